Background: an optimization exercise with open tools, aiming at small area. Do not read the settings as production practice. The RTL was checked by simulation tests, not by an equivalence proof against the original design. Runs are listed by start time; runs that overlapped did not see each other's results, and the first one shown may already differ from the original design. Some runs may be left out. An edit can pass the tests and still lose a function that they never use.

<file path="run.sh">
#!/bin/bash
# synth_recipe.tcl (not shown) runs the flow's synth.tcl, then flattens the netlist and writes it again
# the make line also repeats each setting of config.mk as NAME=value (left out here)
make -C /OpenROAD-flow-scripts/flow DESIGN_CONFIG=/design/flow/config.mk WORK_HOME=/design/flow/orfs CLKGATE_MAP_FILE= SYNTH_SCRIPT=/design/flow/synth_recipe.tcl finish
</file>
<file path="config.mk">
export PLATFORM = sky130hd
export DESIGN_NAME = fb_read_control
export DESIGN_NICKNAME = fb_read_control
export VERILOG_FILES = /design/flow/design.v
export SDC_FILE = /design/flow/constraint.sdc
export NUM_CORES = 4
export LEC_CHECK = 0
export CAP_MARGIN = 20
export CORE_MARGIN = 2
export CORE_UTILIZATION = 40
export SLEW_MARGIN = 20
</file>
<file path="constraint.sdc">
create_clock -name core_clock -period 8.0 [get_ports {vout_clk_i}]
set_input_delay 1.6000 -clock core_clock [delete_from_list [all_inputs] [get_ports {vout_clk_i}]]
set_output_delay 1.6000 -clock core_clock [all_outputs]
set_load 0.01 [all_outputs]
</file>
<file path="design.v">
/*verilator lint_off WIDTHEXPAND*/
/*verilator lint_off WIDTHTRUNC*/
module fb_read_control #
(
    parameter int BURST_SIZE = 48,  
    parameter int PIXEL_SIZE = 24,   
    parameter int MEMORY_WIDTH = 128,  
    parameter int VOUT_WIDTH = 1280,
    parameter int VOUT_HEIGHT = 720,
    parameter int VOUT_H_FRONT_PORCH = 110,
    parameter int VOUT_H_SYNC_WIDTH = 40,
    parameter int VOUT_H_BACK_PORCH = 220,
    parameter int VOUT_V_FRONT_PORCH = 5,
    parameter int VOUT_V_SYNC_WIDTH = 5,
    parameter int VOUT_V_BACK_PORCH = 20,
    parameter BACKGROUND_TYPE = "GRADIENT"  
)
(
    input  logic                    rstn_i,
    input  logic                    vout_clk_i,
    output logic                    vout_hsync_o,
    output logic                    vout_vsync_o,
    output logic                    vout_de_o,
    output logic [7:0]              vout_r_o,
    output logic [7:0]              vout_g_o,
    output logic [7:0]              vout_b_o,
    output logic [10:0]             vout_h_count_o,  
    output logic [9:0]              vout_v_count_o, 
    input  logic [9:0]              vin_width_i,    
    input  logic [8:0]              vin_height_i,   
    input  logic [10:0]             vout_width_i,   
    input  logic [9:0]              vout_height_i,  
    input  logic [PIXEL_SIZE-1:0]   vout_bg_color_i,  
    output logic                    vout_buf_data_req_o,
    output logic [8:0]              vout_buf_rd_line_o,
    output logic [9:0]              vout_buf_rd_pixel_o,
    output logic [9:0]              vout_buf_rd_word_o,
    input  logic                    vout_buf_rd_complete_i,  
    output logic                    vout_frame_update_o,  
    output logic                    vout_buf_rd_en_o,
    input  logic [23:0]             vout_buf_rd_data_i
);
localparam int WORDS_PER_BURST = BURST_SIZE * PIXEL_SIZE / MEMORY_WIDTH;
localparam int VOUT_HSYNC_START = VOUT_H_FRONT_PORCH;
localparam int VOUT_HSYNC_END = VOUT_H_FRONT_PORCH + VOUT_H_SYNC_WIDTH;
localparam int VOUT_VSYNC_START = VOUT_V_FRONT_PORCH;
localparam int VOUT_VSYNC_END = VOUT_V_FRONT_PORCH + VOUT_V_SYNC_WIDTH;
localparam int VOUT_H_BLANK = VOUT_H_FRONT_PORCH + VOUT_H_SYNC_WIDTH + VOUT_H_BACK_PORCH;
localparam int VOUT_V_BLANK = VOUT_V_FRONT_PORCH + VOUT_V_SYNC_WIDTH + VOUT_V_BACK_PORCH;
localparam int VOUT_H_TOTAL = VOUT_H_BLANK + VOUT_WIDTH;
localparam int VOUT_V_TOTAL = VOUT_V_BLANK + VOUT_HEIGHT;
logic [10:0] o_h_container_start;  
logic [9:0]  o_v_container_start;
logic [10:0] o_h_container_end;
logic [9:0]  o_v_container_end;
logic [10:0] o_cx;  
logic [9:0]  o_cy;   
logic [10:0] o_xcnt;  
logic [10:0] o_ycnt; 
logic        o_container_active;
logic        o_v_count_prev;  
always_ff @(posedge vout_clk_i or negedge rstn_i) begin
    if (!rstn_i) begin
        vout_h_count_o <= 0;
        vout_v_count_o <= 0;
        vout_frame_update_o <= 0;
    end else begin
        vout_frame_update_o <= 0;  
        if (vout_h_count_o == VOUT_H_TOTAL - 1) begin
            vout_h_count_o <= 0;
            if (vout_v_count_o == VOUT_V_TOTAL - 1) begin
                vout_v_count_o <= 0;
                vout_frame_update_o <= 1;
            end else begin
                vout_v_count_o <= vout_v_count_o + 1;
            end
        end else begin
            vout_h_count_o <= vout_h_count_o + 1;
        end
    end
end
logic o_hs;
logic o_vs;
logic o_de;
always_ff @(posedge vout_clk_i or negedge rstn_i) begin
    if (!rstn_i) begin
        vout_hsync_o <= 0;
        vout_vsync_o <= 0;
        vout_de_o <= 0;
    end else begin
        vout_hsync_o <= o_hs;
        vout_vsync_o <= o_vs;
        vout_de_o <= o_de;
    end
end
always_comb begin
    o_hs = (vout_h_count_o >= VOUT_HSYNC_START) && (vout_h_count_o < VOUT_HSYNC_END);
    if (vout_v_count_o == VOUT_VSYNC_START) begin
        o_vs = (vout_h_count_o >= VOUT_HSYNC_START);
    end else if (vout_v_count_o == VOUT_VSYNC_END) begin
        o_vs = (vout_h_count_o < VOUT_HSYNC_START);
    end else begin
        o_vs = (vout_v_count_o >= VOUT_VSYNC_START) && (vout_v_count_o < VOUT_VSYNC_END);
    end
    o_de = (vout_h_count_o >= VOUT_H_BLANK) && (vout_v_count_o >= VOUT_V_BLANK);
end
always_comb begin
    o_h_container_start = VOUT_H_BLANK;
    o_h_container_start = o_h_container_start + ((VOUT_WIDTH - vout_width_i) / 2);
    o_v_container_start = VOUT_V_BLANK;
    o_v_container_start = o_v_container_start + ((VOUT_HEIGHT - vout_height_i) / 2);
    o_h_container_end = o_h_container_start + vout_width_i;
    o_v_container_end = o_v_container_start + vout_height_i;
end
always_ff @(posedge vout_clk_i or negedge rstn_i) begin
    if (!rstn_i) begin
        o_cx <= 0;
        o_cy <= 0;
        o_xcnt <= 0;
        o_ycnt <= 0;
        o_container_active <= 0;
    end else begin
        if(vout_v_count_o >= o_v_container_start && vout_v_count_o < o_v_container_end) begin
            if (vout_h_count_o == o_h_container_start - 1) begin
                o_container_active <= 1;
            end
            if (vout_h_count_o == o_h_container_end - 1) begin
                o_container_active <= 0;
            end
            if (o_container_active) begin
                o_xcnt <= o_xcnt + vin_width_i;
                if (o_xcnt + vin_width_i >= vout_width_i) begin
                    o_xcnt <= o_xcnt + vin_width_i - vout_width_i;
                    o_cx <= o_cx + 1;
                end
            end else begin
                o_cx <= 0;
                o_xcnt <= 0;
            end
            o_v_count_prev <= vout_v_count_o[0];
            if( o_v_count_prev != vout_v_count_o[0]) begin
                o_ycnt <= o_ycnt + vin_height_i;
                if (o_ycnt + vin_height_i >= vout_height_i) begin
                    o_ycnt <= o_ycnt + vin_height_i - vout_height_i;
                    o_cy <= o_cy + 1;
                end
            end
        end else begin
            o_v_count_prev <= o_v_container_start[0];  
            o_cy <= 0;
            o_ycnt <= 0;
        end
    end
end
typedef enum logic {
    IDLE,
    READ
} buffer_read_state;
buffer_read_state buf_state;
always_ff @(posedge vout_clk_i or negedge rstn_i) begin
    if (!rstn_i) begin
        buf_state <= IDLE;
        vout_buf_rd_line_o <= 0;
        vout_buf_rd_pixel_o <= 0;
        vout_buf_rd_word_o <= 0;
        vout_buf_data_req_o <= 0;
    end else begin
        vout_buf_data_req_o <= 0;
        case (buf_state)
            IDLE: begin
                if(vout_v_count_o >= o_v_container_start && vout_v_count_o < o_v_container_end) begin
                    if (vout_h_count_o == VOUT_HSYNC_START) begin
                        vout_buf_rd_line_o <= o_cy;
                        vout_buf_rd_pixel_o <= 0;
                        vout_buf_rd_word_o <= 0;
                        vout_buf_data_req_o <= 1;
                        buf_state <= READ;
                    end else if ((vout_h_count_o >= VOUT_HSYNC_START) && (vout_buf_rd_pixel_o == 0)) begin
                        vout_buf_rd_line_o <= o_cy;
                        vout_buf_rd_pixel_o <= vout_buf_rd_pixel_o + BURST_SIZE;
                        vout_buf_rd_word_o <= vout_buf_rd_word_o + WORDS_PER_BURST;
                        vout_buf_data_req_o <= 1;
                        buf_state <= READ;
                    end else if (o_cx == (vout_buf_rd_pixel_o - 1)) begin  
                        if((vout_buf_rd_pixel_o + BURST_SIZE) < vin_width_i) begin
                            vout_buf_rd_line_o <= o_cy;
                            vout_buf_rd_pixel_o <= vout_buf_rd_pixel_o + BURST_SIZE;
                            vout_buf_rd_word_o <= vout_buf_rd_word_o + WORDS_PER_BURST;
                            vout_buf_data_req_o <= 1;
                            buf_state <= READ;
                        end
                    end
                end
            end
            READ: begin
                if (vout_buf_rd_complete_i) begin
                    buf_state <= IDLE;
                end
            end
            default: buf_state <= IDLE;
        endcase
    end
end
logic [23:0] bg_color;
logic [10:0] o_prev_cx;
logic o_prev_container_active;
assign vout_buf_rd_en_o = o_container_active && (o_cx != o_prev_cx);
assign {vout_r_o, vout_g_o, vout_b_o} = (o_prev_container_active) ? (vout_buf_rd_data_i) : bg_color;
always_ff @(posedge vout_clk_i or negedge rstn_i) begin
    if(!rstn_i) begin
        o_prev_cx <= 0;
        o_prev_container_active <= 0;
    end else begin
        o_prev_container_active <= o_container_active;
        if (o_container_active) begin
            o_prev_cx <= o_cx;
        end else begin
            o_prev_cx <= vin_width_i;
        end
    end
end
generate
    if (BACKGROUND_TYPE == "SOLID") begin : BG_SOLID
        assign bg_color = vout_bg_color_i;
    end 
    else if (BACKGROUND_TYPE == "GRADIENT") begin : BG_GRADIENT
        always_ff @(posedge vout_clk_i or negedge rstn_i) begin
            if(!rstn_i) begin
                bg_color <= 24'h000000;
            end else begin
                bg_color[7:0] <= 8'(11'(vout_bg_color_i[7:0]) + 11'(vout_h_count_o) + 11'(vout_v_count_o));
                bg_color[15:8] <= 8'(11'(vout_bg_color_i[15:8]) + 11'(vout_h_count_o) + 11'(vout_v_count_o));;
                bg_color[23:16] <= 8'(11'(vout_bg_color_i[23:16]) + 11'(vout_h_count_o) + 11'(vout_v_count_o));;
            end
        end
    end
    else begin : BG_DEFAULT
        assign bg_color = 24'h808080;
    end
endgenerate
endmodule
/*verilator lint_on WIDTHEXPAND*/
/*verilator lint_on WIDTHTRUNC*/
</file>
==> results of run 1 <==
-- layout make-up --
cell class              instances  area (um2)  share of cell area
clock buffers                  19         433              0.0290
multi-input cells            1095        8340               0.559
clock inverters                13         173              0.0116
flip-flops and latches        132        3310               0.222
well taps                     396         495              0.0332
inverters                     113         424              0.0284
repair buffers                177        1750               0.117
-- routing by layer --
layer,up-vias,share of wire,track usage,wire [um]
met3,25,0.034,0.0281,1130
met1,5066,0.48,0.289,15800
li1,5181,-,-,-
met5,-,0,0,0
met4,0,0.011,0.0460,357
met2,230,0.48,0.345,15800
-- state kept, by name, indices dropped and copies added, names as in the netlist, 6 cells and up --
register and count:
vout_buf_rd_pixel_o 6, o_xcnt 11, o_prev_cx 11, bg_color 24
o_cx 11, o_cy 9, o_ycnt 11, vout_h_count_o 11
vout_buf_rd_word_o 10, vout_buf_rd_line_o 9, vout_v_count_o 10
-- layout by cell type (no fill, tap or decap), types with 14 or more instances in the layout --
master / Yosys / routed
o21bai_1: 18 / 18
nor3_1: 24 / 24
nor2_1: 90 / 90
a21oi_1: 86 / 86
xor2_1: 46 / 46
mux2_2: 41 / 41
nand4_1: 19 / 19
nand3_1: 50 / 50
mux2i_1: 16 / 16
fa_1: 28 / 28
and2_1: 14 / 14
nand2_1: 100 / 100
o21ai_0: 84 / 84
clkdlybuf4s50_1: 0 / 165
ha_1: 124 / 124
xnor2_1: 120 / 119
and3_1: 22 / 22
a21o_1: 26 / 26
dfrtp_1: 131 / 131
clkbuf_16: 0 / 17
inv_1: 112 / 112
-- metrics by stage --
step	worst slack [ns]	util	cells	hold slack, ns	instance area [um2]
after floorplan	1.98	-	1400	0.428	12300
after global placement	1.08	0.470	1913	0.479	14300
after detailed placement	0.875	0.470	1913	0.478	14300
after CTS	1.28	0.490	1945	0.486	14900
after global routing	0.745	0.490	1945	0.515	14900
final	1.23	0.490	1945	0.481	14900
-- worst min-delay path by stage --
stage                                     start                       to  slack, ns
after floorplan              o_container_active  o_prev_container_active       0.43
after global placement    vout_buf_rd_word_o[9]    vout_buf_rd_word_o[9]       0.48
after detailed placement  vout_buf_rd_word_o[9]    vout_buf_rd_word_o[9]       0.48
after CTS                 vout_buf_rd_word_o[9]    vout_buf_rd_word_o[9]       0.49
after global routing      vout_buf_rd_word_o[9]    vout_buf_rd_word_o[9]       0.52
final                     vout_buf_rd_word_o[9]    vout_buf_rd_word_o[9]       0.48
-- kinds of logic after synthesis --
kind of cell / synth area share
and+or+nand+nor: 0.163
DFF: 0.269
buffers and inverters: 0.0553
xor gates and xnor gates: 0.124
muxes: 0.0506
other: 0.000305
AOI/OAI and AO/OA: 0.166
adders and majority gates: 0.172
-- worst max-delay path, stage by stage --
cell             delay, ns
clkdlybuf4s50_1       0.61
inv_1                 0.14
ha_1                  0.23
xnor2_1               0.28
inv_1                 0.11
ha_1                  0.23
xnor2_1               0.23
ha_1                  0.27
inv_1                 0.10
nor2_1                0.06
nor2_1                0.15
nor2b_1               0.07
o21a_1                0.17
o21ai_0               0.21
nand2b_1              0.08
a21oi_1               0.19
xor2_1                0.19
ha_1                  0.25
o21a_1                0.10
o21ai_0               0.14
a21oi_1               0.05
or3_1                 0.43
inv_1                 0.35
nand2_1               0.30
or3_1                 0.42
o211ai_1              0.15
==> flow_metrics.tcl, run 1 <==
set metrics [dict create \
    status "complete, no violations" \
    portBuffers 166 \
    startpoint "vout_height_i[1]" \
    cts_resized 0 \
    synthFlopType "dfrtp_1" \
    cts_setup_buffers 0 \
    startpoint_type "input pin" \
    fin_crit_sh 0.846 \
    fp.dieH_um 179 \
    syn_area_per_cell_um2 8.80 \
    clkTransAtPathRegs_ns 0.06 \
    synth_area_leaders "dfrtp_1 27%, ha_1 13%, xnor2_1 8.5%" \
    via_per_inst 5.40 \
    ioPinCount 171 \
    cts_hold_buf 0 \
    clock-root-buffer "clkbuf_16" \
    gp_congestion 0.865 \
    cp.arrival_ns 7.10 \
    path_class "input pin to register" \
    post_synth_instance_area_mm2 0.0123 \
    reg2reg_from "o_ycnt[0]" \
    finalSetupViolations 0 \
    grt_max_degree 70 \
    r2r_cells 17 \
    gr-usage-all-layers 0.208 \
    max_freq_mhz 148 \
    finalMaxSlewViolations 0 \
    drtIter0Drc 645 \
    synth_cell_types 84 \
    synth_seq_cells 132 \
    core-area_mm2 0.0304 \
    place.detailed.hpwl_um 25000 \
    area_delta_synth_final_pct 21.3 \
    grt_pass1_wl_um 53100 \
    cts_tree "done" \
    totalWireLength_um 33100 \
    worst_clock_skew_ns 0.0218 \
    nets 1779 \
    rows 64 \
    maxCapViolCount 0 \
    yosysSeqAreaShare 0.269 \
    reg2reg_to "o_ycnt[1]" \
    setup_tns_ns 0 \
    endpoint "o_xcnt[9]" \
    cts_num_sinks 132 \
    cp-end-kind "register" \
    rsz0062_at_grt "no" \
    num_vias 10500 \
    drc 0 \
    async_flop_share 0.992 \
    tightest_slew_ns 1.04 \
    synthCells 1397 \
    ys_warn_count 1 \
    hold_violations 0 \
    grt_pass1_vias 10200 \
    yosysMostFrequentCell "dfrtp_1" \
    start_util 0.404 \
    whs_path_depth 1 \
    drive_gt1_frac 0.0633 \
    slew_headroom 0.306 \
    worst_skew_pair.late_latency_ns 0.43 \
    synth_top_area_cell "dfrtp_1" \
    synthTopCellsByCount "131 x dfrtp_1, 124 x ha_1, 120 x xnor2_1, 112 x inv_1, 100 x nand2_1" \
    clockBufferDepth 2 \
    cp_max_fo 13 \
    die_area_mm2 0.0322 \
    synthDominantCellAreaShare 0.267 \
    min_period_ns 6.77 \
    synth-edff-count 1 \
    die-width_um 179 \
    hp-class "register to register" \
    required_ns 8.34 \
    fillers 2866 \
    dr.pass1.iters 7 \
    ant_nets 0 \
    gr-total-overflow 0 \
    ctsHtreeMaxLevel 4 \
    antenna_found_initial 0 \
    reg2reg_slack_ns 3.34 \
    antenna_cells 0 \
    avgRoutedWirePerCell_um 17.0 \
    cts_made_buffers 17 \
]
Power of run 1 is not shown: the default activity estimate is doubtful for this run.
==> run 2, diff against run 1 <==
==> design.v (replaced) <==
module fbr_add #(parameter int W = 8)
(
    input  logic [W-1:0] a,
    input  logic [W-1:0] b,
    input  logic         ci,
    output logic [W-1:0] s,
    output logic         co
);
    logic [W:0] c;
    assign c[0] = ci;
    genvar i;
    generate
        for (i = 0; i < W; i = i + 1) begin : g_bit
            assign {c[i+1], s[i]} = a[i] + b[i] + c[i];
        end
    endgenerate
    assign co = c[W];
endmodule
module fbr_sum_eq #(parameter int W = 8, parameter logic [W-1:0] K = '0)
(
    input  logic [W-1:0] a,
    input  logic [W-1:0] b,
    input  logic         ci,
    output logic         eq
);
    logic [W-1:0] x;    
    logic [W-1:0] ok;
    assign x = a ^ b ^ K;
    assign ok[0] = (x[0] == ci);
    genvar i;
    generate
        for (i = 1; i < W; i = i + 1) begin : g_bit
            assign ok[i] = (((a[i-1] & b[i-1]) | (x[i-1] & (a[i-1] ^ b[i-1]))) == x[i]);
        end
    endgenerate
    assign eq = &ok;
endmodule
module fb_read_control #
(
    parameter int BURST_SIZE = 48,
    parameter int PIXEL_SIZE = 24,
    parameter int MEMORY_WIDTH = 128,
    parameter int VOUT_WIDTH = 1280,
    parameter int VOUT_HEIGHT = 720,
    parameter int VOUT_H_FRONT_PORCH = 110,
    parameter int VOUT_H_SYNC_WIDTH = 40,
    parameter int VOUT_H_BACK_PORCH = 220,
    parameter int VOUT_V_FRONT_PORCH = 5,
    parameter int VOUT_V_SYNC_WIDTH = 5,
    parameter int VOUT_V_BACK_PORCH = 20,
    parameter BACKGROUND_TYPE = "GRADIENT"
)
(
    input  logic                    rstn_i,
    input  logic                    vout_clk_i,
    output logic                    vout_hsync_o,
    output logic                    vout_vsync_o,
    output logic                    vout_de_o,
    output logic [7:0]              vout_r_o,
    output logic [7:0]              vout_g_o,
    output logic [7:0]              vout_b_o,
    output logic [10:0]             vout_h_count_o,
    output logic [9:0]              vout_v_count_o,
    input  logic [9:0]              vin_width_i,
    input  logic [8:0]              vin_height_i,
    input  logic [10:0]             vout_width_i,
    input  logic [9:0]              vout_height_i,
    input  logic [PIXEL_SIZE-1:0]   vout_bg_color_i,
    output logic                    vout_buf_data_req_o,
    output logic [8:0]              vout_buf_rd_line_o,
    output logic [9:0]              vout_buf_rd_pixel_o,
    output logic [9:0]              vout_buf_rd_word_o,
    input  logic                    vout_buf_rd_complete_i,
    output logic                    vout_frame_update_o,
    output logic                    vout_buf_rd_en_o,
    input  logic [23:0]             vout_buf_rd_data_i
);
logic [10:0] h;
logic [9:0]  v;
assign vout_h_count_o = h;
assign vout_v_count_o = v;
wire h_last = (h == 11'd1649);
wire v_last = (v == 10'd749);
wire h_zero = (h == 11'd0);
logic [10:0] h_inc;
logic [9:0]  v_inc;
logic        h_co, v_co;
fbr_add #(11) u_h_inc (.a(h), .b(11'd0), .ci(1'b1), .s(h_inc), .co(h_co));
fbr_add #(10) u_v_inc (.a(v), .b(10'd0), .ci(1'b1), .s(v_inc), .co(v_co));
always_ff @(posedge vout_clk_i or negedge rstn_i) begin
    if (!rstn_i) begin
        h <= 0;
        v <= 0;
        vout_frame_update_o <= 0;
    end else begin
        vout_frame_update_o <= h_last & v_last;
        if (h_last) begin
            h <= 0;
            v <= v_last ? 10'd0 : v_inc;
        end else begin
            h <= h_inc;
        end
    end
end
assign vout_hsync_o = (h >= 11'd111) && (h <= 11'd150);
assign vout_vsync_o = ((v == 10'd5) && (h >= 11'd111)) || ((v >= 10'd6) && (v <= 10'd9)) ||
                      ((v == 10'd10) && (h <= 11'd110));
assign vout_de_o = ((h >= 11'd371) && (v >= 10'd30)) || (h_zero && ((v >= 10'd31) || vout_frame_update_o));
logic in_v;
logic active;
logic v_hit, h_hit;
wire [9:0]  qv = {1'b0, vout_height_i[9:1]};
wire [10:0] qh = {1'b0, vout_width_i[10:1]};
fbr_sum_eq #(10, 10'd389)  u_v_hit (.a(v), .b(in_v ? ~qv : qv), .ci(in_v | vout_height_i[0]), .eq(v_hit));
fbr_sum_eq #(11, 11'd1009) u_h_hit (.a(h), .b(active ? ~qh : qh), .ci(active | vout_width_i[0]), .eq(h_hit));
logic [10:0] xcnt;
logic [9:0]  cx;
logic [9:0]  ycnt;
logic [8:0]  cy;
logic        first_line;
logic        prev_active;
logic        rd_pending;
logic [10:0] xsum, xdif;
logic        xinc, xs_co;
fbr_add #(11) u_xsum (.a(xcnt), .b({1'b0, vin_width_i}), .ci(1'b0), .s(xsum), .co(xs_co));
fbr_add #(11) u_xdif (.a(xsum), .b(~vout_width_i), .ci(1'b1), .s(xdif), .co(xinc));
logic [10:0] ysum, ydif;
logic        yinc, ys_co;
fbr_add #(11) u_ysum (.a({1'b0, ycnt}), .b({2'b00, vin_height_i}), .ci(1'b0), .s(ysum), .co(ys_co));
fbr_add #(11) u_ydif (.a(ysum), .b(~{1'b0, vout_height_i}), .ci(1'b1), .s(ydif), .co(yinc));
logic [9:0] cx_inc;
logic [8:0] cy_inc;
logic       cx_co, cy_co;
fbr_add #(10) u_cx_inc (.a(cx), .b(10'd0), .ci(1'b1), .s(cx_inc), .co(cx_co));
fbr_add #(9)  u_cy_inc (.a(cy), .b(9'd0), .ci(1'b1), .s(cy_inc), .co(cy_co));
always_ff @(posedge vout_clk_i or negedge rstn_i) begin
    if (!rstn_i) begin
        in_v <= 0;
        active <= 0;
        prev_active <= 0;
    end else begin
        prev_active <= active;
        if (h_last) in_v <= in_v ^ v_hit;
        if (active) active <= !h_hit;
        else        active <= in_v & h_hit;
    end
end
always_ff @(posedge vout_clk_i) begin
    rd_pending <= !active || xinc;
    first_line <= !in_v;
    if (active) begin
        xcnt <= xinc ? xdif : xsum;
        if (xinc) cx <= cx_inc;
    end else begin
        xcnt <= 0;
        if (in_v) cx <= 0;
    end
    if (in_v) begin
        if (h_zero && !first_line) begin
            ycnt <= yinc ? ydif[9:0] : ysum[9:0];
            if (yinc) cy <= cy_inc;
        end
    end else begin
        ycnt <= 0;
        cy <= 0;
    end
end
assign vout_buf_rd_en_o = active && rd_pending;
logic       rd_busy;
logic [5:0] m;
logic [5:0] m3, m_next, m_dec;
logic       m3_co, mn_co, md_co;
assign vout_buf_rd_pixel_o = {m, 4'b0000};
fbr_add #(6) u_m3   (.a({1'b0, m[5:1]}), .b(m), .ci(1'b0), .s(m3), .co(m3_co));
assign vout_buf_rd_word_o  = {2'b00, m3_co, m3, m[0]};
fbr_add #(6) u_mnext (.a(m), .b(6'd3), .ci(1'b0), .s(m_next), .co(mn_co));
fbr_add #(6) u_mdec  (.a(m), .b(6'h3F), .ci(1'b0), .s(m_dec), .co(md_co));
logic more, more_co;
logic [10:0] more_s;
fbr_add #(11) u_more (.a({1'b0, vin_width_i}), .b(~{mn_co, m_next, 4'b0000}), .ci(1'b0), .s(more_s), .co(more));
wire at_burst_end = (m != 0) && (cx[3:0] == 4'hF) && (cx[9:4] == m_dec);
always_ff @(posedge vout_clk_i or negedge rstn_i) begin
    if (!rstn_i) begin
        rd_busy <= 0;
        m <= 0;
        vout_buf_rd_line_o <= 0;
        vout_buf_data_req_o <= 0;
    end else begin
        vout_buf_data_req_o <= 0;
        if (!rd_busy) begin
            if (in_v) begin
                if (h == 11'd110) begin
                    vout_buf_rd_line_o <= cy;
                    m <= 0;
                    vout_buf_data_req_o <= 1;
                    rd_busy <= 1;
                end else if ((h >= 11'd110) && (m == 0)) begin
                    vout_buf_rd_line_o <= cy;
                    m <= 6'd3;
                    vout_buf_data_req_o <= 1;
                    rd_busy <= 1;
                end else if (at_burst_end && more) begin
                    vout_buf_rd_line_o <= cy;
                    m <= m_next;
                    vout_buf_data_req_o <= 1;
                    rd_busy <= 1;
                end
            end
        end else if (vout_buf_rd_complete_i) begin
            rd_busy <= 0;
        end
    end
end
logic [23:0] bg;
logic [23:0] bg_next;
logic [7:0]  hv;
logic        hv_co;
logic [2:0]  bg_co;
fbr_add #(8) u_hv (.a(h[7:0]), .b(v[7:0]), .ci(1'b0), .s(hv), .co(hv_co));
fbr_add #(8) u_bg0 (.a(vout_bg_color_i[7:0]),   .b(hv), .ci(1'b0), .s(bg_next[7:0]),   .co(bg_co[0]));
fbr_add #(8) u_bg1 (.a(vout_bg_color_i[15:8]),  .b(hv), .ci(1'b0), .s(bg_next[15:8]),  .co(bg_co[1]));
fbr_add #(8) u_bg2 (.a(vout_bg_color_i[23:16]), .b(hv), .ci(1'b0), .s(bg_next[23:16]), .co(bg_co[2]));
assign {vout_r_o, vout_g_o, vout_b_o} = prev_active ? vout_buf_rd_data_i : bg;
always_ff @(posedge vout_clk_i or negedge rstn_i) begin
    if (!rstn_i) begin
        bg <= 0;
    end else begin
        bg <= bg_next;
    end
end
endmodule
==> flow_metrics.tcl, run 2 <==
set metrics [dict create \
    antenna_cells 0 \
    max_freq_mhz 142 \
    path_buf_inv 4 \
    status "complete, no violations" \
    portBuffers 164 \
    crit_chain "clkdlybuf4s50_1 -> ha_1 -> fa_1 -> fa_1 -> fa_1 -> inv_1 -> fa_1 -> inv_1 -> fa_1 -> fa_1 -> fa_1 -> fa_1 -> fa_1 -> fa_1 -> fa_1 -> nand2_1 -> o21ai_0 -> buf_4" \
    dr.pass1.iters 4 \
    grt_pass1_vias 5455 \
    ant_nets 0 \
    num_vias 5432 \
    cp-end-kind "register" \
    yosysMostFrequentCell "inv_1" \
    cts_setup_buffers 0 \
    gr-usage-all-layers 0.171 \
    startpoint_type "input pin" \
    fillers 1812 \
    place.detailed.hpwl_um 13400 \
    final_common_cell "clkdlybuf4s50_1" \
    rsz0062_at_grt "no" \
    start_util 0.405 \
    largest_reg_flops 24 \
    gr-total-overflow 0 \
    post_synth_instance_area_mm2 0.00783 \
    synth_seq_cells 108 \
    hp-class "register to register" \
    fp.dieH_um 144 \
    cp_max_fo 10 \
    ctsHtreeMaxLevel 3 \
    cts_num_sinks 108 \
    die-width_um 144 \
    synth_top_area_cell "dfrtp_1" \
    min_period_ns 7.04 \
    finalSetupViolations 0 \
    die_area_mm2 0.0207 \
    slew_headroom 0.360 \
    worst_clock_skew_ns 0.00768 \
    synthFlopType "dfrtp_1" \
    tightest_slew_ns 0.960 \
    cts_made_buffers 9 \
    synth_area_leaders "dfrtp_1 21%, fa_1 16%, ha_1 13%" \
    rows 51 \
    area_delta_synth_final_pct 27.6 \
    finalMaxSlewViolations 0 \
    maxCapViolCount 0 \
    synth_cell_types 52 \
    r2r_cells 17 \
    via_per_inst 4.65 \
    nets 1137 \
    setup_tns_ns 0 \
    fin_area_mm2 0.00999 \
    syn_area_per_cell_um2 10.5 \
    cp.arrival_ns 7.15 \
    top_regs "bg x24, h x11, xcnt x11" \
    hold_violations 0 \
    fin_crit_sh 0.879 \
    synthCells 744 \
    async_flop_share 0.611 \
    cts_hold_buf 0 \
    ioPinCount 171 \
    cts_tree "done" \
    path_common_cell "fa_1" \
    grt_max_degree 67 \
    drive_gt1_frac 0.0642 \
    antenna_found_initial 0 \
    path_delay_family "adder cells" \
    required_ns 8.12 \
    regMostFlops "bg" \
    grt_pass1_wl_um 27500 \
    cts_resized 0 \
    ys_warn_count 1 \
    whs_path_depth 2 \
    clock-root-buffer "clkbuf_16" \
    drtIter0Drc 139 \
    synth-edff-count 10 \
    layout_common_cells "163 x clkdlybuf4s50_1, 132 x inv_1, 83 x ha_1, 66 x dfrtp_1, 64 x fa_1" \
    yosysSeqAreaShare 0.331 \
    slowest_delay_ns 0.48 \
    drc 0 \
    worst_skew_pair.late_latency_ns 0.36 \
    clockBufferDepth 2 \
    worst-path-stages 18 \
    clkTransAtPathRegs_ns 0.08 \
    path_class "input pin to register" \
    core-area_mm2 0.0193 \
    slowest_stage "fa_1" \
    avgRoutedWirePerCell_um 14.4 \
    gp_congestion 0.791 \
    synthDominantCellAreaShare 0.211 \
    dpl-instance-area_mm2 0.00970 \
    totalWireLength_um 16900 \
    synthTopCellsByCount "132 x inv_1, 83 x ha_1, 66 x dfrtp_1, 64 x fa_1, 46 x nand2_1" \
]
==> run 2: cell count changes in the layout (fill, tap and decap cells not counted), moves of 18 or more <==
cell	previous run	this run
xnor2_1	119	25
a21oi_1	86	18
dfrtp_1	131	66
nor2_1	90	25
o21ai_0	84	23
nand2_1	100	46
ha_1	124	83
nand3_1	50	9
fa_1	28	64
dfxtp_1	0	32
inv_1	112	132
and3_1	22	3
a21o_1	26	8
o21bai_1	18	0
==> run 2: through the flow <==
step | utilization | hold slack (ns) | setup WS [ns] | instances
5_1_grt | 0.517 | 0.505 | 0.731 | 1169
3_3_place_gp | 0.502 | 0.467 | 0.700 | 1153
6_report | 0.517 | 0.487 | 0.964 | 1169
3_5_place_dp | 0.502 | 0.475 | 0.565 | 1153
2_1_floorplan | - | 0.366 | 0.805 | 749
4_1_cts | 0.517 | 0.487 | 0.949 | 1169
==> run 2: layer usage <==
metal,vias up,global-route usage,part of all wire
li1,2693,-,-
met1,2602,0.226,0.46
met2,124,0.287,0.47
met3,13,0.0410,0.053
met4,0,0.0351,0.012
met5,-,0,0
==> run 2: cell families after synthesis <==
family          after synthesis  share of synthesized area
flops                       108                      0.331
mux                          44                     0.0636
xor+xnor                     59                     0.0670
simple gates                152                      0.100
fa+ha+maj                   147                      0.296
other cells                   1                   0.000479
buf+inv                     161                     0.0823
compound gates               72                     0.0591
==> run 2: path summary, 6_finish.rpt <==
path / start / endpoint / slack (ns)
worst max-delay path: vin_width_i[0] / cx[0] / 0.96
worst min-delay path: cy[1] / cy[1] / 0.49
worst max register to register: xcnt[0] / cx[0] / 2.37
worst min register to register: cy[1] / cy[1] / 0.49
max in group asynchronous: rstn_i / m[4] / 6.06
min in group asynchronous: rstn_i / v[8] / 1.36
==> run 2: layout make-up <==
cell class / instances / area (um2) / share of cell area
multi-input combinational: 480 / 4610 / 0.461
sequential: 108 / 2590 / 0.259
timing repair buffer: 168 / 1670 / 0.167
inverter: 132 / 495 / 0.0496
tap: 265 / 332 / 0.0332
clock buffer: 9 / 225 / 0.0225
clock inverter: 7 / 66.3 / 0.00664
==> run 2: tightest hold or removal path: stages, from the launching register on <==
cell and delay, ns:
dfxtp_1 0.33, nand2_1 0.06, a21oi_1 0.05
Power of run 2 is not shown: the default activity estimate is doubtful for this run.
==> run 3, diff against run 2 <==
--- a/design.v
+++ b/design.v
@@ -120,14 +120,17 @@
 logic        first_line;
 logic        prev_active;
 logic        rd_pending;
-logic [10:0] xsum, xdif;
-logic        xinc, xs_co;
-fbr_add #(11) u_xsum (.a(xcnt), .b({1'b0, vin_width_i}), .ci(1'b0), .s(xsum), .co(xs_co));
-fbr_add #(11) u_xdif (.a(xsum), .b(~vout_width_i), .ci(1'b1), .s(xdif), .co(xinc));
-logic [10:0] ysum, ydif;
-logic        yinc, ys_co;
-fbr_add #(11) u_ysum (.a({1'b0, ycnt}), .b({2'b00, vin_height_i}), .ci(1'b0), .s(ysum), .co(ys_co));
-fbr_add #(11) u_ydif (.a(ysum), .b(~{1'b0, vout_height_i}), .ci(1'b1), .s(ydif), .co(yinc));
+logic [10:0] acc, addend, modulus;
+assign acc     = xcnt | ({1'b0, ycnt} & {11{~active}});
+assign addend  = active ? {1'b0, vin_width_i} : {2'b00, vin_height_i};
+assign modulus = active ? vout_width_i : {1'b0, vout_height_i};
+logic [10:0] bsum, bdif, bnext;
+logic        binc, bs_co;
+fbr_add #(11) u_bsum (.a(acc), .b(addend), .ci(1'b0), .s(bsum), .co(bs_co));
+fbr_add #(11) u_bdif (.a(bsum), .b(~modulus), .ci(1'b1), .s(bdif), .co(binc));
+assign bnext = binc ? bdif : bsum;
+wire xinc = binc;
+wire yinc = binc;
 logic [9:0] cx_inc;
 logic [8:0] cy_inc;
 logic       cx_co, cy_co;
@@ -149,7 +152,7 @@
     rd_pending <= !active || xinc;
     first_line <= !in_v;
     if (active) begin
-        xcnt <= xinc ? xdif : xsum;
+        xcnt <= bnext;
         if (xinc) cx <= cx_inc;
     end else begin
         xcnt <= 0;
@@ -157,7 +160,7 @@
     end
     if (in_v) begin
         if (h_zero && !first_line) begin
-            ycnt <= yinc ? ydif[9:0] : ysum[9:0];
+            ycnt <= bnext[9:0];
             if (yinc) cy <= cy_inc;
         end
     end else begin
@@ -168,17 +171,16 @@
 assign vout_buf_rd_en_o = active && rd_pending;
 logic       rd_busy;
 logic [5:0] m;
-logic [5:0] m3, m_next, m_dec;
-logic       m3_co, mn_co, md_co;
+logic [5:0] m3, m_next;
+logic       m3_co, mn_co;
 assign vout_buf_rd_pixel_o = {m, 4'b0000};
 fbr_add #(6) u_m3   (.a({1'b0, m[5:1]}), .b(m), .ci(1'b0), .s(m3), .co(m3_co));
 assign vout_buf_rd_word_o  = {2'b00, m3_co, m3, m[0]};
 fbr_add #(6) u_mnext (.a(m), .b(6'd3), .ci(1'b0), .s(m_next), .co(mn_co));
-fbr_add #(6) u_mdec  (.a(m), .b(6'h3F), .ci(1'b0), .s(m_dec), .co(md_co));
-logic more, more_co;
-logic [10:0] more_s;
-fbr_add #(11) u_more (.a({1'b0, vin_width_i}), .b(~{mn_co, m_next, 4'b0000}), .ci(1'b0), .s(more_s), .co(more));
-wire at_burst_end = (m != 0) && (cx[3:0] == 4'hF) && (cx[9:4] == m_dec);
+logic more;
+logic [6:0] more_s;
+fbr_add #(7) u_more (.a({1'b0, vin_width_i[9:4]}), .b(~{mn_co, m_next}), .ci(|vin_width_i[3:0]), .s(more_s), .co(more));
+wire at_burst_end = (cx[3:0] == 4'hF) && !cx_co && (cx_inc[9:4] == m);
 always_ff @(posedge vout_clk_i or negedge rstn_i) begin
     if (!rstn_i) begin
         rd_busy <= 0;
@@ -220,12 +222,17 @@
 fbr_add #(8) u_bg0 (.a(vout_bg_color_i[7:0]),   .b(hv), .ci(1'b0), .s(bg_next[7:0]),   .co(bg_co[0]));
 fbr_add #(8) u_bg1 (.a(vout_bg_color_i[15:8]),  .b(hv), .ci(1'b0), .s(bg_next[15:8]),  .co(bg_co[1]));
 fbr_add #(8) u_bg2 (.a(vout_bg_color_i[23:16]), .b(hv), .ci(1'b0), .s(bg_next[23:16]), .co(bg_co[2]));
-assign {vout_r_o, vout_g_o, vout_b_o} = prev_active ? vout_buf_rd_data_i : bg;
-always_ff @(posedge vout_clk_i or negedge rstn_i) begin
-    if (!rstn_i) begin
-        bg <= 0;
-    end else begin
-        bg <= bg_next;
-    end
+logic bg_valid;
+wire  show_bg = bg_valid & ~prev_active;
+assign {vout_r_o, vout_g_o, vout_b_o} = ({24{prev_active}} & vout_buf_rd_data_i) | ({24{show_bg}} & bg);
+always_ff @(posedge vout_clk_i or negedge rstn_i) begin
+    if (!rstn_i) begin
+        bg_valid <= 0;
+    end else begin
+        bg_valid <= 1;
+    end
+end
+always_ff @(posedge vout_clk_i) begin
+    bg <= bg_next;
 end
 endmodule
==> flow_metrics.tcl, run 3 <==
set metrics [dict create \
    status "complete, no violations" \
    avgRoutedWirePerCell_um 16.7 \
    gr-usage-all-layers 0.194 \
    yosysMostFrequentCell "ha_1" \
    start_util 0.412 \
    startpoint_type "input pin" \
    portBuffers 164 \
    cts_setup_buffers 0 \
    ys_warn_count 1 \
    cts_num_sinks 109 \
    top_regs "bg x24, h x11, xcnt x11" \
    largest_reg_flops 24 \
    post_synth_instance_area_mm2 0.00718 \
    rows 48 \
    fillers 1557 \
    synthFlopType "dfxtp_1" \
    gp_congestion 0.842 \
    clock-root-buffer "clkbuf_16" \
    synth_area_leaders "dfxtp_1 16%, dfrtp_1 15%, ha_1 14%" \
    path_common_cell "fa_1" \
    ant_nets 0 \
    cp.arrival_ns 7.91 \
    slowest_delay_ns 0.57 \
    finalSetupViolations 0 \
    clockBufferDepth 2 \
    place_ws_ns -0.380 \
    crit_chain "clkdlybuf4s50_1 -> mux2_2 -> ha_1 -> inv_1 -> fa_1 -> fa_2 -> fa_2 -> fa_1 -> fa_2 -> fa_1 -> fa_1 -> fa_1 -> fa_1 -> inv_1 -> fa_1 -> inv_1 -> fa_2 -> mux2_2 -> mux2i_1 -> nor2_1" \
    cp-end-kind "register" \
    synth_cell_types 48 \
    synth_top_area_cell "dfxtp_1" \
    slowest_stage "fa_1" \
    maxCapViolCount 0 \
    grt_pass1_vias 5251 \
    num_vias 5165 \
    rsz0062_at_grt "no" \
    core-area_mm2 0.0174 \
    cts_made_buffers 9 \
    cts_tree "done" \
    synth-edff-count 10 \
    fin_crit_sh 0.962 \
    cts_hold_buf 0 \
    worst_skew_pair.late_latency_ns 0.35 \
    grt_max_degree 46 \
    yosysSeqAreaShare 0.348 \
    totalWireLength_um 17600 \
    min_period_ns 7.69 \
    drive_gt1_frac 0.0713 \
    hold_violations 0 \
    synthDominantCellAreaShare 0.156 \
    nets 1040 \
    worst_clock_skew_ns 0.0113 \
    path_buf_inv 4 \
    slew_headroom 0.383 \
    die-width_um 138 \
    ioPinCount 171 \
    path_class "input pin to register" \
    ctsHtreeMaxLevel 3 \
    antenna_found_initial 0 \
    place.detailed.hpwl_um 13800 \
    fp.dieH_um 138 \
    regMostFlops "bg" \
    required_ns 8.21 \
    hp-class "register to register" \
    final_common_cell "clkdlybuf4s50_1" \
    cp_max_fo 6 \
    tightest_slew_ns 0.918 \
    max_freq_mhz 130 \
    synth_seq_cells 109 \
    via_per_inst 4.90 \
    drc 0 \
    gr-total-overflow 0 \
    layout_common_cells "163 x clkdlybuf4s50_1, 79 x ha_1, 74 x inv_1, 56 x dfxtp_1" \
    grt_pass1_wl_um 27900 \
    synthTopCellsByCount "79 x ha_1, 74 x inv_1, 56 x dfxtp_1, 47 x fa_1, 43 x dfrtp_1" \
    die_area_mm2 0.0190 \
    drtIter0Drc 190 \
    path_delay_family "adder cells" \
    async_flop_share 0.394 \
    area_delta_synth_final_pct 30.6 \
    clkTransAtPathRegs_ns 0.07 \
    finalMaxSlewViolations 0 \
    synthCells 663 \
    dr.pass1.iters 4 \
    syn_area_per_cell_um2 10.8 \
    fin_hold_ws_ns 0.499 \
    setup_ws_ns 0.307 \
]
==> run 3: cell types whose count changed after synthesis, moves of 15 or more <==
| cell | delta |
|---|---|
| a22o_1 | +22 |
| nor2_1 | +15 |
| mux2i_1 | +28 |
| nand2_1 | -23 |
| dfrtp_1 | -23 |
| inv_1 | -58 |
| mux2_2 | -18 |
| dfxtp_1 | +24 |
| fa_1 | -17 |
==> run 3: stage by stage <==
step	cells	TNS [ns]	cell area, um2	utilization
floorplan	668	0	7210	-
finish	1054	0	9380	0.539
detailed placement	1037	-12.38	9050	0.520
global placement	1037	-9.63	9050	0.519
global route	1053	0	9380	0.539
CTS	1053	0	9360	0.537
==> run 3: routing by layer <==
layer	vias up	global-route usage	routed length [um]
met3	17	0.0256	996
met2	154	0.304	7810
met5	-	0	0
met4	0	0.0561	252
met1	2447	0.281	8500
li1	2547	-	-
==> run 3: path summary, 6_finish.rpt <==
path / startpoint / to / slack, ns / cells after the start
setup / recovery: vin_width_i[0] / ycnt[6] / 0.31 / 20
hold / removal: ycnt[7] / ycnt[7] / 0.50 / 2
setup reg to reg: active / ycnt[6] / 1.44 / 19
hold reg to reg: ycnt[7] / ycnt[7] / 0.50 / 2
max in group asynchronous: rstn_i / m[3] / 6.24 / 2
min in group asynchronous: rstn_i / vout_buf_rd_line_o[1] / 1.32 / 2
==> run 3: logic make-up (layout without fill, tap and decap cells) <==
logic type / count (synthesis) / after routing / share of synthesized area
AO/OA/AOI/OAI: 86 / 86 / 0.0873
XOR/XNOR: 56 / 56 / 0.0683
adder cells (fa/ha/maj): 126 / 126 / 0.269
buffers and inverters: 106 / 266 / 0.0615
flip-flops: 109 / 109 / 0.348
multiplexers: 51 / 51 / 0.0744
other: 2 / 8 / 0.00105
AND/OR/NAND/NOR: 127 / 127 / 0.0911
==> run 3: area by class of cell <==
class,count,area (um2),area share
flip-flops and latches,109,2500,0.266
multi-input cells,453,4280,0.457
diodes,1,2.50,0.000267
well taps,225,282,0.0300
inverters,75,282,0.0300
clock inverters,5,43.8,0.00467
repair buffers,175,1730,0.184
clock buffers,11,264,0.0281
==> run 3: worst min-delay path: stages, from the launching register on <==
cell and delay [ns]:
dfxtp_1 0.31, nor2_1 0.09, a211oi_1 0.05
==> run 3: repair_timing <==
item | 4_1_cts | 5_1_grt
gates resized for setup | 1 | 7
setup endpoints to repair | 11 | 35
pin swaps | 0 | 1
Power of run 3 is not shown: the default activity estimate is doubtful for this run.
==> run 4, diff against run 3 <==
==> flow/run.sh (new file) <==
#!/bin/bash
# Standard ORFS layout with two changes: port buffers use the smallest buffer cell, and clock tree
# synthesis inserts no dummy loads. Each tool's output goes to its own log here and under orfs/logs.
set -euo pipefail
export BUFFER_PORTS_ARGS="-buffer_cell sky130_fd_sc_hd__buf_1"
export CTS_ARGS="-sink_clustering_enable -repair_clock_nets -dont_use_dummy_load"
bash standard.sh > standard_flow.log 2>&1
==> standard.sh (new file) <==
#!/bin/bash
# synth_recipe.tcl (not shown) runs the flow's synth.tcl, then flattens the netlist and writes it again
# the make line also repeats each setting of config.mk as NAME=value (left out here)
make -C /OpenROAD-flow-scripts/flow DESIGN_CONFIG=/design/flow/config.mk WORK_HOME=/design/flow/orfs CLKGATE_MAP_FILE= SYNTH_SCRIPT=/design/flow/synth_recipe.tcl "${@:-finish}"
removed: run.sh
==> flow_metrics.tcl, run 4 <==
set metrics [dict create \
    slowest_delay_ns 0.51 \
    slowest_stage "fa_1" \
    antenna_cells 0 \
    fin_crit_sh 0.946 \
    antenna_found_initial 1 \
    muxShareOfSynthArea 0.0744 \
    cts_made_buffers 9 \
    hp-start "ycnt[7]" \
    r2r_cells 19 \
    fin_hold_ws_ns 0.503 \
    post_synth_instance_area_mm2 0.00718 \
    grt_busiest_layer "met2" \
    dr.pass1.iters 4 \
    synth-edff-count 10 \
    totalWireLength_um 16900 \
    path_delay_family "adder cells" \
    reg2reg_from "active" \
    slew_headroom 0.430 \
    yosysMostFrequentCell "ha_1" \
    cp_max_fo 8 \
    synth_top_family_by_area "adder cells" \
    hp-class "register to register" \
    grt_pass1_wl_um 26600 \
    ant_nets 0 \
    required_ns 8.05 \
    worst_clock_skew_ns 0.0163 \
    fp.dieH_um 138 \
    grt_util_met3 0.0380 \
    whs_path_depth 2 \
    use_met1 0.265 \
    setup_tns_ns 0 \
    clockBufferDepth 2 \
    finalMaxSlewViolations 0 \
    grt_pass1_vias 4981 \
    die-width_um 138 \
    rows 48 \
    cts_tree "done" \
    largest_reg_flops 24 \
    synthCells 663 \
    clock-root-buffer "clkbuf_16" \
    ys_warn_count 1 \
    path_common_cell "fa_1" \
    crit_chain "buf_1 -> mux2_2 -> ha_1 -> inv_1 -> fa_1 -> fa_1 -> fa_1 -> fa_1 -> fa_1 -> fa_1 -> fa_1 -> fa_1 -> fa_1 -> inv_1 -> fa_1 -> inv_1 -> fa_1 -> buf_4 -> mux2i_2 -> buf_4" \
    synthFlopType "dfxtp_1" \
    ioPinCount 171 \
    yosysSeqAreaShare 0.348 \
    startpoint_type "input pin" \
    synth_compound_area_frac 0.0873 \
    drive_gt1_frac 0.0560 \
    grt_max_degree 44 \
    status "complete, no violations" \
    die_area_mm2 0.0190 \
    area_delta_synth_final_pct 15.0 \
    path_class "input pin to register" \
    core-area_mm2 0.0174 \
    min_period_ns 7.56 \
    cp-end-kind "register" \
    cts_setup_buffers 0 \
    finalSetupViolations 0 \
    synth_area_leaders "dfxtp_1 16%, dfrtp_1 15%, ha_1 14%" \
    dpl-instance-area_mm2 0.00803 \
    synthAdderAreaFrac 0.269 \
    place.detailed.hpwl_um 13400 \
    gr-usage-all-layers 0.185 \
    hold-path-endpoint "ycnt[7]" \
    drc 0 \
    maxCapViolCount 0 \
    portBuffers 164 \
    reg2reg_slack_ns 1.26 \
    synthTopCellsByCount "79 x ha_1, 74 x inv_1, 56 x dfxtp_1, 47 x fa_1, 43 x dfrtp_1" \
    async_flop_share 0.394 \
    hold_violations 0 \
    tightest_slew_ns 0.849 \
    gr-total-overflow 0 \
    ctsHtreeMaxLevel 3 \
    nets 1041 \
    syn_area_per_cell_um2 10.8 \
    drtIter0Drc 198 \
    final_common_cell "buf_1" \
    synth_top_area_cell "dfxtp_1" \
    layout_common_cells "163 x buf_1, 79 x ha_1, 74 x inv_1, 56 x dfxtp_1, 47 x fa_1" \
    num_vias 5103 \
    via_per_inst 4.87 \
    synth_cell_types 48 \
    synthDominantCellAreaShare 0.156 \
    gr-usage-met2 0.291 \
    cts_hold_buf 0 \
    top_regs "bg x24, h x11, xcnt x11" \
    synth-xor-area-share 0.0683 \
    yosys.area_share.simple 0.0911 \
    worst_skew_pair.late_latency_ns 0.35 \
    synth_seq_cells 109 \
    max_freq_mhz 132 \
    rsz0062_at_grt "no" \
    cts_resized 0 \
    fin_area_mm2 0.00826 \
    avgRoutedWirePerCell_um 16.1 \
    clkTransAtPathRegs_ns 0.06 \
    reg2reg_to "cx[4]" \
    cp.arrival_ns 7.62 \
    path_buf_inv 6 \
    gp_congestion 0.827 \
    cts_num_sinks 109 \
    start_util 0.412 \
    regMostFlops "bg" \
]
## run 4: cell counts after synthesis
Identical to the previous run, type by type.
## run 4: worst min-delay path: stages, from the launching register on
cell and delay (ns):
dfxtp_1 0.31, nor2_1 0.09, a211oi_1 0.05
## run 4: through the flow
stage / setup slack [ns] / util / std cells
after floorplan: 0.0646 / - / 668
after global placement: 0.118 / 0.461 / 1038
after detailed placement: 0.0277 / 0.461 / 1038
after CTS: 0.390 / 0.474 / 1047
after global routing: 0.169 / 0.474 / 1047
final: 0.435 / 0.474 / 1047
## run 4: cells by family (layout without fill, tap and decap cells)
logic type,count (synthesis),after routing
and+or+nand+nor,127,127
adders and majority gates,126,126
DFF,109,109
buffers and inverters,106,260
AOI/OAI and AO/OA,86,86
xor gates and xnor gates,56,56
muxes,51,51
other,2,7
## run 4: layout make-up
type | count | area, um2
Fill cell | 1704 | 9160
Multi-Input combinational cell | 453 | 4270
Sequential cell | 109 | 2500
Timing Repair Buffer | 176 | 707
Inverter | 75 | 282
Tap cell | 225 | 282
Clock buffer | 9 | 225
## run 4: metal layers
layer / share of wire / wire length, um / vias up
met3: 0.054 / 909 / 14
li1: - / - / 2534
met1: 0.49 / 8320 / 2412
met5: 0.0011 / 18 / -
met2: 0.44 / 7440 / 141
met4: 0.011 / 180 / 2
## run 4: how the worst max path moves through the flow
stage                               from       to  slack (ns)  depth (start not counted)
after floorplan           vin_width_i[0]    cx[0]        0.06                         19
after global placement    vin_width_i[0]    cx[5]        0.12                         20
after detailed placement  vin_width_i[0]    cx[4]        0.03                         20
after CTS                 vin_width_i[0]    cx[5]        0.39                         20
after global routing      vin_width_i[0]  ycnt[9]        0.17                         22
final                     vin_width_i[0]    cx[4]        0.44                         20
Power of run 4 is not shown: the default activity estimate is doubtful for this run.
==> run 5, diff against run 4 <==
==> flow/run.sh (replaced) <==
#!/bin/bash
# Standard ORFS layout with two changes: port buffers use the smallest buffer cell, and clock tree
# synthesis uses small clock buffers and inserts no dummy loads. Each tool's output goes to its
# own log here and under orfs/logs.
set -euo pipefail
export BUFFER_PORTS_ARGS="-buffer_cell sky130_fd_sc_hd__buf_1"
export CTS_ARGS="-sink_clustering_enable -repair_clock_nets -dont_use_dummy_load -buf_list {sky130_fd_sc_hd__clkbuf_4 sky130_fd_sc_hd__clkbuf_8}"
bash standard.sh > standard_flow.log 2>&1
==> flow_metrics.tcl, run 5 <==
set metrics [dict create \
    status "complete, no violations" \
    fp.dieH_um 138 \
    tightest_slew_ns 0.885 \
    min_period_ns 7.53 \
    rows 48 \
    totalWireLength_um 16800 \
    layout_common_cells "163 x buf_1, 79 x ha_1, 74 x inv_1, 56 x dfxtp_1, 47 x fa_1" \
    finalSetupViolations 0 \
    cp_max_fo 8 \
    drtIter0Drc 195 \
    gr-usage-all-layers 0.184 \
    cp.arrival_ns 7.61 \
    die_area_mm2 0.0190 \
    nets 1041 \
    worst_skew_pair.late_latency_ns 0.38 \
    clock-root-buffer "clkbuf_8" \
    synthFlopType "dfxtp_1" \
    syn_area_per_cell_um2 10.8 \
    ant_nets 0 \
    cts_tree "done" \
    via_per_inst 4.87 \
    num_vias 5099 \
    clockBufferDepth 2 \
    async_flop_share 0.394 \
    place.detailed.hpwl_um 13400 \
    setup_tns_ns 0 \
    slew_headroom 0.406 \
    largest_reg_flops 24 \
    startpoint_type "input pin" \
    hold_violations 0 \
    core-area_mm2 0.0174 \
    antenna_cells 0 \
    ioPinCount 171 \
    grt_max_degree 44 \
    regMostFlops "bg" \
    cp-end-kind "register" \
    gp_congestion 0.827 \
    synth-edff-count 10 \
    cts_made_buffers 9 \
    ctsHtreeMaxLevel 3 \
    path_class "input pin to register" \
    gr-total-overflow 0 \
    required_ns 8.09 \
    area_delta_synth_final_pct 13.6 \
    ys_warn_count 1 \
    synth_top_area_cell "dfxtp_1" \
    finalMaxSlewViolations 0 \
    synth_seq_cells 109 \
    portBuffers 164 \
    hp-class "register to register" \
    synth_area_leaders "dfxtp_1 16%, dfrtp_1 15%, ha_1 14%" \
    cts_hold_buf 0 \
    fillers 1720 \
    synthTopCellsByCount "79 x ha_1, 74 x inv_1, 56 x dfxtp_1, 47 x fa_1, 43 x dfrtp_1" \
    max_freq_mhz 133 \
    grt_pass1_vias 4988 \
    clkTransAtPathRegs_ns 0.09 \
    final_common_cell "buf_1" \
    synth_cell_types 48 \
    top_regs "bg x24, h x11, xcnt x11" \
    drive_gt1_frac 0.0560 \
    worst_clock_skew_ns 0.0296 \
    drc 0 \
    yosysSeqAreaShare 0.348 \
    synthDominantCellAreaShare 0.156 \
    rsz0062_at_grt "no" \
    cts_resized 0 \
    start_util 0.412 \
    post_synth_instance_area_mm2 0.00718 \
    final_util 0.468 \
    die-width_um 138 \
    avgRoutedWirePerCell_um 16.0 \
    cts_num_sinks 109 \
    grt_pass1_wl_um 26500 \
    maxCapViolCount 0 \
    synthCells 663 \
    cts_setup_buffers 0 \
    yosysMostFrequentCell "ha_1" \
    antenna_found_initial 1 \
    dr.pass1.iters 4 \
    fin_crit_sh 0.941 \
]
## run 5: cell counts after synthesis
No cell type changed its count.
## run 5: cells by family (layout without fill, tap and decap cells)
group / Yosys count / in the layout / synth area share
xor gates and xnor gates: 56 / 56 / 0.0683
AOI/OAI and AO/OA: 86 / 86 / 0.0873
buffers and inverters: 106 / 260 / 0.0615
adders and majority gates: 126 / 126 / 0.269
other: 2 / 7 / 0.00105
DFF: 109 / 109 / 0.348
and+or+nand+nor: 127 / 127 / 0.0911
muxes: 51 / 51 / 0.0744
## run 5: worst max-delay path, cell delays in order
cell and delay, ns:
buf_1 0.08, mux2_2 0.15, ha_1 0.14, inv_1 0.05
fa_1 0.44, fa_1 0.46, fa_1 0.48, fa_1 0.46
fa_1 0.46, fa_1 0.46, fa_1 0.46, fa_1 0.46
fa_1 0.51, inv_1 0.10, fa_1 0.17, inv_1 0.05
fa_1 0.50, buf_4 0.22, mux2i_2 0.17, buf_4 0.19
## run 5: final timing paths
kind	cells after the start	end	slack, ns	from
min in group asynchronous	2	vout_buf_rd_line_o[1]	1.29	rstn_i
min	2	ycnt[7]	0.51	ycnt[7]
max reg2reg	19	cx[5]	1.26	active
min reg2reg	2	ycnt[7]	0.51	ycnt[7]
max	20	cx[5]	0.47	vin_width_i[0]
max in group asynchronous	2	in_v	6.26	rstn_i
## run 5: layout make-up
| type | instances | area (um2) | area share |
|---|---|---|---|
| multi-input combinational | 453 | 4270 | 0.523 |
| sequential | 109 | 2500 | 0.306 |
| timing repair buffer | 176 | 707 | 0.0867 |
| clock buffer | 9 | 124 | 0.0152 |
| tap | 225 | 282 | 0.0345 |
| inverter | 75 | 282 | 0.0345 |
## run 5: metrics by stage
step           hold slack [ns]  area, um2  worst slack [ns]  cells
2_1_floorplan            0.430       7210            0.0646    668
3_3_place_gp             0.482       8030             0.118   1038
3_5_place_dp             0.488       8030            0.0277   1038
4_1_cts                  0.506       8160             0.426   1047
5_1_grt                  0.535       8160             0.201   1047
6_report                 0.507       8160             0.474   1047
## run 5: routing by layer
| metal | wire, um | part of all wire | track usage | vias up |
|---|---|---|---|---|
| li1 | - | - | - | 2532 |
| met1 | 8270 | 0.49 | 0.263 | 2411 |
| met2 | 7470 | 0.45 | 0.292 | 140 |
| met3 | 849 | 0.051 | 0.0369 | 14 |
| met4 | 183 | 0.011 | 0.0363 | 2 |
| met5 | 17 | 0.0010 | 0 | - |
Power of run 5 is not shown: the default activity estimate is doubtful for this run.
==> run 6, diff against run 5 <==
==> flow/run.sh (replaced) <==
#!/bin/bash
# Layout flow: the standard ORFS flow (standard.sh) with these changes:
#  - port buffers use the smallest buffer cell (buf_1);
#  - clock tree synthesis uses clkbuf_4/clkbuf_8 and inserts no dummy loads;
#  - after the standard synthesis, flow/polarity.py removes inverters around full-adder cells
#    (it only rewires combinational cells; registers are untouched). The rewritten netlist is
#    proven equal to the synthesized one (flip-flops cut into ports, SAT miter); if the proof
#    fails, the synthesized netlist is used as it is.
# Each tool writes its full output to its own log file in this folder.
set -euo pipefail
export BUFFER_PORTS_ARGS="-buffer_cell sky130_fd_sc_hd__buf_1"
export CTS_ARGS="-sink_clustering_enable -repair_clock_nets -dont_use_dummy_load -buf_list {sky130_fd_sc_hd__clkbuf_4 sky130_fd_sc_hd__clkbuf_8}"
R=orfs/results/${FLOW_PLATFORM:-sky130hd}/fb_read_control/base

bash standard.sh synth > synth.log 2>&1
cp "$R/1_2_yosys.v" synth_netlist.v

python3 flow/polarity.py synth_netlist.v polarity_netlist.v > polarity.log 2>&1
python3 flow/cutff.py synth_netlist.v eq_gold.v > cutff.log 2>&1
python3 flow/cutff.py polarity_netlist.v eq_gate.v >> cutff.log 2>&1
LIB=$FLOW_HOME/platforms/sky130hd/lib/sky130_fd_sc_hd__tt_025C_1v80.lib
if yosys -p "read_liberty -overwrite -ignore_miss_func $LIB; read_verilog eq_gold.v; rename fb_read_control gold; read_verilog eq_gate.v; rename fb_read_control gate; hierarchy -check; flatten; miter -equiv -flatten -make_outputs gold gate miter; hierarchy -top miter; sat -verify -prove trigger 0 miter" > equiv.log 2>&1; then
  echo "polarity netlist proven equal; using it" >> polarity.log
  cp polarity_netlist.v "$R/1_2_yosys.v"
  rm -f "$R/1_synth.odb" "$R/1_synth.sdc"
else
  echo "polarity netlist NOT proven equal; keeping the synthesized netlist" >> polarity.log
fi

bash standard.sh > standard_flow.log 2>&1
==> flow/cutff.py (new file) <==
#!/usr/bin/env python3
"""Turn a mapped netlist combinational: each flip-flop becomes input ports for its outputs and
output ports for its inputs, named after the flip-flop. usage: cutff.py IN.v OUT.v"""
import re, sys
src = open(sys.argv[1]).read()
CELL_RE = re.compile(r"^(\s*)(sky130_fd_sc_hd__\w+)\s+(\S+)\s*\((.*?)\);", re.S | re.M)
ports_in, ports_out, assigns = [], [], []
def clean(n): return re.sub(r"[^A-Za-z0-9_]", "_", n)
def fmt(n): return n + " " if n.startswith("\\") else n
out = []; last = 0
for m in CELL_RE.finditer(src):
    typ = m.group(2).split("__")[1]
    out.append(src[last:m.start()]); last = m.end()
    if not re.match(r"(df|edf|sdf|dl)", typ):
        out.append(src[m.start():m.end()]); continue
    name = clean(m.group(3))
    for p, n in re.findall(r"\.(\w+)\(\s*(.*?)\s*\)\s*(?:,|$)", m.group(4), re.S):
        if p == "CLK": continue
        pn = f"ff_{name}_{p}"
        if p in ("Q", "Q_N"):
            ports_in.append(pn); assigns.append(f"  assign {fmt(n)} = {pn};\n")
        else:
            ports_out.append(pn); assigns.append(f"  assign {pn} = {fmt(n)};\n")
out.append(src[last:])
text = "".join(out)
hdr = re.search(r"module fb_read_control\((.*?)\);", text, re.S)
newhdr = "module fb_read_control(" + hdr.group(1) + ", " + ", ".join(ports_in + ports_out) + ");\n"
decl = "".join(f"  input {p};\n" for p in ports_in) + "".join(f"  output {p};\n" for p in ports_out)
text = text[:hdr.start()] + newhdr + decl + text[hdr.end():]
end = text.rindex("endmodule")
text = text[:end] + "".join(assigns) + text[end:]
open(sys.argv[2], "w").write(text)
==> flow/polarity.py (new file) <==
#!/usr/bin/env python3
"""Remove inverters around full-adder cells of a mapped sky130 netlist.

A full adder computes SUM = A^B^CIN and COUT = MAJ(A,B,CIN); fed with all three inputs inverted
it gives both outputs inverted. Yosys's adder extraction often leaves chains whose carries or
operands go through inverters. This script picks, for each fa cell, whether to feed it inverted
inputs, so that the number of inverters needed is smallest, and rewrites the netlist: every
inverter not on an output port is removed and at most one inverter per signal is put back.

usage: polarity.py IN.v OUT.v
"""
import re
import sys
from collections import defaultdict

OUT_PINS = {"X", "Y", "Q", "Q_N", "SUM", "COUT", "HI", "LO"}
CELL_RE = re.compile(r"^(\s*)(sky130_fd_sc_hd__\w+)\s+(\S+)\s*\((.*?)\);", re.S | re.M)
PIN_RE = re.compile(r"\.(\w+)\(\s*(.*?)\s*\)(?=\s*[,)]|\s*$)", re.S)


def parse_pins(body):
    pins = []
    for part in body.split("\n"):
        part = part.strip().rstrip(",")
        if not part:
            continue
        m = re.match(r"\.(\w+)\((.*)\)$", part)
        if not m:
            raise SystemExit(f"cannot parse pin: {part!r}")
        pins.append((m.group(1), m.group(2).strip()))
    return pins


def main():
    src = open(sys.argv[1]).read()
    out_path = sys.argv[2]

    out_ports = set()
    for m in re.finditer(r"^\s*output\s+(\[\d+:\d+\]\s+)?(\S+);", src, re.M):
        out_ports.add(m.group(2))

    def is_port_net(net):
        base = net.lstrip("\\").split("[")[0].strip()
        return base in out_ports

    cells = []
    for m in CELL_RE.finditer(src):
        typ = m.group(2).split("__")[1]
        cells.append({"span": m.span(), "indent": m.group(1), "type": typ, "name": m.group(3),
                      "pins": parse_pins(m.group(4))})

    def is_inv(c):
        return re.match(r"(clk)?inv_\d+$", c["type"]) is not None

    def is_fa(c):
        return re.match(r"fa_\d+$", c["type"]) is not None

    driver = {}
    for i, c in enumerate(cells):
        for p, n in c["pins"]:
            if p in OUT_PINS:
                driver[n] = (i, p)

    inv_in = {}
    for i, c in enumerate(cells):
        if is_inv(c):
            d = dict(c["pins"])
            inv_in[d["Y"]] = d["A"]

    def root(net):
        par = 0
        seen = set()
        while net in inv_in and net not in seen:
            seen.add(net)
            net = inv_in[net]
            par ^= 1
        return net, par

    # demands: (cell index or None for port, pin, root, parity)
    demands = []
    for i, c in enumerate(cells):
        if is_inv(c):
            continue
        for p, n in c["pins"]:
            if p in OUT_PINS:
                continue
            r, par = root(n)
            demands.append((i, p, r, par))
    # output ports driven through inverters keep their inverters (frozen roots)
    frozen = set()
    for n in list(inv_in):
        if is_port_net(n):
            frozen.add(root(n)[0])
    port_driven = set(n for n in driver if is_port_net(n))

    fa_idx = [i for i, c in enumerate(cells) if is_fa(c)]
    fa_out_root = {}
    for i in fa_idx:
        for p, n in cells[i]["pins"]:
            if p in ("SUM", "COUT"):
                fa_out_root[n] = i
    flippable = set(i for i in fa_idx
                    if not any((n if p in ("SUM", "COUT") else root(n)[0]) in frozen
                               or (p in ("SUM", "COUT") and n in port_driven)
                               for p, n in cells[i]["pins"]))

    by_root = defaultdict(list)
    for d in demands:
        by_root[d[2]].append(d)

    def cost(flip):
        total = 0
        for r, ds in by_root.items():
            if r in frozen:
                continue
            prod = flip.get(fa_out_root.get(r), 0)
            if any((par ^ flip.get(i, 0)) != prod for i, p, rr, par in ds):
                total += 1
        return total

    flip = {}
    best = cost(flip)
    start = best
    improved = True
    while improved:
        improved = False
        for i in sorted(flippable):
            flip[i] = 1 - flip.get(i, 0)
            c = cost(flip)
            if c < best:
                best = c
                improved = True
            else:
                flip[i] = 1 - flip[i]
        # pairs of adders joined by a carry
        for i in sorted(flippable):
            for p, n in cells[i]["pins"]:
                if p != "COUT":
                    continue
                for d in by_root.get(n, []):
                    j = d[0]
                    if j is None or j not in flippable or j == i:
                        continue
                    flip[i] = 1 - flip.get(i, 0)
                    flip[j] = 1 - flip.get(j, 0)
                    c = cost(flip)
                    if c < best:
                        best = c
                        improved = True
                    else:
                        flip[i] = 1 - flip[i]
                        flip[j] = 1 - flip[j]

    import random
    rng = random.Random(1)
    fl = sorted(flippable)
    for _ in range(200):
        trial = dict(flip)
        for i in rng.sample(fl, min(len(fl), rng.randint(1, 6))):
            trial[i] = 1 - trial.get(i, 0)
        tc = cost(trial)
        changed = True
        while changed:
            changed = False
            for i in fl:
                trial[i] = 1 - trial.get(i, 0)
                c = cost(trial)
                if c < tc:
                    tc = c
                    changed = True
                else:
                    trial[i] = 1 - trial[i]
        if tc < best:
            best, flip = tc, trial

    n_inv_before = sum(1 for c in cells if is_inv(c))
    n_frozen_inv = 0
    keep_inv = set()
    for i, c in enumerate(cells):
        if is_inv(c):
            d = dict(c["pins"])
            if root(d["Y"])[0] in frozen:
                keep_inv.add(i)
    n_frozen_inv = len(keep_inv)

    # rewrite
    def fmt(n):
        return n + " " if n.startswith("\\") else n

    new_nets = {}
    inv_lines = []
    indent = cells[0]["indent"] if cells else "  "

    def comp_net(r):
        if r not in new_nets:
            base = r.lstrip("\\").strip()
            nn = "\\" + base + "_pn "
            new_nets[r] = nn
            inv_lines.append(f"{indent}sky130_fd_sc_hd__inv_1 \\pol_inv_{len(new_nets)} (\n"
                             f"    .A({fmt(r)}),\n    .Y({nn})\n  );\n")
        return new_nets[r]

    pieces = []
    last = 0
    for i, c in enumerate(cells):
        a, b = c["span"]
        pieces.append(src[last:a])
        last = b
        if is_inv(c) and i not in keep_inv:
            continue
        if is_inv(c):
            pieces.append(src[a:b])
            continue
        f = flip.get(i, 0)
        pin_txt = []
        for p, n in c["pins"]:
            if p in OUT_PINS:
                pin_txt.append(f".{p}({fmt(n)})")
                continue
            r, par = root(n)
            if r in frozen:
                if f:
                    raise SystemExit("flipped cell reads a frozen signal")
                pin_txt.append(f".{p}({fmt(n)})")
                continue
            want = par ^ f
            prod = flip.get(fa_out_root.get(r), 0)
            pin_txt.append(f".{p}({fmt(r) if want == prod else comp_net(r)})")
        pieces.append(f"{c['indent']}sky130_fd_sc_hd__{c['type']} {c['name']} (\n    "
                      + ",\n    ".join(pin_txt) + "\n  );")
    pieces.append(src[last:])
    text = "".join(pieces)
    decl = "".join(f"  wire {nn};\n" for nn in new_nets.values())
    end = text.rindex("endmodule")
    text = text[:end] + "".join(inv_lines) + text[end:]
    # declare the new wires after the port list
    m = re.search(r"\);\n", text)
    text = text[:m.end()] + decl + text[m.end():]
    open(out_path, "w").write(text)
    print(f"inverters before {n_inv_before}, kept on ports {n_frozen_inv}, "
          f"needed before {start}, after {best}, adders flipped {sum(flip.values())}, "
          f"written {len(new_nets) + n_frozen_inv}")


if __name__ == "__main__":
    main()
==> flow_metrics.tcl, run 6 <==
set metrics [dict create \
    cts_tree "done" \
    cts_made_buffers 9 \
    slew_headroom 0.497 \
    r2r_cells 19 \
    fin_hold_ws_ns 0.507 \
    layoutNonFillerInstCount 1014 \
    gp_congestion 0.829 \
    syn_area_per_cell_um2 11.2 \
    die_area_mm2 0.0187 \
    num_vias 4934 \
    min_period_ns 7.56 \
    max_freq_mhz 132 \
    path_buf_inv 6 \
    area_delta_synth_final_pct 13.7 \
    path_delay_family "adder cells" \
    ant_nets 0 \
    startpoint_type "input pin" \
    cts_resized 0 \
    whs_path_depth 2 \
    path_common_cell "fa_1" \
    gr-usage-all-layers 0.181 \
    cts_hold_buf 0 \
    layout_common_cells "163 x buf_1, 79 x ha_1, 56 x dfxtp_1, 47 x fa_1, 43 x inv_1" \
    required_ns 8.12 \
    top_regs "bg x24, h x11, xcnt x11" \
    finalMaxSlewViolations 0 \
    ys_warn_count 1 \
    fin_area_mm2 0.00803 \
    dpl-instance-area_mm2 0.00791 \
    fillers 1661 \
    worst_skew_pair.late_latency_ns 0.38 \
    post_synth_instance_area_mm2 0.00706 \
    slowest_stage "fa_1" \
    clkTransAtPathRegs_ns 0.07 \
    drc 0 \
    nets 1008 \
    cts_setup_buffers 0 \
    clockBufferDepth 2 \
    maxCapViolCount 0 \
    place_inst 1005 \
    grt_pass1_wl_um 25500 \
    regMostFlops "bg" \
    fp.dieH_um 137 \
    hp-class "register to register" \
    place.detailed.hpwl_um 13000 \
    synthCells 631 \
    ioPinCount 171 \
    antenna_found_initial 0 \
    portBuffers 164 \
    dr.pass1.iters 4 \
    avgRoutedWirePerCell_um 15.9 \
    startpoint "vin_width_i[0]" \
    path_class "input pin to register" \
    final_common_cell "buf_1" \
    via_per_inst 4.87 \
    crit_chain "buf_1 -> mux2_2 -> ha_1 -> inv_1 -> fa_1 -> fa_1 -> fa_1 -> fa_1 -> fa_1 -> fa_1 -> fa_1 -> fa_1 -> fa_1 -> inv_1 -> fa_1 -> inv_1 -> fa_1 -> buf_4 -> mux2i_2 -> buf_4" \
    reg2reg_from "active" \
    cts_num_sinks 109 \
    status "complete, no violations" \
    tightest_slew_ns 0.755 \
    gr-total-overflow 0 \
    slowest_delay_ns 0.58 \
    grt_pass1_vias 4862 \
    start_util 0.408 \
    fin_crit_sh 0.945 \
    setup_tns_ns 0 \
    hp-start "ycnt[9]" \
    drtIter0Drc 162 \
    ctsHtreeMaxLevel 3 \
    largest_reg_flops 24 \
    grt_max_degree 44 \
    clock-root-buffer "clkbuf_8" \
    rows 48 \
    reg2reg_slack_ns 0.98 \
    cp-end-kind "register" \
    worst_clock_skew_ns 0.0317 \
    finalSetupViolations 0 \
    worst-path-stages 20 \
    hold_violations 0 \
    rsz0062_at_grt "no" \
    totalWireLength_um 16200 \
    core-area_mm2 0.0173 \
    cp_max_fo 8 \
    drive_gt1_frac 0.0570 \
    die-width_um 137 \
    antenna_cells 0 \
    cp.arrival_ns 7.69 \
]
-- run 6: cell count changes in the layout (fill, tap and decap cells not counted), sizes merged --
cell | previous run | this run
inv | 74 | 43
buf | 175 | 174
clkinv | 1 | 0
-- run 6: final timing paths --
path,to
hold / removal,ycnt[9]
setup / recovery,cx[9]
hold reg to reg,ycnt[9]
setup reg to reg,cx[9]
min in group asynchronous,vout_buf_rd_line_o[8]
max in group asynchronous,m[0]
-- run 6: metrics by stage --
stage	utilization	worst slack [ns]
2_1_floorplan	-	0.0646
3_3_place_gp	0.457	0.103
3_5_place_dp	0.457	0.0264
4_1_cts	0.464	0.409
5_1_grt	0.464	0.137
6_report	0.464	0.438
-- run 6: layout make-up --
type                       count  area, um2  area share
inverter                      43        161      0.0201
multi-input combinational    453       4270       0.531
clock buffer                   9        124      0.0154
sequential                   109       2500       0.311
tap                          225        282      0.0351
timing repair buffer         175        699      0.0871
-- run 6: worst reg2reg max path: stages (launching register included) --
cell and delay [ns]:
dfrtp_2 0.59, inv_1 0.14, buf_4 0.25, a21oi_1 0.13
fa_1 0.43, fa_1 0.46, fa_1 0.46, fa_1 0.46
fa_1 0.47, fa_1 0.48, fa_1 0.46, fa_1 0.46
fa_1 0.58, inv_1 0.07, fa_1 0.41, inv_1 0.08
fa_1 0.34, buf_4 0.22, mux2i_2 0.09, buf_4 0.20
-- run 6: routing by layer --
metal  track usage  part of all wire  up-vias  wire (um)
met5             0                 0        -          0
met4        0.0596             0.016        0        261
met3        0.0407             0.063       17       1010
met2         0.295              0.47      119       7530
met1         0.237              0.46     2325       7360
li1              -                 -     2473          -
Power of run 6 is not shown: the default activity estimate is doubtful for this run.
==> run 7, diff against run 6 <==
==> flow/run.sh (replaced) <==
#!/bin/bash
# Layout flow: the standard ORFS flow (standard.sh) with these changes:
#  - port buffers use the smallest buffer cell (buf_1);
#  - clock tree synthesis uses clkbuf_4/clkbuf_8 and inserts no dummy loads;
#  - after the standard synthesis, the combinational logic is optimised further, registers untouched:
#    flow/polarity.py removes inverters around full-adder cells, then ABC maps the logic between
#    registers, full adders and half adders again with an area-oriented script
#    (flow/abc_resynth.script). Each result is proven equal to the synthesized netlist
#    (flip-flops cut into ports, SAT miter); a netlist that is not proven equal is not used.
# Each tool writes its full output to its own log file in this folder.
set -uo pipefail
export BUFFER_PORTS_ARGS="-buffer_cell sky130_fd_sc_hd__buf_1"
export CTS_ARGS="-sink_clustering_enable -repair_clock_nets -dont_use_dummy_load -buf_list {sky130_fd_sc_hd__clkbuf_4 sky130_fd_sc_hd__clkbuf_8}"
R=orfs/results/${FLOW_PLATFORM:-sky130hd}/fb_read_control/base
LIB=$FLOW_HOME/platforms/sky130hd/lib/sky130_fd_sc_hd__tt_025C_1v80.lib
PERIOD_PS=$(awk "BEGIN{print int(${FLOW_PERIOD_NS:-8} * 1000)}")

bash standard.sh synth > synth.log 2>&1 || exit 1
cp "$R/1_2_yosys.v" synth_netlist.v
python3 flow/cutff.py synth_netlist.v eq_gold.v > cutff.log 2>&1 || exit 1

# prove NETLIST equal to the synthesized one; log to equiv_TAG.log
prove() {
  python3 flow/cutff.py "$1" "eq_$2.v" >> cutff.log 2>&1 || return 1
  yosys -p "read_liberty -overwrite -ignore_miss_func $LIB; read_verilog eq_gold.v; rename fb_read_control gold; read_verilog eq_$2.v; rename fb_read_control gate; hierarchy -check; flatten; miter -equiv -flatten -make_outputs gold gate miter; hierarchy -top miter; sat -verify -prove trigger 0 miter" > "equiv_$2.log" 2>&1
}

use=synth_netlist.v
if python3 flow/polarity.py synth_netlist.v polarity_netlist.v > polarity.log 2>&1 && prove polarity_netlist.v polarity; then
  use=polarity_netlist.v
fi
KEEP=$(grep -o "sky130_fd_sc_hd__[a-z0-9_]*" $use | sort -u | grep -E "__(df|edf|fa_|ha_|conb)" | tr '\n' ' ')
if yosys -p "read_liberty -overwrite -ignore_miss_func $LIB; read_verilog $use; blackbox $KEEP; hierarchy -top fb_read_control; flatten; opt_clean; abc -script flow/abc_resynth.script -liberty $LIB $(cat flow/dont_use.txt) -constr flow/abc.constr -D $PERIOD_PS; opt_clean -purge; stat -liberty $LIB; write_verilog -noattr -noexpr resynth_netlist.v" > resynth.log 2>&1 && prove resynth_netlist.v resynth; then
  use=resynth_netlist.v
fi
echo "using $use" > netlist_choice.log
if [[ $use != synth_netlist.v ]]; then
  cp $use "$R/1_2_yosys.v"
  rm -f "$R/1_synth.odb" "$R/1_synth.sdc"
fi

bash standard.sh > standard_flow.log 2>&1
==> flow/abc.constr (new file) <==
set_driving_cell sky130_fd_sc_hd__buf_1
set_load 5
==> flow/abc_resynth.script (new file) <==
&get -n
&st
&dch -f
&nf -a -R 1000
&st
&syn2
&dch -f
&nf -a -R 1000
&put
topo
stime -c
buffer -c
upsize -c
dnsize -c
==> flow/dont_use.txt (new file) <==
-dont_use sky130_fd_sc_hd__lpflow_bleeder_1 -dont_use sky130_fd_sc_hd__lpflow_clkbufkapwr_1 -dont_use sky130_fd_sc_hd__lpflow_clkbufkapwr_16 -dont_use sky130_fd_sc_hd__lpflow_clkbufkapwr_2 -dont_use sky130_fd_sc_hd__lpflow_clkbufkapwr_4 -dont_use sky130_fd_sc_hd__lpflow_clkbufkapwr_8 -dont_use sky130_fd_sc_hd__lpflow_clkinvkapwr_1 -dont_use sky130_fd_sc_hd__lpflow_clkinvkapwr_16 -dont_use sky130_fd_sc_hd__lpflow_clkinvkapwr_2 -dont_use sky130_fd_sc_hd__lpflow_clkinvkapwr_4 -dont_use sky130_fd_sc_hd__lpflow_clkinvkapwr_8 -dont_use sky130_fd_sc_hd__lpflow_decapkapwr_12 -dont_use sky130_fd_sc_hd__lpflow_decapkapwr_3 -dont_use sky130_fd_sc_hd__lpflow_decapkapwr_4 -dont_use sky130_fd_sc_hd__lpflow_decapkapwr_6 -dont_use sky130_fd_sc_hd__lpflow_decapkapwr_8 -dont_use sky130_fd_sc_hd__lpflow_inputiso0n_1 -dont_use sky130_fd_sc_hd__lpflow_inputiso0p_1 -dont_use sky130_fd_sc_hd__lpflow_inputiso1n_1 -dont_use sky130_fd_sc_hd__lpflow_inputiso1p_1 -dont_use sky130_fd_sc_hd__lpflow_inputisolatch_1 -dont_use sky130_fd_sc_hd__lpflow_isobufsrc_1 -dont_use sky130_fd_sc_hd__lpflow_isobufsrc_16 -dont_use sky130_fd_sc_hd__lpflow_isobufsrc_2 -dont_use sky130_fd_sc_hd__lpflow_isobufsrc_4 -dont_use sky130_fd_sc_hd__lpflow_isobufsrc_8 -dont_use sky130_fd_sc_hd__lpflow_isobufsrckapwr_16 -dont_use sky130_fd_sc_hd__lpflow_lsbuf_lh_hl_isowell_tap_1 -dont_use sky130_fd_sc_hd__lpflow_lsbuf_lh_hl_isowell_tap_2 -dont_use sky130_fd_sc_hd__lpflow_lsbuf_lh_hl_isowell_tap_4 -dont_use sky130_fd_sc_hd__lpflow_lsbuf_lh_isowell_4 -dont_use sky130_fd_sc_hd__lpflow_lsbuf_lh_isowell_tap_1 -dont_use sky130_fd_sc_hd__lpflow_lsbuf_lh_isowell_tap_2 -dont_use sky130_fd_sc_hd__lpflow_lsbuf_lh_isowell_tap_4 -dont_use sky130_fd_sc_hd__probe_p_8 -dont_use sky130_fd_sc_hd__probec_p_8 
==> flow_metrics.tcl, run 7 <==
set metrics [dict create \
    tightest_slew_ns 0.790 \
    min_period_ns 7.57 \
    ioPinCount 171 \
    hp-class "register to register" \
    path_class "input pin to register" \
    avgRoutedWirePerCell_um 16.2 \
    cts_resized 0 \
    core-area_mm2 0.0171 \
    multiInputGateArea_mm2 0.00421 \
    gr-usage-all-layers 0.189 \
    die-width_um 136 \
    nets 1012 \
    clockBufferDepth 2 \
    clkTransAtPathRegs_ns 0.09 \
    grt_pass1_wl_um 26400 \
    antenna_found_initial 0 \
    rows 48 \
    grt_max_degree 44 \
    worst_skew_pair.late_latency_ns 0.39 \
    final_common_cell "buf_1" \
    place.detailed.hpwl_um 13000 \
    status "complete, no violations" \
    grt_pass1_vias 4994 \
    rsz0062_at_grt "no" \
    cts_made_buffers 9 \
    ctsHtreeMaxLevel 3 \
    post_synth_instance_area_mm2 0.00694 \
    antenna_cells 0 \
    drc 0 \
    fp.dieH_um 136 \
    portBuffers 164 \
    syn_area_per_cell_um2 11.0 \
    cts_num_sinks 109 \
    totalWireLength_um 16500 \
    finalSetupViolations 0 \
    maxCapViolCount 0 \
    layoutNonFillerInstCount 1018 \
    cp_max_fo 7 \
    largest_reg_flops 24 \
    cp-end-kind "register" \
    layout_common_cells "163 x buf_1, 79 x ha_1, 56 x dfxtp_1, 48 x nor2_1, 47 x fa_1" \
    startpoint_type "input pin" \
    fillers 1659 \
    regArea_mm2 0.00250 \
    clock-root-buffer "clkbuf_8" \
    cts_setup_buffers 0 \
    hold_violations 0 \
    required_ns 8.28 \
    slew_headroom 0.473 \
    cts_tree "done" \
    max_freq_mhz 132 \
    num_vias 5055 \
    cp.arrival_ns 7.86 \
    dr.pass1.iters 4 \
    die_area_mm2 0.0184 \
    gr-total-overflow 0 \
    start_util 0.406 \
    area_delta_synth_final_pct 14.6 \
    cts_hold_buf 0 \
    ant_nets 0 \
    ys_warn_count 1 \
    drive_gt1_frac 0.0517 \
    synthCells 630 \
    regMostFlops "bg" \
    place_inst 1009 \
    top_regs "bg x24, h x11, xcnt x11" \
    setup_tns_ns 0 \
    gp_congestion 0.820 \
    worst_clock_skew_ns 0.0255 \
    finalMaxSlewViolations 0 \
    drtIter0Drc 204 \
    via_per_inst 4.97 \
    fin_crit_sh 0.947 \
]
[run 7: changes by cell type in the layout (fill, tap and decap cells not counted), moves of 4 or more]
cell and delta:
a21oi_1 +4, buf_4 -4, mux2i_1 -20, nor2_1 +8
nor3_1 +4, and2_1 -6, o21ai_0 +14, nor4_1 -5
a22o_2 -4, xnor2_1 -4
[run 7: stage by stage]
stage	setup WS [ns]	hold slack, ns	cell area, um2	utilization
floorplan	0.109	0.376	6960	-
global placement	0.0813	0.492	7830	0.457
detailed placement	0.0552	0.492	7830	0.457
CTS	0.443	0.502	7950	0.465
global route	0.0282	0.525	7950	0.465
finish	0.426	0.502	7950	0.465
[run 7: cell type report]
class | count | area share
Clock buffer | 9 | 0.0156
Inverter | 41 | 0.0193
Multi-Input combinational cell | 462 | 0.529
Sequential cell | 109 | 0.314
Tap cell | 225 | 0.0354
Timing Repair Buffer | 172 | 0.0867
[run 7: worst paths after layout]
path	from	endpoint	slack [ns]	cells after the start
max in group asynchronous	rstn_i	active	6.22	2
worst min-delay path	ycnt[4]	ycnt[4]	0.50	2
worst max-delay path	vin_width_i[0]	cy[2]	0.43	20
worst max register to register	active	cy[2]	1.11	19
worst min register to register	ycnt[4]	ycnt[4]	0.50	2
min in group asynchronous	rstn_i	prev_active	1.31	2
[run 7: worst max-delay path: stages]
cell     delay [ns]
buf_1          0.08
mux2_2         0.15
ha_1           0.14
inv_1          0.05
fa_1           0.44
fa_1           0.48
fa_1           0.47
fa_1           0.47
fa_1           0.46
fa_1           0.47
fa_1           0.47
fa_1           0.46
fa_1           0.50
inv_1          0.09
fa_1           0.17
inv_1          0.05
fa_1           0.50
or3_1          0.52
o21ai_0        0.22
nor2_1         0.06
[run 7: routing by layer]
layer	GRT usage	routed length, um	vias to the layer above
li1	-	-	2497
met4	0.0613	258	0
met1	0.270	8200	2397
met3	0.0311	837	17
met5	0	0	-
met2	0.293	7200	144
Power of run 7 is not shown: the default activity estimate is doubtful for this run.
==> run 8, diff against run 7 <==
--- a/flow/run.sh
+++ b/flow/run.sh
@@ -10,7 +10,7 @@
 # Each tool writes its full output to its own log file in this folder.
 set -uo pipefail
 export BUFFER_PORTS_ARGS="-buffer_cell sky130_fd_sc_hd__buf_1"
-export CTS_ARGS="-sink_clustering_enable -repair_clock_nets -dont_use_dummy_load -buf_list {sky130_fd_sc_hd__clkbuf_4 sky130_fd_sc_hd__clkbuf_8}"
+export CTS_ARGS="-sink_clustering_enable -repair_clock_nets -dont_use_dummy_load -sink_clustering_size 40 -sink_clustering_max_diameter 250 -buf_list {sky130_fd_sc_hd__clkbuf_8 sky130_fd_sc_hd__clkbuf_16}"
 R=orfs/results/${FLOW_PLATFORM:-sky130hd}/fb_read_control/base
 LIB=$FLOW_HOME/platforms/sky130hd/lib/sky130_fd_sc_hd__tt_025C_1v80.lib
 PERIOD_PS=$(awk "BEGIN{print int(${FLOW_PERIOD_NS:-8} * 1000)}")
==> flow_metrics.tcl, run 8 <==
set metrics [dict create \
    cts_resized 0 \
    ctsHtreeMaxLevel 3 \
    core-area_mm2 0.0171 \
    clkTransAtPathRegs_ns 0.07 \
    cts_made_buffers 9 \
    dr.pass1.iters 5 \
    syn_area_per_cell_um2 11.0 \
    cp-end-kind "register" \
    crit_chain "buf_1 -> mux2_2 -> ha_1 -> inv_1 -> fa_1 -> fa_1 -> fa_1 -> fa_1 -> fa_1 -> fa_1 -> fa_1 -> fa_1 -> fa_1 -> inv_1 -> fa_1 -> inv_1 -> fa_1 -> or3_1 -> o21ai_0 -> nor2_1" \
    worst_skew_pair.late_latency_ns 0.35 \
    path_common_cell "fa_1" \
    totalWireLength_um 16600 \
    finalMaxSlewViolations 0 \
    drtIter0Drc 200 \
    nets 1012 \
    antenna_cells 0 \
    hold_violations 0 \
    ant_nets 0 \
    antenna_found_initial 0 \
    slew_headroom 0.474 \
    status "complete, no violations" \
    cp.arrival_ns 7.85 \
    post_synth_instance_area_mm2 0.00694 \
    cp_max_fo 7 \
    regMostFlops "bg" \
    hp-class "register to register" \
    top_regs "bg x24, h x11, xcnt x11" \
    worst_clock_skew_ns 0.0188 \
    area_delta_synth_final_pct 16.1 \
    layout_common_cells "163 x buf_1, 79 x ha_1, 56 x dfxtp_1, 48 x nor2_1, 47 x fa_1" \
    drive_gt1_frac 0.0517 \
    path_delay_family "adder cells" \
    finalSetupViolations 0 \
    die-width_um 136 \
    slowest_delay_ns 0.52 \
    largest_reg_flops 24 \
    cts_tree "done" \
    grt_max_degree 44 \
    path_buf_inv 4 \
    place.detailed.hpwl_um 13000 \
    rows 48 \
    num_vias 5082 \
    synthCells 630 \
    drc 0 \
    via_per_inst 4.99 \
    start_util 0.406 \
    required_ns 8.24 \
    slowest_stage "or3_1" \
    path_class "input pin to register" \
    fp.dieH_um 136 \
    fin_crit_sh 0.951 \
    grt_pass1_vias 5000 \
    cts_hold_buf 0 \
    cts_num_sinks 109 \
    startpoint_type "input pin" \
    avgRoutedWirePerCell_um 16.3 \
    gr-usage-all-layers 0.188 \
    gp_congestion 0.820 \
    setup_tns_ns 0 \
    max_freq_mhz 131 \
    tightest_slew_ns 0.789 \
    clockBufferDepth 2 \
    final_common_cell "buf_1" \
    cts_setup_buffers 0 \
    rsz0062_at_grt "no" \
    min_period_ns 7.61 \
    grt_pass1_wl_um 26400 \
    portBuffers 164 \
    clock-root-buffer "clkbuf_16" \
    ys_warn_count 1 \
    ioPinCount 171 \
    die_area_mm2 0.0184 \
    gr-total-overflow 0 \
    maxCapViolCount 0 \
]
==> run 8: worst min-delay path, stage by stage, from the launching register on <==
cell and delay (ns):
dfxtp_1 0.31, nor2_1 0.10, a211oi_1 0.05
==> run 8: path summary, 6_finish.rpt <==
check	from	end	slack, ns	cells after the start
min in group asynchronous	rstn_i	vout_buf_rd_line_o[5]	1.36	2
worst min-delay path	ycnt[4]	ycnt[4]	0.50	2
worst max register to register	active	cy[1]	1.12	19
worst max-delay path	vin_width_i[0]	cy[1]	0.39	20
max in group asynchronous	rstn_i	active	6.17	2
worst min register to register	ycnt[4]	ycnt[4]	0.50	2
==> run 8: layer usage <==
| metal | track usage | vias to the layer above | wire length (um) |
|---|---|---|---|
| met2 | 0.294 | 148 | 7220 |
| met4 | 0.0475 | 0 | 212 |
| met5 | 0 | - | 0 |
| met3 | 0.0333 | 15 | 1080 |
| li1 | - | 2500 | - |
| met1 | 0.271 | 2419 | 8050 |
==> run 8: stage by stage <==
stage                     std cells  area [um2]  worst slack, ns   util  hold WS (ns)
after global routing           1018        8060           0.0223  0.471         0.521
after global placement         1009        7830           0.0813  0.457         0.492
after CTS                      1018        8060            0.394  0.471         0.500
after floorplan                 635        6960            0.109      -         0.376
after detailed placement       1009        7830           0.0552  0.457         0.492
final                          1018        8060            0.391  0.471         0.500
==> run 8: layout make-up <==
type                    count  area [um2]
multi-input cells         462        4210
inverters                  41         154
clock buffers               9         225
repair buffers            172         693
well taps                 225         282
fillers                  1647        9060
flip-flops and latches    109        2500
Power of run 8 is not shown: the default activity estimate is doubtful for this run.
==> run 9, diff against run 8 <==
--- a/flow/run.sh
+++ b/flow/run.sh
@@ -10,7 +10,7 @@
 # Each tool writes its full output to its own log file in this folder.
 set -uo pipefail
 export BUFFER_PORTS_ARGS="-buffer_cell sky130_fd_sc_hd__buf_1"
-export CTS_ARGS="-sink_clustering_enable -repair_clock_nets -dont_use_dummy_load -sink_clustering_size 40 -sink_clustering_max_diameter 250 -buf_list {sky130_fd_sc_hd__clkbuf_8 sky130_fd_sc_hd__clkbuf_16}"
+export CTS_ARGS="-sink_clustering_enable -repair_clock_nets -dont_use_dummy_load -buf_list {sky130_fd_sc_hd__clkbuf_4 sky130_fd_sc_hd__clkbuf_8}"
 R=orfs/results/${FLOW_PLATFORM:-sky130hd}/fb_read_control/base
 LIB=$FLOW_HOME/platforms/sky130hd/lib/sky130_fd_sc_hd__tt_025C_1v80.lib
 PERIOD_PS=$(awk "BEGIN{print int(${FLOW_PERIOD_NS:-8} * 1000)}")
==> flow/abc_resynth.script (replaced) <==
&get -n
&st
&dch -f
&nf -a -R 1000
&st
&syn2
&dch -f
&nf -a -R 1000
&put
topo
stime -c
dnsize -c
==> flow_metrics.tcl, run 9 <==
set metrics [dict create \
    drtIter0Drc 278 \
    grt_max_degree 44 \
    reg2reg_to "cy[7]" \
    start_util 0.408 \
    finalMaxSlewViolations 0 \
    fin_area_mm2 0.00787 \
    tightest_slew_ns 0.773 \
    reg2reg_slack_ns 1.09 \
    place.detailed.hpwl_um 13500 \
    drive_gt1_frac 0.0289 \
    path_common_cell "fa_1" \
    hold-path-endpoint "vout_buf_rd_line_o[7]" \
    min_period_ns 7.64 \
    die-width_um 134 \
    via_per_inst 5.11 \
    rsz0062_at_grt "no" \
    synthCells 607 \
    cts_made_buffers 9 \
    wl_met2_um 8190 \
    worst_clock_skew_ns 0.0285 \
    routed-wl-met3_um 926 \
    required_ns 8.27 \
    grt_pass1_wl_um 27400 \
    post_synth_instance_area_mm2 0.00675 \
    met1_length_um 7500 \
    slew_headroom 0.485 \
    top_regs "bg x24, h x11, xcnt x11" \
    drc 0 \
    path_delay_family "adder cells" \
    gp_congestion 0.894 \
    final_common_cell "buf_1" \
    cp.arrival_ns 7.90 \
    path_buf_inv 5 \
    grt_pass1_vias 5325 \
    hp-start "vout_buf_rd_line_o[7]" \
    crit_chain "buf_1 -> mux2_1 -> ha_1 -> clkinv_1 -> fa_1 -> fa_1 -> fa_1 -> fa_1 -> fa_1 -> fa_1 -> fa_1 -> fa_1 -> fa_1 -> clkinv_1 -> fa_1 -> clkinv_1 -> fa_2 -> buf_4 -> or3_1 -> o21ai_0 -> nor2_1" \
    maxCapViolCount 0 \
    path_class "input pin to register" \
    die_area_mm2 0.0179 \
    largest_reg_flops 24 \
    avgRoutedWirePerCell_um 16.6 \
    r2r_cells 20 \
    cp-end-kind "register" \
    cts_resized 0 \
    ctsHtreeMaxLevel 3 \
    cts_tree "done" \
    antenna_cells 0 \
    gr-usage-all-layers 0.196 \
    totalWireLength_um 16900 \
    whs_path_depth 1 \
    final_util 0.476 \
    clockBufferDepth 2 \
    hold_violations 0 \
    clkTransAtPathRegs_ns 0.08 \
    antenna_found_initial 0 \
    num_vias 5182 \
    area_delta_synth_final_pct 16.6 \
    startpoint_type "input pin" \
    cts_setup_buffers 0 \
    fin_crit_sh 0.955 \
    cts_num_sinks 109 \
    cts_hold_buf 0 \
    hp-class "register to register" \
    ioPinCount 171 \
    regMostFlops "bg" \
    finalSetupViolations 0 \
    slowest_stage "fa_1" \
    fp.dieH_um 134 \
    ys_warn_count 1 \
    nets 1014 \
    layout_common_cells "163 x buf_1, 79 x ha_1, 56 x dfxtp_1, 49 x nor2_1, 46 x fa_1" \
    worst_skew_pair.late_latency_ns 0.39 \
    reg2reg_from "active" \
    core-area_mm2 0.0165 \
    status "complete, no violations" \
    syn_area_per_cell_um2 11.1 \
    cp_max_fo 7 \
    clock-root-buffer "clkbuf_8" \
    rows 47 \
    place_inst 1006 \
    max_freq_mhz 131 \
    routed.top_layer "met4" \
    slowest_delay_ns 0.50 \
    dr.pass1.iters 4 \
    gr-total-overflow 0 \
    portBuffers 164 \
    dpl-instance-area_mm2 0.00774 \
    layoutNonFillerInstCount 1015 \
    ant_nets 0 \
]
-- run 9: area by class of cell --
type                    count  area [um2]
clock buffers               9         124
fillers                  1548        8660
inverters                  41         154
multi-input cells         462        4130
flip-flops and latches    109        2500
well taps                 220         275
repair buffers            174         692
-- run 9: how the worst max path moves through the flow --
stage / endpoint / startpoint / slack (ns) / cells after the start
2_1_floorplan: cx[0] / vin_width_i[0] / 0.05 / 18
3_3_place_gp: cy[8] / vin_width_i[0] / -0.27 / 20
3_5_place_dp: cy[8] / vin_width_i[0] / -0.37 / 20
4_1_cts: cy[8] / vin_width_i[0] / 0.04 / 20
5_1_grt: cy[8] / vin_width_i[0] / 0.02 / 20
6_report: cy[7] / vin_width_i[0] / 0.36 / 21
-- run 9: routing by layer --
metal / up-vias / track usage
met1: 2522 / 0.256
met4: 0 / 0.0638
met2: 145 / 0.331
met5: - / 0
met3: 17 / 0.0344
li1: 2498 / -
-- run 9: stage by stage --
stage,setup slack (ns),TNS [ns],hold WS (ns)
global route,0.0222,0,0.517
CTS,0.0364,0,0.503
global placement,-0.274,-1.18,0.475
floorplan,0.0482,0,0.457
finish,0.363,0,0.496
detailed placement,-0.374,-2.25,0.483
-- run 9: worst register-to-register path: stages, from the launching register on --
cell and delay (ns):
dfrtp_2 0.48, clkinv_1 0.08, buf_4 0.27, a21oi_1 0.15, fa_1 0.43, fa_1 0.46
fa_1 0.47, fa_1 0.47, fa_1 0.46, fa_1 0.47, fa_1 0.47, fa_1 0.46
fa_1 0.50, clkinv_1 0.08, fa_1 0.18, clkinv_1 0.09, fa_2 0.40, buf_4 0.17
or3_1 0.47, o21ai_0 0.20, nor2_1 0.05
Power of run 9 is not shown: the default activity estimate is doubtful for this run.
==> run 10, diff against run 9 <==
==> flow/run.sh (replaced) <==
#!/bin/bash
# Layout flow: the standard ORFS flow (standard.sh) with these changes:
#  - port buffers use the smallest buffer cell (buf_1);
#  - clock tree synthesis uses clkbuf_4/clkbuf_8 and inserts no dummy loads;
#  - after the standard synthesis, the combinational logic is optimised further; registers are
#    untouched. flow/polarity.py removes inverters around full-adder cells, then ABC maps the
#    logic between registers and full adders again with an area-oriented script
#    (flow/abc_resynth.script), once with the half-adder cells kept and once with them opened up;
#    the smaller netlist is used. Each netlist is proven equal to the synthesized one (flip-flops
#    cut into ports, SAT miter); a netlist that is not proven equal is not used.
# Each tool writes its full output to its own log file in this folder.
set -uo pipefail
export BUFFER_PORTS_ARGS="-buffer_cell sky130_fd_sc_hd__buf_1"
export CTS_ARGS="-sink_clustering_enable -repair_clock_nets -dont_use_dummy_load -buf_list {sky130_fd_sc_hd__clkbuf_4 sky130_fd_sc_hd__clkbuf_8}"
R=orfs/results/${FLOW_PLATFORM:-sky130hd}/fb_read_control/base
LIB=$FLOW_HOME/platforms/sky130hd/lib/sky130_fd_sc_hd__tt_025C_1v80.lib
PERIOD_PS=$(awk "BEGIN{print int(${FLOW_PERIOD_NS:-8} * 1000)}")

bash standard.sh synth > synth.log 2>&1 || exit 1
cp "$R/1_2_yosys.v" synth_netlist.v
python3 flow/cutff.py synth_netlist.v eq_gold.v > cutff.log 2>&1 || exit 1

# prove NETLIST equal to the synthesized one; log to equiv_TAG.log
prove() {
  python3 flow/cutff.py "$1" "eq_$2.v" >> cutff.log 2>&1 || return 1
  yosys -p "read_liberty -overwrite -ignore_miss_func $LIB; read_verilog eq_gold.v; rename fb_read_control gold; read_verilog eq_$2.v; rename fb_read_control gate; hierarchy -check; flatten; miter -equiv -flatten -make_outputs gold gate miter; hierarchy -top miter; sat -verify -prove trigger 0 miter" > "equiv_$2.log" 2>&1
}
# cell area of a netlist
area() {
  yosys -p "read_liberty -lib $LIB; read_verilog $1; stat -liberty $LIB" > "area_$2.log" 2>&1
  awk '/Chip area for module/ {print $NF}' "area_$2.log" | tail -1
}

use=synth_netlist.v
best=$(area synth_netlist.v synth)
start=synth_netlist.v
if python3 flow/polarity.py synth_netlist.v polarity_netlist.v > polarity.log 2>&1 && prove polarity_netlist.v polarity; then
  start=polarity_netlist.v
  a=$(area polarity_netlist.v polarity)
  if awk "BEGIN{exit !($a < $best)}"; then use=polarity_netlist.v; best=$a; fi
fi
# resynthesis keeping these cells: flip-flops, tie cells, full adders (and half adders in "ha")
for tag in noha ha; do
  pat='__(df|edf|conb|fa_)'
  [[ $tag == ha ]] && pat='__(df|edf|conb|fa_|ha_)'
  KEEP=$(grep -o "sky130_fd_sc_hd__[a-z0-9_]*" $start | sort -u | grep -E "$pat" | tr '\n' ' ')
  out=resynth_$tag.v
  if yosys -p "read_liberty -overwrite -ignore_miss_func $LIB; read_verilog $start; blackbox $KEEP; hierarchy -top fb_read_control; flatten; opt_clean; abc -script flow/abc_resynth.script -liberty $LIB $(cat flow/dont_use.txt) -constr flow/abc.constr -D $PERIOD_PS; opt_clean -purge; write_verilog -noattr -noexpr $out" > "resynth_$tag.log" 2>&1 && prove $out $tag; then
    a=$(area $out $tag)
    if awk "BEGIN{exit !($a < $best)}"; then use=$out; best=$a; fi
  fi
done
echo "using $use, cell area $best" > netlist_choice.log
if [[ $use != synth_netlist.v ]]; then
  cp $use "$R/1_2_yosys.v"
  rm -f "$R/1_synth.odb" "$R/1_synth.sdc"
fi

bash standard.sh > standard_flow.log 2>&1
==> flow_metrics.tcl, run 10 <==
set metrics [dict create \
    slowest_delay_ns 0.51 \
    rows 46 \
    syn_area_per_cell_um2 9.98 \
    clock-root-buffer "clkbuf_8" \
    startpoint_type "input pin" \
    fp.dieH_um 131 \
    gr-total-overflow 0 \
    rsz0062_at_grt "no" \
    hp-class "register to register" \
    gp_congestion 0.851 \
    drive_gt1_frac 0.0337 \
    tightest_slew_ns 0.759 \
    die-width_um 131 \
    die_area_mm2 0.0171 \
    core-area_mm2 0.0158 \
    grt_pass1_wl_um 26600 \
    crit_chain "buf_1 -> o21ai_0 -> nor2_1 -> a31oi_1 -> fa_2 -> fa_1 -> fa_1 -> fa_1 -> fa_1 -> fa_1 -> fa_1 -> fa_1 -> fa_1 -> clkinv_1 -> fa_1 -> clkinv_1 -> fa_2 -> nor3_4 -> and3_4 -> nand3_1 -> nor2_2 -> and3_2 -> and3_1 -> nor3_1" \
    antenna_found_initial 0 \
    dpl-instance-area_mm2 0.00742 \
    post_synth_instance_area_mm2 0.00642 \
    ys_warn_count 1 \
    largest_reg_flops 24 \
    hold-path-endpoint "vout_buf_rd_line_o[4]" \
    path_common_cell "fa_1" \
    cts_made_buffers 9 \
    top_regs "bg x24, h x11, xcnt x11" \
    synthCells 643 \
    finalSetupViolations 0 \
    path_delay_family "adder cells" \
    maxCapViolCount 0 \
    fin_area_mm2 0.00755 \
    antenna_cells 0 \
    fin_hold_ws_ns 0.485 \
    portBuffers 164 \
    area_delta_synth_final_pct 17.7 \
    reg2reg_from "active" \
    multiInputGateArea_mm2 0.00387 \
    hp-start "cy[4]" \
    dr.pass1.iters 4 \
    grt_max_degree 44 \
    drtIter0Drc 329 \
    final_common_cell "buf_1" \
    layoutNonFillerInstCount 1047 \
    regMostFlops "bg" \
    whs_path_depth 2 \
    slowest_stage "fa_1" \
    max_freq_mhz 131 \
    worst_skew_pair.late_latency_ns 0.39 \
    cts_hold_buf 0 \
    fin_crit_sh 0.957 \
    clockBufferDepth 2 \
    r2r_cells 22 \
    worst_clock_skew_ns 0.0382 \
    status "complete, no violations" \
    required_ns 8.28 \
    drc 0 \
    fillers 1535 \
    place.detailed.hpwl_um 13300 \
    ioPinCount 171 \
    via_per_inst 5.24 \
    reg2reg_to "cy[8]" \
    path_class "input pin to register" \
    slew_headroom 0.494 \
    totalWireLength_um 16800 \
    reg2reg_slack_ns 1.01 \
    num_vias 5489 \
    path_buf_inv 3 \
    min_period_ns 7.66 \
    nets 971 \
    avgRoutedWirePerCell_um 16.1 \
    place_inst 1038 \
    layout_common_cells "163 x buf_1, 71 x nor2_1, 56 x dfxtp_1, 45 x fa_1, 45 x a21oi_1" \
    ctsHtreeMaxLevel 3 \
    finalMaxSlewViolations 0 \
    cp-end-kind "register" \
    cp_max_fo 6 \
    clkTransAtPathRegs_ns 0.11 \
    cts_tree "done" \
    cp.arrival_ns 7.94 \
    start_util 0.407 \
    gr-usage-all-layers 0.201 \
    cts_num_sinks 109 \
    hold_violations 0 \
    ant_nets 0 \
    regArea_mm2 0.00250 \
    grt_pass1_vias 5279 \
]
## run 10: what timing repair did
action,in CTS,in global routing
endpoints found under the setup margin,0,2
hold endpoints to repair,0,0
setup buffers,0,0
resized for setup,0,2
## run 10: area by class of cell
class / count / share of cell area
inverters: 27 / 0.0136
multi-input cells: 512 / 0.512
repair buffers: 174 / 0.0916
flip-flops and latches: 109 / 0.331
well taps: 216 / 0.0358
clock buffers: 9 / 0.0164
## run 10: worst max-delay path by stage
stage,from,end,slack (ns),cells past startpoint
after global placement,vin_height_i[0],cy[8],0.02,24
after global routing,vin_height_i[0],cy[7],0.005,24
after CTS,vin_height_i[0],cy[8],0.30,24
after detailed placement,vin_height_i[0],cy[8],-0.13,24
final,vin_height_i[0],cy[8],0.34,24
after floorplan,vin_height_i[0],cy[8],0.03,23
## run 10: per-layer routing
| layer | up-vias | GRT usage | part of all wire | wire length (um) |
|---|---|---|---|---|
| li1 | 2657 | - | - | - |
| met1 | 2628 | 0.268 | 0.44 | 7340 |
| met2 | 188 | 0.331 | 0.49 | 8190 |
| met3 | 16 | 0.0428 | 0.062 | 1040 |
| met4 | 0 | 0.0607 | 0.015 | 259 |
| met5 | - | 0 | 0 | 0 |
## run 10: worst register-to-register path, stage by stage (launching register included)
cell      delay [ns]
dfrtp_1         0.60
clkinv_2        0.11
buf_4           0.26
o311ai_0        0.59
nand2b_1        0.16
fa_1            0.45
fa_1            0.46
fa_1            0.43
fa_1            0.44
fa_1            0.45
fa_1            0.44
fa_1            0.44
fa_1            0.44
fa_1            0.40
clkinv_1        0.07
fa_2            0.22
nor3_4          0.06
and3_4          0.21
nand3_1         0.12
nor2_2          0.05
and3_2          0.23
and3_1          0.18
nor3_1          0.14
## run 10: through the flow
step | setup TNS, ns | util | setup slack [ns]
after global routing | 0 | 0.479 | 0.00461
after detailed placement | -0.190 | 0.471 | -0.125
after global placement | 0 | 0.471 | 0.0165
final | 0 | 0.479 | 0.343
after floorplan | 0 | - | 0.0264
after CTS | 0 | 0.478 | 0.300
Power of run 10 is not shown: the default activity estimate is doubtful for this run.
==> run 11, diff against run 10 <==
--- a/config.mk
+++ b/config.mk
@@ -5,7 +5,7 @@
 export SDC_FILE = /design/flow/constraint.sdc
 export NUM_CORES = 4
 export LEC_CHECK = 0
-export CAP_MARGIN = 20
+export CAP_MARGIN = 0
 export CORE_MARGIN = 2
 export CORE_UTILIZATION = 40
-export SLEW_MARGIN = 20
+export SLEW_MARGIN = 0
==> flow_metrics.tcl, run 11 <==
set metrics [dict create \
    largest_reg_flops 24 \
    clkTransAtPathRegs_ns 0.11 \
    core-area_mm2 0.0158 \
    num_vias 5489 \
    ctsHtreeMaxLevel 3 \
    grt_pass1_vias 5279 \
    cts_setup_buffers 0 \
    regMostFlops "bg" \
    hp-class "register to register" \
    min_period_ns 7.66 \
    fillers 1535 \
    rsz0062_at_grt "no" \
    hp-start "cy[4]" \
    gr-total-overflow 0 \
    fin_area_mm2 0.00755 \
    drtIter0Drc 329 \
    post_synth_instance_area_mm2 0.00642 \
    cts_resized 0 \
    setup_tns_ns 0 \
    cts_tree "done" \
    totalWireLength_um 16800 \
    die_area_mm2 0.0171 \
    max_freq_mhz 131 \
    clockBufferDepth 2 \
    cp-end-kind "register" \
    syn_area_per_cell_um2 9.98 \
    layout_common_cells "163 x buf_1, 71 x nor2_1, 56 x dfxtp_1, 45 x fa_1, 45 x a21oi_1" \
    via_per_inst 5.24 \
    place_ws_ns -0.125 \
    start_util 0.407 \
    cp_max_fo 6 \
    area_delta_synth_final_pct 17.7 \
    gr-usage-all-layers 0.201 \
    ioPinCount 171 \
    fin_crit_sh 0.957 \
    dr.pass1.iters 4 \
    reg2reg_from "active" \
    portBuffers 164 \
    fp.dieH_um 131 \
    startpoint "vin_height_i[0]" \
    final_util 0.479 \
    worst_clock_skew_ns 0.0382 \
    clock-root-buffer "clkbuf_8" \
    synthCells 643 \
    worst_skew_pair.late_latency_ns 0.39 \
    status "complete, no violations" \
    required_ns 8.28 \
    tightest_slew_ns 0.759 \
    nets 971 \
    ant_nets 0 \
    cts_num_sinks 109 \
    multiInputGateArea_mm2 0.00387 \
    finalSetupViolations 0 \
    place.detailed.hpwl_um 13300 \
    antenna_found_initial 0 \
    drive_gt1_frac 0.0337 \
    finalMaxSlewViolations 0 \
    setup_ws_ns 0.343 \
    cts_made_buffers 9 \
    maxCapViolCount 0 \
    grt_pass1_wl_um 26600 \
    slew_headroom 0.494 \
    hold_violations 0 \
    gp_congestion 0.851 \
    cp.arrival_ns 7.94 \
    drc 0 \
    grt_max_degree 44 \
    dpl-instance-area_mm2 0.00742 \
    top_regs "bg x24, h x11, xcnt x11" \
    die-width_um 131 \
    regArea_mm2 0.00250 \
    path_class "input pin to register" \
    avgRoutedWirePerCell_um 16.1 \
    final_common_cell "buf_1" \
    ys_warn_count 1 \
    startpoint_type "input pin" \
    cts_hold_buf 0 \
    rows 46 \
    antenna_cells 0 \
]
run 11: final timing paths:
check | to | slack (ns) | cells after the start
worst max-delay path | cy[8] | 0.34 | 24
worst min-delay path | vout_buf_rd_line_o[4] | 0.49 | 2
worst max register to register | cy[8] | 1.01 | 22
worst min register to register | vout_buf_rd_line_o[4] | 0.49 | 2
max in group asynchronous | v[1] | 6.26 | 2
min in group asynchronous | vout_buf_rd_line_o[5] | 1.26 | 2
run 11: worst max-delay path, stage by stage:
cell and delay (ns):
buf_1 0.08, o21ai_0 0.07, nor2_1 0.09, a31oi_1 0.08
fa_2 0.41, fa_1 0.46, fa_1 0.48, fa_1 0.48
fa_1 0.46, fa_1 0.47, fa_1 0.46, fa_1 0.46
fa_1 0.51, clkinv_1 0.08, fa_1 0.17, clkinv_1 0.07
fa_2 0.37, nor3_4 0.22, and3_4 0.24, nand3_1 0.12
nor2_2 0.12, and3_2 0.23, and3_1 0.16, nor3_1 0.04
run 11: layer usage:
layer / track usage / vias up / routed length, um
li1: - / 2657 / -
met1: 0.268 / 2628 / 7340
met2: 0.331 / 188 / 8190
met3: 0.0428 / 16 / 1040
met4: 0.0607 / 0 / 259
met5: 0 / - / 0
run 11: stage by stage:
stage / instances / hold slack [ns]
2_1_floorplan: 648 / 0.439
3_5_place_dp: 1038 / 0.460
4_1_cts: 1047 / 0.492
6_report: 1047 / 0.485
3_3_place_gp: 1038 / 0.468
5_1_grt: 1047 / 0.527
run 11: final cells by class:
cell class / count / share of cell area
Inverter: 27 / 0.0136
Timing Repair Buffer: 174 / 0.0916
Multi-Input combinational cell: 512 / 0.512
Clock buffer: 9 / 0.0164
Sequential cell: 109 / 0.331
Tap cell: 216 / 0.0358
Power of run 11 is not shown: the default activity estimate is doubtful for this run.
==> run 12, diff against run 11 <==
--- a/design.v
+++ b/design.v
@@ -16,20 +16,23 @@
     endgenerate
     assign co = c[W];
 endmodule
-module fbr_sum_eq #(parameter int W = 8, parameter logic [W-1:0] K = '0)
-(
-    input  logic [W-1:0] a,
-    input  logic [W-1:0] b,
-    input  logic         ci,
-    output logic         eq
+module fbr_sum_eq2
+(
+    input  logic        sel_v,
+    input  logic [10:0] a,
+    input  logic [10:0] b,
+    input  logic        ci,
+    output logic        eq
 );
-    logic [W-1:0] x;    
-    logic [W-1:0] ok;
-    assign x = a ^ b ^ K;
+    logic [10:0] k;
+    logic [10:0] x;
+    logic [10:0] ok;
+    assign k = sel_v ? 11'd389 : 11'd1009;
+    assign x = a ^ b ^ k;
     assign ok[0] = (x[0] == ci);
     genvar i;
     generate
-        for (i = 1; i < W; i = i + 1) begin : g_bit
+        for (i = 1; i < 11; i = i + 1) begin : g_bit
             assign ok[i] = (((a[i-1] & b[i-1]) | (x[i-1] & (a[i-1] ^ b[i-1]))) == x[i]);
         end
     endgenerate
@@ -82,6 +85,8 @@
 wire h_last = (h == 11'd1649);
 wire v_last = (v == 10'd749);
 wire h_zero = (h == 11'd0);
+logic bg_valid;
+assign vout_frame_update_o = h_zero & (v == 10'd0) & bg_valid;
 logic [10:0] h_inc;
 logic [9:0]  v_inc;
 logic        h_co, v_co;
@@ -91,9 +96,7 @@
     if (!rstn_i) begin
         h <= 0;
         v <= 0;
-        vout_frame_update_o <= 0;
-    end else begin
-        vout_frame_update_o <= h_last & v_last;
+    end else begin
         if (h_last) begin
             h <= 0;
             v <= v_last ? 10'd0 : v_inc;
@@ -111,8 +114,14 @@
 logic v_hit, h_hit;
 wire [9:0]  qv = {1'b0, vout_height_i[9:1]};
 wire [10:0] qh = {1'b0, vout_width_i[10:1]};
-fbr_sum_eq #(10, 10'd389)  u_v_hit (.a(v), .b(in_v ? ~qv : qv), .ci(in_v | vout_height_i[0]), .eq(v_hit));
-fbr_sum_eq #(11, 11'd1009) u_h_hit (.a(h), .b(active ? ~qh : qh), .ci(active | vout_width_i[0]), .eq(h_hit));
+logic hit;
+fbr_sum_eq2 u_hit (.sel_v(h_last),
+                   .a(h_last ? {1'b0, v} : h),
+                   .b(h_last ? (in_v ? {1'b1, ~qv} : {1'b0, qv}) : (active ? ~qh : qh)),
+                   .ci(h_last ? (in_v | vout_height_i[0]) : (active | vout_width_i[0])),
+                   .eq(hit));
+assign v_hit = hit;
+assign h_hit = hit;
 logic [10:0] xcnt;
 logic [9:0]  cx;
 logic [9:0]  ycnt;
@@ -143,9 +152,14 @@
         prev_active <= 0;
     end else begin
         prev_active <= active;
-        if (h_last) in_v <= in_v ^ v_hit;
-        if (active) active <= !h_hit;
-        else        active <= in_v & h_hit;
+        if (h_last) begin
+            in_v <= in_v ^ v_hit;
+            active <= 0;
+        end else if (active) begin
+            active <= !h_hit;
+        end else begin
+            active <= in_v & h_hit;
+        end
     end
 end
 always_ff @(posedge vout_clk_i) begin
@@ -222,7 +236,6 @@
 fbr_add #(8) u_bg0 (.a(vout_bg_color_i[7:0]),   .b(hv), .ci(1'b0), .s(bg_next[7:0]),   .co(bg_co[0]));
 fbr_add #(8) u_bg1 (.a(vout_bg_color_i[15:8]),  .b(hv), .ci(1'b0), .s(bg_next[15:8]),  .co(bg_co[1]));
 fbr_add #(8) u_bg2 (.a(vout_bg_color_i[23:16]), .b(hv), .ci(1'b0), .s(bg_next[23:16]), .co(bg_co[2]));
-logic bg_valid;
 wire  show_bg = bg_valid & ~prev_active;
 assign {vout_r_o, vout_g_o, vout_b_o} = ({24{prev_active}} & vout_buf_rd_data_i) | ({24{show_bg}} & bg);
 always_ff @(posedge vout_clk_i or negedge rstn_i) begin
--- a/config.mk
+++ b/config.mk
@@ -5,7 +5,7 @@
 export SDC_FILE = /design/flow/constraint.sdc
 export NUM_CORES = 4
 export LEC_CHECK = 0
-export CAP_MARGIN = 0
+export CAP_MARGIN = 20
 export CORE_MARGIN = 2
 export CORE_UTILIZATION = 40
-export SLEW_MARGIN = 0
+export SLEW_MARGIN = 20
==> flow_metrics.tcl, run 12 <==
set metrics [dict create \
    cp-end-kind "register" \
    antenna_cells 0 \
    hp-class "register to register" \
    path_class "input pin to register" \
    cts_resized 0 \
    clockBufferDepth 2 \
    ioPinCount 171 \
    avgRoutedWirePerCell_um 14.7 \
    fillers 1561 \
    rows 46 \
    gr-usage-all-layers 0.192 \
    tightest_slew_ns 0.782 \
    clkTransAtPathRegs_ns 0.09 \
    syn_area_per_cell_um2 9.64 \
    required_ns 8.27 \
    slew_headroom 0.478 \
    num_vias 5326 \
    final_util 0.479 \
    rsz0062_at_grt "no" \
    cts_made_buffers 9 \
    layout_common_cells "163 x buf_1, 78 x nand2_1, 75 x nor2_1, 59 x o21ai_0, 56 x dfxtp_1" \
    via_per_inst 5.00 \
    grt_pass1_vias 4948 \
    regMostFlops "bg" \
    start_util 0.404 \
    antenna_found_initial 0 \
    maxCapViolCount 0 \
    ant_nets 0 \
    die-width_um 130 \
    core-area_mm2 0.0157 \
    min_period_ns 7.56 \
    max_freq_mhz 132 \
    grt_max_degree 43 \
    status "complete, no violations" \
    startpoint_type "input pin" \
    totalWireLength_um 15700 \
    drtIter0Drc 230 \
    top_regs "bg x24, h x11, xcnt x11" \
    worst_clock_skew_ns 0.0328 \
    setup_tns_ns 0 \
    worst_skew_pair.late_latency_ns 0.39 \
    area_delta_synth_final_pct 18.4 \
    place.detailed.hpwl_um 12000 \
    portBuffers 164 \
    drive_gt1_frac 0.0447 \
    cts_num_sinks 108 \
    hold_violations 0 \
    fin_crit_sh 0.945 \
    final_common_cell "buf_1" \
    finalSetupViolations 0 \
    clock-root-buffer "clkbuf_8" \
    ys_warn_count 1 \
    synthCells 659 \
    ctsHtreeMaxLevel 3 \
    nets 995 \
    dr.pass1.iters 4 \
    post_synth_instance_area_mm2 0.00635 \
    cp_max_fo 3 \
    cts_hold_buf 0 \
    cp.arrival_ns 7.83 \
    cts_tree "done" \
    die_area_mm2 0.0169 \
    fp.dieH_um 130 \
    largest_reg_flops 24 \
    gr-total-overflow 0 \
    grt_pass1_wl_um 25200 \
    cts_setup_buffers 0 \
    finalMaxSlewViolations 0 \
    drc 0 \
    gp_congestion 0.842 \
]
-- run 12: area by class of cell --
type                    count  area, um2  area share
clock buffers               9        124      0.0165
inverters                  25       95.1      0.0126
multi-input cells         531       3840       0.511
flip-flops and latches    108       2470       0.329
well taps                 216        270      0.0359
repair buffers            177        714      0.0950
-- run 12: worst max-delay path, stage by stage --
cell      delay, ns
buf_1          0.09
o21ai_0        0.09
nand2_1        0.09
nand2_1        0.08
fa_2           0.59
clkinv_1       0.08
fa_1           0.44
fa_1           0.42
fa_1           0.42
fa_1           0.42
fa_1           0.42
fa_1           0.42
fa_1           0.43
fa_2           0.38
fa_1           0.39
clkinv_1       0.06
fa_2           0.20
nor3_2         0.06
and2_0         0.18
and3_1         0.19
and3_1         0.20
and2_1         0.17
and3_1         0.20
o21ai_0        0.15
a21oi_1        0.05
-- run 12: worst paths after layout --
kind | from | slack [ns] | depth (start not counted) | to
max in group asynchronous | rstn_i | 6.30 | 2 | active
min in group asynchronous | rstn_i | 1.29 | 2 | v[3]
min | cy[5] | 0.46 | 2 | vout_buf_rd_line_o[5]
max reg2reg | active | 1.21 | 24 | cy[8]
min reg2reg | cy[5] | 0.46 | 2 | vout_buf_rd_line_o[5]
max | vin_height_i[0] | 0.44 | 25 | cy[8]
-- run 12: per-layer routing --
layer	track usage	vias up	part of all wire
li1	-	2693	-
met1	0.285	2491	0.49
met2	0.292	131	0.45
met3	0.0349	11	0.052
met4	0.0500	0	0.010
met5	0	-	0
-- run 12: per-stage QoR --
| step | instance area, um2 | hold slack (ns) | worst slack (ns) | instances |
|---|---|---|---|---|
| 2_1_floorplan | 6400 | 0.418 | 0.0350 | 664 |
| 3_3_place_gp | 7400 | 0.443 | 0.0519 | 1057 |
| 3_5_place_dp | 7400 | 0.433 | 0.00709 | 1057 |
| 4_1_cts | 7520 | 0.458 | 0.408 | 1066 |
| 5_1_grt | 7520 | 0.476 | 0.0411 | 1066 |
| 6_report | 7520 | 0.457 | 0.443 | 1066 |
Power of run 12 is not shown: the default activity estimate is doubtful for this run.
==> run 13, diff against run 12 <==
--- a/design.v
+++ b/design.v
@@ -15,28 +15,6 @@
         end
     endgenerate
     assign co = c[W];
-endmodule
-module fbr_sum_eq2
-(
-    input  logic        sel_v,
-    input  logic [10:0] a,
-    input  logic [10:0] b,
-    input  logic        ci,
-    output logic        eq
-);
-    logic [10:0] k;
-    logic [10:0] x;
-    logic [10:0] ok;
-    assign k = sel_v ? 11'd389 : 11'd1009;
-    assign x = a ^ b ^ k;
-    assign ok[0] = (x[0] == ci);
-    genvar i;
-    generate
-        for (i = 1; i < 11; i = i + 1) begin : g_bit
-            assign ok[i] = (((a[i-1] & b[i-1]) | (x[i-1] & (a[i-1] ^ b[i-1]))) == x[i]);
-        end
-    endgenerate
-    assign eq = &ok;
 endmodule
 module fb_read_control #
 (
@@ -111,17 +89,20 @@
 assign vout_de_o = ((h >= 11'd371) && (v >= 10'd30)) || (h_zero && ((v >= 10'd31) || vout_frame_update_o));
 logic in_v;
 logic active;
-logic v_hit, h_hit;
-wire [9:0]  qv = {1'b0, vout_height_i[9:1]};
-wire [10:0] qh = {1'b0, vout_width_i[10:1]};
-logic hit;
-fbr_sum_eq2 u_hit (.sel_v(h_last),
-                   .a(h_last ? {1'b0, v} : h),
-                   .b(h_last ? (in_v ? {1'b1, ~qv} : {1'b0, qv}) : (active ? ~qh : qh)),
-                   .ci(h_last ? (in_v | vout_height_i[0]) : (active | vout_width_i[0])),
-                   .eq(hit));
-assign v_hit = hit;
-assign h_hit = hit;
+logic [9:0]  pv;
+logic [10:0] ph;
+logic        pv_co, ph_co;
+fbr_add #(10) u_pv (.a(v), .b(10'd634),  .ci(1'b0), .s(pv), .co(pv_co));    
+fbr_add #(11) u_ph (.a(h), .b(11'd1039), .ci(1'b0), .s(ph), .co(ph_co));    
+wire [9:0]  mv = pv[9]  ? {~pv[8:0], ~vout_height_i[0]} : {pv[8:0], 1'b1};
+wire [10:0] mh = ph[10] ? {~ph[9:0], ~vout_width_i[0]}  : {ph[9:0], 1'b1};
+logic mv_lt, mh_lt;
+logic [9:0]  mv_d;
+logic [10:0] mh_d;
+fbr_add #(10) u_mv (.a(mv), .b(~vout_height_i), .ci(1'b1), .s(mv_d), .co(mv_lt));   
+fbr_add #(11) u_mh (.a(mh), .b(~vout_width_i),  .ci(1'b1), .s(mh_d), .co(mh_lt));   
+assign in_v = ~mv_lt;
+wire   h_in = ~mh_lt;
 logic [10:0] xcnt;
 logic [9:0]  cx;
 logic [9:0]  ycnt;
@@ -147,19 +128,11 @@
 fbr_add #(9)  u_cy_inc (.a(cy), .b(9'd0), .ci(1'b1), .s(cy_inc), .co(cy_co));
 always_ff @(posedge vout_clk_i or negedge rstn_i) begin
     if (!rstn_i) begin
-        in_v <= 0;
         active <= 0;
         prev_active <= 0;
     end else begin
         prev_active <= active;
-        if (h_last) begin
-            in_v <= in_v ^ v_hit;
-            active <= 0;
-        end else if (active) begin
-            active <= !h_hit;
-        end else begin
-            active <= in_v & h_hit;
-        end
+        active <= in_v & h_in;
     end
 end
 always_ff @(posedge vout_clk_i) begin
==> flow_metrics.tcl, run 13 <==
set metrics [dict create \
    layoutNonFillerInstCount 1030 \
    synthCells 623 \
    ctsHtreeMaxLevel 3 \
    clock-root-buffer "clkbuf_8" \
    slew_headroom 0.491 \
    path_class "input pin to register" \
    cts_made_buffers 9 \
    place.detailed.hpwl_um 13200 \
    grt_max_degree 42 \
    fin_area_mm2 0.00744 \
    ant_nets 0 \
    min_period_ns 7.67 \
    rsz0062_at_grt "no" \
    portBuffers 164 \
    max_freq_mhz 130 \
    cp_max_fo 4 \
    cts_tree "done" \
    syn_area_per_cell_um2 10.0 \
    avgRoutedWirePerCell_um 16.2 \
    clkTransAtPathRegs_ns 0.09 \
    num_vias 5408 \
    dpl-instance-area_mm2 0.00731 \
    place_inst 1020 \
    gr-total-overflow 0 \
    fp.dieH_um 129 \
    grt_pass1_wl_um 26800 \
    totalWireLength_um 16600 \
    cts_setup_buffers 0 \
    grt_pass1_vias 5209 \
    worst_clock_skew_ns 0.0274 \
    gr-usage-all-layers 0.207 \
    hold_violations 0 \
    fillers 1498 \
    cts_hold_buf 0 \
    hp-class "register to register" \
    r2r_cells 21 \
    status "complete, no violations" \
    finalMaxSlewViolations 0 \
    ioPinCount 171 \
    fin_crit_sh 0.959 \
    core-area_mm2 0.0153 \
    regMostFlops "bg" \
    rows 45 \
    cts_resized 0 \
    gp_congestion 0.856 \
    startpoint_type "input pin" \
    drtIter0Drc 253 \
    post_synth_instance_area_mm2 0.00626 \
    cts_num_sinks 107 \
    antenna_cells 0 \
    ys_warn_count 1 \
    die-width_um 129 \
    start_util 0.410 \
    clockBufferDepth 2 \
    largest_reg_flops 24 \
    worst_skew_pair.late_latency_ns 0.39 \
    dr.pass1.iters 5 \
    antenna_found_initial 0 \
    nets 959 \
    drc 0 \
    top_regs "bg x24, h x11, xcnt x11" \
    required_ns 8.26 \
    maxCapViolCount 0 \
    layout_common_cells "163 x buf_1, 81 x nor2_1, 56 x dfxtp_1, 46 x fa_1, 46 x a21oi_1" \
    final_common_cell "buf_1" \
    die_area_mm2 0.0167 \
    cp.arrival_ns 7.93 \
    whs_path_depth 1 \
    area_delta_synth_final_pct 18.8 \
    cp-end-kind "register" \
    via_per_inst 5.25 \
    tightest_slew_ns 0.757 \
    drive_gt1_frac 0.0415 \
    finalSetupViolations 0 \
]
[run 13: cell count changes in the layout (fill, tap and decap cells not counted), sizes merged, moves of 6 or more]
cell   before  now
o21ai      59   30
mux2        0   25
mux2i      18   10
nand2      78   38
nand3       4   15
nor2       75   81
[run 13: cell type report]
cell class / instances / area [um2] / area share
Multi-Input combinational cell: 498 / 3770 / 0.506
Inverter: 23 / 86.3 / 0.0116
Tap cell: 211 / 264 / 0.0355
Sequential cell: 107 / 2450 / 0.329
Clock buffer: 9 / 124 / 0.0167
Timing Repair Buffer: 182 / 749 / 0.101
[run 13: critical path: stages]
cell      delay [ns]
buf_1           0.08
o21ai_0         0.08
o21ai_1         0.22
fa_1            0.22
clkinv_1        0.08
fa_1            0.45
fa_1            0.48
fa_1            0.47
fa_1            0.46
fa_1            0.46
fa_1            0.46
fa_1            0.47
fa_1            0.54
fa_1            0.45
fa_2            0.35
clkinv_1        0.07
and3_4          0.17
and3_1          0.18
and2_4          0.14
and3_4          0.20
nand3_1         0.09
xor2_1          0.14
nor2_1          0.05
[run 13: worst paths after layout]
check                                 startpoint                     to  slack, ns
setup / recovery                 vin_height_i[0]                  cy[8]       0.33
hold / removal             vout_buf_rd_line_o[4]  vout_buf_rd_line_o[4]       0.50
setup reg to reg                          active                  cy[8]       1.10
hold reg to reg            vout_buf_rd_line_o[4]  vout_buf_rd_line_o[4]       0.50
max in group asynchronous                 rstn_i                 active       6.29
min in group asynchronous                 rstn_i  vout_buf_rd_line_o[6]       1.27
[run 13: through the flow]
stage               hold WS, ns  setup WS (ns)  TNS, ns   util
detailed placement        0.482        -0.0556  -0.0948  0.479
CTS                       0.503          0.307        0  0.487
global route              0.519         0.0236        0  0.487
global placement          0.473         0.0102        0  0.479
finish                    0.498          0.326        0  0.487
floorplan                 0.463         0.0147        0      -
[run 13: layer usage]
layer,global-route usage,wire [um],vias to the layer above
met3,0.0367,762,14
met4,0.0499,148,0
li1,-,-,2617
met1,0.289,7700,2647
met5,0,0,-
met2,0.336,8030,130
Power of run 13 is not shown: the default activity estimate is doubtful for this run.
==> run 14, diff against run 13 <==
--- a/flow/run.sh
+++ b/flow/run.sh
@@ -11,7 +11,7 @@
 # Each tool writes its full output to its own log file in this folder.
 set -uo pipefail
 export BUFFER_PORTS_ARGS="-buffer_cell sky130_fd_sc_hd__buf_1"
-export CTS_ARGS="-sink_clustering_enable -repair_clock_nets -dont_use_dummy_load -buf_list {sky130_fd_sc_hd__clkbuf_4 sky130_fd_sc_hd__clkbuf_8}"
+export CTS_ARGS="-repair_clock_nets -dont_use_dummy_load -buf_list {sky130_fd_sc_hd__clkbuf_4 sky130_fd_sc_hd__clkbuf_8}"
 R=orfs/results/${FLOW_PLATFORM:-sky130hd}/fb_read_control/base
 LIB=$FLOW_HOME/platforms/sky130hd/lib/sky130_fd_sc_hd__tt_025C_1v80.lib
 PERIOD_PS=$(awk "BEGIN{print int(${FLOW_PERIOD_NS:-8} * 1000)}")
==> flow_metrics.tcl, run 14 <==
set metrics [dict create \
    status "complete, no violations" \
    cts_num_sinks 107 \
    fin_crit_sh 0.959 \
    routed-wl-met3_um 762 \
    rsz0062_at_grt "no" \
    hp-start "vout_buf_rd_line_o[4]" \
    hold_violations 0 \
    gr-total-overflow 0 \
    max_freq_mhz 130 \
    required_ns 8.26 \
    portBuffers 164 \
    worst_clock_skew_ns 0.0274 \
    post_synth_instance_area_mm2 0.00626 \
    worst_skew_pair.late_latency_ns 0.39 \
    reg2reg_to "cy[8]" \
    layout_common_cells "163 x buf_1, 81 x nor2_1, 56 x dfxtp_1, 46 x fa_1, 46 x a21oi_1" \
    cts_setup_buffers 0 \
    routed.top_layer "met4" \
    num_vias 5408 \
    hp-class "register to register" \
    ant_nets 0 \
    finalSetupViolations 0 \
    drive_gt1_frac 0.0415 \
    finalMaxSlewViolations 0 \
    dr.pass1.iters 5 \
    top_regs "bg x24, h x11, xcnt x11" \
    clockBufferDepth 2 \
    slew_headroom 0.491 \
    reg2reg_from "active" \
    die-width_um 129 \
    syn_area_per_cell_um2 10.0 \
    clkTransAtPathRegs_ns 0.09 \
    grt_max_degree 42 \
    gr-usage-all-layers 0.207 \
    gp_congestion 0.856 \
    clock-root-buffer "clkbuf_8" \
    totalWireLength_um 16600 \
    synthCells 623 \
    place.detailed.hpwl_um 13200 \
    final_common_cell "buf_1" \
    die_area_mm2 0.0167 \
    antenna_cells 0 \
    nets 959 \
    wl_met2_um 8030 \
    path_class "input pin to register" \
    cts_resized 0 \
    grt_pass1_vias 5209 \
    avgRoutedWirePerCell_um 16.2 \
    antenna_found_initial 0 \
    regMostFlops "bg" \
    min_period_ns 7.67 \
    fin_area_mm2 0.00744 \
    cts_hold_buf 0 \
    area_delta_synth_final_pct 18.8 \
    drc 0 \
    rows 45 \
    core-area_mm2 0.0153 \
    cts_made_buffers 9 \
    hold-path-endpoint "vout_buf_rd_line_o[4]" \
    largest_reg_flops 24 \
    tightest_slew_ns 0.757 \
    cp.arrival_ns 7.93 \
    start_util 0.410 \
    ys_warn_count 1 \
    reg2reg_slack_ns 1.10 \
    fp.dieH_um 129 \
    via_per_inst 5.25 \
    ctsHtreeMaxLevel 3 \
    met1_length_um 7700 \
    whs_path_depth 1 \
    grt_pass1_wl_um 26800 \
    cp-end-kind "register" \
    dpl-instance-area_mm2 0.00731 \
    startpoint_type "input pin" \
    cp_max_fo 4 \
    drtIter0Drc 253 \
    r2r_cells 21 \
    ioPinCount 171 \
    cts_tree "done" \
    maxCapViolCount 0 \
]
==> run 14: worst max path at each step <==
stage | from | end | slack, ns | cells after the start
2_1_floorplan | vin_height_i[0] | cy[8] | 0.01 | 22
3_3_place_gp | vin_height_i[0] | cy[8] | 0.01 | 23
3_5_place_dp | vin_height_i[0] | cy[8] | -0.06 | 23
4_1_cts | vin_height_i[0] | cy[8] | 0.31 | 23
5_1_grt | vin_height_i[0] | cy[8] | 0.02 | 23
6_report | vin_height_i[0] | cy[8] | 0.33 | 23
==> run 14: per-layer routing <==
metal | track usage | vias up
met3 | 0.0367 | 14
met2 | 0.336 | 130
met1 | 0.289 | 2647
met5 | 0 | -
li1 | - | 2617
met4 | 0.0499 | 0
==> run 14: cell type report <==
class / count / area [um2]
Multi-Input combinational cell: 498 / 3770
Fill cell: 1498 / 7820
Inverter: 23 / 86.3
Tap cell: 211 / 264
Sequential cell: 107 / 2450
Clock buffer: 9 / 124
Timing Repair Buffer: 182 / 749
==> run 14: through the flow <==
step	std cells	setup TNS, ns	setup slack [ns]	hold slack, ns	util
2_1_floorplan	628	0	0.0147	0.463	-
3_3_place_gp	1020	0	0.0102	0.473	0.479
3_5_place_dp	1020	-0.0948	-0.0556	0.482	0.479
4_1_cts	1029	0	0.307	0.503	0.487
5_1_grt	1030	0	0.0236	0.519	0.487
6_report	1030	0	0.326	0.498	0.487
==> run 14: critical path, stage by stage <==
cell	delay, ns
buf_1	0.08
o21ai_0	0.08
o21ai_1	0.22
fa_1	0.22
clkinv_1	0.08
fa_1	0.45
fa_1	0.48
fa_1	0.47
fa_1	0.46
fa_1	0.46
fa_1	0.46
fa_1	0.47
fa_1	0.54
fa_1	0.45
fa_2	0.35
clkinv_1	0.07
and3_4	0.17
and3_1	0.18
and2_4	0.14
and3_4	0.20
nand3_1	0.09
xor2_1	0.14
nor2_1	0.05
Power of run 14 is not shown: the default activity estimate is doubtful for this run.
==> run 15, diff against run 14 <==
--- a/flow/run.sh
+++ b/flow/run.sh
@@ -11,7 +11,7 @@
 # Each tool writes its full output to its own log file in this folder.
 set -uo pipefail
 export BUFFER_PORTS_ARGS="-buffer_cell sky130_fd_sc_hd__buf_1"
-export CTS_ARGS="-repair_clock_nets -dont_use_dummy_load -buf_list {sky130_fd_sc_hd__clkbuf_4 sky130_fd_sc_hd__clkbuf_8}"
+export CTS_ARGS="-sink_clustering_enable -sink_clustering_size 30 -sink_clustering_max_diameter 150 -repair_clock_nets -dont_use_dummy_load -buf_list {sky130_fd_sc_hd__clkbuf_4 sky130_fd_sc_hd__clkbuf_8}"
 R=orfs/results/${FLOW_PLATFORM:-sky130hd}/fb_read_control/base
 LIB=$FLOW_HOME/platforms/sky130hd/lib/sky130_fd_sc_hd__tt_025C_1v80.lib
 PERIOD_PS=$(awk "BEGIN{print int(${FLOW_PERIOD_NS:-8} * 1000)}")
==> flow_metrics.tcl, run 15 <==
set metrics [dict create \
    status "complete, no violations" \
    via_per_inst 5.25 \
    nets 959 \
    path_class "input pin to register" \
    ioPinCount 171 \
    gr-usage-met2 0.336 \
    layoutNonFillerInstCount 1030 \
    portBuffers 164 \
    ctsHtreeMaxLevel 3 \
    worst_skew_pair.late_latency_ns 0.39 \
    maxCapViolCount 0 \
    fillers 1498 \
    post_synth_instance_area_mm2 0.00626 \
    rows 45 \
    layout_common_cells "163 x buf_1, 81 x nor2_1, 56 x dfxtp_1, 46 x fa_1, 46 x a21oi_1" \
    final_common_cell "buf_1" \
    slowest_delay_ns 0.54 \
    ant_nets 0 \
    top_regs "bg x24, h x11, xcnt x11" \
    path_buf_inv 3 \
    startpoint_type "input pin" \
    gr-total-overflow 0 \
    required_ns 8.26 \
    start_util 0.410 \
    gp_congestion 0.856 \
    hp-class "register to register" \
    cts_setup_buffers 0 \
    clock-root-buffer "clkbuf_8" \
    use_met1 0.289 \
    final_util 0.487 \
    die_area_mm2 0.0167 \
    min_period_ns 7.67 \
    avgRoutedWirePerCell_um 16.2 \
    cts_made_buffers 9 \
    cts_hold_buf 0 \
    grt_util_met3 0.0367 \
    drtIter0Drc 253 \
    gr-usage-all-layers 0.207 \
    worst_clock_skew_ns 0.0274 \
    max_freq_mhz 130 \
    place_inst 1020 \
    whs_path_depth 1 \
    clkTransAtPathRegs_ns 0.09 \
    grt_pass1_vias 5209 \
    tightest_slew_ns 0.757 \
    clockBufferDepth 2 \
    antenna_found_initial 0 \
    slew_headroom 0.491 \
    r2r_cells 21 \
    area_delta_synth_final_pct 18.8 \
    crit_chain "buf_1 -> o21ai_0 -> o21ai_1 -> fa_1 -> clkinv_1 -> fa_1 -> fa_1 -> fa_1 -> fa_1 -> fa_1 -> fa_1 -> fa_1 -> fa_1 -> fa_1 -> fa_2 -> clkinv_1 -> and3_4 -> and3_1 -> and2_4 -> and3_4 -> nand3_1 -> xor2_1 -> nor2_1" \
    drc 0 \
    cp.arrival_ns 7.93 \
    grt_pass1_wl_um 26800 \
    place.detailed.hpwl_um 13200 \
    cp_max_fo 4 \
    slowest_stage "fa_1" \
    path_common_cell "fa_1" \
    ys_warn_count 1 \
    antenna_cells 0 \
    finalMaxSlewViolations 0 \
    dr.pass1.iters 5 \
    totalWireLength_um 16600 \
    hold_violations 0 \
    cts_num_sinks 107 \
    num_vias 5408 \
    drive_gt1_frac 0.0415 \
    fin_crit_sh 0.959 \
    finalSetupViolations 0 \
    syn_area_per_cell_um2 10.0 \
    setup_tns_ns 0 \
    rsz0062_at_grt "no" \
    cp-end-kind "register" \
    cts_tree "done" \
    largest_reg_flops 24 \
    cts_resized 0 \
    path_delay_family "adder cells" \
    worst-path-stages 23 \
    grt_busiest_layer "met2" \
    die-width_um 129 \
    regMostFlops "bg" \
    core-area_mm2 0.0153 \
    grt_max_degree 42 \
    synthCells 623 \
    fin_hold_ws_ns 0.498 \
    fp.dieH_um 129 \
]
## run 15: final timing paths
kind                                          to                  start  slack [ns]
setup / recovery                           cy[8]        vin_height_i[0]        0.33
min in group asynchronous  vout_buf_rd_line_o[6]                 rstn_i        1.27
setup reg to reg                           cy[8]                 active        1.10
max in group asynchronous                 active                 rstn_i        6.29
hold reg to reg            vout_buf_rd_line_o[4]  vout_buf_rd_line_o[4]        0.50
hold / removal             vout_buf_rd_line_o[4]  vout_buf_rd_line_o[4]        0.50
## run 15: layer usage
layer / up-vias / part of all wire
li1: 2617 / -
met1: 2647 / 0.46
met2: 130 / 0.48
met3: 14 / 0.046
met4: 0 / 0.0089
met5: - / 0
## run 15: cell type report
type,count,area [um2],area share
timing repair buffer,182,749,0.101
inverter,23,86.3,0.0116
tap,211,264,0.0355
multi-input combinational,498,3770,0.506
sequential,107,2450,0.329
clock buffer,9,124,0.0167
## run 15: per-stage QoR
| stage | area [um2] | setup WS (ns) |
|---|---|---|
| 6_report | 7440 | 0.326 |
| 5_1_grt | 7440 | 0.0236 |
| 4_1_cts | 7430 | 0.307 |
| 3_5_place_dp | 7310 | -0.0556 |
| 3_3_place_gp | 7310 | 0.0102 |
| 2_1_floorplan | 6300 | 0.0147 |
Power of run 15 is not shown: the default activity estimate is doubtful for this run.
==> run 16, diff against run 15 <==
--- a/flow/run.sh
+++ b/flow/run.sh
@@ -4,14 +4,14 @@
 #  - clock tree synthesis uses clkbuf_4/clkbuf_8 and inserts no dummy loads;
 #  - after the standard synthesis, the combinational logic is optimised further; registers are
 #    untouched. flow/polarity.py removes inverters around full-adder cells, then ABC maps the
-#    logic between registers and full adders again with an area-oriented script
-#    (flow/abc_resynth.script), once with the half-adder cells kept and once with them opened up;
-#    the smaller netlist is used. Each netlist is proven equal to the synthesized one (flip-flops
+#    logic between registers and full adders again with three area-oriented scripts
+#    (flow/abc_resynth*.script; two use ABC's SAT-based &deepsyn for 60 s); the smallest
+#    netlist is used. Each netlist is proven equal to the synthesized one (flip-flops
 #    cut into ports, SAT miter); a netlist that is not proven equal is not used.
 # Each tool writes its full output to its own log file in this folder.
 set -uo pipefail
 export BUFFER_PORTS_ARGS="-buffer_cell sky130_fd_sc_hd__buf_1"
-export CTS_ARGS="-sink_clustering_enable -sink_clustering_size 30 -sink_clustering_max_diameter 150 -repair_clock_nets -dont_use_dummy_load -buf_list {sky130_fd_sc_hd__clkbuf_4 sky130_fd_sc_hd__clkbuf_8}"
+export CTS_ARGS="-sink_clustering_enable -repair_clock_nets -dont_use_dummy_load -buf_list {sky130_fd_sc_hd__clkbuf_4 sky130_fd_sc_hd__clkbuf_8}"
 R=orfs/results/${FLOW_PLATFORM:-sky130hd}/fb_read_control/base
 LIB=$FLOW_HOME/platforms/sky130hd/lib/sky130_fd_sc_hd__tt_025C_1v80.lib
 PERIOD_PS=$(awk "BEGIN{print int(${FLOW_PERIOD_NS:-8} * 1000)}")
@@ -39,13 +39,11 @@
   a=$(area polarity_netlist.v polarity)
   if awk "BEGIN{exit !($a < $best)}"; then use=polarity_netlist.v; best=$a; fi
 fi
-# resynthesis keeping these cells: flip-flops, tie cells, full adders (and half adders in "ha")
-for tag in noha ha; do
-  pat='__(df|edf|conb|fa_)'
-  [[ $tag == ha ]] && pat='__(df|edf|conb|fa_|ha_)'
-  KEEP=$(grep -o "sky130_fd_sc_hd__[a-z0-9_]*" $start | sort -u | grep -E "$pat" | tr '\n' ' ')
-  out=resynth_$tag.v
-  if yosys -p "read_liberty -overwrite -ignore_miss_func $LIB; read_verilog $start; blackbox $KEEP; hierarchy -top fb_read_control; flatten; opt_clean; abc -script flow/abc_resynth.script -liberty $LIB $(cat flow/dont_use.txt) -constr flow/abc.constr -D $PERIOD_PS; opt_clean -purge; write_verilog -noattr -noexpr $out" > "resynth_$tag.log" 2>&1 && prove $out $tag; then
+# resynthesis keeping flip-flops, tie cells and full adders, with three ABC scripts
+KEEP=$(grep -o "sky130_fd_sc_hd__[a-z0-9_]*" $start | sort -u | grep -E '__(df|edf|conb|fa_)' | tr '\n' ' ')
+for tag in resynth resynth_deep resynth_deep_amap; do
+  out=$tag.v
+  if yosys -p "read_liberty -overwrite -ignore_miss_func $LIB; read_verilog $start; blackbox $KEEP; hierarchy -top fb_read_control; flatten; opt_clean; abc -script flow/abc_$tag.script -liberty $LIB $(cat flow/dont_use.txt) -constr flow/abc.constr -D $PERIOD_PS; opt_clean -purge; write_verilog -noattr -noexpr $out" > "$tag.log" 2>&1 && prove $out $tag; then
     a=$(area $out $tag)
     if awk "BEGIN{exit !($a < $best)}"; then use=$out; best=$a; fi
   fi
==> flow/abc_resynth_deep.script (new file) <==
&get -n
&st
&deepsyn -T 60
&dch -f
&nf -a -R 1000
&put
topo
stime -c
dnsize -c
==> flow/abc_resynth_deep_amap.script (new file) <==
&get -n
&st
&deepsyn -T 60
&dch -f
&nf -a -R 1000
&put
strash
dch -f
amap
topo
stime -c
dnsize -c
==> flow_metrics.tcl, run 16 <==
set metrics [dict create \
    antenna_cells 0 \
    largest_reg_flops 24 \
    cp.arrival_ns 7.99 \
    cts_hold_buf 0 \
    regMostFlops "bg" \
    syn_area_per_cell_um2 9.03 \
    place.detailed.hpwl_um 13300 \
    worst_clock_skew_ns 0.0273 \
    min_period_ns 7.69 \
    cts_tree "done" \
    antenna_found_initial 0 \
    via_per_inst 5.45 \
    gp_congestion 0.904 \
    final_common_cell "buf_1" \
    dr.pass1.iters 4 \
    ys_warn_count 1 \
    nets 1003 \
    grt_max_degree 43 \
    finalMaxSlewViolations 0 \
    gr-total-overflow 0 \
    path_class "input pin to register" \
    num_vias 5730 \
    worst_skew_pair.late_latency_ns 0.39 \
    drc 0 \
    setup_tns_ns 0 \
    start_util 0.404 \
    drive_gt1_frac 0.0382 \
    finalSetupViolations 0 \
    rows 45 \
    cts_num_sinks 107 \
    cts_resized 0 \
    ioPinCount 171 \
    avgRoutedWirePerCell_um 16.0 \
    hp-class "register to register" \
    max_freq_mhz 130 \
    startpoint_type "input pin" \
    status "complete, no violations" \
    fin_hold_ws_ns 0.461 \
    maxCapViolCount 0 \
    totalWireLength_um 16900 \
    fp.dieH_um 127 \
    fin_area_mm2 0.00720 \
    final_util 0.479 \
    grt_pass1_wl_um 28000 \
    clockBufferDepth 2 \
    gr-usage-all-layers 0.217 \
    drtIter0Drc 234 \
    dpl-instance-area_mm2 0.00706 \
    portBuffers 164 \
    post_synth_instance_area_mm2 0.00608 \
    die_area_mm2 0.0162 \
    fin_crit_sh 0.962 \
    slew_headroom 0.424 \
    cp_max_fo 3 \
    clkTransAtPathRegs_ns 0.10 \
    tightest_slew_ns 0.864 \
    top_regs "bg x24, h x11, xcnt x11" \
    core-area_mm2 0.0150 \
    hold_violations 0 \
    clock-root-buffer "clkbuf_8" \
    synthCells 673 \
    required_ns 8.30 \
    area_delta_synth_final_pct 18.4 \
    cts_setup_buffers 0 \
    ctsHtreeMaxLevel 3 \
    cp-end-kind "register" \
    layout_common_cells "163 x buf_1, 128 x nor2_1, 63 x a21oi_1, 59 x clkinv_1, 56 x dfxtp_1" \
    die-width_um 127 \
    grt_pass1_vias 5773 \
    cts_made_buffers 9 \
    ant_nets 0 \
]
run 16: routing by layer:
metal  GRT usage  wire length (um)  vias to the layer above
li1            -                 -                     2808
met1       0.274              7600                     2691
met2       0.377              8030                      206
met3      0.0348               883                       25
met4      0.0795               346                        0
met5           0                 0                        -
run 16: area by class of cell:
type / count / area, um2
clock buffer: 9 / 124
fill: 1505 / 7830
inverter: 61 / 235
multi-input combinational: 510 / 3450
sequential: 107 / 2450
tap: 188 / 235
timing repair buffer: 176 / 707
run 16: worst paths after layout:
check	startpoint	endpoint	slack [ns]	cells past startpoint
setup / recovery	vin_height_i[0]	cy[8]	0.31	24
hold / removal	cy[8]	vout_buf_rd_line_o[8]	0.46	2
setup reg to reg	active	cy[8]	0.77	24
hold reg to reg	cy[8]	vout_buf_rd_line_o[8]	0.46	2
max in group asynchronous	rstn_i	h[4]	6.30	2
min in group asynchronous	rstn_i	vout_buf_rd_line_o[5]	1.27	2
run 16: through the flow:
| stage | cells | setup WS (ns) |
|---|---|---|
| 6_report | 1051 | 0.307 |
| 5_1_grt | 1051 | -0.0511 |
| 4_1_cts | 1051 | 0.321 |
| 3_5_place_dp | 1042 | -0.106 |
| 3_3_place_gp | 1042 | -0.00738 |
| 2_1_floorplan | 678 | 0.0147 |
run 16: critical path, stage by stage:
cell and delay (ns):
buf_1 0.09, o22ai_2 0.18, nor2_2 0.07, fa_1 0.59, clkinv_1 0.10, fa_1 0.44, fa_1 0.42, fa_1 0.42
fa_1 0.42, fa_1 0.42, fa_1 0.43, fa_2 0.38, fa_2 0.37, fa_1 0.42, fa_2 0.39, clkinv_4 0.05
and3_1 0.15, and2_1 0.16, nand2_1 0.10, nor2_2 0.11, and2_4 0.15, and3_1 0.20, nand2_1 0.10, a211oi_1 0.22
Power of run 16 is not shown: the default activity estimate is doubtful for this run.
==> run 17, diff against run 16 <==
--- a/config.mk
+++ b/config.mk
@@ -7,5 +7,5 @@
 export LEC_CHECK = 0
 export CAP_MARGIN = 20
 export CORE_MARGIN = 2
-export CORE_UTILIZATION = 40
+export CORE_UTILIZATION = 65
 export SLEW_MARGIN = 20
==> flow_metrics.tcl, run 17 <==
set metrics [dict create \
    post_synth_instance_area_mm2 0.00608 \
    largest_reg_flops 24 \
    grt_pass1_vias 5496 \
    die-width_um 101 \
    fp.dieH_um 101 \
    met1_length_um 6270 \
    fin_crit_sh 0.958 \
    drive_gt1_frac 0.0395 \
    cts_tree "done" \
    routed.top_layer "met4" \
    worst_skew_pair.late_latency_ns 0.39 \
    status "complete, no violations" \
    clockBufferDepth 2 \
    finalSetupViolations 0 \
    cp-end-kind "register" \
    antenna_cells 0 \
    min_period_ns 7.67 \
    cts_num_sinks 107 \
    drc 0 \
    routed-wl-met3_um 1160 \
    top_regs "bg x24, h x11, xcnt x11" \
    max_freq_mhz 130 \
    syn_area_per_cell_um2 9.03 \
    core-area_mm2 0.00915 \
    gr-usage-all-layers 0.322 \
    rsz0062_at_grt "no" \
    required_ns 8.26 \
    avgRoutedWirePerCell_um 16.1 \
    ioPinCount 171 \
    fin_hold_ws_ns 0.443 \
    dr.pass1.iters 5 \
    fillers 663 \
    clkTransAtPathRegs_ns 0.11 \
    setup_tns_ns 0 \
    startpoint_type "input pin" \
    totalWireLength_um 15700 \
    wl_met2_um 7790 \
    regArea_mm2 0.00245 \
    via_per_inst 6.03 \
    ys_warn_count 1 \
    regMostFlops "bg" \
    synthCells 673 \
    cp_max_fo 3 \
    grt_max_degree 42 \
    layout_common_cells "163 x buf_1, 128 x nor2_1, 63 x a21oi_1, 59 x clkinv_1, 56 x dfxtp_1" \
    cts_made_buffers 9 \
    reg2reg_from "active" \
    final_common_cell "buf_1" \
    cp.arrival_ns 7.93 \
    cts_hold_buf 0 \
    clock-root-buffer "clkbuf_8" \
    finalMaxSlewViolations 0 \
    worst_clock_skew_ns 0.0351 \
    place.detailed.hpwl_um 12300 \
    multiInputGateArea_mm2 0.00346 \
    ant_nets 0 \
    nets 1001 \
    portBuffers 164 \
    drtIter0Drc 346 \
    path_class "input pin to register" \
    gr-total-overflow 0 \
    antenna_found_initial 0 \
    start_util 0.664 \
    tightest_slew_ns 0.974 \
    gp_congestion 1.01 \
    ctsHtreeMaxLevel 3 \
    startpoint "vin_height_i[0]" \
    hold_violations 0 \
    die_area_mm2 0.0101 \
    hp-class "register to register" \
    maxCapViolCount 0 \
    rows 35 \
    area_delta_synth_final_pct 16.8 \
    hp-start "cy[3]" \
    num_vias 5860 \
    grt_pass1_wl_um 25500 \
    slew_headroom 0.350 \
]
==> run 17: layout make-up <==
cell class / count / share of cell area
tap: 111 / 0.0196
inverter: 61 / 0.0331
clock buffer: 9 / 0.0175
timing repair buffer: 174 / 0.0975
sequential: 107 / 0.345
multi-input combinational: 510 / 0.488
==> run 17: what timing repair did <==
item | 4_1_cts | 5_1_grt
setup endpoints to repair | 0 | 3
setup buffers | 0 | 0
gates resized for setup | 0 | 6
==> run 17: path summary, 6_finish.rpt <==
kind                                              end  slack [ns]  cells after the start
worst max-delay path                            cy[8]        0.33                     25
worst min-delay path            vout_buf_rd_line_o[3]        0.44                      2
worst max register to register                  cy[8]        0.80                     25
worst min register to register  vout_buf_rd_line_o[3]        0.44                      2
max in group asynchronous                        m[1]        6.00                      1
min in group asynchronous                    bg_valid        1.37                      1
==> run 17: stage by stage <==
stage	utilization	instance area, um2	setup WS, ns	std cells
6_report	0.776	7100	0.332	972
5_1_grt	0.776	7100	0.0206	972
4_1_cts	0.773	7070	0.204	972
3_5_place_dp	0.759	6950	-0.190	963
3_3_place_gp	0.759	6950	0.00428	963
2_1_floorplan	-	6120	0.0147	678
==> run 17: routing by layer <==
layer  track usage  vias up
met4         0.131        0
met2         0.555      269
met5             0        -
met3        0.0472       40
met1         0.409     2749
li1              -     2802
==> run 17: worst max-delay path: stages <==
cell      delay (ns)
buf_1           0.08
o22ai_2         0.18
nor2_2          0.08
fa_1            0.58
clkinv_1        0.10
fa_1            0.45
fa_1            0.43
fa_1            0.42
fa_1            0.42
fa_1            0.43
fa_2            0.39
fa_2            0.38
fa_2            0.37
fa_1            0.42
fa_2            0.39
clkinv_4        0.06
and3_1          0.18
and2_1          0.18
nand2_1         0.09
nor2_2          0.10
and2_4          0.14
and3_1          0.18
nand2_1         0.10
nor2_1          0.12
a211oi_2        0.05
Power of run 17 is not shown: the default activity estimate is doubtful for this run.

==> re-timing with driven ports <==
The flow's constraints put no driver on any port. The routed layouts listed below were extracted and timed again, unchanged, in two steps.
Step 1 assumes that a clkbuf_16 drives the clock port and a buf_2 every other input.
Step 2 adds t to the input delays and takes it off the output delays; t is the mean of the earliest and latest rising clock arrival at the registers after step 1. Input paths then give back, and output paths get back, about the clock's delay inside the block.
Slacks: no drivers / after step 1 / after step 2; pairs: no drivers / after step 1.
run | t, ns | slack for setup (ns) | worst setup path at the end | cell pins on the clock port's net
run 1 | 0.463 | 1.233 / 1.252 / 0.790 | input to register | 1
run 2 | 0.396 | 0.964 / 0.983 / 0.587 | input to register | 1
run 3 | 0.391 | 0.307 / 0.324 / -0.067 | input to register | 1
run 4 | 0.385 | 0.435 / 0.454 / 0.069 | input to register | 1
run 5 | 0.406 | 0.474 / 0.487 / 0.080 | input to register | 1
run 6 | 0.409 | 0.438 / 0.450 / 0.040 | input to register | 1
run 7 | 0.414 | 0.426 / 0.440 / 0.026 | input to register | 1
run 8 | 0.388 | 0.391 / 0.411 / 0.023 | input to register | 1
run 9 | 0.417 | 0.363 / 0.378 / -0.040 | input to register | 1
run 10 | 0.409 | 0.343 / 0.354 / -0.055 | input to register | 1
run 11 | 0.409 | 0.343 / 0.354 / -0.055 | input to register | 1
run 12 | 0.411 | 0.443 / 0.457 / 0.046 | input to register | 1
run 13 | 0.414 | 0.326 / 0.338 / -0.076 | input to register | 1
run 14 | 0.414 | 0.326 / 0.338 / -0.076 | input to register | 1
run 15 | 0.414 | 0.326 / 0.338 / -0.076 | input to register | 1
run 16 | 0.415 | 0.307 / 0.322 / -0.093 | input to register | 1
run 17 | 0.401 | 0.332 / 0.344 / -0.058 | input to register | 1
Met with ideal ports but missed after step 2: setup timing in 9 of these runs. For run 1, which loses most, drivers alone change the setup slack by +0.019 ns; drivers and shift together by -0.443 ns.
